Background: an optimization exercise with open tools, aiming at small area. Do not read the settings as production practice. At most, simulation tests tie the RTL to the original design; equivalence was not proved. The runs stand in the order in which they began. Some may have run side by side, so a run need not build on the results above it, and the first need not be the original design. The series may have gaps, and a smaller design here may also do less where the tests do not look. For runs 2 and 8 to 11, only the layout was checked, not whether the RTL still works. In runs 14 to 25 the design's own scripts or RTL, not TritonCTS, make the clock network. No driver is modelled on the clock port, so clock power and skew are understated where the tree is cut down; a real chip needs a root buffer or a tree.

$ cat config.mk
export PLATFORM = sky130hd
export DESIGN_NAME = op_code
export DESIGN_NICKNAME = op_code
export VERILOG_FILES = /design/flow/design.v
export SDC_FILE = /design/flow/constraint.sdc
export NUM_CORES = 8
export LEC_CHECK = 0
export CAP_MARGIN = 20
export CORE_MARGIN = 2
export CORE_UTILIZATION = 40
export SLEW_MARGIN = 20
$ cat constraint.sdc
create_clock -name core_clock -period 320.0 [get_ports {clk}]
set_input_delay 64.0000 -clock core_clock [delete_from_list [all_inputs] [get_ports {clk}]]
set_output_delay 64.0000 -clock core_clock [all_outputs]
set_load 0.01 [all_outputs]
$ cat design.v
`timescale 1ns / 1ps
module edge_detector_n(
    input clk, reset_p,
    input cp,
    output p_edge, n_edge
);
    reg ff_cur, ff_old;  
    always @(posedge clk or posedge reset_p)begin
        if(reset_p)begin
            ff_cur <= 0;
            ff_old <= 0;
        end
        else begin
            ff_old <= ff_cur;  
            ff_cur <= cp;
        end
    end
    assign p_edge = ({ff_cur, ff_old} == 2'b10) ? 1 : 0;  
    assign n_edge = ({ff_cur, ff_old} == 2'b01) ? 1 : 0;
endmodule
`timescale 1ns / 1ps
module bin_to_dec_result(   
    input [53:0] bin,    
    output reg [63:0] bcd   
);
    reg [5:0] i;   
    always @(bin) begin
        bcd = 0;
        for (i = 0; i < 54; i = i + 1) begin
            bcd = {bcd[62:0], bin[53-i]};   
            if (i < 53 && bcd[3:0] > 4'd4) bcd[3:0] = bcd[3:0] + 4'd3;
            if (i < 53 && bcd[7:4] > 4'd4) bcd[7:4] = bcd[7:4] + 4'd3;
            if (i < 53 && bcd[11:8] > 4'd4) bcd[11:8] = bcd[11:8] + 4'd3;
            if (i < 53 && bcd[15:12] > 4'd4) bcd[15:12] = bcd[15:12] + 4'd3;
            if (i < 53 && bcd[19:16] > 4'd4) bcd[19:16] = bcd[19:16] + 4'd3;
            if (i < 53 && bcd[23:20] > 4'd4) bcd[23:20] = bcd[23:20] + 4'd3;
            if (i < 53 && bcd[27:24] > 4'd4) bcd[27:24] = bcd[27:24] + 4'd3;
            if (i < 53 && bcd[31:28] > 4'd4) bcd[31:28] = bcd[31:28] + 4'd3;
            if (i < 53 && bcd[35:32] > 4'd4) bcd[35:32] = bcd[35:32] + 4'd3;
            if (i < 53 && bcd[39:36] > 4'd4) bcd[39:36] = bcd[39:36] + 4'd3;
            if (i < 53 && bcd[43:40] > 4'd4) bcd[43:40] = bcd[43:40] + 4'd3;
            if (i < 53 && bcd[47:44] > 4'd4) bcd[47:44] = bcd[47:44] + 4'd3;
            if (i < 53 && bcd[51:48] > 4'd4) bcd[51:48] = bcd[51:48] + 4'd3;
            if (i < 53 && bcd[55:52] > 4'd4) bcd[55:52] = bcd[55:52] + 4'd3;
            if (i < 53 && bcd[59:56] > 4'd4) bcd[59:56] = bcd[59:56] + 4'd3;
            if (i < 53 && bcd[63:60] > 4'd4) bcd[63:60] = bcd[63:60] + 4'd3;
        end
    end
endmodule
`timescale 1ns / 1ps
module op_code(
    input clk, reset_p,
    input [3:0] key_value,
    input key_valid,
    output [63:0] result_bcd,
    output [15:0] led
);
    reg [31:0] first_number;
    reg [31:0] second_number;
    reg [3:0] operator;   
    reg input_stage;      
    reg [53:0] result;
    assign led = result;
    bin_to_dec_result result_b2d(   
        .bin(result[53:0]),    
        .bcd(result_bcd)   
    );
    wire key_valid_pedge;
    edge_detector_n ed(
        .clk(clk), .reset_p(reset_p), .cp(key_valid),
        .p_edge(key_valid_pedge)
    );
    always @(posedge clk, posedge reset_p) begin
        if (reset_p) begin
            first_number <= 53'd0;
            second_number <= 53'd0;
            operator <= 4'd0;
            result <= 53'd0;
            input_stage <= 1'b0;   
        end 
        else if (key_valid_pedge) begin
            if (!input_stage) begin
                case (key_value)
                    4'h0: first_number <= (first_number * 10) + 1; 
                    4'h1: first_number <= (first_number * 10) + 2; 
                    4'h2: first_number <= (first_number * 10) + 3; 
                    4'h4: first_number <= (first_number * 10) + 4; 
                    4'h5: first_number <= (first_number * 10) + 5; 
                    4'h6: first_number <= (first_number * 10) + 6; 
                    4'h8: first_number <= (first_number * 10) + 7; 
                    4'h9: first_number <= (first_number * 10) + 8; 
                    4'ha: first_number <= (first_number * 10) + 9; 
                    4'hd: first_number <= (first_number * 10) + 0;
                    4'h3, 4'h7, 4'hb, 4'hf: begin  
                        operator <= key_value;
                        input_stage <= 1'b1;  
                    end
                    default: first_number <= 0;
                endcase
            end
            else begin
                case (key_value)
                    4'h0: second_number <= (second_number * 10) + 1;
                    4'h1: second_number <= (second_number * 10) + 2;
                    4'h2: second_number <= (second_number * 10) + 3;
                    4'h4: second_number <= (second_number * 10) + 4;
                    4'h5: second_number <= (second_number * 10) + 5;
                    4'h6: second_number <= (second_number * 10) + 6;
                    4'h8: second_number <= (second_number * 10) + 7;
                    4'h9: second_number <= (second_number * 10) + 8;
                    4'ha: second_number <= (second_number * 10) + 9;
                    4'hd: second_number <= (second_number * 10) + 0;
                    4'he: begin  
                        case (operator)
                            4'h3: result <= first_number + second_number;  
                            4'h7: result <= first_number - second_number;  
                            4'hb: result <= first_number * second_number;  
                            4'hf: result <= (second_number == 0) ? 54'd0 : first_number / second_number;  
                            default: result <= 53'd0;
                        endcase
                        first_number <= 16'd0;
                        second_number <= 16'd0;
                        operator <= 4'd0;
                        input_stage <= 0;
                    end
                    default: second_number <= 0;
                endcase
            end
        end
    end
endmodule
$ cat run.sh
#!/bin/bash
# synth_recipe.tcl (not shown) runs the flow's synth.tcl, then flattens the netlist and writes it again
# the make line also repeats each setting of config.mk as NAME=value (left out here)
make -C /OpenROAD-flow-scripts/flow DESIGN_CONFIG=/design/flow/config.mk WORK_HOME=/design/flow/orfs CLKGATE_MAP_FILE= SYNTH_SCRIPT=/design/flow/synth_recipe.tcl finish
==> summary.txt, run 1 <==
Setup path
  – R2r setup slk: 31830 ps
  – Crit Reg-Reg Endpoint: result[0]
  – CP max-delay cell: nor4_1
  – Most used cell, CP: o21a_1
  – Element type at the critical path end: flop
  – R2R depth: 1353
  – Worst path top cell family by delay: compound AO/OA/AOI/OAI gates
  – Critical Path Source Type: flop
  – R2r startpoint: second_number[27]
  – Critical Path AT: 288590 ps
  – Worst Setup SP: second_number[27]
  – CP Depth: 759
  – Buffers and inverters on the worst path: 21
  – Req. time, crit path: 320430 ps
  – Largest stage delay on the critical path: 860 ps
  – CP endpoint: result[0]
  – CP Max Fanout: 45
  – Critical path type: flop to flop

Routing
  – WL final: 531 mm
  – Detailed-router iteration count before antenna repair: 7
  – Routed vias/inst: 6.03
  – Post-route ant nets: 0
  – 1st-iter DRT viols: 10898
  – Routed vias: about 170k
  – DRC: 0
  – Routed length per placed instance: between 15 and 20 µm

CTS
  – Clock Tree Buf Depth: 3
  – TritonCTS clock tree: done
  – H-tree levels: 4
  – Resized Gates After CTS: 0
  – Clock latency (worst-skew pair): ~610 ps
  – Clock Tree Root: clkbuf_16
  – Hold_buf cts: 0
  – CTS Buf Count: 25
  – CTS sink cnt: 125
  – Clock transition at the registers of the reported paths: 90 ps
  – Post-CTS Repair Setup Buffers: 0

Yosys
  – Cell Area, Synth: approximately 170000 µm²
  – Async SR Flop Fraction: 100%
  – Yosys top cell by area: ha_1
  – Synth unique cells: 190
  – Syn Inst Count: 22246
  – Synth area leaders: ha_1, fa_1, o21a_1, nand2_1, nor2_1
  – Post-synth EDFFs: 0
  – Synth top cells by count: ha_1, nand2_1, nor2_1
  – Ys flop type: dfrtp_1
  – Synth Warn #: 3
  – Mean Syn Cell Area: 7.57 µm²
  – Register area share after synthesis: 1.86%
  – Flops & latches, synth: 125
  – Synth top area share: a little under a fifth
  – Count leader, synth: ha_1

Global routing
  – First-pass GRT wire length: approximately 850 mm
  – M1 GR Usage: 30.0%
  – Initial antenna violation count: 19
  – Overflow after GRT: 0
  – Met3 GRT Util: 2.59%
  – Vias in the first global route: between 150k and 200k
  – GR Layer Usage met2: around two fifths
  – Largest net degree at the start of global routing: 63
  – Gr usage total: 24.0%
  – Gr busiest metal: met2

Floorplanning
  – Starting Density: between 40% and 50%
  – I/O Pins: 87
  – Row count: 238
  – Die height: 653 µm
  – Die ar.: 426000 µm²
  – Die Wd: around 650 µm
  – Core box area: 420000 µm²

Place
  – Hpwl dp: 429 mm
  – Final Wtd Congestion: 0.982
  – Port-buffer cells: 86

Layout
  – Fin nets: 25391
  – Syn-to-layout area delta: 4.84%
  – Layout cells sized above 1: 9.05%

Worst hold path
  – Hold path start: ed.ff_cur
  – Hold WC Path Type: flop to flop
  – Worst hold path depth: 0
  – Worst Hold End: ed.ff_old

STA
  – Slew margin rel.: 15.8%
  – Endpoints failing setup: 0
  – Final Hold Vio Count: 0
  – Peak Freq: 3.47 MHz
  – RSZ-0062 raised after global routing: no
  – Fin. max-slew vios: 0
  – Sum Neg Setup Slack: 0 ps
  – Period utilisation layout: 90.1%
  – Tmin final: slightly below 300000 ps
  – Slew at the pin closest to its max-slew limit: approximately 1200 ps
  – Fin Clk Skew: 53.3 ps

Outcome
  – Status: timing/DRC/antenna clean

Job
  – Max Cap Viol: 0
[per-stage QoR]
step	instance area, µm²	hold slack [ps]	util (%)	worst slack [ps]	instances
5_1_grt	177000	477	42.1	8810	27526
6_report	177000	472	42.1	31830	27534
3_3_place_gp	176000	455	41.9	41980	27485
4_1_cts	177000	473	42.0	35140	27519
3_5_place_dp	176000	437	41.9	36250	27486
2_1_floorplan	169000	368	-	47160	22266
[cell families (layout without fill, tap and decap cells)]
| group | after synthesis | count (layout) | synth area share [%] |
|---|---|---|---|
| xor gates and xnor gates | 739 | 739 | 4.04 |
| buffers and inverters | 2474 | 2208 | 5.64 |
| AOI/OAI and AO/OA | 6687 | 6687 | 29.3 |
| muxes | 1217 | 1217 | 8.05 |
| adders and majority gates | 3393 | 3393 | 29.0 |
| and+or+nand+nor | 7610 | 7610 | 22.1 |
| other | 1 | 35 | 0.00223 |
| DFF | 125 | 125 | 1.86 |
[flip-flops by register name (all words and copies together) (netlist names)]
register       flops
ed.ff_old          1
second_number     32
result            54
input_stage        1
operator           4
first_number      32
ed.ff_cur          1
[area by class of cell]
class / count / area (µm²)
Sequential cell: 125 / 3130
Multi-Input combinational cell: 19667 / 156000
Clock buffer: 30 / 664
Fill cell: 43031 / 243000
Inverter: 1840 / 6920
Antenna cell: 14 / 35.0
Timing Repair Buffer: 335 / 2770
Tap cell: 5520 / 6910
Clock inverter: 3 / 40.0
[metal layers]
layer,up-vias,wire (µm)
met5,-,74
met4,10,23900
met3,918,29200
met2,4095,250000
met1,79278,228000
li1,81747,-
[placed cells by master (no fill, tap or decap), types with 141 or more instances in the layout]
| master | n |
|---|---|
| o21a_1 | 1107 |
| a21o_1 | 347 |
| inv_1 | 1755 |
| buf_4 | 245 |
| a31oi_1 | 290 |
| xnor2_1 | 441 |
| o211ai_1 | 224 |
| nand2_1 | 2008 |
| o21ai_0 | 690 |
| nand2b_1 | 181 |
| o31ai_1 | 464 |
| and2_1 | 442 |
| nor3_1 | 1243 |
| nor2_1 | 1828 |
| nand3_1 | 327 |
| and3_1 | 152 |
| fa_1 | 857 |
| ha_1 | 2533 |
| mux2i_1 | 461 |
| o21bai_1 | 158 |
| mux2_2 | 600 |
| or3_1 | 204 |
| xor2_1 | 257 |
| nand4_1 | 141 |
| or2_2 | 289 |
| a211oi_1 | 198 |
| a21oi_1 | 1142 |
Power of run 1 is not shown: the default activity estimate is doubtful for this run.
==> run 2, diff against run 1 <==
==> design.v (replaced) <==
`timescale 1ns / 1ps
module op_code(
    input clk, reset_p,
    input [3:0] key_value,
    input key_valid,
    output [63:0] result_bcd,
    output [15:0] led
);
    reg        kv_prev;
    reg        stage;       
    reg  [1:0] op;          
    reg        busy;
    reg        calc;        
    reg  [6:0] t;
    reg [31:0] U, V;
    reg [63:0] D;
    reg [15:0] L;
    reg        c;           
    assign result_bcd = D;
    assign led = L;
    wire ev = key_valid & ~kv_prev;
    wire [3:0] k = key_value;
    wire is_op  = (k[1:0] == 2'b11);
    wire is_clr = (k == 4'hc);
    wire is_eq  = (k == 4'he);
    wire is_dig = ~is_op & ~is_clr & ~is_eq;
    reg [2:0] p; reg q0, ci;
    always @(*) begin
        p = 3'd0; q0 = 1'b0; ci = 1'b0;
        case (k)
            4'h0: p = 3'd1;
            4'h1: p = 3'd2;
            4'h2: p = 3'd3;
            4'h4: p = 3'd4;
            4'h5: p = 3'd5;
            4'h6: p = 3'd6;
            4'h8: p = 3'd7;
            4'h9: begin p = 3'd7; q0 = 1'b1; end
            4'ha: begin p = 3'd7; q0 = 1'b1; ci = 1'b1; end
            default: ;
        endcase
    end
    wire ent        = ev & is_dig;
    wire start_move = ev & ~stage & is_op;
    wire start_calc = ev & stage & is_eq;
    wire uclr       = ev & (stage ? (is_clr | is_op) : (is_clr | is_eq));
    wire P0 = busy & ~t[6] & ~t[5];
    wire P1 = busy & ~t[6] &  t[5];
    wire P2 = busy &  t[6];
    wire t31 = (t[4:0] == 5'd31);
    wire opm  = busy & ~calc;
    wire mul  = calc & (op == 2'b10);
    wire div  = calc & (op == 2'b11);
    wire as   = calc & ~op[1];
    wire sub  = op[0];
    wire MOVE_m = P0 & mul;
    wire MOVE_a = P0 & as & ~t31;
    wire ADD    = P0 & as & t31;
    wire MULT   = P1 & mul;
    wire DIV    = P1 & div;
    wire CONV   = P2 & calc & ~(div & t[5]);
    genvar g;
    wire        selXD = DIV | ADD;
    wire [31:0] X = selXD ? {D[30:0], V[31]} : {U[30:0], ent & q0};
    wire        inv = DIV | (ADD & sub);
    wire [31:0] Y = ent  ? {U[28:0], p} :
                    MULT ? (D[31:0] & {32{V[31]}}) :
                           (U ^ {32{inv}});
    wire        cin = ent ? ci : inv;
    wire [32:0] cc;
    wire [31:0] S;
    assign cc[0] = cin;
    generate for (g = 0; g < 32; g = g + 1) begin : fa
        assign S[g] = X[g] ^ Y[g] ^ cc[g];
        assign cc[g+1] = (X[g] & Y[g]) | (cc[g] & (X[g] ^ Y[g]));
    end endgenerate
    wire        cout = cc[32];
    wire dz = (U == 32'd0);
    wire q  = D[31] | cout;
    wire qv = q & ~dz;
    wire s_as = (t < 7'd86) ? (sub ? ~c : ((t == 7'd85) & c)) : V[21];
    wire s = div ? V[31] : mul ? V[21] : s_as;
    wire [63:0] Dc;
    generate for (g = 0; g < 16; g = g + 1) begin : dd
        wire [3:0] a = D[4*g +: 4];
        wire ge5 = a[3] | (a[2] & (a[1] | a[0]));
        assign Dc[4*g+3] = ge5;
        assign Dc[4*g+2] = ge5 ? (a[3] & a[0]) : a[2];
        assign Dc[4*g+1] = ge5 ? ~(a[1] ^ a[0]) : a[1];
        assign Dc[4*g+0] = a[0] ^ ge5;
    end endgenerate
    wire [21:0] Va = {V[20:0], U[31]};
    wire [22:0] Vc;
    assign Vc[0] = MULT & cout;
    generate for (g = 0; g < 22; g = g + 1) begin : inc
        assign Vc[g+1] = Va[g] & Vc[g];
    end endgenerate
    wire [21:0] Vinc = Va ^ Vc[21:0];
    always @(posedge clk or posedge reset_p) begin
        if (reset_p) begin
            kv_prev <= 1'b0;
            stage <= 1'b0;
            busy <= 1'b0;
            calc <= 1'b0;
            t <= 7'd0;
            D <= 64'd0;
            L <= 16'd0;
        end else begin
            kv_prev <= key_valid;
            if (start_move) begin
                stage <= 1'b1;
                busy <= 1'b1;
                calc <= 1'b0;
                t <= 7'd0;
            end else if (start_calc) begin
                stage <= 1'b0;
                busy <= 1'b1;
                calc <= 1'b1;
                t <= 7'd0;
            end else if (busy) begin
                t <= t + 7'd1;
                if ((opm & t31 & ~t[5]) | (calc & t == 7'd117)) busy <= 1'b0;
            end
            if (start_calc | (P1 & t31) | ADD) D <= 64'd0;
            else if (CONV) D <= {Dc[62:0], s};
            else if (MOVE_m | MOVE_a) D <= {D[62:0], V[31]};
            else if (DIV) D[31:0] <= q ? S : {D[30:0], V[31]};
            if (CONV) L <= {L[14:0], s};
        end
    end
    always @(posedge clk) begin
        if (start_move) op <= k[3:2];
        if (ADD) c <= cout;
        if (reset_p | uclr) U <= 32'd0;
        else if (ent | MULT | ADD) U <= S;
        else if (opm | MOVE_m | CONV) U <= {U[30:0], 1'b0};
        if (DIV) V <= {V[30:0], qv};
        else if (opm | MOVE_m | MOVE_a | CONV | MULT) V <= {V[30:21], Vinc};
    end
endmodule
==> run 2 against run 1 <==
Effect of this change: via count shrank 95%; first-iteration DRC count fell by 92%; critical endpoint is now V[20]; synthesized cell count is 95% lower; count of clock-buffer cells in the layout fell by 9; area after synthesis is 94% lower; register-to-register slack improved by 270000 ps; critical path type is now primary input to flop; die area down 93%; still clean on timing, DRC and antenna; cell count is 94% lower; utilization grew 4.5 points; design area fell by 93%; highest routed layer is now met4; non-clock buffer count decreased by 229; worst hold slack worse by 52 ps.
==> summary.txt, run 2 <==
Outcome
  – Status: timing/DRC/antenna clean

Layout
  – Fin nets: 1299
  – Layout Cells excl Fill: 1570
  – Most common cell after layout, fill and taps aside: nand2_1
  – Layout cells sized above 1: under 10%
  – Most frequent cells in the layout: nand2_1, nor2_1, dfrtp_1
  – Diode count: 0
  – Post-route core utilization: 46.5%
  – Largest register FFs: 64
  – Top flop regs: D: 64 flops, U: 32 flops, V: 32 flops
  – Syn-to-layout area delta: 15.2%
  – Most flops, register: D
  – Fillcell total: 2527

Floorplanning
  – Die Wd: 169 µm
  – Die ar.: around 28000 µm²
  – Die height: about 170 µm
  – I/O Pins: 87
  – Row count: 60
  – Starting Density: 40.4%
  – Core box area: 26800 µm²

Worst hold path
  – Hold WC Path Type: flop to flop
  – Worst Hold End: V[27]
  – Hold path start: V[26]
  – Worst hold path depth: 0

CTS
  – Clock Tree Buf Depth: 2
  – Clock latency (worst-skew pair): 420 ps
  – H-tree levels: 4
  – Resized Gates After CTS: 0
  – Clock transition at the registers of the reported paths: around 70 ps
  – CTS sink cnt: 158
  – CTS Buf Count: 17
  – Clock Tree Root: clkbuf_16
  – TritonCTS clock tree: done
  – Hold_buf cts: 0
  – Post-CTS Repair Setup Buffers: 0

Setup path
  – Req. time, crit path: 320170 ps
  – Critical Path Source Type: primary input
  – Critical Path AT: about 85000 ps
  – Crit Reg-Reg Endpoint: V[20]
  – CP max-delay cell: buf_4
  – CP Max Fanout: 65
  – R2R depth: 63
  – Critical path type: primary input to flop
  – R2r setup slk: 297930 ps
  – Most used cell, CP: fa_1
  – Element type at the critical path end: flop
  – Largest stage delay on the critical path: roughly 590 ps
  – R2r startpoint: t[1]

Yosys
  – Syn Inst Count: 1180
  – Mean Syn Cell Area: 9.18 µm²
  – Ys flop type: dfrtp_1
  – Register area share after synthesis: 36.6%
  – Synth top area share: 21.0%
  – Synth top cells by count: nand2_1, nor2_1, dfrtp_1
  – Flops & latches, synth: between 150 and 200
  – Synth Warn #: 1
  – Synth unique cells: 60
  – Synth area leaders: dfrtp_1, edfxtp_1, dfxtp_1, fa_1, nand2_1
  – Async SR Flop Fraction: 57.6%
  – Count leader, synth: nand2_1
  – Post-synth EDFFs: 35
  – Yosys top cell by area: dfrtp_1
  – Cell Area, Synth: 10800 µm²

Routing
  – Post-route ant nets: 0
  – Routed length per placed instance: 18.6 µm
  – 1st-iter DRT viols: 819
  – Routed vias: 9062
  – Detailed-router iteration count before antenna repair: 5
  – WL final: 29.2 mm
  – DRC: 0
  – Routed vias/inst: 5.77

STA
  – Endpoints failing setup: 0
  – Final Hold Vio Count: 0
  – Fin Clk Skew: 15.2 ps
  – Sum Neg Setup Slack: 0 ps
  – RSZ-0062 raised after global routing: no
  – Period utilisation layout: 26.6%
  – Slew at the pin closest to its max-slew limit: 1020 ps
  – Tmin final: 84980 ps
  – Slew margin rel.: 31.8%
  – Fin. max-slew vios: 0
  – Peak Freq: 11.8 MHz

Global routing
  – Vias in the first global route: 8801
  – Overflow after GRT: 0
  – Largest net degree at the start of global routing: between 60 and 70
  – First-pass GRT wire length: 48.7 mm
  – Initial antenna violation count: 0
  – Gr usage total: 21.2%

Place
  – Cells after DPL: 1538
  – Final Wtd Congestion: 0.814
  – Port-buffer cells: 86
  – Hpwl dp: 18.5 mm

Job
  – Max Cap Viol: 0
-- run 2: cell count changes after synthesis, moves of 660 or more --
cell and change:
o21a_1 -1106, a21oi_1 -1076, ha_1 -2489, nor3_1 -1239
nand2_1 -1850, nor2_1 -1733, fa_1 -825, o21ai_0 -660
inv_1 -1730
-- run 2: final cells by class --
cell class              instances  area [µm²]  share of cell area [%]
flip-flops and latches        158        3970                    31.8
well taps                     341         427                    3.42
repair buffers                106        1010                    8.11
inverters                      55         209                    1.68
clock inverters                11         155                    1.24
clock buffers                  21         462                    3.70
multi-input cells             878        6240                    50.0
-- run 2: worst max-delay path by stage --
stage | endpoint | depth (start not counted) | slack (ps) | from
6_report | V[20] | 60 | 235030 | key_valid
4_1_cts | V[20] | 60 | 234910 | key_valid
3_5_place_dp | V[20] | 60 | 234510 | key_valid
2_1_floorplan | V[20] | 61 | 235780 | key_value[2]
5_1_grt | V[20] | 60 | 234190 | key_valid
3_3_place_gp | V[20] | 60 | 234690 | key_valid
-- run 2: metal layers --
metal | GRT usage (%) | vias to the layer above | share of wire, %
met5 | 0 | - | 0
met4 | 5.66 | 0 | 1.4
met3 | 3.88 | 29 | 5.5
met2 | 33.4 | 268 | 45
met1 | 30.2 | 4475 | 48
li1 | - | 4290 | -
-- run 2: per-stage QoR --
stage          hold slack (ps)  setup WS [ps]  cell area, µm²
2_1_floorplan              400         235780           10800
3_3_place_gp               406         234690           11900
3_5_place_dp               407         234510           11900
4_1_cts                    421         234910           12500
5_1_grt                    435         234190           12500
6_report                   420         235030           12500
-- run 2: kinds of logic after synthesis --
logic type / after synthesis / synth area share (%)
buffers and inverters: 144 / 6.17
adder cells (fa/ha/maj): 76 / 11.0
multiplexers: 102 / 10.0
AND/OR/NAND/NOR: 371 / 15.1
AO/OA/AOI/OAI: 307 / 19.3
XOR/XNOR: 22 / 1.78
flip-flops: 158 / 36.6
-- run 2: worst max-delay path: cells and delay by family --
family,cells,cell delay (ps)
AO/OA/AOI/OAI,2,530
adder cells (fa/ha/maj),53,18890
buffers and inverters,2,1090
multiplexers,1,260
AND/OR/NAND/NOR,2,350
Power of run 2 is not shown: the default activity estimate is doubtful for this run.
==> run 3, diff against run 2 <==
==> design.v (replaced) <==
`timescale 1ns / 1ps
module op_code(
    input clk, reset_p,
    input [3:0] key_value,
    input key_valid,
    output [63:0] result_bcd,
    output [15:0] led
);
    reg        kv_prev;
    reg        stage;       
    reg  [1:0] op;          
    reg        busy;
    reg        calc;        
    reg  [6:0] t;
    reg [31:0] R1, R2;
    reg [63:0] D;
    reg [15:0] L;
    reg        c;           
    assign result_bcd = D;
    assign led = L;
    genvar g;
    wire ev = key_valid & ~kv_prev;
    wire [3:0] k = key_value;
    wire is_op  = (k[1:0] == 2'b11);
    wire is_clr = (k == 4'hc);
    wire is_eq  = (k == 4'he);
    wire is_dig = ~is_op & ~is_clr & ~is_eq;
    reg [2:0] p; reg q0, ci;
    always @(*) begin
        p = 3'd0; q0 = 1'b0; ci = 1'b0;
        case (k)
            4'h0: p = 3'd1;
            4'h1: p = 3'd2;
            4'h2: p = 3'd3;
            4'h4: p = 3'd4;
            4'h5: p = 3'd5;
            4'h6: p = 3'd6;
            4'h8: p = 3'd7;
            4'h9: begin p = 3'd7; q0 = 1'b1; end
            4'ha: begin p = 3'd7; q0 = 1'b1; ci = 1'b1; end
            default: ;
        endcase
    end
    wire ent        = ev & is_dig;
    wire start_move = ev & ~stage & is_op;
    wire start_calc = ev & stage & is_eq;
    wire uclr       = ev & (stage ? (is_clr | is_op) : (is_clr | is_eq));
    wire P0  = busy & ~t[6] & ~t[5];
    wire P1  = busy & ~t[6] &  t[5];
    wire P2  = busy &  t[6];
    wire t0  = (t[4:0] == 5'd0);
    wire t31 = (t[4:0] == 5'd31);
    wire opm = busy & ~calc;
    wire mul = calc & (op == 2'b10);
    wire div = calc & (op == 2'b11);
    wire as  = calc & ~op[1];
    wire sub = op[0];
    wire MOVE  = P0 & calc;
    wire MULT  = P1 & mul;
    wire DIV   = P1 & div;
    wire ADD   = P1 & as & t0;
    wire CONV  = P2 & ~(div & t[5]);
    wire CHAIN = opm | CONV;           
    wire        x0 = ent ? q0 : ((DIV | ADD) & R1[31]);
    wire [31:0] X = {R2[30:0], x0};
    wire        m = ~ent & (~MULT | R1[31]);
    wire [31:0] Y = ({32{ent}} & {R2[28:0], p}) | ({32{m}} & D[31:0]);
    wire        cin = ent ? ci : (DIV | (ADD & sub));
    wire [32:0] cc;
    wire [31:0] S;
    assign cc[0] = cin;
    generate for (g = 0; g < 32; g = g + 1) begin : fa
        assign S[g] = X[g] ^ Y[g] ^ cc[g];
        assign cc[g+1] = (X[g] & Y[g]) | (cc[g] & (X[g] ^ Y[g]));
    end endgenerate
    wire cout = cc[32];
    wire q = R2[31] | cout;            
    wire s_as = (t < 7'd86) ? (sub ? ~c : ((t == 7'd85) & c)) : R1[21];
    wire s = div ? R1[31] : mul ? R1[21] : s_as;
    wire [63:0] Dc;
    generate for (g = 0; g < 16; g = g + 1) begin : dd
        wire [3:0] a = D[4*g +: 4];
        wire ge5 = CONV & (a[3] | (a[2] & (a[1] | a[0])));
        assign Dc[4*g+3] = ge5 | a[3];
        assign Dc[4*g+2] = ge5 ? (a[3] & a[0]) : a[2];
        assign Dc[4*g+1] = ge5 ? ~(a[1] ^ a[0]) : a[1];
        assign Dc[4*g+0] = a[0] ^ ge5;
    end endgenerate
    wire d0 = CONV ? s : (R2[31] ^ (div | sub));
    wire r1in = DIV ? (q & c) : R2[31];
    wire [22:0] ic;
    assign ic[0] = MULT & cout;
    generate for (g = 0; g < 22; g = g + 1) begin : inc
        assign ic[g+1] = ic[g] & (g == 0 ? r1in : R1[g-1]);
    end endgenerate
    wire [31:0] R1sh = {R1[30:21], {R1[20:0], r1in} ^ ic[21:0]};
    wire D_sh   = MOVE | CONV;
    wire D_hold = ~D_sh & ~start_calc & ~(P1 & t31);
    wire R1_sh  = CHAIN | MULT | DIV | (MOVE & as & ~t0);
    wire R2_S   = ~reset_p & (ent | MULT | ADD | (DIV & q));
    wire R2_sh  = ~reset_p & (CHAIN | MOVE | (DIV & ~q));
    wire R2_hold = ~reset_p & ~uclr & ~R2_S & ~R2_sh;
    wire r2in   = (MOVE & as) & R1[31] | DIV & R1[31];
    always @(posedge clk or posedge reset_p) begin
        if (reset_p) begin
            kv_prev <= 1'b0;
            stage <= 1'b0;
            busy <= 1'b0;
            calc <= 1'b0;
            t <= 7'd0;
            D <= 64'd0;
            L <= 16'd0;
        end else begin
            kv_prev <= key_valid;
            if (start_move) begin
                stage <= 1'b1;
                busy <= 1'b1;
                calc <= 1'b0;
                t <= 7'd0;
            end else if (start_calc) begin
                stage <= 1'b0;
                busy <= 1'b1;
                calc <= 1'b1;
                t <= 7'd0;
            end else if (busy) begin
                t <= t + 7'd1;
                if ((opm & t31) | (calc & t == 7'd117)) busy <= 1'b0;
            end
            D <= ({64{D_sh}} & {Dc[62:0], d0}) | ({64{D_hold}} & D);
            if (CONV) L <= {L[14:0], s};
        end
    end
    always @(posedge clk) begin
        if (start_move) op <= k[3:2];
        if (ADD) c <= cout;
        else if (MOVE & div) c <= (c & ~t0) | R2[31];
        R2 <= ({32{R2_S}} & S) | ({32{R2_sh}} & {R2[30:0], r2in}) | ({32{R2_hold}} & R2);
        if (R1_sh) R1 <= R1sh;
    end
endmodule
==> run 3 against run 2 <==
Effect of this change: sequential share of layout area up 6.7 points; count of clock-buffer cells in the layout did not move; fmax rose by 1.6%; utilization up 2.2 points; worst hold slack got worse by 2.8 ps; worst setup slack improved by 1400 ps; synthesized cell count decreased by 31%; critical path depth up 4; area after synthesis shrank 20%; clock skew hardly changed; sequential cell count is the same; cell count shrank 26%.
==> summary.txt, run 3 <==
Setup path
  – Req. time, crit path: ~320000 ps
  – Critical Path Source Type: primary input
  – CP Depth: 64
  – Worst Setup SP: key_valid
  – Crit Reg-Reg Endpoint: R1[21]
  – Worst path top cell family by delay: adder cells
  – CP Max Fanout: 32
  – CP endpoint: R1[21]
  – Critical Path AT: 83780 ps
  – R2r startpoint: busy
  – Element type at the critical path end: flop
  – Buffers and inverters on the worst path: 3
  – Largest stage delay on the critical path: 480 ps
  – R2r setup slk: about 300000 ps
  – CP max-delay cell: clkdlybuf4s50_1
  – Most used cell, CP: fa_1
  – R2R depth: 62
  – Critical path type: primary input to flop

STA
  – Period utilisation layout: 26.1%
  – Slew at the pin closest to its max-slew limit: 1020 ps
  – Fin. max-slew vios: 0
  – Hold_ws: 418 ps
  – Tmin final: 83600 ps
  – Slew margin rel.: between 30% and 40%
  – Fin Clk Skew: 15.4 ps
  – Final Hold Vio Count: 0
  – Sum Neg Setup Slack: 0 ps
  – Endpoints failing setup: 0
  – Peak Freq: 12.0 MHz
  – RSZ-0062 raised after global routing: no

CTS
  – Clock Tree Buf Depth: 2
  – Hold_buf cts: 0
  – CTS Buf Count: 17
  – Clock Tree Root: clkbuf_16
  – Post-CTS Repair Setup Buffers: 0
  – H-tree levels: 4
  – Clock latency (worst-skew pair): 430 ps
  – CTS sink cnt: 158
  – Clock transition at the registers of the reported paths: 70 ps
  – TritonCTS clock tree: done
  – Resized Gates After CTS: 0

Layout
  – Top flop regs: D: 64 flops, R1: 32 flops, R2: 32 flops
  – Most frequent cells in the layout: nand2_1, dfrtp_1, clkdlybuf4s50_1
  – Syn-to-layout area delta: 18.8%
  – Post-route core utilization: 48.7%
  – Largest register FFs: 64
  – Fin nets: approximately 960
  – Diode count: 0
  – Most common cell after layout, fill and taps aside: nand2_1
  – Fillcell total: 1941
  – Layout cells sized above 1: 10.4%
  – Most flops, register: D

Yosys
  – Flops & latches, synth: 158
  – Synth unique cells: 55
  – Synth top area share: 26.2%
  – Ys flop type: dfrtp_1
  – Post-synth EDFFs: 35
  – Syn Inst Count: 817
  – Mean Syn Cell Area: 10.6 µm²
  – Cell Area, Synth: approximately 8700 µm²
  – Synth area leaders: dfrtp_1, edfxtp_1, dfxtp_1, fa_1, ha_1
  – Count leader, synth: nand2_1
  – Synth Warn #: 1
  – Register area share after synthesis: 45.7%
  – Yosys top cell by area: dfrtp_1
  – Synth top cells by count: nand2_1, dfrtp_1, a22o_1
  – Async SR Flop Fraction: 57.6%

Global routing
  – First-pass GRT wire length: 33.3 mm
  – M1 GR Usage: between 20% and 30%
  – GR Layer Usage met2: 27.8%
  – Met3 GRT Util: 4.64%
  – Largest net degree at the start of global routing: 89
  – Overflow after GRT: 0
  – Gr busiest metal: met2
  – Initial antenna violation count: 0
  – Gr usage total: a little under a fifth
  – Vias in the first global route: 6318

Routing
  – WL final: 19.9 mm
  – DRC: 0
  – Post-route ant nets: 0
  – Routed length per placed instance: 17.0 µm
  – Routed vias/inst: 5.57
  – Detailed-router iteration count before antenna repair: 4
  – 1st-iter DRT viols: 430
  – Routed vias: 6498

Job
  – Max Cap Viol: 0

Floorplanning
  – Die ar.: 22900 µm²
  – Die Wd: about 150 µm
  – I/O Pins: 87
  – Core box area: between 20000 and 25000 µm²
  – Row count: 53
  – Starting Density: 41.0%
  – Die height: 151 µm

Worst hold path
  – Hold WC Path Type: flop to flop
  – Hold path start: R1[25]

Place
  – Port-buffer cells: 86
  – Hpwl dp: 12.6 mm
  – Final Wtd Congestion: ~0.8

Outcome
  – Status: timing/DRC/antenna clean
[run 3: changes by cell type in the layout (fill, tap and decap cells not counted), moves of 33 or more]
cell | previous run | this run
a21oi_1 | 69 | 10
nor2_1 | 106 | 18
a211o_1 | 33 | 0
o21ai_2 | 1 | 42
mux2i_1 | 51 | 2
a211oi_1 | 62 | 1
mux2_2 | 51 | 0
[run 3: worst min path at each step]
stage / to / slack (ps) / cells after the start
after global placement: R1[29] / 400 / 0
after global routing: R1[26] / 420 / 0
final: R1[26] / 420 / 0
after detailed placement: R1[26] / 410 / 0
after CTS: R1[26] / 420 / 0
after floorplan: R1[23] / 400 / 0
[run 3: cell type report]
class	instances	area, µm²	area share [%]
clock buffers	21	483	4.68
clock inverters	11	106	1.03
inverters	44	170	1.65
multi-input cells	562	4310	41.8
flip-flops and latches	158	3970	38.5
well taps	275	344	3.34
repair buffers	95	928	9.00
[run 3: metal layers]
layer,wire length (µm),up-vias
met4,111,0
met2,8920,130
met5,0,-
li1,-,3088
met3,995,9
met1,9850,3271
[run 3: per-stage QoR]
stage / worst slack [ps] / area (µm²) / cells
after floorplan: 237220 / 8680 / 817
after global placement: 236050 / 9720 / 1134
after detailed placement: 235860 / 9720 / 1134
after CTS: 236280 / 10300 / 1166
after global routing: 235560 / 10300 / 1166
final: 236400 / 10300 / 1166
[run 3: kinds of logic after synthesis]
group                      share of synthesized area (%)
AOI/OAI and AO/OA                                   20.2
xor gates and xnor gates                            2.42
adders and majority gates                           13.9
buffers and inverters                               4.89
DFF                                                 45.7
muxes                                              0.231
and+or+nand+nor                                     12.7
Power of run 3 is not shown: the default activity estimate is doubtful for this run.
==> run 4, diff against run 3 <==
--- a/design.v
+++ b/design.v
@@ -76,30 +76,31 @@
     wire cout = cc[32];
     wire q = R2[31] | cout;            
-    wire s_as = (t < 7'd86) ? (sub ? ~c : ((t == 7'd85) & c)) : R1[21];
-    wire s = div ? R1[31] : mul ? R1[21] : s_as;
-    wire [63:0] Dc;
+    wire s = div ? R1[31] : R1[21];
+    wire [64:1] Dn;
     generate for (g = 0; g < 16; g = g + 1) begin : dd
         wire [3:0] a = D[4*g +: 4];
-        wire ge5 = CONV & (a[3] | (a[2] & (a[1] | a[0])));
-        assign Dc[4*g+3] = ge5 | a[3];
-        assign Dc[4*g+2] = ge5 ? (a[3] & a[0]) : a[2];
-        assign Dc[4*g+1] = ge5 ? ~(a[1] ^ a[0]) : a[1];
-        assign Dc[4*g+0] = a[0] ^ ge5;
+        wire ge5 = (g < 8 ? CONV : 1'b1) & (a[3] | (a[2] & (a[1] | a[0])));
+        assign Dn[4*g+4] = ge5 | a[3];
+        assign Dn[4*g+3] = ge5 ? (a[3] & a[0]) : a[2];
+        assign Dn[4*g+2] = ge5 ? ((a[1] & a[0]) | (a[3] & ~a[0])) : a[1];
+        assign Dn[4*g+1] = a[0] ^ ge5;
     end endgenerate
     wire d0 = CONV ? s : (R2[31] ^ (div | sub));
-    wire r1in = DIV ? (q & c) : R2[31];
+    wire r1in = DIV ? (q & c) : (MOVE | ADD) ? sub : R2[31];
     wire [22:0] ic;
-    assign ic[0] = MULT & cout;
+    assign ic[0] = (MULT | ADD) & cout;
     generate for (g = 0; g < 22; g = g + 1) begin : inc
         assign ic[g+1] = ic[g] & (g == 0 ? r1in : R1[g-1]);
     end endgenerate
     wire [31:0] R1sh = {R1[30:21], {R1[20:0], r1in} ^ ic[21:0]};
-    wire D_sh   = MOVE | CONV;
-    wire D_hold = ~D_sh & ~start_calc & ~(P1 & t31);
-    wire R1_sh  = CHAIN | MULT | DIV | (MOVE & as & ~t0);
-    wire R2_S   = ~reset_p & (ent | MULT | ADD | (DIV & q));
-    wire R2_sh  = ~reset_p & (CHAIN | MOVE | (DIV & ~q));
+    wire Dlo_sh  = MOVE | CONV;
+    wire Dclr    = P1 & t31;
+    wire Dlo_hold = ~Dlo_sh & ~Dclr;
+    wire Dhi_hold = ~CONV & ~Dclr;
+    wire R1_sh   = CHAIN | MULT | DIV | ADD | (MOVE & as & ~t0);
+    wire R2_S    = ~reset_p & (ent | MULT | ADD | (DIV & q));
+    wire R2_sh   = ~reset_p & (CHAIN | MOVE | (DIV & ~q));
     wire R2_hold = ~reset_p & ~uclr & ~R2_S & ~R2_sh;
-    wire r2in   = (MOVE & as) & R1[31] | DIV & R1[31];
+    wire r2in    = ((MOVE & as) | DIV) & R1[31];
     always @(posedge clk or posedge reset_p) begin
         if (reset_p) begin
@@ -127,5 +128,6 @@
                 if ((opm & t31) | (calc & t == 7'd117)) busy <= 1'b0;
             end
-            D <= ({64{D_sh}} & {Dc[62:0], d0}) | ({64{D_hold}} & D);
+            D[31:0]  <= ({32{Dlo_sh}} & {Dn[31:1], d0}) | ({32{Dlo_hold}} & D[31:0]);
+            D[63:32] <= ({32{CONV}} & Dn[63:32]) | ({32{Dhi_hold}} & D[63:32]);
             if (CONV) L <= {L[14:0], s};
         end
@@ -133,6 +135,5 @@
     always @(posedge clk) begin
         if (start_move) op <= k[3:2];
-        if (ADD) c <= cout;
-        else if (MOVE & div) c <= (c & ~t0) | R2[31];
+        if (MOVE) c <= (c & ~t0) | R2[31];
         R2 <= ({32{R2_S}} & S) | ({32{R2_sh}} & {R2[30:0], r2in}) | ({32{R2_hold}} & R2);
         if (R1_sh) R1 <= R1sh;
==> flow/run.sh (new file) <==
#!/bin/bash
# Own layout flow: the standard ORFS flow with two changes
#  - synthesis maps the logic with an area-oriented ABC script (flow/abc.script);
#    registers are mapped before ABC runs, so they are the standard synthesis's
#  - port buffers use the smallest buffer cell (sky130_fd_sc_hd__buf_1)
# Each tool's full output is in orfs/logs/...; make's own output is in flow.log.
set -euo pipefail
W=$PWD
rm -rf "$W/scripts_mod"
cp -r "$FLOW_HOME/scripts" "$W/scripts_mod"
cp "$W/flow/abc.script" "$W/scripts_mod/abc_speed.script"
bash "$W/standard.sh" "SCRIPTS_DIR=$W/scripts_mod" \
    "BUFFER_PORTS_ARGS=-buffer_cell sky130_fd_sc_hd__buf_1" finish > "$W/flow.log" 2>&1
==> flow/abc.script (new file) <==
strash
dch -f
amap
topo
==> standard.sh (new file) <==
#!/bin/bash
# synth_recipe.tcl (not shown) runs the flow's synth.tcl, then flattens the netlist and writes it again
# the make line also repeats each setting of config.mk as NAME=value (left out here)
make -C /OpenROAD-flow-scripts/flow DESIGN_CONFIG=/design/flow/config.mk WORK_HOME=/design/flow/orfs CLKGATE_MAP_FILE= SYNTH_SCRIPT=/design/flow/synth_recipe.tcl "${@:-finish}"
removed: run.sh
==> run 4 against run 3 <==
Effect of this change: still clean; cell count shrank 1.5%; global-route usage shrank 0.13 points; register-to-register slack lost 160 ps; worst setup slack worse by 48 ps; non-clock buffer count is 4 higher; synthesized cell count down 7.3%; largest cell class is now registers.
==> summary.txt, run 4 <==
Job
  – Max Cap Viol: 0

CTS
  – CTS Buf Count: 17
  – Clock latency (worst-skew pair): 430 ps
  – Hold_buf cts: 0
  – Resized Gates After CTS: 0
  – Post-CTS Repair Setup Buffers: 0
  – Clock transition at the registers of the reported paths: 60 ps
  – CTS sink cnt: 158
  – Clock Tree Root: clkbuf_16
  – TritonCTS clock tree: done
  – Clock Tree Buf Depth: 2
  – H-tree levels: 4

Floorplanning
  – Die Wd: 143 µm
  – Die height: 143 µm
  – I/O Pins: 87
  – Starting Density: between 40% and 50%
  – Die ar.: between 20000 and 25000 µm²
  – Row count: 50
  – Core box area: 18900 µm²

STA
  – Fin. max-slew vios: 0
  – Final WS setup: 236350 ps
  – Slew margin rel.: 43.6%
  – Sum Neg Setup Slack: 0 ps
  – RSZ-0062 raised after global routing: no
  – Final Hold Vio Count: 0
  – Slew at the pin closest to its max-slew limit: 845 ps
  – Tmin final: about 84000 ps
  – Period utilisation layout: 26.1%
  – Endpoints failing setup: 0
  – Peak Freq: 12.0 MHz
  – Fin Clk Skew: approximately 12 ps

Setup path
  – Worst path top cell family by delay: adder cells
  – Critical path type: primary input to flop
  – R2R depth: 65
  – Critical Path AT: 83830 ps
  – Element type at the critical path end: flop
  – CP Max Fanout: 34
  – Most used cell, CP: fa_1
  – Buffers and inverters on the worst path: 5
  – Req. time, crit path: 320180 ps
  – CP max-delay cell: fa_1
  – CP Depth: 67
  – Largest stage delay on the critical path: 460 ps
  – Critical Path Source Type: primary input

Layout
  – Diode count: 0
  – Fin area: 9080 µm²
  – Fillcell total: 1799
  – Top flop regs: D: 64 flops, R1: 32 flops, R2: 32 flops
  – Layout Cells excl Fill: about 1100
  – Most frequent cells in the layout: clkinv_1, dfrtp_1, buf_1
  – Layout cells sized above 1: 5.29%
  – Most common cell after layout, fill and taps aside: clkinv_1
  – Largest register FFs: 64
  – Fin nets: 943
  – Syn-to-layout area delta: 17.1%
  – Most flops, register: D

Yosys
  – Syn Inst Count: about 760
  – Post-synth EDFFs: 35
  – Synth top area share: 29.4%
  – Mean Syn Cell Area: 10.2 µm²
  – Register area share after synthesis: 51.2%
  – Count leader, synth: clkinv_1
  – Ys flop type: dfrtp_1
  – Cell Area, Synth: 7750 µm²
  – Synth unique cells: 29
  – Synth area leaders: dfrtp_1, edfxtp_1, dfxtp_1, fa_1, clkinv_1
  – Yosys top cell by area: dfrtp_1
  – Synth Warn #: 1
  – Flops & latches, synth: 158
  – Async SR Flop Fraction: between 50% and 60%
  – Synth top cells by count: clkinv_1, dfrtp_1, o21ai_0

Global routing
  – Largest net degree at the start of global routing: 68
  – Gr usage total: 18.2%
  – Vias in the first global route: 5769
  – Overflow after GRT: 0
  – First-pass GRT wire length: 29.6 mm
  – Initial antenna violation count: 0

Place
  – Port-buffer cells: 86
  – Cells after DPL: 1116
  – Dpl ws: around 240000 ps
  – Hpwl dp: 11.8 mm
  – Final Wtd Congestion: 0.819
  – Placed inst area: 8530 µm²

Worst hold path
  – Hold WC Path Type: flop to flop
  – Worst hold path depth: 0

Routing
  – Routed vias/inst: 5.41
  – Top sig layer: met4
  – WL met1: 8.67 mm
  – Post-route ant nets: 0
  – Routed vias: approximately 6200
  – Detailed-router iteration count before antenna repair: 6
  – Length of routed met3 wiring: 984 µm
  – 1st-iter DRT viols: 623
  – DRC: 0
  – Met2 WL: roughly 7.8 mm
  – WL final: 17.7 mm
  – Routed length per placed instance: 15.4 µm

Outcome
  – Status: timing/DRC/antenna clean
## run 4: cell count changes after synthesis, sizes merged, moves of 44 or more
cell    before  now
nand2      147   47
inv         44    0
clkinv       0  135
nor2        18   85
a22o        46    0
## run 4: layer usage
metal | track usage (%) | vias to the layer above
met1 | 26.9 | 3015
met2 | 26.7 | 184
met4 | 5.16 | 0
li1 | - | 2995
met5 | 0 | -
met3 | 4.56 | 19
## run 4: cell type report
| type | count | area, µm² | share of cell area, % |
|---|---|---|---|
| Sequential cell | 158 | 3970 | 43.7 |
| Multi-Input combinational cell | 464 | 3310 | 36.4 |
| Tap cell | 260 | 325 | 3.58 |
| Clock inverter | 9 | 88.8 | 0.978 |
| Clock buffer | 23 | 458 | 5.04 |
| Inverter | 135 | 509 | 5.61 |
| Timing Repair Buffer | 99 | 420 | 4.63 |
## run 4: logic make-up after synthesis
kind of cell | Yosys count | share of synthesized area (%)
adders and majority gates | 61 | 12.9
buffers and inverters | 135 | 6.54
AOI/OAI and AO/OA | 234 | 20.4
DFF | 158 | 51.2
and+or+nand+nor | 169 | 8.96
## run 4: worst register-to-register path, delay by kind of cell (launching register included)
kind            cells  cell delay, ps
buf+inv             2             520
compound gates      4             440
fa+ha+maj          53           17530
simple gates        6            1060
flops               1             510
## run 4: stage by stage
| step | hold slack [ps] | utilization [%] |
|---|---|---|
| 2_1_floorplan | 400 | - |
| 3_3_place_gp | 402 | 45.2 |
| 3_5_place_dp | 407 | 45.2 |
| 4_1_cts | 419 | 48.1 |
| 5_1_grt | 429 | 48.1 |
| 6_report | 424 | 48.1 |
## run 4: final timing paths
path | from | slack [ps] | end
max in group asynchronous | reset_p | 255140 | t[1]
max reg2reg | t[5] | 299680 | R1[21]
min reg2reg | R1[22] | 420 | R1[23]
max | key_value[3] | 236350 | R1[21]
min | R1[22] | 420 | R1[23]
min in group asynchronous | reset_p | 63670 | stage
Power of run 4 is not shown: the default activity estimate is doubtful for this run.
==> run 5, diff against run 4 <==
--- a/config.mk
+++ b/config.mk
@@ -8,4 +8,6 @@
 export CAP_MARGIN = 20
 export CORE_MARGIN = 2
-export CORE_UTILIZATION = 40
+export CORE_UTILIZATION = 70
+export CTS_BUF_LIST = sky130_fd_sc_hd__clkbuf_8
+export CTS_CLUSTER_SIZE = 30
 export SLEW_MARGIN = 20
==> run 5 against run 4 <==
Effect of this change: still clean; sequential cell count unchanged; synthesized cell count unchanged; area after synthesis unchanged; global-route usage up 14 points; count of clock-buffer cells in the layout down 6; clock skew up 1.1 ps; utilization up 33 points; non-clock buffer count down 3; worst hold slack worse by 2.0 ps; worst setup slack worse by 1200 ps; cell count down 11%; wire length up 2.8%; critical endpoint unchanged.
==> summary.txt, run 5 <==
Global routing
  – Overflow after GRT: 0
  – Vias in the first global route: 6150
  – First-pass GRT wire length: a little under 30 mm
  – Initial antenna violation count: 0
  – Gr usage total: a little under a third
  – Largest net degree at the start of global routing: 70

Routing
  – Routed vias/inst: 6.36
  – Routed length per placed instance: roughly 18 µm
  – Detailed-router iteration count before antenna repair: 6
  – Routed vias: 6514
  – DRC: 0
  – WL final: 18.2 mm
  – 1st-iter DRT viols: roughly 760
  – Post-route ant nets: 0

Floorplanning
  – Core box area: 10800 µm²
  – Row count: 38
  – I/O Pins: between 80 and 90
  – Die height: between 100 and 150 µm
  – Die Wd: 109 µm
  – Starting Density: 71.5%
  – Die ar.: 11900 µm²

Layout
  – Layout cells sized above 1: 5.42%
  – Most flops, register: D
  – Syn-to-layout area delta: 13.1%
  – Diode count: 0
  – Most frequent cells in the layout: clkinv_1, dfrtp_1, buf_1
  – Largest register FFs: 64
  – Fillcell total: 704
  – Most common cell after layout, fill and taps aside: clkinv_1
  – Fin nets: 940
  – Top flop regs: D: 64 flops, R1: 32 flops, R2: 32 flops

Setup path
  – CP endpoint: R1[21]
  – Req. time, crit path: 320230 ps
  – Worst Setup SP: key_value[3]
  – R2r setup slk: 299220 ps
  – R2r startpoint: kv_prev
  – Critical path type: primary input to flop
  – Critical Path Source Type: primary input
  – CP Max Fanout: 34
  – CP Depth: 66
  – Worst path top cell family by delay: adder cells
  – Element type at the critical path end: flop
  – Crit Reg-Reg Endpoint: R1[21]
  – Largest stage delay on the critical path: 890 ps
  – Buffers and inverters on the worst path: 4
  – CP max-delay cell: clkinv_1
  – R2R depth: 63
  – Critical Path AT: 85110 ps
  – Most used cell, CP: fa_1

Place
  – Hpwl dp: approximately 13 mm
  – Port-buffer cells: 86
  – Final Wtd Congestion: 0.938

Yosys
  – Synth unique cells: 29
  – Synth area leaders: dfrtp_1, edfxtp_1, dfxtp_1, fa_1, clkinv_1
  – Synth top area share: between 20% and 30%
  – Async SR Flop Fraction: around 58%
  – Synth Area in Compound Gates: 20.4%
  – Cell Area, Synth: 7750 µm²
  – Post-synth EDFFs: 35
  – Flops & latches, synth: 158
  – Syn Inst Count: 757
  – Post-Synth XOR/XNOR Area: 0%
  – Synth Warn #: 1
  – Post-synthesis mux area share: 0%
  – Post-synthesis adder-cell area fraction: 12.9%
  – Main combinational cell family by area after synthesis: compound AO/OA/AOI/OAI gates
  – Yosys top cell by area: dfrtp_1
  – Ys flop type: dfrtp_1
  – Synth top cells by count: clkinv_1, dfrtp_1, o21ai_0
  – Count leader, synth: clkinv_1
  – Simple-gate area share of the yosys netlist: 8.96%
  – Register area share after synthesis: 51.2%
  – Mean Syn Cell Area: 10.2 µm²

STA
  – Fin. max-slew vios: 0
  – Fin Clk Skew: 13.4 ps
  – Tmin final: 84880 ps
  – Final Hold Vio Count: 0
  – Peak Freq: 11.8 MHz
  – Slew at the pin closest to its max-slew limit: approximately 1000 ps
  – RSZ-0062 raised after global routing: no
  – Slew margin rel.: 34.2%
  – Sum Neg Setup Slack: 0 ps
  – Period utilisation layout: 26.5%
  – Endpoints failing setup: 0

CTS
  – Hold_buf cts: 0
  – CTS Buf Count: 17
  – Clock Tree Root: clkbuf_8
  – CTS sink cnt: 158
  – Post-CTS Repair Setup Buffers: 0
  – Clock Tree Buf Depth: 2
  – Clock latency (worst-skew pair): 460 ps
  – Clock transition at the registers of the reported paths: 90 ps
  – H-tree levels: 4
  – Resized Gates After CTS: 0
  – TritonCTS clock tree: done

Worst hold path
  – Worst hold path depth: 0
  – Hold WC Path Type: flop to flop

Job
  – Max Cap Viol: 0

Outcome
  – Status: timing/DRC/antenna clean
==> run 5: worst min-delay path by stage <==
stage	startpoint	slack (ps)	endpoint
floorplan	R1[22]	400	R1[23]
global placement	R1[24]	410	R1[25]
detailed placement	R1[23]	410	R1[24]
CTS	R1[23]	420	R1[24]
global route	R1[23]	440	R1[24]
finish	R1[23]	420	R1[24]
==> run 5: layout make-up <==
class | instances | area, µm² | share of cell area [%]
well taps | 140 | 175 | 2.00
inverters | 135 | 508 | 5.79
repair buffers | 96 | 405 | 4.62
multi-input cells | 464 | 3310 | 37.8
clock inverters | 15 | 164 | 1.87
flip-flops and latches | 158 | 3970 | 45.3
clock buffers | 17 | 234 | 2.67
==> run 5: layer usage <==
| layer | track usage (%) | wire length [µm] | vias to the layer above |
|---|---|---|---|
| met5 | 0 | 0 | - |
| met4 | 9.86 | 412 | 0 |
| li1 | - | - | 2978 |
| met1 | 41.3 | 7120 | 3147 |
| met2 | 53.9 | 9180 | 346 |
| met3 | 7.29 | 1450 | 43 |
==> run 5: kinds of logic (layout without fill, tap and decap cells) <==
| group | Yosys count | count (layout) |
|---|---|---|
| AO/OA/AOI/OAI | 234 | 234 |
| adder cells (fa/ha/maj) | 61 | 61 |
| buffers and inverters | 135 | 263 |
| flip-flops | 158 | 158 |
| AND/OR/NAND/NOR | 169 | 169 |
==> run 5: metrics by stage <==
stage                     instances  util [%]  area (µm²)  hold WS, ps  setup WS, ps
after detailed placement        993      77.2        8370          406        234910
after global placement          992      77.0        8350          407        235540
after CTS                      1025      80.9        8770          423        235220
after global routing           1025      80.9        8770          435        234340
after floorplan                 757         -        7750          400        236600
final                          1025      80.9        8770          422        235120
Power of run 5 is not shown: the default activity estimate is doubtful for this run.
==> run 6, diff against run 5 <==
--- a/config.mk
+++ b/config.mk
@@ -8,6 +8,6 @@
 export CAP_MARGIN = 20
 export CORE_MARGIN = 2
-export CORE_UTILIZATION = 70
+export CORE_UTILIZATION = 40
 export CTS_BUF_LIST = sky130_fd_sc_hd__clkbuf_8
-export CTS_CLUSTER_SIZE = 30
+export CTS_CLUSTER_SIZE = 20
 export SLEW_MARGIN = 20
==> run 6 against run 5 <==
Effect of this change: still clean on timing, DRC and antenna; fmax rose by 1.5%; via count decreased by 5.6%; critical path depth rose by 1; count of clock-buffer cells in the layout grew 1; worst hold slack gained 5.7 ps; wire length fell by 2.7%; worst setup slack gained 1300 ps; synthesized cell count unchanged; clock skew increased by 3.6 ps; critical endpoint unchanged.
==> summary.txt, run 6 <==
Outcome
  – Status: timing/DRC/antenna clean

Setup path
  – CP Max Fanout: 34
  – R2r setup slk: 299710 ps
  – Critical Path Source Type: primary input
  – CP max-delay cell: fa_1
  – Largest stage delay on the critical path: 460 ps
  – CP endpoint: R1[21]
  – Element type at the critical path end: flop
  – Worst Setup SP: key_value[3]
  – Worst path top cell family by delay: adder cells
  – Req. time, crit path: 320220 ps
  – R2R depth: 65
  – CP Depth: 67
  – Buffers and inverters on the worst path: 5
  – R2r startpoint: t[5]
  – Critical path type: primary input to flop
  – Crit Reg-Reg Endpoint: R1[21]
  – Most used cell, CP: fa_1
  – Critical Path AT: 83840 ps

Layout
  – Area of the multi-input gates: 3310 µm²
  – Largest register FFs: 64
  – Fin nets: 943
  – Most flops, register: D
  – Layout cells sized above 1: ~5.3%
  – Flip-flop and latch area: a little under 4000 µm²
  – Diode count: 0
  – Top flop regs: D: 64 flops, R1: 32 flops, R2: 32 flops
  – Fillcell total: 1832
  – Syn-to-layout area delta: 14.6%
  – Most common cell after layout, fill and taps aside: clkinv_1
  – Most frequent cells in the layout: clkinv_1, dfrtp_1, buf_1

Job
  – Max Cap Viol: 0

Place
  – Port-buffer cells: 86
  – Final Wtd Congestion: 0.819
  – Hpwl dp: between 10 and 15 mm

Yosys
  – Post-synthesis adder-cell area fraction: 12.9%
  – Synth top area share: 29.4%
  – Post-synth EDFFs: 35
  – Post-Synth XOR/XNOR Area: 0%
  – Flops & latches, synth: 158
  – Synth area leaders: dfrtp_1, edfxtp_1, dfxtp_1, fa_1, clkinv_1
  – Syn Inst Count: approximately 760
  – Post-synthesis mux area share: 0%
  – Yosys top cell by area: dfrtp_1
  – Synth Area in Compound Gates: 20.4%
  – Simple-gate area share of the yosys netlist: under 10%
  – Mean Syn Cell Area: 10.2 µm²
  – Synth unique cells: 29
  – Ys flop type: dfrtp_1
  – Count leader, synth: clkinv_1
  – Synth top cells by count: clkinv_1, dfrtp_1, o21ai_0
  – Main combinational cell family by area after synthesis: compound AO/OA/AOI/OAI gates
  – Async SR Flop Fraction: 57.6%
  – Cell Area, Synth: 7750 µm²
  – Register area share after synthesis: between 50% and 60%
  – Synth Warn #: 1

STA
  – RSZ-0062 raised after global routing: no
  – Final Hold Vio Count: 0
  – Peak Freq: 12.0 MHz
  – Fin. max-slew vios: 0
  – Slew margin rel.: 44.0%
  – Fin Clk Skew: ~17 ps
  – Tmin final: 83620 ps
  – Slew at the pin closest to its max-slew limit: 841 ps
  – Period utilisation layout: between 20% and 30%
  – Endpoints failing setup: 0
  – Sum Neg Setup Slack: 0 ps

CTS
  – Clock latency (worst-skew pair): approximately 460 ps
  – Hold_buf cts: 0
  – Clock transition at the registers of the reported paths: 90 ps
  – Clock Tree Buf Depth: 2
  – TritonCTS clock tree: done
  – CTS Buf Count: 17
  – CTS sink cnt: 158
  – H-tree levels: 4
  – Post-CTS Repair Setup Buffers: 0
  – Resized Gates After CTS: 0
  – Clock Tree Root: clkbuf_8

Routing
  – Routed vias: around 6100
  – DRC: 0
  – Routed length per placed instance: roughly 15 µm
  – 1st-iter DRT viols: 593
  – WL final: 17.7 mm
  – Routed vias/inst: ~5.4
  – Post-route ant nets: 0
  – Detailed-router iteration count before antenna repair: 6

Global routing
  – Largest net degree at the start of global routing: 68
  – Vias in the first global route: 5728
  – Initial antenna violation count: 0
  – Overflow after GRT: 0
  – First-pass GRT wire length: 29.4 mm
  – Gr usage total: between 10% and 20%

Floorplanning
  – Die ar.: just over 20000 µm²
  – Row count: 50
  – Core box area: between 15000 and 20000 µm²
  – Starting Density: 41.0%
  – I/O Pins: 87
  – Die height: 143 µm
  – Die Wd: 143 µm

Worst hold path
  – Hold WC Path Type: flop to flop
run 6: cell types whose count changed in the layout (fill, tap and decap cells not counted), sizes merged:
cell    before  now
clkinv     140  136
inv          4    8
buf         96   99
bufinv       2    1
clkbuf      17   18
run 6: kinds of logic (layout without fill, tap and decap cells):
group / count (synthesis) / in the layout
and+or+nand+nor: 169 / 169
DFF: 158 / 158
AOI/OAI and AO/OA: 234 / 234
adders and majority gates: 61 / 61
buffers and inverters: 135 / 266
run 6: per-layer routing:
layer | wire, µm | global-route usage [%] | part of all wire [%] | up-vias
met5 | 0 | 0 | 0 | -
met2 | 7860 | 26.4 | 44 | 161
li1 | - | - | - | 2984
met1 | 8650 | 26.9 | 49 | 2985
met3 | 976 | 4.36 | 5.5 | 18
met4 | 186 | 5.62 | 1.1 | 0
run 6: stage by stage:
step                      hold WS (ps)  cell area (µm²)  std cells  setup slack (ps)  util, %
final                              428             8890       1148            236380     47.0
after global routing               435             8890       1148            235400     47.0
after CTS                          424             8890       1148            236310     47.0
after detailed placement           407             8530       1116            235920     45.2
after global placement             402             8530       1116            236040     45.2
after floorplan                    400             7750        757            236600        -
run 6: area by class of cell:
class | count | area share, %
Clock buffer | 18 | 2.79
Clock inverter | 14 | 1.21
Inverter | 135 | 5.73
Multi-Input combinational cell | 464 | 37.2
Sequential cell | 158 | 44.7
Tap cell | 260 | 3.66
Timing Repair Buffer | 99 | 4.73
run 6: worst min-delay path by stage:
stage	to	startpoint	cells after the start
after floorplan	R1[23]	R1[22]	0
after global placement	R1[30]	R1[29]	0
after detailed placement	R1[31]	R1[30]	0
after CTS	R1[28]	R1[27]	0
after global routing	R1[28]	R1[27]	0
final	R1[23]	R1[22]	0
Power of run 6 is not shown: the default activity estimate is doubtful for this run.
==> run 7, diff against run 6 <==
--- a/config.mk
+++ b/config.mk
@@ -6,8 +6,9 @@
 export NUM_CORES = 8
 export LEC_CHECK = 0
-export CAP_MARGIN = 20
+export CAP_MARGIN = 0
 export CORE_MARGIN = 2
 export CORE_UTILIZATION = 40
 export CTS_BUF_LIST = sky130_fd_sc_hd__clkbuf_8
 export CTS_CLUSTER_SIZE = 20
-export SLEW_MARGIN = 20
+export GPL_TIMING_DRIVEN = 0
+export SLEW_MARGIN = 0
==> run 7 against run 6 <==
Effect of this change: still clean on timing, DRC and antenna; die area is the same; non-clock buffer count shrank 5; area after synthesis is the same; synthesized cell count is the same; critical path type unchanged; highest routed layer unchanged.
==> summary.txt, run 7 <==
Layout
  – Fin nets: 938
  – Syn-to-layout area delta: 16.1%
  – Most frequent cells in the layout: clkinv_1, dfrtp_1, buf_1
  – Layout cells sized above 1: ~5.2%
  – Largest register FFs: 64
  – Most common cell after layout, fill and taps aside: clkinv_1
  – Post-route core utilization: between 40% and 50%
  – Most flops, register: D
  – Diode count: 0
  – Top flop regs: D: 64 flops, R1: 32 flops, R2: 32 flops

Yosys
  – Syn Inst Count: 757
  – Synth top area share: 29.4%
  – Synth Warn #: 1
  – Post-synth EDFFs: 35
  – Ys flop type: dfrtp_1
  – Mean Syn Cell Area: 10.2 µm²
  – Count leader, synth: clkinv_1
  – Cell Area, Synth: 7750 µm²
  – Register area share after synthesis: 51.2%
  – Flops & latches, synth: about 160
  – Synth unique cells: 29
  – Synth top cells by count: clkinv_1, dfrtp_1, o21ai_0
  – Yosys top cell by area: dfrtp_1
  – Synth area leaders: dfrtp_1, edfxtp_1, dfxtp_1, fa_1, clkinv_1
  – Async SR Flop Fraction: between 50% and 60%

Setup path
  – CP Depth: 66
  – R2r startpoint: t[5]
  – Req. time, crit path: 320220 ps
  – CP Max Fanout: 34
  – Worst path top cell family by delay: adder cells
  – Element type at the critical path end: flop
  – Largest stage delay on the critical path: 920 ps
  – Critical path type: primary input to flop
  – Buffers and inverters on the worst path: 4
  – CP max-delay cell: clkinv_1
  – R2R depth: 65
  – R2r setup slk: 299360 ps
  – Crit Reg-Reg Endpoint: R1[21]
  – Critical Path Source Type: primary input
  – CP endpoint: R1[21]
  – Most used cell, CP: fa_1
  – Critical Path AT: 84850 ps
  – Worst Setup SP: key_value[3]

Worst hold path
  – Hold path start: R1[28]
  – Hold WC Path Type: flop to flop

STA
  – Final Hold Vio Count: 0
  – Fin Clk Skew: ~13 ps
  – Peak Freq: between 10 and 15 MHz
  – Fin. max-slew vios: 0
  – Slew margin rel.: 9.16%
  – Slew at the pin closest to its max-slew limit: ~1400 ps
  – Final WS setup: 235370 ps
  – Sum Neg Setup Slack: 0 ps
  – Period utilisation layout: roughly a quarter
  – RSZ-0062 raised after global routing: no
  – Tmin final: 84630 ps
  – Endpoints failing setup: 0

CTS
  – Post-CTS Repair Setup Buffers: 0
  – TritonCTS clock tree: done
  – Clock latency (worst-skew pair): about 460 ps
  – Resized Gates After CTS: 0
  – CTS sink cnt: 158
  – CTS Buf Count: 17
  – H-tree levels: 4
  – Clock Tree Buf Depth: 2
  – Clock transition at the registers of the reported paths: 90 ps
  – Clock Tree Root: clkbuf_8
  – Hold_buf cts: 0

Floorplanning
  – Die ar.: 20500 µm²
  – Die Wd: 143 µm
  – I/O Pins: 87
  – Die height: about 140 µm
  – Starting Density: ~41%
  – Core box area: 18900 µm²
  – Row count: 50

Global routing
  – Overflow after GRT: 0
  – Largest net degree at the start of global routing: 93
  – First-pass GRT wire length: 28.6 mm
  – Initial antenna violation count: 0
  – Vias in the first global route: 5734
  – Gr usage total: 17.6%

Routing
  – DRC: 0
  – Routed vias/inst: 5.38
  – Detailed-router iteration count before antenna repair: 5
  – Top sig layer: met4
  – Routed vias: 6150
  – Length of routed met3 wiring: ~850 µm
  – WL final: 17.0 mm
  – 1st-iter DRT viols: 550
  – Post-route ant nets: 0
  – Routed length per placed instance: 14.9 µm
  – Met2 WL: about 7.6 mm
  – WL met1: 8.29 mm

Place
  – Dpl ws: 234880 ps
  – Port-buffer cells: 86
  – Hpwl dp: approximately 12 mm
  – Final Wtd Congestion: ~0.8

Outcome
  – Status: timing/DRC/antenna clean

Job
  – Max Cap Viol: 0
==> run 7: cell counts after synthesis <==
Identical to the previous run, type by type.
==> run 7: logic make-up (layout without fill, tap and decap cells) <==
family                   after synthesis  count (layout)  synth area share [%]
flip-flops                           158             158                  51.2
AO/OA/AOI/OAI                        234             234                  20.4
buffers and inverters                135             261                  6.54
adder cells (fa/ha/maj)               61              61                  12.9
AND/OR/NAND/NOR                      169             169                  8.96
==> run 7: worst register-to-register path: cells and delay by family, from the launching register on <==
| family | cells | cell delay (ps) |
|---|---|---|
| buffers and inverters | 2 | 420 |
| and+or+nand+nor | 6 | 990 |
| adders and majority gates | 53 | 17720 |
| DFF | 1 | 510 |
| AOI/OAI and AO/OA | 4 | 810 |
==> run 7: per-stage QoR <==
stage          hold slack, ps  cell area (µm²)  cells
2_1_floorplan             400             7750    757
3_3_place_gp              405             8400   1103
3_5_place_dp              406             8590   1111
4_1_cts                   435             9000   1143
5_1_grt                   437             9000   1143
6_report                  431             9000   1143
==> run 7: final cells by class <==
cell class	count	area (µm²)
Multi-Input combinational cell	464	3320
Tap cell	260	325
Inverter	135	512
Timing Repair Buffer	94	464
Sequential cell	158	3970
Clock buffer	17	234
Fill cell	1808	9890
Clock inverter	15	178
==> run 7: routing by layer <==
layer / up-vias / track usage (%)
li1: 2975 / -
met1: 3000 / 25.3
met2: 157 / 26.3
met3: 18 / 4.19
met4: 0 / 5.57
met5: - / 0
==> run 7: worst min path at each step <==
stage	to	depth (start not counted)
floorplan	R1[23]	0
global placement	R1[24]	0
detailed placement	R1[23]	0
CTS	R1[29]	0
global route	R1[29]	0
finish	R1[29]	0
Power of run 7 is not shown: the default activity estimate is doubtful for this run.
==> run 8, diff against run 7 <==
--- a/design.v
+++ b/design.v
@@ -11,5 +11,4 @@
     reg  [1:0] op;          
     reg        busy;
-    reg        calc;        
     reg  [6:0] t;
     reg [31:0] R1, R2;
@@ -51,5 +50,6 @@
     wire t0  = (t[4:0] == 5'd0);
     wire t31 = (t[4:0] == 5'd31);
-    wire opm = busy & ~calc;
+    wire opm  = busy & stage;          
+    wire calc = busy & ~stage;         
     wire mul = calc & (op == 2'b10);
     wire div = calc & (op == 2'b11);
@@ -108,5 +108,4 @@
             stage <= 1'b0;
             busy <= 1'b0;
-            calc <= 1'b0;
             t <= 7'd0;
             D <= 64'd0;
@@ -117,10 +116,8 @@
                 stage <= 1'b1;
                 busy <= 1'b1;
-                calc <= 1'b0;
                 t <= 7'd0;
             end else if (start_calc) begin
                 stage <= 1'b0;
                 busy <= 1'b1;
-                calc <= 1'b1;
                 t <= 7'd0;
             end else if (busy) begin
==> flow/run.sh (replaced) <==
#!/bin/bash
# Own layout flow: the standard ORFS flow (standard.sh) with these changes
#  - synthesis maps the logic with an area-oriented ABC script (flow/abc.script);
#    registers are mapped before ABC runs, so they are the standard synthesis's
#  - extra ORFS variables from flow/make_args (one NAME=value per line), e.g.
#    the port buffer cell and the clock tree options
# Each tool's full output is in orfs/logs/...; make's own output is in flow.log.
set -euo pipefail
W=$PWD
rm -rf "$W/scripts_mod"
cp -r "$FLOW_HOME/scripts" "$W/scripts_mod"
cp "$W/flow/abc.script" "$W/scripts_mod/abc_speed.script"
args=("SCRIPTS_DIR=$W/scripts_mod")
if [[ -f "$W/flow/make_args" ]]; then
  while IFS= read -r line; do
    [[ -n "$line" && "$line" != \#* ]] && args+=("$line")
  done < "$W/flow/make_args"
fi
bash "$W/standard.sh" "${args[@]}" finish > "$W/flow.log" 2>&1
==> flow/make_args (new file) <==
BUFFER_PORTS_ARGS=-buffer_cell sky130_fd_sc_hd__buf_1
CTS_ARGS=-sink_clustering_enable -repair_clock_nets -buf_list sky130_fd_sc_hd__clkbuf_8 -root_buf sky130_fd_sc_hd__clkbuf_16 -sink_clustering_size 40 -sink_clustering_max_diameter 150 -sink_clustering_levels 1
--- a/config.mk
+++ b/config.mk
@@ -6,9 +6,8 @@
 export NUM_CORES = 8
 export LEC_CHECK = 0
-export CAP_MARGIN = 0
+export CAP_MARGIN = 20
 export CORE_MARGIN = 2
 export CORE_UTILIZATION = 40
 export CTS_BUF_LIST = sky130_fd_sc_hd__clkbuf_8
 export CTS_CLUSTER_SIZE = 20
-export GPL_TIMING_DRIVEN = 0
-export SLEW_MARGIN = 0
+export SLEW_MARGIN = 20
==> run 8 against run 7 <==
Effect of this change: die area decreased by 0.45%; non-clock buffer count increased by 5; cell count unchanged; fmax increased by 0.49%; count of clock-buffer cells in the layout increased by 2; sequential cell count decreased by 1; sequential share of layout area about the same; critical endpoint unchanged; global-route usage increased by 1.1 points; worst setup slack improved by 410 ps.
==> summary.txt, run 8 <==
CTS
  – Clock latency (worst-skew pair): 390 ps
  – Hold_buf cts: 0
  – Clock Tree Buf Depth: 2
  – CTS sink cnt: roughly 160
  – Clock transition at the registers of the reported paths: ~90 ps
  – Clock Tree Root: clkbuf_16
  – Resized Gates After CTS: 0
  – H-tree levels: 4
  – TritonCTS clock tree: done
  – Post-CTS Repair Setup Buffers: 0
  – CTS Buf Count: 17

STA
  – Peak Freq: ~12 MHz
  – Tmin final: approximately 84000 ps
  – Fin Clk Skew: 13.0 ps
  – Fin. max-slew vios: 0
  – Slew at the pin closest to its max-slew limit: 888 ps
  – RSZ-0062 raised after global routing: no
  – Sum Neg Setup Slack: 0 ps
  – Final WS setup: 235780 ps
  – Final Hold Vio Count: 0
  – Hold_ws: 422 ps
  – Endpoints failing setup: 0
  – Slew margin rel.: 40.8%
  – Period utilisation layout: 26.3%

Layout
  – Most flops, register: D
  – Fillcell total: about 1800
  – Layout cells sized above 1: 5.89%
  – Flip-flop and latch area: 3940 µm²
  – Most common cell after layout, fill and taps aside: clkinv_1
  – Largest register FFs: 64
  – Area of the multi-input gates: 3330 µm²
  – Most frequent cells in the layout: clkinv_1, dfrtp_1, nor2_1, o21ai_0, buf_1
  – Post-route core utilization: 47.5%
  – Diode count: 0
  – Fin nets: 938
  – Top flop regs: D: 64 flops, R1: 32 flops, R2: 32 flops
  – Syn-to-layout area delta: 15.8%

Floorplanning
  – Die Wd: approximately 140 µm
  – Starting Density: 41.0%
  – Die height: 143 µm
  – Die ar.: 20400 µm²
  – I/O Pins: 87
  – Row count: 50
  – Core box area: around 19000 µm²

Setup path
  – Critical path type: primary input to flop
  – Critical Path Source Type: primary input
  – Buffers and inverters on the worst path: 5
  – R2r setup slk: 299230 ps
  – Element type at the critical path end: flop
  – CP max-delay cell: clkinv_1
  – Most used cell, CP: fa_1
  – Critical Path AT: ~84000 ps
  – Worst path top cell family by delay: adder cells
  – CP Max Fanout: 32
  – Largest stage delay on the critical path: about 490 ps
  – Req. time, crit path: about 320000 ps

Job
  – Max Cap Viol: 0

Yosys
  – Yosys top cell by area: dfrtp_1
  – Syn Inst Count: 752
  – Synth top cells by count: clkinv_1, dfrtp_1, nor2_1, o21ai_0, edfxtp_1
  – Flops & latches, synth: about 160
  – Synth Warn #: 1
  – Async SR Flop Fraction: 57.3%
  – Synth top area share: roughly 29%
  – Mean Syn Cell Area: 10.3 µm²
  – Post-synth EDFFs: 35
  – Cell Area, Synth: approximately 7700 µm²
  – Synth area leaders: dfrtp_1, edfxtp_1, dfxtp_1, fa_1, clkinv_1
  – Register area share after synthesis: 51.1%
  – Ys flop type: dfrtp_1
  – Synth unique cells: 34
  – Count leader, synth: clkinv_1

Routing
  – Length of routed met3 wiring: around 740 µm
  – Detailed-router iteration count before antenna repair: 7
  – WL met1: approximately 8.9 mm
  – Post-route ant nets: 0
  – WL final: 18.0 mm
  – DRC: 0
  – Routed vias/inst: 5.43
  – Met2 WL: roughly 8 mm
  – 1st-iter DRT viols: 617
  – Top sig layer: met4
  – Routed vias: 6208
  – Routed length per placed instance: 15.8 µm

Worst hold path
  – Hold WC Path Type: flop to flop

Place
  – Dpl ws: 235300 ps
  – Final Wtd Congestion: 0.841
  – Hpwl dp: 12.4 mm
  – Port-buffer cells: 86

Global routing
  – Initial antenna violation count: 0
  – Largest net degree at the start of global routing: 70
  – Overflow after GRT: 0
  – First-pass GRT wire length: 30.1 mm
  – Gr usage total: 18.6%
  – Vias in the first global route: 5848

Outcome
  – Status: timing/DRC/antenna clean
## run 8: cell types whose count changed in the layout (fill, tap and decap cells not counted), sizes merged, moves of 3 or more
| cell | delta |
|---|---|
| o22ai | +13 |
| nor2 | +3 |
| clkinv | -7 |
| a222oi | -16 |
| nor3 | +3 |
| nor4 | -4 |
| a21oi | -4 |
| buf | +5 |
| a22oi | +15 |
| nand2 | -16 |
## run 8: cell families after synthesis
logic type      count (synthesis)  share of synthesized area, %
fa+ha+maj                      61                          13.0
simple gates                  155                          8.28
flops                         157                          51.1
buf+inv                       130                          6.32
compound gates                249                          21.3
## run 8: layer usage
layer / track usage [%] / up-vias
li1: - / 2978
met1: 27.5 / 3058
met2: 27.3 / 149
met3: 3.89 / 23
met4: 6.36 / 0
met5: 0 / -
## run 8: final cells by class
type | count | area share (%)
clock inverters | 13 | 1.74
flip-flops and latches | 157 | 44.1
repair buffers | 99 | 4.70
inverters | 130 | 5.49
multi-input cells | 465 | 37.3
clock buffers | 19 | 3.05
well taps | 260 | 3.64
## run 8: stage by stage
| step | instance area [µm²] | cells |
|---|---|---|
| floorplan | 7720 | 752 |
| global placement | 8510 | 1111 |
| CTS | 8940 | 1143 |
| finish | 8940 | 1143 |
| global route | 8940 | 1143 |
| detailed placement | 8510 | 1111 |
## run 8: path summary, 6_finish.rpt
check,start,end,cells past startpoint
worst max-delay path,key_value[2],R1[21],67
worst min-delay path,R1[23],R1[24],0
worst max register to register,kv_prev,R1[21],65
worst min register to register,R1[23],R1[24],0
max in group asynchronous,reset_p,D[20],3
min in group asynchronous,reset_p,kv_prev,2
Power of run 8 is not shown: the default activity estimate is doubtful for this run.
==> run 9, diff against run 8 <==
==> flow/make_args (replaced) <==
BUFFER_PORTS_ARGS=-buffer_cell sky130_fd_sc_hd__buf_1
DONT_USE_CELLS=sky130_fd_sc_hd__probe_p_8 sky130_fd_sc_hd__probec_p_8 sky130_fd_sc_hd__lpflow_bleeder_1 sky130_fd_sc_hd__lpflow_clkbufkapwr_1 sky130_fd_sc_hd__lpflow_clkbufkapwr_16 sky130_fd_sc_hd__lpflow_clkbufkapwr_2 sky130_fd_sc_hd__lpflow_clkbufkapwr_4 sky130_fd_sc_hd__lpflow_clkbufkapwr_8 sky130_fd_sc_hd__lpflow_clkinvkapwr_1 sky130_fd_sc_hd__lpflow_clkinvkapwr_16 sky130_fd_sc_hd__lpflow_clkinvkapwr_2 sky130_fd_sc_hd__lpflow_clkinvkapwr_4 sky130_fd_sc_hd__lpflow_clkinvkapwr_8 sky130_fd_sc_hd__lpflow_decapkapwr_12 sky130_fd_sc_hd__lpflow_decapkapwr_3 sky130_fd_sc_hd__lpflow_decapkapwr_4 sky130_fd_sc_hd__lpflow_decapkapwr_6 sky130_fd_sc_hd__lpflow_decapkapwr_8 sky130_fd_sc_hd__lpflow_inputiso0n_1 sky130_fd_sc_hd__lpflow_inputiso0p_1 sky130_fd_sc_hd__lpflow_inputiso1n_1 sky130_fd_sc_hd__lpflow_inputiso1p_1 sky130_fd_sc_hd__lpflow_inputisolatch_1 sky130_fd_sc_hd__lpflow_isobufsrc_1 sky130_fd_sc_hd__lpflow_isobufsrc_16 sky130_fd_sc_hd__lpflow_isobufsrc_2 sky130_fd_sc_hd__lpflow_isobufsrc_4 sky130_fd_sc_hd__lpflow_isobufsrc_8 sky130_fd_sc_hd__lpflow_isobufsrckapwr_16 sky130_fd_sc_hd__lpflow_lsbuf_lh_hl_isowell_tap_1 sky130_fd_sc_hd__lpflow_lsbuf_lh_hl_isowell_tap_2 sky130_fd_sc_hd__lpflow_lsbuf_lh_hl_isowell_tap_4 sky130_fd_sc_hd__lpflow_lsbuf_lh_isowell_4 sky130_fd_sc_hd__lpflow_lsbuf_lh_isowell_tap_1 sky130_fd_sc_hd__lpflow_lsbuf_lh_isowell_tap_2 sky130_fd_sc_hd__lpflow_lsbuf_lh_isowell_tap_4 sky130_fd_sc_hd__fill_1 sky130_fd_sc_hd__fill_2 sky130_fd_sc_hd__fill_4 sky130_fd_sc_hd__fill_8  sky130_fd_sc_hd__buf_6 sky130_fd_sc_hd__buf_8 sky130_fd_sc_hd__buf_12 sky130_fd_sc_hd__buf_16 sky130_fd_sc_hd__bufinv_8 sky130_fd_sc_hd__bufinv_16 sky130_fd_sc_hd__inv_6 sky130_fd_sc_hd__inv_8 sky130_fd_sc_hd__inv_12 sky130_fd_sc_hd__inv_16 sky130_fd_sc_hd__clkinv_8 sky130_fd_sc_hd__clkinv_16 sky130_fd_sc_hd__clkinvlp_4
==> run 9 against run 8 <==
Effect of this change: synthesized cell count is the same; wire length decreased by 1.0%; via count decreased by 0.81%; clock skew up 16 ps; register-to-register slack got worse by 350 ps; fmax decreased by 0.36%; utilization decreased by 0.29 points; critical path depth shrank 2; sequential share of layout area is 0.27 points higher; highest routed layer unchanged.
==> summary.txt, run 9 <==
Outcome
  – Status: timing/DRC/antenna clean

STA
  – Peak Freq: 11.8 MHz
  – Fin. max-slew vios: 0
  – RSZ-0062 raised after global routing: no
  – Fin Clk Skew: between 20 and 30 ps
  – Tmin final: 84520 ps
  – Slew margin rel.: 31.7%
  – Slew at the pin closest to its max-slew limit: between 1000 and 1500 ps
  – Endpoints failing setup: 0
  – Period utilisation layout: 26.4%
  – Sum Neg Setup Slack: 0 ps
  – Final WS setup: approximately 240000 ps
  – Final Hold Vio Count: 0

Setup path
  – Critical Path Source Type: primary input
  – Largest stage delay on the critical path: 730 ps
  – Most used cell, CP: fa_1
  – Req. time, crit path: 320210 ps
  – R2r setup slk: about 300000 ps
  – CP max-delay cell: clkinv_1
  – Critical Path AT: 84730 ps
  – Critical path type: primary input to flop
  – Element type at the critical path end: flop
  – Worst Setup SP: key_value[0]
  – R2r startpoint: kv_prev
  – CP Max Fanout: 20

Yosys
  – Syn Inst Count: 752
  – Post-synth EDFFs: 35
  – Ys flop type: dfrtp_1
  – Count leader, synth: clkinv_1
  – Flops & latches, synth: 157
  – Cell Area, Synth: 7720 µm²
  – Synth area leaders: dfrtp_1, edfxtp_1, dfxtp_1, fa_1, clkinv_1
  – Synth top area share: 29.2%
  – Synth unique cells: 34
  – Mean Syn Cell Area: about 10 µm²
  – Async SR Flop Fraction: a little under three fifths
  – Yosys top cell by area: dfrtp_1
  – Synth top cells by count: clkinv_1, dfrtp_1, nor2_1, o21ai_0, edfxtp_1
  – Synth Warn #: 1
  – Register area share after synthesis: between 50 and 60%

CTS
  – H-tree levels: 4
  – CTS sink cnt: 157
  – Hold_buf cts: 0
  – TritonCTS clock tree: done
  – Clock Tree Buf Depth: 2
  – CTS Buf Count: 17
  – Clock Tree Root: clkbuf_8
  – Clock latency (worst-skew pair): approximately 460 ps
  – Post-CTS Repair Setup Buffers: 0
  – Clock transition at the registers of the reported paths: 90 ps
  – Resized Gates After CTS: 0

Global routing
  – First-pass GRT wire length: 29.7 mm
  – Vias in the first global route: 5886
  – Gr usage total: 18.4%
  – Overflow after GRT: 0
  – Largest net degree at the start of global routing: 72
  – Initial antenna violation count: 0

Floorplanning
  – Die height: 143 µm
  – Die Wd: 143 µm
  – Die ar.: 20400 µm²
  – I/O Pins: 87
  – Core box area: 18800 µm²
  – Starting Density: between 40% and 50%
  – Row count: 50

Routing
  – DRC: 0
  – 1st-iter DRT viols: 424
  – Routed vias/inst: 5.38
  – Post-route ant nets: 0
  – Detailed-router iteration count before antenna repair: 5
  – WL final: about 18 mm
  – Routed vias: 6158
  – Routed length per placed instance: between 15 and 20 µm

Worst hold path
  – Hold path start: R1[23]
  – Hold WC Path Type: flop to flop

Layout
  – Most flops, register: D
  – Syn-to-layout area delta: 15.1%
  – Largest register FFs: 64
  – Top flop regs: D: 64 flops, R1: 32 flops, R2: 32 flops
  – Layout cells sized above 1: 4.98%
  – Diode count: 0
  – Most common cell after layout, fill and taps aside: clkinv_1
  – Fin nets: ~940
  – Layout Cells excl Fill: 1144
  – Most frequent cells in the layout: clkinv_1, dfrtp_1, nor2_1, o21ai_0, buf_1

Job
  – Max Cap Viol: 0

Place
  – Final Wtd Congestion: 0.842
  – Dpl ws: between 200000 and 250000 ps
  – Port-buffer cells: between 80 and 90
  – Cells after DPL: approximately 1100
  – Hpwl dp: 12.3 mm
run 9: changes by cell type in the layout (fill, tap and decap cells not counted), moves of 3 or more:
cell           delta
buf_2             +3
buf_4            -13
clkinv_4          +7
dlygate4sd1_1    +10
inv_6             -4
run 9: worst paths after layout:
kind / cells past startpoint / end
max in group asynchronous: 3 / D[18]
worst min register to register: 0 / R1[24]
worst max register to register: 64 / R1[21]
worst max-delay path: 65 / R1[21]
min in group asynchronous: 2 / stage
worst min-delay path: 0 / R1[24]
run 9: area by class of cell:
| type | count | area, µm² |
|---|---|---|
| Timing Repair Buffer | 100 | 435 |
| Clock inverter | 14 | 110 |
| Fill cell | 1799 | 9950 |
| Sequential cell | 157 | 3940 |
| Multi-Input combinational cell | 465 | 3330 |
| Inverter | 130 | 490 |
| Tap cell | 260 | 325 |
| Clock buffer | 18 | 248 |
run 9: per-layer routing:
metal / wire length (µm) / vias up / GRT usage (%)
met3: 740 / 25 / 3.39
met1: 8600 / 3005 / 26.3
met4: 338 / 0 / 7.82
li1: - / 2978 / -
met5: 0 / - / 0
met2: 8180 / 150 / 27.7
run 9: worst max-delay path: cells and delay by family:
family                   cells  cell delay, ps
adder cells (fa/ha/maj)     53           17520
buffers and inverters        4            1780
AO/OA/AOI/OAI                6            1020
AND/OR/NAND/NOR              2             370
run 9: metrics by stage:
step	utilization (%)	instance area, µm²	hold slack, ps
global placement	45.3	8540	405
CTS	47.2	8890	422
finish	47.2	8880	429
floorplan	-	7720	400
global route	47.2	8880	437
detailed placement	45.3	8540	406
run 9: kinds of logic after synthesis:
group                      count (synthesis)  synth area share, %
and+or+nand+nor                          155                 8.28
AOI/OAI and AO/OA                        249                 21.3
DFF                                      157                 51.1
adders and majority gates                 61                 13.0
buffers and inverters                    130                 6.32
Power of run 9 is not shown: the default activity estimate is doubtful for this run.
==> run 10, diff against run 9 <==
==> flow/make_args (replaced) <==
BUFFER_PORTS_ARGS=-buffer_cell sky130_fd_sc_hd__buf_1
DONT_USE_CELLS=sky130_fd_sc_hd__probe_p_8 sky130_fd_sc_hd__probec_p_8 sky130_fd_sc_hd__lpflow_bleeder_1 sky130_fd_sc_hd__lpflow_clkbufkapwr_1 sky130_fd_sc_hd__lpflow_clkbufkapwr_16 sky130_fd_sc_hd__lpflow_clkbufkapwr_2 sky130_fd_sc_hd__lpflow_clkbufkapwr_4 sky130_fd_sc_hd__lpflow_clkbufkapwr_8 sky130_fd_sc_hd__lpflow_clkinvkapwr_1 sky130_fd_sc_hd__lpflow_clkinvkapwr_16 sky130_fd_sc_hd__lpflow_clkinvkapwr_2 sky130_fd_sc_hd__lpflow_clkinvkapwr_4 sky130_fd_sc_hd__lpflow_clkinvkapwr_8 sky130_fd_sc_hd__lpflow_decapkapwr_12 sky130_fd_sc_hd__lpflow_decapkapwr_3 sky130_fd_sc_hd__lpflow_decapkapwr_4 sky130_fd_sc_hd__lpflow_decapkapwr_6 sky130_fd_sc_hd__lpflow_decapkapwr_8 sky130_fd_sc_hd__lpflow_inputiso0n_1 sky130_fd_sc_hd__lpflow_inputiso0p_1 sky130_fd_sc_hd__lpflow_inputiso1n_1 sky130_fd_sc_hd__lpflow_inputiso1p_1 sky130_fd_sc_hd__lpflow_inputisolatch_1 sky130_fd_sc_hd__lpflow_isobufsrc_1 sky130_fd_sc_hd__lpflow_isobufsrc_16 sky130_fd_sc_hd__lpflow_isobufsrc_2 sky130_fd_sc_hd__lpflow_isobufsrc_4 sky130_fd_sc_hd__lpflow_isobufsrc_8 sky130_fd_sc_hd__lpflow_isobufsrckapwr_16 sky130_fd_sc_hd__lpflow_lsbuf_lh_hl_isowell_tap_1 sky130_fd_sc_hd__lpflow_lsbuf_lh_hl_isowell_tap_2 sky130_fd_sc_hd__lpflow_lsbuf_lh_hl_isowell_tap_4 sky130_fd_sc_hd__lpflow_lsbuf_lh_isowell_4 sky130_fd_sc_hd__lpflow_lsbuf_lh_isowell_tap_1 sky130_fd_sc_hd__lpflow_lsbuf_lh_isowell_tap_2 sky130_fd_sc_hd__lpflow_lsbuf_lh_isowell_tap_4 sky130_fd_sc_hd__fill_1 sky130_fd_sc_hd__fill_2 sky130_fd_sc_hd__fill_4 sky130_fd_sc_hd__fill_8  sky130_fd_sc_hd__buf_6 sky130_fd_sc_hd__buf_8 sky130_fd_sc_hd__buf_12 sky130_fd_sc_hd__buf_16 sky130_fd_sc_hd__bufinv_8 sky130_fd_sc_hd__bufinv_16 sky130_fd_sc_hd__inv_6 sky130_fd_sc_hd__inv_8 sky130_fd_sc_hd__inv_12 sky130_fd_sc_hd__inv_16 sky130_fd_sc_hd__clkinv_8 sky130_fd_sc_hd__clkinv_16 sky130_fd_sc_hd__clkinvlp_4
CTS_ARGS=-sink_clustering_enable -repair_clock_nets -buf_list sky130_fd_sc_hd__clkbuf_8 -sink_clustering_size 20 -dont_use_dummy_load
--- a/config.mk
+++ b/config.mk
@@ -8,5 +8,5 @@
 export CAP_MARGIN = 20
 export CORE_MARGIN = 2
-export CORE_UTILIZATION = 40
+export CORE_UTILIZATION = 60
 export CTS_BUF_LIST = sky130_fd_sc_hd__clkbuf_8
 export CTS_CLUSTER_SIZE = 20
==> run 10 against run 9 <==
Effect of this change: clock skew down 6.1 ps; register-to-register slack worse by 780 ps; wire length down 2.0%.
==> summary.txt, run 10 <==
Outcome
  – Status: timing/DRC/antenna clean

CTS
  – TritonCTS clock tree: done
  – Hold_buf cts: 0
  – H-tree levels: 4
  – CTS sink cnt: roughly 160
  – Post-CTS Repair Setup Buffers: 0
  – Clock latency (worst-skew pair): 450 ps
  – Clock transition at the registers of the reported paths: approximately 70 ps
  – Clock Tree Root: clkbuf_8
  – Clock Tree Buf Depth: 2
  – CTS Buf Count: 17
  – Resized Gates After CTS: 0

Global routing
  – GR Layer Usage met2: 40.1%
  – Largest net degree at the start of global routing: 53
  – Gr busiest metal: met2
  – Initial antenna violation count: 0
  – Gr usage total: roughly a quarter
  – Overflow after GRT: 0
  – M1 GR Usage: 38.1%
  – Vias in the first global route: 6053
  – Met3 GRT Util: between 5 and 6%
  – First-pass GRT wire length: 29.5 mm

Floorplanning
  – Die height: 117 µm
  – Row count: 41
  – Die Wd: 117 µm
  – Core box area: around 13000 µm²
  – Starting Density: 61.4%
  – Die ar.: 13800 µm²
  – I/O Pins: 87

Setup path
  – Element type at the critical path end: flop
  – R2R depth: 64
  – Critical path type: primary input to flop
  – Critical Path AT: 85480 ps
  – R2r startpoint: kv_prev
  – R2r setup slk: 298100 ps
  – Most used cell, CP: fa_1
  – CP max-delay cell: dlygate4sd1_1
  – CP Max Fanout: 20
  – Req. time, crit path: 320190 ps
  – Crit Reg-Reg Endpoint: R1[21]
  – Largest stage delay on the critical path: 770 ps
  – Critical Path Source Type: primary input

Yosys
  – Synth top cells by count: clkinv_1, dfrtp_1, nor2_1, o21ai_0, edfxtp_1
  – Flops & latches, synth: 157
  – Synth area leaders: dfrtp_1, edfxtp_1, dfxtp_1, fa_1, clkinv_1
  – Count leader, synth: clkinv_1
  – Post-synthesis mux area share: 0%
  – Post-synth EDFFs: 35
  – Post-synthesis adder-cell area fraction: 13.0%
  – Cell Area, Synth: 7720 µm²
  – Mean Syn Cell Area: 10.3 µm²
  – Async SR Flop Fraction: 57.3%
  – Synth top area share: 29.2%
  – Post-Synth XOR/XNOR Area: 0%
  – Simple-gate area share of the yosys netlist: 8.28%
  – Main combinational cell family by area after synthesis: compound AO/OA/AOI/OAI gates
  – Yosys top cell by area: dfrtp_1
  – Synth Warn #: 1
  – Syn Inst Count: 752
  – Register area share after synthesis: 51.1%
  – Ys flop type: dfrtp_1
  – Synth unique cells: 34
  – Synth Area in Compound Gates: 21.3%

Layout
  – Largest register FFs: 64
  – Layout Cells excl Fill: 1040
  – Most frequent cells in the layout: clkinv_1, dfrtp_1, nor2_1, o21ai_0, buf_1
  – Fin area: 8640 µm²
  – Most flops, register: D
  – Layout cells sized above 1: 3.57%
  – Fillcell total: 1020
  – Diode count: 0
  – Top flop regs: D: 64 flops, R1: 32 flops, R2: 32 flops
  – Fin nets: about 940
  – Syn-to-layout area delta: 11.9%
  – Most common cell after layout, fill and taps aside: clkinv_1

Routing
  – Detailed-router iteration count before antenna repair: 5
  – WL final: ~18 mm
  – DRC: 0
  – Routed vias: approximately 6300
  – Routed length per placed instance: 16.8 µm
  – 1st-iter DRT viols: 565
  – Routed vias/inst: about 6.0
  – Post-route ant nets: 0

STA
  – RSZ-0062 raised after global routing: no
  – Slew margin rel.: between 30% and 40%
  – Tmin final: 85290 ps
  – Sum Neg Setup Slack: 0 ps
  – Final WS setup: ~230000 ps
  – Period utilisation layout: 26.7%
  – Final Hold Vio Count: 0
  – Peak Freq: around 12 MHz
  – Fin Clk Skew: between 20 and 25 ps
  – Fin. max-slew vios: 0
  – Endpoints failing setup: 0
  – Slew at the pin closest to its max-slew limit: 999 ps

Place
  – Placed inst area: 8420 µm²
  – Cells after DPL: 1023
  – Dpl ws: ~230000 ps
  – Hpwl dp: 12.3 mm
  – Final Wtd Congestion: 0.904
  – Port-buffer cells: 86

Worst hold path
  – Hold WC Path Type: flop to flop
  – Worst hold path depth: 0
  – Worst Hold End: R1[30]
  – Hold path start: R1[29]

Job
  – Max Cap Viol: 0
## run 10: cell count changes in the layout (fill, tap and decap cells not counted), sizes merged
cell         change
buf              +1
inv              -3
clkinv          -11
dlygate4sd1      -2
clkbuf           -1
## run 10: worst max path at each step
stage / startpoint / to / slack (ps) / cells past startpoint
2_1_floorplan: key_value[2] / R1[21] / 235180 / 64
3_3_place_gp: key_value[0] / R1[21] / 234860 / 65
3_5_place_dp: key_value[0] / R1[21] / 234330 / 65
4_1_cts: key_value[0] / R1[21] / 234680 / 65
5_1_grt: key_value[0] / R1[21] / 233830 / 65
6_report: key_value[0] / R1[21] / 234710 / 65
## run 10: kinds of logic (layout without fill, tap and decap cells)
logic type                 count (synthesis)  in the layout
adders and majority gates                 61             61
AOI/OAI and AO/OA                        249            249
DFF                                      157            157
and+or+nand+nor                          155            155
buffers and inverters                    130            246
## run 10: critical path: cells and delay by family
family          cells  cell delay (ps)
fa+ha+maj          53            17780
buf+inv             4             1880
compound gates      6             1400
simple gates        2              400
## run 10: layout make-up
type | count | area, µm² | share of cell area (%)
flip-flops and latches | 157 | 3940 | 45.6
multi-input cells | 465 | 3330 | 38.6
inverters | 130 | 489 | 5.66
repair buffers | 99 | 423 | 4.90
clock buffers | 17 | 234 | 2.71
well taps | 172 | 215 | 2.49
## run 10: stage by stage
stage / hold slack (ps) / util [%]
finish: 412 / 68.7
global route: 416 / 68.7
CTS: 418 / 68.8
detailed placement: 405 / 67.0
global placement: 408 / 67.0
floorplan: 400 / -
## run 10: routing by layer
layer	part of all wire (%)	wire, µm	up-vias
met4	1.8	318	0
met3	6.2	1090	32
met2	46	8120	227
met1	46	7970	3044
li1	-	-	2950
met5	0	0	-
Power of run 10 is not shown: the default activity estimate is doubtful for this run.
==> run 11, diff against run 10 <==
--- a/config.mk
+++ b/config.mk
@@ -8,5 +8,5 @@
 export CAP_MARGIN = 20
 export CORE_MARGIN = 2
-export CORE_UTILIZATION = 60
+export CORE_UTILIZATION = 40
 export CTS_BUF_LIST = sky130_fd_sc_hd__clkbuf_8
 export CTS_CLUSTER_SIZE = 20
==> run 11 against run 10 <==
Effect of this change: global-route usage down 8.1 points; die area grew 48%; worst hold slack better by 12 ps; cell count is 8.6% higher; count of clock-buffer cells in the layout unchanged; sequential share of layout area fell by 0.62 points; area after synthesis is the same; via count down 2.5%; highest routed layer unchanged.
==> summary.txt, run 11 <==
Layout
  – Fin nets: 939
  – Syn-to-layout area delta: 13.5%
  – Fillcell total: 1811
  – Flip-flop and latch area: 3940 µm²
  – Area of the multi-input gates: 3330 µm²
  – Diode count: 0
  – Layout cells sized above 1: 3.34%
  – Top flop regs: D: 64 flops, R1: 32 flops, R2: 32 flops
  – Most common cell after layout, fill and taps aside: clkinv_1
  – Most frequent cells in the layout: clkinv_1, dfrtp_1, nor2_1, o21ai_0, buf_1
  – Post-route core utilization: 46.5%
  – Most flops, register: D
  – Largest register FFs: 64

Routing
  – Post-route ant nets: 0
  – Detailed-router iteration count before antenna repair: 5
  – Routed length per placed instance: 15.8 µm
  – Routed vias/inst: 5.40
  – 1st-iter DRT viols: 434
  – WL final: 17.8 mm
  – DRC: 0
  – Routed vias: 6096

Yosys
  – Flops & latches, synth: about 160
  – Cell Area, Synth: ~7700 µm²
  – Yosys top cell by area: dfrtp_1
  – Synth top cells by count: clkinv_1, dfrtp_1, nor2_1, o21ai_0, edfxtp_1
  – Mean Syn Cell Area: 10.3 µm²
  – Ys flop type: dfrtp_1
  – Syn Inst Count: 752
  – Async SR Flop Fraction: between 50 and 60%
  – Synth unique cells: 34
  – Register area share after synthesis: 51.1%
  – Synth top area share: 29.2%
  – Count leader, synth: clkinv_1
  – Post-synth EDFFs: 35
  – Synth area leaders: dfrtp_1, edfxtp_1, dfxtp_1, fa_1, clkinv_1
  – Synth Warn #: 1

Setup path
  – Worst Setup SP: key_value[0]
  – Critical path type: primary input to flop
  – Element type at the critical path end: flop
  – R2r startpoint: kv_prev
  – Critical Path Source Type: primary input
  – CP max-delay cell: clkinv_1
  – R2r setup slk: 298880 ps
  – Req. time, crit path: 320210 ps
  – Crit Reg-Reg Endpoint: R1[21]
  – Critical Path AT: 84740 ps
  – Most used cell, CP: fa_1
  – R2R depth: 64
  – CP Max Fanout: 20
  – Largest stage delay on the critical path: 730 ps

Worst hold path
  – Hold path start: R1[24]
  – Worst Hold End: R1[25]
  – Hold WC Path Type: flop to flop
  – Worst hold path depth: 0

STA
  – Final WS setup: 235470 ps
  – Endpoints failing setup: 0
  – Final Hold Vio Count: 0
  – RSZ-0062 raised after global routing: no
  – Slew margin rel.: 30.8%
  – Fin. max-slew vios: 0
  – Slew at the pin closest to its max-slew limit: 1040 ps
  – Sum Neg Setup Slack: 0 ps
  – Peak Freq: 11.8 MHz
  – Fin Clk Skew: 37.2 ps
  – Period utilisation layout: 26.4%
  – Tmin final: 84540 ps

Global routing
  – Overflow after GRT: 0
  – First-pass GRT wire length: between 20 and 30 mm
  – Largest net degree at the start of global routing: 72
  – Vias in the first global route: approximately 5900
  – M1 GR Usage: roughly a quarter
  – Met3 GRT Util: 3.99%
  – Gr usage total: 18.5%
  – Initial antenna violation count: 0
  – Gr busiest metal: met2
  – GR Layer Usage met2: 27.8%

Floorplanning
  – Starting Density: 41.0%
  – Core box area: 18800 µm²
  – Die height: 143 µm
  – Die ar.: 20400 µm²
  – Row count: 50
  – Die Wd: 143 µm
  – I/O Pins: 87

CTS
  – Clock Tree Buf Depth: 2
  – Clock transition at the registers of the reported paths: around 80 ps
  – Clock latency (worst-skew pair): 460 ps
  – Clock Tree Root: clkbuf_8
  – TritonCTS clock tree: done
  – H-tree levels: 4
  – CTS Buf Count: 17
  – CTS sink cnt: 157
  – Hold_buf cts: 0
  – Resized Gates After CTS: 0
  – Post-CTS Repair Setup Buffers: 0

Place
  – Port-buffer cells: 86
  – Dpl ws: 234960 ps
  – Hpwl dp: 12.3 mm
  – Final Wtd Congestion: 0.842

Outcome
  – Status: timing/DRC/antenna clean

Job
  – Max Cap Viol: 0
[run 11: worst max path at each step]
stage               slack, ps  endpoint
finish                 235470    R1[21]
global route           234380    R1[21]
CTS                    235370    R1[21]
detailed placement     234960    R1[21]
global placement       235220    R1[21]
floorplan              235180    R1[21]
[run 11: layout make-up]
type	instances	share of cell area, %
Clock buffer	17	2.67
Inverter	130	5.60
Sequential cell	157	45.0
Timing Repair Buffer	100	4.97
Multi-Input combinational cell	465	38.0
Tap cell	260	3.71
[run 11: through the flow]
step | area, µm² | hold slack [ps] | instances
floorplan | 7720 | 400 | 752
global placement | 8540 | 405 | 1112
detailed placement | 8540 | 406 | 1112
CTS | 8770 | 419 | 1129
global route | 8760 | 434 | 1129
finish | 8760 | 424 | 1129
[run 11: logic make-up after synthesis]
| group | after synthesis | synth area share, % |
|---|---|---|
| AO/OA/AOI/OAI | 249 | 21.3 |
| adder cells (fa/ha/maj) | 61 | 13.0 |
| buffers and inverters | 130 | 6.32 |
| flip-flops | 157 | 51.1 |
| AND/OR/NAND/NOR | 155 | 8.28 |
[run 11: critical path, delay by kind of cell]
| kind | cells | cell delay [ps] |
|---|---|---|
| adders and majority gates | 53 | 17520 |
| AOI/OAI and AO/OA | 6 | 1020 |
| and+or+nand+nor | 2 | 370 |
| buffers and inverters | 4 | 1780 |
[run 11: metal layers]
layer / share of wire (%) / routed length [µm]
met5: 0 / 0
met4: 2.1 / 376
met3: 4.2 / 752
met2: 46 / 8110
met1: 48 / 8590
Power of run 11 is not shown: the default activity estimate is doubtful for this run.
==> run 12, diff against run 11 <==
--- a/design.v
+++ b/design.v
@@ -105,24 +105,16 @@
     always @(posedge clk or posedge reset_p) begin
         if (reset_p) begin
-            kv_prev <= 1'b0;
             stage <= 1'b0;
             busy <= 1'b0;
-            t <= 7'd0;
             D <= 64'd0;
             L <= 16'd0;
         end else begin
-            kv_prev <= key_valid;
             if (start_move) begin
                 stage <= 1'b1;
                 busy <= 1'b1;
-                t <= 7'd0;
             end else if (start_calc) begin
                 stage <= 1'b0;
                 busy <= 1'b1;
-                t <= 7'd0;
-            end else if (busy) begin
-                t <= t + 7'd1;
-                if ((opm & t31) | (calc & t == 7'd117)) busy <= 1'b0;
-            end
+            end else if ((opm & t31) | (calc & t == 7'd117)) busy <= 1'b0;
             D[31:0]  <= ({32{Dlo_sh}} & {Dn[31:1], d0}) | ({32{Dlo_hold}} & D[31:0]);
             D[63:32] <= ({32{CONV}} & Dn[63:32]) | ({32{Dhi_hold}} & D[63:32]);
@@ -131,4 +123,7 @@
     end
     always @(posedge clk) begin
+        kv_prev <= key_valid;
+        if (start_move | start_calc) t <= 7'd0;
+        else if (busy) t <= t + 7'd1;
         if (start_move) op <= k[3:2];
         if (MOVE) c <= (c & ~t0) | R2[31];
==> flow/make_args (replaced) <==
BUFFER_PORTS_ARGS=-buffer_cell sky130_fd_sc_hd__buf_1
DONT_USE_CELLS=sky130_fd_sc_hd__probe_p_8 sky130_fd_sc_hd__probec_p_8 sky130_fd_sc_hd__lpflow_bleeder_1 sky130_fd_sc_hd__lpflow_clkbufkapwr_1 sky130_fd_sc_hd__lpflow_clkbufkapwr_16 sky130_fd_sc_hd__lpflow_clkbufkapwr_2 sky130_fd_sc_hd__lpflow_clkbufkapwr_4 sky130_fd_sc_hd__lpflow_clkbufkapwr_8 sky130_fd_sc_hd__lpflow_clkinvkapwr_1 sky130_fd_sc_hd__lpflow_clkinvkapwr_16 sky130_fd_sc_hd__lpflow_clkinvkapwr_2 sky130_fd_sc_hd__lpflow_clkinvkapwr_4 sky130_fd_sc_hd__lpflow_clkinvkapwr_8 sky130_fd_sc_hd__lpflow_decapkapwr_12 sky130_fd_sc_hd__lpflow_decapkapwr_3 sky130_fd_sc_hd__lpflow_decapkapwr_4 sky130_fd_sc_hd__lpflow_decapkapwr_6 sky130_fd_sc_hd__lpflow_decapkapwr_8 sky130_fd_sc_hd__lpflow_inputiso0n_1 sky130_fd_sc_hd__lpflow_inputiso0p_1 sky130_fd_sc_hd__lpflow_inputiso1n_1 sky130_fd_sc_hd__lpflow_inputiso1p_1 sky130_fd_sc_hd__lpflow_inputisolatch_1 sky130_fd_sc_hd__lpflow_isobufsrc_1 sky130_fd_sc_hd__lpflow_isobufsrc_16 sky130_fd_sc_hd__lpflow_isobufsrc_2 sky130_fd_sc_hd__lpflow_isobufsrc_4 sky130_fd_sc_hd__lpflow_isobufsrc_8 sky130_fd_sc_hd__lpflow_isobufsrckapwr_16 sky130_fd_sc_hd__lpflow_lsbuf_lh_hl_isowell_tap_1 sky130_fd_sc_hd__lpflow_lsbuf_lh_hl_isowell_tap_2 sky130_fd_sc_hd__lpflow_lsbuf_lh_hl_isowell_tap_4 sky130_fd_sc_hd__lpflow_lsbuf_lh_isowell_4 sky130_fd_sc_hd__lpflow_lsbuf_lh_isowell_tap_1 sky130_fd_sc_hd__lpflow_lsbuf_lh_isowell_tap_2 sky130_fd_sc_hd__lpflow_lsbuf_lh_isowell_tap_4 sky130_fd_sc_hd__fill_1 sky130_fd_sc_hd__fill_2 sky130_fd_sc_hd__fill_4 sky130_fd_sc_hd__fill_8  sky130_fd_sc_hd__buf_6 sky130_fd_sc_hd__buf_8 sky130_fd_sc_hd__buf_12 sky130_fd_sc_hd__buf_16 sky130_fd_sc_hd__bufinv_8 sky130_fd_sc_hd__bufinv_16 sky130_fd_sc_hd__inv_6 sky130_fd_sc_hd__inv_8 sky130_fd_sc_hd__inv_12 sky130_fd_sc_hd__inv_16 sky130_fd_sc_hd__clkinv_8 sky130_fd_sc_hd__clkinv_16 sky130_fd_sc_hd__clkinvlp_4
CTS_ARGS=-repair_clock_nets -buf_list sky130_fd_sc_hd__clkbuf_16 -dont_use_dummy_load
==> run 12 against run 11 <==
Effect of this change: still clean on timing, DRC and antenna; critical path depth rose by 1; design area increased by 1.0%; die area fell by 0.43%; highest routed layer unchanged.
==> summary.txt, run 12 <==
CTS
  – Clock Tree Root: clkbuf_16
  – TritonCTS clock tree: done
  – H-tree levels: 4
  – Clock latency (worst-skew pair): 430 ps
  – Post-CTS Repair Setup Buffers: 0
  – CTS sink cnt: about 160
  – Clock transition at the registers of the reported paths: around 60 ps
  – Resized Gates After CTS: 0
  – CTS Buf Count: 17
  – Clock Tree Buf Depth: 2
  – Hold_buf cts: 0

Global routing
  – Overflow after GRT: 0
  – First-pass GRT wire length: 29.0 mm
  – Largest net degree at the start of global routing: 44
  – Initial antenna violation count: 0
  – Vias in the first global route: 5801
  – Gr usage total: 18.1%

Routing
  – Routed vias/inst: 5.50
  – Post-route ant nets: 0
  – WL final: 17.5 mm
  – DRC: 0
  – Detailed-router iteration count before antenna repair: 9
  – 1st-iter DRT viols: 512
  – Routed length per placed instance: approximately 16 µm
  – Routed vias: 6063

Yosys
  – Cell Area, Synth: 7680 µm²
  – Synth area leaders: dfrtp_1, edfxtp_1, dfxtp_1, fa_1, clkinv_1
  – Flops & latches, synth: 157
  – Register area share after synthesis: 50.8%
  – Count leader, synth: clkinv_1
  – Mean Syn Cell Area: 10.2 µm²
  – Synth top cells by count: clkinv_1, nor2_1, o21ai_0
  – Synth unique cells: 32
  – Synth top area share: 26.7%
  – Synth Warn #: 1
  – Yosys top cell by area: dfrtp_1
  – Syn Inst Count: 753
  – Post-synth EDFFs: 35
  – Ys flop type: dfrtp_1
  – Async SR Flop Fraction: a little over half

STA
  – Fin Clk Skew: roughly 22 ps
  – RSZ-0062 raised after global routing: no
  – Slew at the pin closest to its max-slew limit: 1060 ps
  – Fin. max-slew vios: 0
  – Tmin final: 84250 ps
  – Endpoints failing setup: 0
  – Final Hold Vio Count: 0
  – Hold_ws: 420 ps
  – Period utilisation layout: between 20% and 30%
  – Peak Freq: 11.9 MHz
  – Final WS setup: 235750 ps
  – Slew margin rel.: 29.0%
  – Sum Neg Setup Slack: 0 ps

Job
  – Max Cap Viol: 0

Floorplanning
  – Die ar.: 20300 µm²
  – Starting Density: 40.9%
  – I/O Pins: 87
  – Die height: between 100 and 150 µm
  – Core box area: 18800 µm²
  – Die Wd: 143 µm
  – Row count: 50

Setup path
  – Element type at the critical path end: flop
  – Critical path type: primary input to flop
  – CP max-delay cell: clkinv_1
  – Most used cell, CP: fa_1
  – Largest stage delay on the critical path: approximately 620 ps
  – Critical Path Source Type: primary input
  – CP Max Fanout: 19
  – Req. time, crit path: 320180 ps
  – Critical Path AT: 84420 ps

Layout
  – Most common cell after layout, fill and taps aside: clkinv_1
  – Layout cells sized above 1: 3.11%
  – Most flops, register: D
  – Syn-to-layout area delta: 15.2%
  – Diode count: 0
  – Fin nets: 938
  – Largest register FFs: 64
  – Top flop regs: D: 64 flops, R1: 32 flops, R2: 32 flops
  – Most frequent cells in the layout: clkinv_1, buf_1, nor2_1

Worst hold path
  – Hold WC Path Type: flop to flop

Place
  – Hpwl dp: 12.0 mm
  – Dpl ws: 235200 ps
  – Final Wtd Congestion: 0.825
  – Port-buffer cells: 86

Outcome
  – Status: timing/DRC/antenna clean
==> run 12: final cells by class <==
type | instances | area, µm²
inverter | 136 | 512
multi-input combinational | 460 | 3300
tap | 234 | 293
clock buffer | 17 | 425
sequential | 157 | 3900
timing repair buffer | 98 | 415
fill | 1767 | 9920
==> run 12: stage by stage <==
step,area (µm²),util [%],instances
floorplan,7680,-,753
global placement,8430,44.9,1084
detailed placement,8440,45.0,1085
CTS,8860,47.2,1102
global route,8850,47.2,1102
finish,8850,47.2,1102
==> run 12: critical path: cells and delay by family <==
family                     cells  cell delay (ps)
AOI/OAI and AO/OA              6             1150
and+or+nand+nor                3              530
adders and majority gates     53            17530
buffers and inverters          4             1170
==> run 12: final timing paths <==
kind | startpoint | end | slack (ps) | depth (start not counted)
max | key_value[2] | R1[21] | 235750 | 66
min | R1[23] | R1[24] | 420 | 0
max reg2reg | busy | R1[21] | 299860 | 62
min reg2reg | R1[23] | R1[24] | 420 | 0
max in group asynchronous | reset_p | D[33] | 254740 | 3
min in group asynchronous | reset_p | L[2] | 63820 | 2
==> run 12: cell families after synthesis <==
logic type | synth area share [%]
simple gates | 8.76
compound gates | 20.7
flops | 50.8
buf+inv | 6.64
fa+ha+maj | 13.1
==> run 12: per-layer routing <==
metal	vias to the layer above	wire length (µm)	track usage, %
met5	-	0	0
met4	0	337	7.03
met3	27	1120	4.21
met2	199	7850	27.9
met1	2892	8170	24.9
li1	2945	-	-
Power of run 12 is not shown: the default activity estimate is doubtful for this run.
==> run 13, diff against run 12 <==
==> flow/make_args (replaced) <==
BUFFER_PORTS_ARGS=-buffer_cell sky130_fd_sc_hd__buf_1
DONT_USE_CELLS=sky130_fd_sc_hd__probe_p_8 sky130_fd_sc_hd__probec_p_8 sky130_fd_sc_hd__lpflow_bleeder_1 sky130_fd_sc_hd__lpflow_clkbufkapwr_1 sky130_fd_sc_hd__lpflow_clkbufkapwr_16 sky130_fd_sc_hd__lpflow_clkbufkapwr_2 sky130_fd_sc_hd__lpflow_clkbufkapwr_4 sky130_fd_sc_hd__lpflow_clkbufkapwr_8 sky130_fd_sc_hd__lpflow_clkinvkapwr_1 sky130_fd_sc_hd__lpflow_clkinvkapwr_16 sky130_fd_sc_hd__lpflow_clkinvkapwr_2 sky130_fd_sc_hd__lpflow_clkinvkapwr_4 sky130_fd_sc_hd__lpflow_clkinvkapwr_8 sky130_fd_sc_hd__lpflow_decapkapwr_12 sky130_fd_sc_hd__lpflow_decapkapwr_3 sky130_fd_sc_hd__lpflow_decapkapwr_4 sky130_fd_sc_hd__lpflow_decapkapwr_6 sky130_fd_sc_hd__lpflow_decapkapwr_8 sky130_fd_sc_hd__lpflow_inputiso0n_1 sky130_fd_sc_hd__lpflow_inputiso0p_1 sky130_fd_sc_hd__lpflow_inputiso1n_1 sky130_fd_sc_hd__lpflow_inputiso1p_1 sky130_fd_sc_hd__lpflow_inputisolatch_1 sky130_fd_sc_hd__lpflow_isobufsrc_1 sky130_fd_sc_hd__lpflow_isobufsrc_16 sky130_fd_sc_hd__lpflow_isobufsrc_2 sky130_fd_sc_hd__lpflow_isobufsrc_4 sky130_fd_sc_hd__lpflow_isobufsrc_8 sky130_fd_sc_hd__lpflow_isobufsrckapwr_16 sky130_fd_sc_hd__lpflow_lsbuf_lh_hl_isowell_tap_1 sky130_fd_sc_hd__lpflow_lsbuf_lh_hl_isowell_tap_2 sky130_fd_sc_hd__lpflow_lsbuf_lh_hl_isowell_tap_4 sky130_fd_sc_hd__lpflow_lsbuf_lh_isowell_4 sky130_fd_sc_hd__lpflow_lsbuf_lh_isowell_tap_1 sky130_fd_sc_hd__lpflow_lsbuf_lh_isowell_tap_2 sky130_fd_sc_hd__lpflow_lsbuf_lh_isowell_tap_4 sky130_fd_sc_hd__fill_1 sky130_fd_sc_hd__fill_2 sky130_fd_sc_hd__fill_4 sky130_fd_sc_hd__fill_8  sky130_fd_sc_hd__buf_6 sky130_fd_sc_hd__buf_8 sky130_fd_sc_hd__buf_12 sky130_fd_sc_hd__buf_16 sky130_fd_sc_hd__bufinv_8 sky130_fd_sc_hd__bufinv_16 sky130_fd_sc_hd__inv_6 sky130_fd_sc_hd__inv_8 sky130_fd_sc_hd__inv_12 sky130_fd_sc_hd__inv_16 sky130_fd_sc_hd__clkinv_8 sky130_fd_sc_hd__clkinv_16 sky130_fd_sc_hd__clkinvlp_4
CTS_ARGS=-sink_clustering_enable -repair_clock_nets -buf_list sky130_fd_sc_hd__clkbuf_8 -sink_clustering_size 25 -sink_clustering_max_diameter 200 -sink_buffer_max_cap_derate 1.0 -dont_use_dummy_load
==> run 13 against run 12 <==
Effect of this change: utilization is 1.0 points lower; synthesized cell count stayed put; wire length is 1.0% lower; area after synthesis did not move; fmax barely moved; clock skew grew 5.4 ps; critical path type unchanged; still clean on timing, DRC and antenna; sequential cell count is the same; via count grew 0.49%; critical endpoint unchanged; global-route usage is 0.18 points lower.
==> summary.txt, run 13 <==
Outcome
  – Status: timing/DRC/antenna clean

Yosys
  – Syn Inst Count: 753
  – Synth Area in Compound Gates: 20.7%
  – Flops & latches, synth: roughly 160
  – Post-synthesis mux area share: 0%
  – Post-Synth XOR/XNOR Area: 0%
  – Yosys top cell by area: dfrtp_1
  – Cell Area, Synth: 7680 µm²
  – Async SR Flop Fraction: 52.2%
  – Post-synthesis adder-cell area fraction: 13.1%
  – Main combinational cell family by area after synthesis: compound AO/OA/AOI/OAI gates
  – Synth Warn #: 1
  – Simple-gate area share of the yosys netlist: 8.76%
  – Register area share after synthesis: approximately 50%
  – Count leader, synth: clkinv_1
  – Synth top area share: a little over a quarter
  – Ys flop type: dfrtp_1
  – Synth unique cells: 32
  – Post-synth EDFFs: 35
  – Synth top cells by count: clkinv_1, nor2_1, o21ai_0
  – Mean Syn Cell Area: around 10 µm²
  – Synth area leaders: dfrtp_1, edfxtp_1, dfxtp_1, fa_1, clkinv_1

Place
  – Dpl ws: ~240000 ps
  – Final Wtd Congestion: 0.825
  – Hpwl dp: 12.0 mm
  – Port-buffer cells: 86
  – Cells after DPL: 1085

Routing
  – Detailed-router iteration count before antenna repair: 9
  – Routed vias: between 6000 and 7000
  – Post-route ant nets: 0
  – Routed length per placed instance: 15.7 µm
  – WL final: 17.3 mm
  – DRC: 0
  – 1st-iter DRT viols: 518
  – Routed vias/inst: 5.53

STA
  – Fin. max-slew vios: 0
  – Sum Neg Setup Slack: 0 ps
  – Final Hold Vio Count: 0
  – Tmin final: 84250 ps
  – Period utilisation layout: about a quarter
  – Endpoints failing setup: 0
  – RSZ-0062 raised after global routing: no
  – Slew at the pin closest to its max-slew limit: 1080 ps
  – Fin Clk Skew: 27.0 ps
  – Slew margin rel.: 27.9%
  – Peak Freq: 11.9 MHz
  – Final WS setup: 235750 ps

CTS
  – Clock transition at the registers of the reported paths: 70 ps
  – CTS Buf Count: 17
  – Clock Tree Root: clkbuf_8
  – H-tree levels: 4
  – Clock Tree Buf Depth: 2
  – Post-CTS Repair Setup Buffers: 0
  – Clock latency (worst-skew pair): between 400 and 500 ps
  – CTS sink cnt: 157
  – Resized Gates After CTS: 0
  – Hold_buf cts: 0
  – TritonCTS clock tree: done

Layout
  – Layout cells sized above 1: 3.11%
  – Most common cell after layout, fill and taps aside: clkinv_1
  – Most frequent cells in the layout: clkinv_1, buf_1, nor2_1
  – Layout Cells excl Fill: between 1000 and 1500
  – Top flop regs: D: 64 flops, R1: 32 flops, R2: 32 flops
  – Most flops, register: D
  – Fin nets: 938
  – Largest register FFs: 64
  – Diode count: 0
  – Syn-to-layout area delta: 12.7%

Floorplanning
  – Starting Density: 40.9%
  – Row count: 50
  – Die height: about 140 µm
  – Die Wd: 143 µm
  – Die ar.: 20300 µm²
  – I/O Pins: 87
  – Core box area: 18800 µm²

Global routing
  – Overflow after GRT: 0
  – Vias in the first global route: 5769
  – Initial antenna violation count: 0
  – Gr usage total: about 18%
  – First-pass GRT wire length: ~29 mm
  – Largest net degree at the start of global routing: 44

Setup path
  – Critical Path AT: 84450 ps
  – R2r setup slk: 299860 ps
  – Req. time, crit path: between 300000 and 400000 ps
  – Worst path top cell family by delay: adder cells
  – Buffers and inverters on the worst path: 4
  – Largest stage delay on the critical path: 620 ps
  – R2R depth: 62
  – Critical Path Source Type: primary input
  – Crit Reg-Reg Endpoint: R1[21]
  – Critical path type: primary input to flop
  – Most used cell, CP: fa_1
  – Element type at the critical path end: flop
  – CP Max Fanout: 19
  – R2r startpoint: busy
  – CP max-delay cell: clkinv_1

Worst hold path
  – Worst hold path depth: 0
  – Hold WC Path Type: flop to flop
  – Hold path start: R1[23]
  – Worst Hold End: R1[24]

Job
  – Max Cap Viol: 0
[run 13: per-layer routing]
| layer | up-vias | GRT usage, % | wire length (µm) | part of all wire [%] |
|---|---|---|---|---|
| met5 | - | 0 | 0 | 0 |
| met4 | 0 | 5.63 | 238 | 1.4 |
| met3 | 17 | 4.44 | 1020 | 5.9 |
| met2 | 183 | 27.6 | 7820 | 45 |
| met1 | 2945 | 25.0 | 8230 | 48 |
| li1 | 2948 | - | - | - |
[run 13: cell families (layout without fill, tap and decap cells)]
| family | after synthesis | count (layout) |
|---|---|---|
| fa+ha+maj | 61 | 61 |
| simple gates | 165 | 165 |
| compound gates | 234 | 234 |
| flops | 157 | 157 |
| buf+inv | 136 | 251 |
[run 13: worst max path at each step]
stage | slack, ps | cells past startpoint | to | startpoint
floorplan | 235700 | 45 | R2[0] | key_value[3]
global placement | 235480 | 66 | R1[21] | key_value[2]
detailed placement | 235200 | 66 | R1[21] | key_value[2]
CTS | 235640 | 66 | R1[21] | key_value[2]
global route | 234610 | 66 | R1[21] | key_value[2]
finish | 235750 | 66 | R1[21] | key_value[2]
[run 13: final cells by class]
type	count	area, µm²
inverter	136	512
clock buffer	17	234
tap	234	293
timing repair buffer	98	415
sequential	157	3900
multi-input combinational	460	3300
fill	1790	10100
[run 13: metrics by stage]
step                hold slack [ps]  area (µm²)  util (%)
finish                          423        8660      46.1
global route                    432        8660      46.1
CTS                             425        8670      46.2
detailed placement              408        8440      45.0
global placement                404        8430      44.9
floorplan                       400        7680         -
[run 13: worst register-to-register path: cells and delay by family (launching register included)]
| family | cells | cell delay [ps] |
|---|---|---|
| AO/OA/AOI/OAI | 4 | 650 |
| AND/OR/NAND/NOR | 5 | 1200 |
| adder cells (fa/ha/maj) | 53 | 17550 |
| flip-flops | 1 | 480 |
Power of run 13 is not shown: the default activity estimate is doubtful for this run.
==> run 14, diff against run 13 <==
--- a/flow/run.sh
+++ b/flow/run.sh
@@ -3,6 +3,9 @@
 #  - synthesis maps the logic with an area-oriented ABC script (flow/abc.script);
 #    registers are mapped before ABC runs, so they are the standard synthesis's
+#  - the clock tree is built by flow/cts_custom.tcl (a root buffer and a few leaf
+#    buffers, each driving an equal share of the registers) instead of
+#    clock_tree_synthesis; the rest of the CTS step (legalizing, repair) is ORFS's
 #  - extra ORFS variables from flow/make_args (one NAME=value per line), e.g.
-#    the port buffer cell and the clock tree options
+#    the port buffer cell
 # Each tool's full output is in orfs/logs/...; make's own output is in flow.log.
 set -euo pipefail
@@ -11,4 +14,7 @@
 cp -r "$FLOW_HOME/scripts" "$W/scripts_mod"
 cp "$W/flow/abc.script" "$W/scripts_mod/abc_speed.script"
+grep -q '^log_cmd clock_tree_synthesis {\*}\$cts_args$' "$W/scripts_mod/cts.tcl"
+sed -i "s#^log_cmd clock_tree_synthesis {\*}\$cts_args\$#source $W/flow/cts_custom.tcl#" "$W/scripts_mod/cts.tcl"
+grep -q "cts_custom.tcl" "$W/scripts_mod/cts.tcl"
 args=("SCRIPTS_DIR=$W/scripts_mod")
 if [[ -f "$W/flow/make_args" ]]; then
==> flow/cts_custom.tcl (new file) <==
# Clock tree built here in place of clock_tree_synthesis: the clock port drives
# one root buffer, which drives LEAVES leaf buffers; the registers are split
# into LEAVES groups of equal size by recursive bisection of their placement,
# and each group is driven by a leaf buffer placed at the group's centre.
set cts_leaves 8
set cts_leaf_cell sky130_fd_sc_hd__clkbuf_8
set cts_root_cell sky130_fd_sc_hd__clkbuf_8

proc cts_bisect { pts n } {
  # split the list of {x y iterm} into n groups of (nearly) equal size
  if { $n <= 1 } { return [list $pts] }
  set xs [lsort -integer [lmap p $pts { lindex $p 0 }]]
  set ys [lsort -integer [lmap p $pts { lindex $p 1 }]]
  set dx [expr { [lindex $xs end] - [lindex $xs 0] }]
  set dy [expr { [lindex $ys end] - [lindex $ys 0] }]
  set idx [expr { $dx >= $dy ? 0 : 1 }]
  set sorted [lsort -integer -index $idx $pts]
  set n1 [expr { $n / 2 }]
  set k [expr { int(round([llength $sorted] * double($n1) / $n)) }]
  return [concat [cts_bisect [lrange $sorted 0 [expr { $k - 1 }]] $n1] \
                 [cts_bisect [lrange $sorted $k end] [expr { $n - $n1 }]]]
}

set cts_block [ord::get_db_block]
set cts_db [ord::get_db]
set cts_clk [$cts_block findNet clk]
set cts_pts {}
foreach it [$cts_clk getITerms] {
  set inst [$it getInst]
  set bb [$inst getBBox]
  lappend cts_pts [list [expr { ([$bb xMin] + [$bb xMax]) / 2 }] \
                        [expr { ([$bb yMin] + [$bb yMax]) / 2 }] $it]
}
puts "custom cts: [llength $cts_pts] sinks, $cts_leaves leaves"

set rootm [$cts_db findMaster $cts_root_cell]
set leafm [$cts_db findMaster $cts_leaf_cell]
set root_net [odb::dbNet_create $cts_block clknet_root]
$root_net setSigType CLOCK
set root [odb::dbInst_create $cts_block $rootm clkbuf_root]
[$root findITerm A] connect $cts_clk
[$root findITerm X] connect $root_net

set sx 0; set sy 0; set nl 0
set i 0
foreach grp [cts_bisect $cts_pts $cts_leaves] {
  set gx 0; set gy 0
  foreach p $grp { incr gx [lindex $p 0]; incr gy [lindex $p 1] }
  set gx [expr { $gx / [llength $grp] }]
  set gy [expr { $gy / [llength $grp] }]
  set net [odb::dbNet_create $cts_block clknet_leaf_$i]
  $net setSigType CLOCK
  set buf [odb::dbInst_create $cts_block $leafm clkbuf_leaf_$i]
  $buf setLocation [expr { $gx - [$leafm getWidth] / 2 }] [expr { $gy - [$leafm getHeight] / 2 }]
  $buf setPlacementStatus PLACED
  [$buf findITerm A] connect $root_net
  [$buf findITerm X] connect $net
  foreach p $grp {
    set it [lindex $p 2]
    $it disconnect
    $it connect $net
  }
  puts "custom cts: leaf $i at ($gx, $gy) drives [llength $grp] sinks"
  incr sx $gx; incr sy $gy; incr nl
  incr i
}
$root setLocation [expr { $sx / $nl - [$rootm getWidth] / 2 }] [expr { $sy / $nl - [$rootm getHeight] / 2 }]
$root setPlacementStatus PLACED
global_connect
==> flow/make_args (replaced) <==
BUFFER_PORTS_ARGS=-buffer_cell sky130_fd_sc_hd__buf_1
DONT_USE_CELLS=sky130_fd_sc_hd__probe_p_8 sky130_fd_sc_hd__probec_p_8 sky130_fd_sc_hd__lpflow_bleeder_1 sky130_fd_sc_hd__lpflow_clkbufkapwr_1 sky130_fd_sc_hd__lpflow_clkbufkapwr_16 sky130_fd_sc_hd__lpflow_clkbufkapwr_2 sky130_fd_sc_hd__lpflow_clkbufkapwr_4 sky130_fd_sc_hd__lpflow_clkbufkapwr_8 sky130_fd_sc_hd__lpflow_clkinvkapwr_1 sky130_fd_sc_hd__lpflow_clkinvkapwr_16 sky130_fd_sc_hd__lpflow_clkinvkapwr_2 sky130_fd_sc_hd__lpflow_clkinvkapwr_4 sky130_fd_sc_hd__lpflow_clkinvkapwr_8 sky130_fd_sc_hd__lpflow_decapkapwr_12 sky130_fd_sc_hd__lpflow_decapkapwr_3 sky130_fd_sc_hd__lpflow_decapkapwr_4 sky130_fd_sc_hd__lpflow_decapkapwr_6 sky130_fd_sc_hd__lpflow_decapkapwr_8 sky130_fd_sc_hd__lpflow_inputiso0n_1 sky130_fd_sc_hd__lpflow_inputiso0p_1 sky130_fd_sc_hd__lpflow_inputiso1n_1 sky130_fd_sc_hd__lpflow_inputiso1p_1 sky130_fd_sc_hd__lpflow_inputisolatch_1 sky130_fd_sc_hd__lpflow_isobufsrc_1 sky130_fd_sc_hd__lpflow_isobufsrc_16 sky130_fd_sc_hd__lpflow_isobufsrc_2 sky130_fd_sc_hd__lpflow_isobufsrc_4 sky130_fd_sc_hd__lpflow_isobufsrc_8 sky130_fd_sc_hd__lpflow_isobufsrckapwr_16 sky130_fd_sc_hd__lpflow_lsbuf_lh_hl_isowell_tap_1 sky130_fd_sc_hd__lpflow_lsbuf_lh_hl_isowell_tap_2 sky130_fd_sc_hd__lpflow_lsbuf_lh_hl_isowell_tap_4 sky130_fd_sc_hd__lpflow_lsbuf_lh_isowell_4 sky130_fd_sc_hd__lpflow_lsbuf_lh_isowell_tap_1 sky130_fd_sc_hd__lpflow_lsbuf_lh_isowell_tap_2 sky130_fd_sc_hd__lpflow_lsbuf_lh_isowell_tap_4 sky130_fd_sc_hd__fill_1 sky130_fd_sc_hd__fill_2 sky130_fd_sc_hd__fill_4 sky130_fd_sc_hd__fill_8  sky130_fd_sc_hd__buf_6 sky130_fd_sc_hd__buf_8 sky130_fd_sc_hd__buf_12 sky130_fd_sc_hd__buf_16 sky130_fd_sc_hd__bufinv_8 sky130_fd_sc_hd__bufinv_16 sky130_fd_sc_hd__inv_6 sky130_fd_sc_hd__inv_8 sky130_fd_sc_hd__inv_12 sky130_fd_sc_hd__inv_16 sky130_fd_sc_hd__clkinv_8 sky130_fd_sc_hd__clkinv_16 sky130_fd_sc_hd__clkinvlp_4
==> run 14 against run 13 <==
Effect of this change: utilization is 0.59 points lower; die area did not move; clock skew down 14 ps; cell count is 0.73% lower; first-iteration DRC count decreased by 6.2%; worst hold slack gained 12 ps; sequential cell count stayed put; critical path depth is the same; design area fell by 1.3%; synthesized cell count did not move; largest cell class unchanged; global-route usage shrank 0.99 points; sequential share of layout area rose by 0.58 points.
==> summary.txt, run 14 <==
Global routing
  – Vias in the first global route: roughly 5700
  – Gr usage total: 16.9%
  – Largest net degree at the start of global routing: 44
  – Overflow after GRT: 0
  – Initial antenna violation count: 0
  – First-pass GRT wire length: 28.7 mm

Setup path
  – Req. time, crit path: 320180 ps
  – Most used cell, CP: fa_1
  – Critical Path AT: roughly 84000 ps
  – Critical path type: primary input to flop
  – CP Max Fanout: 19
  – Critical Path Source Type: primary input
  – Element type at the critical path end: flop
  – CP max-delay cell: clkinv_1
  – Largest stage delay on the critical path: 630 ps

Yosys
  – Synth Warn #: 1
  – Mean Syn Cell Area: 10.2 µm²
  – Post-synth EDFFs: 35
  – Ys flop type: dfrtp_1
  – Cell Area, Synth: just under 8000 µm²
  – Register area share after synthesis: 50.8%
  – Async SR Flop Fraction: between 50% and 60%
  – Synth unique cells: 32
  – Flops & latches, synth: 157
  – Yosys top cell by area: dfrtp_1
  – Synth top cells by count: clkinv_1, nor2_1, o21ai_0
  – Count leader, synth: clkinv_1
  – Syn Inst Count: 753
  – Synth top area share: 26.7%
  – Synth area leaders: dfrtp_1, edfxtp_1, dfxtp_1, fa_1, clkinv_1

CTS
  – Resized Gates After CTS: 0
  – Post-CTS Repair Setup Buffers: 0
  – Clock transition at the registers of the reported paths: 120 ps
  – Hold_buf cts: 0
  – Clock latency (worst-skew pair): 410 ps

Layout
  – Fin nets: 930
  – Most flops, register: D
  – Fillcell total: 1799
  – Top flop regs: D: 64 flops, R1: 32 flops, R2: 32 flops
  – Largest register FFs: 64
  – Area of the multi-input gates: 3300 µm²
  – Flip-flop and latch area: a little under 4000 µm²
  – Most common cell after layout, fill and taps aside: clkinv_1
  – Syn-to-layout area delta: 11.3%
  – Layout cells sized above 1: 2.21%
  – Most frequent cells in the layout: clkinv_1, buf_1, nor2_1
  – Diode count: 0
  – Post-route core utilization: 45.5%

STA
  – Fin. max-slew vios: 0
  – Fin Clk Skew: 12.8 ps
  – Tmin final: between 80000 and 90000 ps
  – Sum Neg Setup Slack: 0 ps
  – Period utilisation layout: 26.3%
  – RSZ-0062 raised after global routing: no
  – Peak Freq: 11.9 MHz
  – Slew margin rel.: 27.5%
  – Final Hold Vio Count: 0
  – Endpoints failing setup: 0
  – Slew at the pin closest to its max-slew limit: between 1000 and 1500 ps

Outcome
  – Status: timing/DRC/antenna clean

Floorplanning
  – Row count: 50
  – Die Wd: 143 µm
  – Starting Density: 40.9%
  – Die ar.: 20300 µm²
  – Die height: around 140 µm
  – Core box area: 18800 µm²
  – I/O Pins: 87

Routing
  – DRC: 0
  – WL final: 17.2 mm
  – Routed vias/inst: 5.51
  – Detailed-router iteration count before antenna repair: 6
  – 1st-iter DRT viols: 486
  – Post-route ant nets: 0
  – Routed vias: 6031
  – Routed length per placed instance: 15.7 µm

Worst hold path
  – Hold WC Path Type: flop to flop

Place
  – Port-buffer cells: between 80 and 90
  – Final Wtd Congestion: 0.825
  – Hpwl dp: around 12 mm

Job
  – Max Cap Viol: 0
run 14: logic make-up (layout without fill, tap and decap cells):
family / after synthesis / count (layout) / share of synthesized area (%)
compound gates: 234 / 234 / 20.7
buf+inv: 136 / 243 / 6.64
simple gates: 165 / 165 / 8.76
flops: 157 / 157 / 50.8
fa+ha+maj: 61 / 61 / 13.1
run 14: layer usage:
| metal | GRT usage (%) | part of all wire (%) | routed length (µm) |
|---|---|---|---|
| met1 | 25.0 | 48 | 8220 |
| met2 | 27.6 | 45 | 7720 |
| met3 | 1.85 | 5.7 | 985 |
| met4 | 2.50 | 1.5 | 252 |
| met5 | 0 | 0 | 0 |
run 14: final timing paths:
kind,start,endpoint,slack [ps],depth (start not counted)
min in group asynchronous,reset_p,stage,63820,2
worst min register to register,R1[23],R1[24],430,0
max in group asynchronous,reset_p,D[50],254750,3
worst max register to register,busy,R1[21],299810,62
worst max-delay path,key_value[2],R1[21],235710,66
worst min-delay path,R1[23],R1[24],430,0
run 14: worst max-delay path: cells and delay by family:
family / cells / cell delay (ps)
simple gates: 3 / 540
fa+ha+maj: 53 / 17550
compound gates: 6 / 1190
buf+inv: 4 / 1180
run 14: cell type report:
| type | instances | share of cell area, % |
|---|---|---|
| Sequential cell | 157 | 45.7 |
| Tap cell | 234 | 3.43 |
| Timing Repair Buffer | 98 | 4.86 |
| Buffer | 9 | 1.45 |
| Inverter | 136 | 5.99 |
| Multi-Input combinational cell | 460 | 38.6 |
run 14: stage by stage:
step	worst slack, ps	hold WS (ps)	std cells	area (µm²)
2_1_floorplan	235700	400	753	7680
3_3_place_gp	235480	404	1084	8430
3_5_place_dp	235200	408	1085	8440
4_1_cts	235170	408	1094	8560
5_1_grt	234590	445	1094	8550
6_report	235710	434	1094	8550
Power of run 14 is not shown: the default activity estimate is doubtful for this run.
==> run 15, diff against run 14 <==
--- a/flow/cts_custom.tcl
+++ b/flow/cts_custom.tcl
@@ -3,5 +3,5 @@
 # into LEAVES groups of equal size by recursive bisection of their placement,
 # and each group is driven by a leaf buffer placed at the group's centre.
-set cts_leaves 8
+set cts_leaves 9
 set cts_leaf_cell sky130_fd_sc_hd__clkbuf_8
 set cts_root_cell sky130_fd_sc_hd__clkbuf_8
==> run 15 against run 14 <==
Effect of this change: fmax about the same; synthesized cell count unchanged; register-to-register slack about the same; worst setup slack better by 9.0 ps; via count down 0.15%; area after synthesis unchanged; critical path depth unchanged; critical endpoint unchanged; clock skew up 0.89 ps; worst hold slack worse by 1.8 ps.
==> summary.txt, run 15 <==
Worst hold path
  – Worst hold path depth: 0
  – Hold path start: R1[23]
  – Worst Hold End: R1[24]
  – Hold WC Path Type: flop to flop

Setup path
  – Crit Reg-Reg Endpoint: R1[21]
  – CP max-delay cell: clkinv_1
  – Critical Path AT: 84470 ps
  – Critical path type: primary input to flop
  – CP Max Fanout: 19
  – Req. time, crit path: 320190 ps
  – R2R depth: 62
  – R2r setup slk: approximately 300000 ps
  – Element type at the critical path end: flop
  – Critical Path Source Type: primary input
  – Most used cell, CP: fa_1
  – Largest stage delay on the critical path: 630 ps
  – R2r startpoint: busy

CTS
  – Post-CTS Repair Setup Buffers: 0
  – Clock transition at the registers of the reported paths: 110 ps
  – Resized Gates After CTS: 0
  – Clock latency (worst-skew pair): 440 ps
  – Hold_buf cts: 0

Global routing
  – Met3 GRT Util: 1.95%
  – Overflow after GRT: 0
  – First-pass GRT wire length: 28.9 mm
  – Gr usage total: 17.0%
  – Gr busiest metal: met2
  – Initial antenna violation count: 0
  – Vias in the first global route: 5778
  – GR Layer Usage met2: 27.7%
  – Largest net degree at the start of global routing: 44
  – M1 GR Usage: 25.1%

Yosys
  – Synth top cells by count: clkinv_1, nor2_1, o21ai_0
  – Mean Syn Cell Area: 10.2 µm²
  – Cell Area, Synth: a little under 8000 µm²
  – Count leader, synth: clkinv_1
  – Async SR Flop Fraction: 52.2%
  – Synth unique cells: 32
  – Post-synth EDFFs: 35
  – Synth top area share: 26.7%
  – Register area share after synthesis: 50.8%
  – Ys flop type: dfrtp_1
  – Synth area leaders: dfrtp_1, edfxtp_1, dfxtp_1, fa_1, clkinv_1
  – Syn Inst Count: 753
  – Synth Warn #: 1
  – Yosys top cell by area: dfrtp_1
  – Flops & latches, synth: 157

Routing
  – Detailed-router iteration count before antenna repair: 6
  – Post-route ant nets: 0
  – Routed vias/inst: 5.50
  – 1st-iter DRT viols: 490
  – DRC: 0
  – Routed vias: between 6000 and 7000
  – Routed length per placed instance: 15.8 µm
  – WL final: 17.3 mm

Layout
  – Most flops, register: D
  – Most frequent cells in the layout: clkinv_1, buf_1, nor2_1
  – Largest register FFs: 64
  – Layout cells sized above 1: 2.32%
  – Most common cell after layout, fill and taps aside: clkinv_1
  – Top flop regs: D: 64 flops, R1: 32 flops, R2: 32 flops
  – Fin nets: 931
  – Syn-to-layout area delta: 11.4%
  – Fillcell total: 1800
  – Diode count: 0

STA
  – Peak Freq: 11.9 MHz
  – Fin Clk Skew: 13.7 ps
  – Final Hold Vio Count: 0
  – Fin. max-slew vios: 0
  – Slew at the pin closest to its max-slew limit: around 1100 ps
  – RSZ-0062 raised after global routing: no
  – Period utilisation layout: 26.3%
  – Hold_ws: approximately 430 ps
  – Slew margin rel.: 26.6%
  – Endpoints failing setup: 0
  – Sum Neg Setup Slack: 0 ps
  – Tmin final: 84280 ps

Floorplanning
  – Starting Density: 40.9%
  – Die height: about 140 µm
  – Row count: 50
  – Core box area: 18800 µm²
  – Die ar.: 20300 µm²
  – I/O Pins: 87
  – Die Wd: 143 µm

Place
  – Port-buffer cells: between 80 and 90
  – Hpwl dp: about 12 mm
  – Final Wtd Congestion: 0.825

Outcome
  – Status: timing/DRC/antenna clean

Job
  – Max Cap Viol: 0
## run 15: cell count changes in the layout (fill, tap and decap cells not counted)
cell and change:
clkbuf_8 +1
## run 15: layer usage
layer | routed length, µm | vias to the layer above
met3 | 1070 | 20
met5 | 0 | -
met4 | 261 | 0
li1 | - | 2926
met2 | 7740 | 168
met1 | 8210 | 2908
## run 15: area by class of cell
class / instances / area [µm²] / share of cell area (%)
well taps: 234 / 293 / 3.42
multi-input cells: 460 / 3300 / 38.6
plain buffers: 10 / 138 / 1.61
inverters: 136 / 512 / 5.98
flip-flops and latches: 157 / 3900 / 45.6
repair buffers: 98 / 415 / 4.85
## run 15: how the worst max path moves through the flow
stage / cells past startpoint / to / start
final: 66 / R1[21] / key_value[2]
after global routing: 66 / R1[21] / key_value[2]
after CTS: 66 / R1[21] / key_value[2]
after detailed placement: 66 / R1[21] / key_value[2]
after global placement: 66 / R1[21] / key_value[2]
after floorplan: 45 / R2[0] / key_value[3]
## run 15: cells by family (layout without fill, tap and decap cells)
group                      after synthesis  count (layout)  share of synthesized area, %
and+or+nand+nor                        165             165                          8.76
adders and majority gates               61              61                          13.1
AOI/OAI and AO/OA                      234             234                          20.7
DFF                                    157             157                          50.8
buffers and inverters                  136             244                          6.64
## run 15: critical path: cells and delay by family
kind                       cells  cell delay [ps]
buffers and inverters          4             1170
adders and majority gates     53            17530
and+or+nand+nor                3              540
AOI/OAI and AO/OA              6             1190
## run 15: metrics by stage
| stage | std cells | instance area [µm²] | setup slack [ps] | utilization [%] |
|---|---|---|---|---|
| after global placement | 1084 | 8430 | 235480 | 44.9 |
| after floorplan | 753 | 7680 | 235700 | - |
| final | 1095 | 8560 | 235720 | 45.6 |
| after CTS | 1095 | 8570 | 235170 | 45.7 |
| after detailed placement | 1085 | 8440 | 235200 | 45.0 |
| after global routing | 1095 | 8560 | 234660 | 45.6 |
Power of run 15 is not shown: the default activity estimate is doubtful for this run.
==> run 16, diff against run 15 <==
--- a/flow/cts_custom.tcl
+++ b/flow/cts_custom.tcl
@@ -3,5 +3,5 @@
 # into LEAVES groups of equal size by recursive bisection of their placement,
 # and each group is driven by a leaf buffer placed at the group's centre.
-set cts_leaves 9
+set cts_leaves 8
 set cts_leaf_cell sky130_fd_sc_hd__clkbuf_8
 set cts_root_cell sky130_fd_sc_hd__clkbuf_8
--- a/config.mk
+++ b/config.mk
@@ -8,5 +8,5 @@
 export CAP_MARGIN = 20
 export CORE_MARGIN = 2
-export CORE_UTILIZATION = 40
+export CORE_UTILIZATION = 65
 export CTS_BUF_LIST = sky130_fd_sc_hd__clkbuf_8
 export CTS_CLUSTER_SIZE = 20
==> run 16 against run 15 <==
Effect of this change: critical endpoint unchanged; critical path depth unchanged; via count is 3.0% higher; die area shrank 38%; synthesized cell count unchanged; area after synthesis unchanged; worst setup slack got worse by 220 ps; wire length down 0.95%; sequential share of layout area up 0.80 points; fmax decreased by 0.26%; clock skew is 1.8 ps higher; cell count is 8.6% lower; sequential cell count unchanged.
==> summary.txt, run 16 <==
Outcome
  – Status: timing/DRC/antenna clean

Yosys
  – Yosys top cell by area: dfrtp_1
  – Ys flop type: dfrtp_1
  – Cell Area, Synth: 7680 µm²
  – Synth Area in Compound Gates: 20.7%
  – Post-synthesis adder-cell area fraction: 13.1%
  – Post-Synth XOR/XNOR Area: 0%
  – Count leader, synth: clkinv_1
  – Post-synth EDFFs: 35
  – Mean Syn Cell Area: 10.2 µm²
  – Register area share after synthesis: 50.8%
  – Flops & latches, synth: around 160
  – Simple-gate area share of the yosys netlist: approximately 8.8%
  – Synth Warn #: 1
  – Synth top area share: between 20% and 30%
  – Synth area leaders: dfrtp_1, edfxtp_1, dfxtp_1, fa_1, clkinv_1
  – Post-synthesis mux area share: 0%
  – Syn Inst Count: between 700 and 800
  – Synth unique cells: 32
  – Main combinational cell family by area after synthesis: compound AO/OA/AOI/OAI gates
  – Async SR Flop Fraction: 52.2%
  – Synth top cells by count: clkinv_1, nor2_1, o21ai_0

Setup path
  – CP max-delay cell: clkinv_1
  – Most used cell, CP: fa_1
  – Critical Path AT: around 85000 ps
  – Crit Reg-Reg Endpoint: R1[21]
  – CP Max Fanout: 19
  – R2r startpoint: kv_prev
  – Largest stage delay on the critical path: 590 ps
  – Req. time, crit path: 320180 ps
  – Critical path type: primary input to flop
  – R2r setup slk: roughly 300000 ps
  – Critical Path Source Type: primary input
  – Element type at the critical path end: flop
  – R2R depth: 63

Layout
  – Layout cells sized above 1: 2.56%
  – Syn-to-layout area delta: 9.51%
  – Top flop regs: D: 64 flops, R1: 32 flops, R2: 32 flops
  – Most common cell after layout, fill and taps aside: clkinv_1
  – Most flops, register: D
  – Fin nets: 928
  – Largest register FFs: 64
  – Layout Cells excl Fill: 1001
  – Post-route core utilization: 73.4%
  – Diode count: 0
  – Most frequent cells in the layout: clkinv_1, buf_1, nor2_1

STA
  – Slew at the pin closest to its max-slew limit: 1160 ps
  – Slew margin rel.: 22.6%
  – Period utilisation layout: a little over a quarter
  – Endpoints failing setup: 0
  – Final Hold Vio Count: 0
  – Tmin final: between 80000 and 90000 ps
  – Fin Clk Skew: roughly 15 ps
  – Peak Freq: approximately 12 MHz
  – Fin. max-slew vios: 0
  – RSZ-0062 raised after global routing: no
  – Sum Neg Setup Slack: 0 ps

Global routing
  – Gr usage total: roughly a quarter
  – Largest net degree at the start of global routing: 43
  – Met3 GRT Util: 3.11%
  – Overflow after GRT: 0
  – Vias in the first global route: between 6000 and 7000
  – M1 GR Usage: 36.9%
  – Initial antenna violation count: 0
  – GR Layer Usage met2: between 40% and 50%
  – Gr busiest metal: met2
  – First-pass GRT wire length: 28.4 mm

Routing
  – 1st-iter DRT viols: 613
  – DRC: 0
  – Routed length per placed instance: 17.1 µm
  – Detailed-router iteration count before antenna repair: 6
  – WL final: 17.1 mm
  – Routed vias/inst: 6.20
  – Routed vias: approximately 6200
  – Post-route ant nets: 0

Job
  – Max Cap Viol: 0

Floorplanning
  – Die height: 113 µm
  – Row count: 39
  – Starting Density: 67.0%
  – Die Wd: 113 µm
  – I/O Pins: 87
  – Die ar.: 12700 µm²
  – Core box area: 11500 µm²

Worst hold path
  – Hold WC Path Type: flop to flop
  – Worst Hold End: R1[30]
  – Hold path start: R1[29]
  – Worst hold path depth: 0

CTS
  – Hold_buf cts: 0
  – Post-CTS Repair Setup Buffers: 0
  – Clock latency (worst-skew pair): 420 ps
  – Resized Gates After CTS: 0
  – Clock transition at the registers of the reported paths: 110 ps

Place
  – Port-buffer cells: 86
  – Cells after DPL: 992
  – Hpwl dp: 12.0 mm
  – Final Wtd Congestion: 0.926
## run 16: changes by cell type in the layout (fill, tap and decap cells not counted), sizes merged
cell,before,now
dlygate4sd1,8,4
clkdlybuf4s18,0,1
clkbuf,10,9
buf,90,91
## run 16: cells by family after synthesis
| logic type | after synthesis |
|---|---|
| compound gates | 234 |
| fa+ha+maj | 61 |
| buf+inv | 136 |
| flops | 157 |
| simple gates | 165 |
## run 16: critical path, delay by kind of cell
family	cells	cell delay, ps
AND/OR/NAND/NOR	3	590
buffers and inverters	4	1140
adder cells (fa/ha/maj)	53	17750
AO/OA/AOI/OAI	6	1190
## run 16: worst max-delay path by stage
stage | from | slack (ps) | to
global route | key_value[2] | 234600 | R1[21]
finish | key_value[2] | 235500 | R1[21]
floorplan | key_value[3] | 235700 | R2[0]
detailed placement | key_value[2] | 235000 | R1[21]
CTS | key_value[2] | 234990 | R1[21]
global placement | key_value[2] | 235600 | R1[21]
## run 16: routing by layer
layer  routed length (µm)  vias up
li1                     -     2920
met1                 7260     3008
met2                 8360      237
met3                 1020       40
met4                  473        0
met5                    0        -
## run 16: stage by stage
step	area, µm²	setup WS (ps)	hold slack (ps)
after CTS	8430	234990	408
after global routing	8410	234600	446
after floorplan	7680	235700	400
final	8410	235500	438
after detailed placement	8310	235000	405
after global placement	8310	235600	407
## run 16: area by class of cell
type | count | area [µm²]
sequential | 157 | 3900
multi-input combinational | 460 | 3300
fill | 872 | 3050
inverter | 136 | 512
timing repair buffer | 96 | 393
tap | 143 | 179
buffer | 9 | 124
Power of run 16 is not shown: the default activity estimate is doubtful for this run.
==> run 17, diff against run 16 <==
--- a/flow/cts_custom.tcl
+++ b/flow/cts_custom.tcl
@@ -3,6 +3,6 @@
 # into LEAVES groups of equal size by recursive bisection of their placement,
 # and each group is driven by a leaf buffer placed at the group's centre.
-set cts_leaves 8
-set cts_leaf_cell sky130_fd_sc_hd__clkbuf_8
+set cts_leaves 5
+set cts_leaf_cell sky130_fd_sc_hd__clkbuf_16
 set cts_root_cell sky130_fd_sc_hd__clkbuf_8
 
==> run 17 against run 16 <==
Effect of this change: still clean; design area increased by 0.18%; sequential share of layout area decreased by 0.083 points; area after synthesis stayed put; first-iteration DRC count increased by 9.3%; sequential cell count did not move; cell count decreased by 0.30%; utilization up 0.13 points; critical endpoint unchanged; highest routed layer unchanged.
==> summary.txt, run 17 <==
Worst hold path
  – Hold path start: R1[29]
  – Worst hold path depth: 0
  – Worst Hold End: R1[30]
  – Hold WC Path Type: flop to flop

Setup path
  – Req. time, crit path: 320160 ps
  – Worst Setup SP: key_value[2]
  – Critical Path AT: 84790 ps
  – Critical Path Source Type: primary input
  – R2r setup slk: 299640 ps
  – Largest stage delay on the critical path: 610 ps
  – R2r startpoint: kv_prev
  – Most used cell, CP: fa_1
  – R2R depth: 63
  – CP Max Fanout: 19
  – Crit Reg-Reg Endpoint: R1[21]
  – CP max-delay cell: clkinv_1
  – Critical path type: primary input to flop
  – Element type at the critical path end: flop

Routing
  – WL final: roughly 17 mm
  – Post-route ant nets: 0
  – 1st-iter DRT viols: 670
  – Routed vias: 6159
  – DRC: 0
  – Routed length per placed instance: 17.2 µm
  – Detailed-router iteration count before antenna repair: 6
  – Routed vias/inst: around 6

Yosys
  – Main combinational cell family by area after synthesis: compound AO/OA/AOI/OAI gates
  – Cell Area, Synth: ~7700 µm²
  – Post-synth EDFFs: 35
  – Synth Warn #: 1
  – Post-synthesis mux area share: 0%
  – Synth unique cells: 32
  – Count leader, synth: clkinv_1
  – Async SR Flop Fraction: 52.2%
  – Post-synthesis adder-cell area fraction: 13.1%
  – Simple-gate area share of the yosys netlist: 8.76%
  – Post-Synth XOR/XNOR Area: 0%
  – Synth area leaders: dfrtp_1, edfxtp_1, dfxtp_1, fa_1, clkinv_1
  – Synth top cells by count: clkinv_1, nor2_1, o21ai_0
  – Ys flop type: dfrtp_1
  – Flops & latches, synth: 157
  – Synth Area in Compound Gates: slightly above 20%
  – Yosys top cell by area: dfrtp_1
  – Mean Syn Cell Area: roughly 10 µm²
  – Register area share after synthesis: 50.8%
  – Synth top area share: a little over a quarter
  – Syn Inst Count: about 750

STA
  – Tmin final: around 85000 ps
  – Final WS setup: 235380 ps
  – Fin Clk Skew: 11.9 ps
  – Endpoints failing setup: 0
  – Fin. max-slew vios: 0
  – RSZ-0062 raised after global routing: no
  – Sum Neg Setup Slack: 0 ps
  – Period utilisation layout: 26.4%
  – Final Hold Vio Count: 0
  – Peak Freq: 11.8 MHz
  – Slew margin rel.: 25.4%
  – Slew at the pin closest to its max-slew limit: approximately 1100 ps

Floorplanning
  – Starting Density: 67.0%
  – Die height: 113 µm
  – Row count: 39
  – Core box area: 11500 µm²
  – Die ar.: approximately 13000 µm²
  – I/O Pins: 87
  – Die Wd: 113 µm

Global routing
  – Initial antenna violation count: 0
  – Largest net degree at the start of global routing: 43
  – Overflow after GRT: 0
  – Gr usage total: 26.9%
  – Vias in the first global route: 6021
  – First-pass GRT wire length: 28.5 mm

CTS
  – Resized Gates After CTS: 0
  – Clock transition at the registers of the reported paths: between 100 and 150 ps
  – Clock latency (worst-skew pair): around 400 ps
  – Hold_buf cts: 0
  – Post-CTS Repair Setup Buffers: 0

Layout
  – Syn-to-layout area delta: 9.71%
  – Diode count: 0
  – Layout cells sized above 1: 2.22%
  – Most flops, register: D
  – Most frequent cells in the layout: clkinv_1, buf_1, nor2_1
  – Top flop regs: D: 64 flops, R1: 32 flops, R2: 32 flops
  – Most common cell after layout, fill and taps aside: clkinv_1
  – Fin nets: 925
  – Largest register FFs: 64

Outcome
  – Status: timing/DRC/antenna clean

Job
  – Max Cap Viol: 0

Place
  – Final Wtd Congestion: 0.926
  – Port-buffer cells: 86
  – Hpwl dp: 12.0 mm
  – Dpl ws: between 200000 and 250000 ps
## run 17: cell counts after synthesis
Identical to the previous run, type by type.
## run 17: logic make-up after synthesis
group                      Yosys count
buffers and inverters              136
DFF                                157
and+or+nand+nor                    165
AOI/OAI and AO/OA                  234
adders and majority gates           61
## run 17: through the flow
stage / cells / util [%] / area [µm²] / hold slack (ps)
CTS: 998 / 73.7 / 8450 / 406
detailed placement: 992 / 72.5 / 8310 / 405
finish: 998 / 73.5 / 8430 / 433
global route: 998 / 73.5 / 8430 / 442
global placement: 992 / 72.4 / 8310 / 407
floorplan: 753 / - / 7680 / 400
## run 17: worst max path at each step
stage / slack (ps) / end / depth (start not counted)
floorplan: 235700 / R2[0] / 45
global placement: 235600 / R1[21] / 66
detailed placement: 235000 / R1[21] / 66
CTS: 234960 / R1[21] / 66
global route: 234550 / R1[21] / 66
finish: 235380 / R1[21] / 66
## run 17: layout make-up
class / count / area [µm²]
well taps: 143 / 179
inverters: 136 / 512
fillers: 864 / 3040
plain buffers: 6 / 139
flip-flops and latches: 157 / 3900
multi-input cells: 460 / 3300
repair buffers: 96 / 393
## run 17: routing by layer
layer  up-vias  part of all wire [%]  GRT usage (%)
li1       2921                     -              -
met1      2980                    42           37.3
met4         0                   2.0           4.88
met2       228                    50           46.8
met3        30                   6.3           3.11
met5         -                     0              0
## run 17: critical path: cells and delay by family
family	cells	cell delay (ps)
AO/OA/AOI/OAI	6	1220
buffers and inverters	4	1190
adder cells (fa/ha/maj)	53	17780
AND/OR/NAND/NOR	3	590
Power of run 17 is not shown: the default activity estimate is doubtful for this run.
==> run 18, diff against run 17 <==
--- a/flow/cts_custom.tcl
+++ b/flow/cts_custom.tcl
@@ -3,6 +3,6 @@
 # into LEAVES groups of equal size by recursive bisection of their placement,
 # and each group is driven by a leaf buffer placed at the group's centre.
-set cts_leaves 5
-set cts_leaf_cell sky130_fd_sc_hd__clkbuf_16
+set cts_leaves 10
+set cts_leaf_cell sky130_fd_sc_hd__clkbuf_8
 set cts_root_cell sky130_fd_sc_hd__clkbuf_8
 
==> run 18 against run 17 <==
Effect of this change: synthesized cell count is the same; clock skew up 6.2 ps; still clean on timing, DRC and antenna; global-route usage is essentially flat; sequential share of layout area down 0.069 points; first-iteration DRC count up 3.3%; highest routed layer unchanged; critical path type unchanged; via count increased by 1.5%; area after synthesis stayed put; register-to-register slack better by 50 ps.
==> summary.txt, run 18 <==
Outcome
  – Status: timing/DRC/antenna clean

STA
  – Fin. max-slew vios: 0
  – Fin Clk Skew: 18.1 ps
  – RSZ-0062 raised after global routing: no
  – Final Hold Vio Count: 0
  – Sum Neg Setup Slack: 0 ps
  – Peak Freq: 11.8 MHz
  – Tmin final: 84560 ps
  – Slew at the pin closest to its max-slew limit: between 1000 and 1500 ps
  – Slew margin rel.: 27.3%
  – Period utilisation layout: 26.4%
  – Endpoints failing setup: 0

Global routing
  – Largest net degree at the start of global routing: 43
  – Initial antenna violation count: 0
  – Overflow after GRT: 0
  – First-pass GRT wire length: 28.6 mm
  – Vias in the first global route: 6056
  – Gr usage total: around 27%

Setup path
  – Most used cell, CP: fa_1
  – CP max-delay cell: clkinv_1
  – Crit Reg-Reg Endpoint: R1[21]
  – R2r startpoint: busy
  – Req. time, crit path: ~320000 ps
  – Critical Path AT: between 80000 and 90000 ps
  – Element type at the critical path end: flop
  – Largest stage delay on the critical path: 590 ps
  – R2R depth: 62
  – Critical Path Source Type: primary input
  – CP Max Fanout: 19
  – R2r setup slk: 299690 ps
  – Critical path type: primary input to flop

Routing
  – Routed vias/inst: 6.23
  – WL met1: 7.29 mm
  – DRC: 0
  – Length of routed met3 wiring: 1.14 mm
  – 1st-iter DRT viols: 692
  – Detailed-router iteration count before antenna repair: 6
  – WL final: 17.2 mm
  – Routed vias: 6250
  – Met2 WL: 8.46 mm
  – Post-route ant nets: 0
  – Top sig layer: met4
  – Routed length per placed instance: 17.1 µm

Layout
  – Most frequent cells in the layout: clkinv_1, buf_1, nor2_1
  – Largest register FFs: 64
  – Fin nets: 930
  – Most flops, register: D
  – Layout cells sized above 1: 2.79%
  – Syn-to-layout area delta: 9.87%
  – Diode count: 0
  – Top flop regs: D: 64 flops, R1: 32 flops, R2: 32 flops
  – Fillcell total: 861
  – Most common cell after layout, fill and taps aside: clkinv_1

Yosys
  – Synth Warn #: 1
  – Mean Syn Cell Area: 10.2 µm²
  – Post-synthesis adder-cell area fraction: 13.1%
  – Post-synth EDFFs: 35
  – Syn Inst Count: 753
  – Flops & latches, synth: 157
  – Register area share after synthesis: 50.8%
  – Synth top cells by count: clkinv_1, nor2_1, o21ai_0
  – Synth area leaders: dfrtp_1, edfxtp_1, dfxtp_1, fa_1, clkinv_1
  – Async SR Flop Fraction: roughly 52%
  – Synth Area in Compound Gates: 20.7%
  – Synth unique cells: 32
  – Cell Area, Synth: roughly 7700 µm²
  – Post-Synth XOR/XNOR Area: 0%
  – Main combinational cell family by area after synthesis: compound AO/OA/AOI/OAI gates
  – Simple-gate area share of the yosys netlist: 8.76%
  – Post-synthesis mux area share: 0%
  – Count leader, synth: clkinv_1
  – Ys flop type: dfrtp_1
  – Yosys top cell by area: dfrtp_1
  – Synth top area share: 26.7%

Worst hold path
  – Hold WC Path Type: flop to flop
  – Hold path start: R1[29]
  – Worst hold path depth: 0
  – Worst Hold End: R1[30]

Floorplanning
  – I/O Pins: just under 90
  – Die Wd: about 110 µm
  – Core box area: around 11000 µm²
  – Die height: 113 µm
  – Row count: 39
  – Die ar.: ~13000 µm²
  – Starting Density: 67.0%

CTS
  – Resized Gates After CTS: 0
  – Post-CTS Repair Setup Buffers: 0
  – Clock transition at the registers of the reported paths: 90 ps
  – Hold_buf cts: 0
  – Clock latency (worst-skew pair): 420 ps

Place
  – Final Wtd Congestion: 0.926
  – Hpwl dp: approximately 12 mm
  – Port-buffer cells: 86

Job
  – Max Cap Viol: 0
run 18: layout make-up:
| cell class | instances | area [µm²] | share of cell area, % |
|---|---|---|---|
| buffer | 11 | 151 | 1.79 |
| inverter | 136 | 512 | 6.06 |
| multi-input combinational | 460 | 3300 | 39.1 |
| sequential | 157 | 3900 | 46.2 |
| tap | 143 | 179 | 2.12 |
| timing repair buffer | 96 | 393 | 4.65 |
run 18: how the worst max path moves through the flow:
stage | to | slack, ps | startpoint | depth (start not counted)
5_1_grt | R1[21] | 234600 | key_value[2] | 66
2_1_floorplan | R2[0] | 235700 | key_value[3] | 45
6_report | R1[21] | 235440 | key_value[2] | 66
3_3_place_gp | R1[21] | 235600 | key_value[2] | 66
4_1_cts | R1[21] | 234980 | key_value[2] | 66
3_5_place_dp | R1[21] | 235000 | key_value[2] | 66
run 18: cell families (layout without fill, tap and decap cells):
| family | count (synthesis) | after routing |
|---|---|---|
| buffers and inverters | 136 | 243 |
| DFF | 157 | 157 |
| adders and majority gates | 61 | 61 |
| and+or+nand+nor | 165 | 165 |
| AOI/OAI and AO/OA | 234 | 234 |
run 18: routing by layer:
metal	track usage (%)	vias to the layer above
met3	3.37	29
met4	4.96	0
li1	-	2931
met1	37.2	3043
met5	0	-
met2	46.8	247
run 18: through the flow:
step | hold WS [ps] | util (%) | area (µm²) | setup slack [ps] | cells
finish | 428 | 73.6 | 8440 | 235440 | 1003
global route | 438 | 73.6 | 8440 | 234600 | 1003
CTS | 406 | 73.8 | 8460 | 234980 | 1003
detailed placement | 405 | 72.5 | 8310 | 235000 | 992
global placement | 407 | 72.4 | 8310 | 235600 | 992
floorplan | 400 | - | 7680 | 235700 | 753
run 18: critical path, delay by kind of cell:
family | cells | cell delay [ps]
adder cells (fa/ha/maj) | 53 | 17780
AND/OR/NAND/NOR | 3 | 600
buffers and inverters | 4 | 1160
AO/OA/AOI/OAI | 6 | 1180
Power of run 18 is not shown: the default activity estimate is doubtful for this run.
==> run 19, diff against run 18 <==
--- a/config.mk
+++ b/config.mk
@@ -9,5 +9,3 @@
 export CORE_MARGIN = 2
 export CORE_UTILIZATION = 65
-export CTS_BUF_LIST = sky130_fd_sc_hd__clkbuf_8
-export CTS_CLUSTER_SIZE = 20
 export SLEW_MARGIN = 20
==> run 19 against run 18 <==
Effect of this change: highest routed layer unchanged; cell count unchanged; global-route usage unchanged; die area unchanged; worst setup slack did not move; sequential cell count stayed put; synthesized cell count unchanged; critical path type unchanged.
==> summary.txt, run 19 <==
Yosys
  – Yosys top cell by area: dfrtp_1
  – Count leader, synth: clkinv_1
  – Async SR Flop Fraction: 52.2%
  – Synth top cells by count: clkinv_1, nor2_1, o21ai_0
  – Post-synth EDFFs: 35
  – Ys flop type: dfrtp_1
  – Synth area leaders: dfrtp_1, edfxtp_1, dfxtp_1, fa_1, clkinv_1
  – Synth unique cells: 32
  – Cell Area, Synth: 7680 µm²
  – Mean Syn Cell Area: 10.2 µm²
  – Synth top area share: between 20% and 30%
  – Syn Inst Count: 753
  – Register area share after synthesis: approximately 51%
  – Flops & latches, synth: between 150 and 200
  – Synth Warn #: 1

Setup path
  – Largest stage delay on the critical path: 590 ps
  – CP max-delay cell: clkinv_1
  – CP Max Fanout: 19
  – Critical Path Source Type: primary input
  – Critical path type: primary input to flop
  – Element type at the critical path end: flop
  – Critical Path AT: 84730 ps
  – R2R depth: 62
  – Most used cell, CP: fa_1
  – Req. time, crit path: 320180 ps

STA
  – Tmin final: 84560 ps
  – Period utilisation layout: a little over a quarter
  – Endpoints failing setup: 0
  – RSZ-0062 raised after global routing: no
  – Fin. max-slew vios: 0
  – Fin Clk Skew: 18.1 ps
  – Final Hold Vio Count: 0
  – Peak Freq: around 12 MHz
  – Slew margin rel.: 27.3%
  – Slew at the pin closest to its max-slew limit: 1090 ps
  – Sum Neg Setup Slack: 0 ps

Layout
  – Most common cell after layout, fill and taps aside: clkinv_1
  – Most frequent cells in the layout: clkinv_1, buf_1, nor2_1
  – Fin nets: 930
  – Diode count: 0
  – Most flops, register: D
  – Largest register FFs: 64
  – Fillcell total: 861
  – Layout cells sized above 1: 2.79%
  – Syn-to-layout area delta: 9.87%
  – Top flop regs: D: 64 flops, R1: 32 flops, R2: 32 flops

Routing
  – Post-route ant nets: 0
  – Routed vias/inst: between 6 and 7
  – Detailed-router iteration count before antenna repair: 6
  – Routed length per placed instance: 17.1 µm
  – 1st-iter DRT viols: 692
  – Routed vias: 6250
  – DRC: 0
  – WL final: 17.2 mm

Worst hold path
  – Worst hold path depth: 0
  – Hold WC Path Type: flop to flop

CTS
  – Hold_buf cts: 0
  – Clock latency (worst-skew pair): 420 ps
  – Post-CTS Repair Setup Buffers: 0
  – Resized Gates After CTS: 0
  – Clock transition at the registers of the reported paths: 90 ps

Global routing
  – Overflow after GRT: 0
  – Gr usage total: about 27%
  – Largest net degree at the start of global routing: 43
  – First-pass GRT wire length: 28.6 mm
  – Vias in the first global route: 6056
  – Initial antenna violation count: 0

Place
  – Hpwl dp: 12.0 mm
  – Port-buffer cells: 86
  – Final Wtd Congestion: ~0.93

Floorplanning
  – Starting Density: 67.0%
  – Row count: 39
  – Core box area: roughly 11000 µm²
  – I/O Pins: 87
  – Die Wd: about 110 µm
  – Die height: 113 µm
  – Die ar.: 12700 µm²

Outcome
  – Status: timing/DRC/antenna clean

Job
  – Max Cap Viol: 0
-- run 19: cell counts after synthesis --
Identical to the previous run, type by type.
-- run 19: cells by family after synthesis --
group / Yosys count / share of synthesized area, %
AOI/OAI and AO/OA: 234 / 20.7
adders and majority gates: 61 / 13.1
buffers and inverters: 136 / 6.64
DFF: 157 / 50.8
and+or+nand+nor: 165 / 8.76
-- run 19: final cells by class --
| cell class | instances | area (µm²) | share of cell area (%) |
|---|---|---|---|
| buffer | 11 | 151 | 1.79 |
| inverter | 136 | 512 | 6.06 |
| multi-input combinational | 460 | 3300 | 39.1 |
| sequential | 157 | 3900 | 46.2 |
| tap | 143 | 179 | 2.12 |
| timing repair buffer | 96 | 393 | 4.65 |
-- run 19: stage by stage --
| stage | setup WS [ps] | cells | util (%) | area [µm²] | hold slack, ps |
|---|---|---|---|---|---|
| 6_report | 235440 | 1003 | 73.6 | 8440 | 428 |
| 3_5_place_dp | 235000 | 992 | 72.5 | 8310 | 405 |
| 3_3_place_gp | 235600 | 992 | 72.4 | 8310 | 407 |
| 5_1_grt | 234600 | 1003 | 73.6 | 8440 | 438 |
| 4_1_cts | 234980 | 1003 | 73.8 | 8460 | 406 |
| 2_1_floorplan | 235700 | 753 | - | 7680 | 400 |
-- run 19: routing by layer --
metal | GRT usage (%) | part of all wire (%) | vias to the layer above
li1 | - | - | 2931
met1 | 37.2 | 42 | 3043
met2 | 46.8 | 49 | 247
met3 | 3.37 | 6.6 | 29
met4 | 4.96 | 1.8 | 0
met5 | 0 | 0 | -
-- run 19: path summary, 6_finish.rpt --
kind	start	endpoint	slack [ps]
setup reg to reg	busy	R1[21]	299690
max in group asynchronous	reset_p	D[39]	254710
min in group asynchronous	reset_p	D[0]	63790
setup / recovery	key_value[2]	R1[21]	235440
hold / removal	R1[29]	R1[30]	430
hold reg to reg	R1[29]	R1[30]	430
-- run 19: worst max-delay path: cells and delay by family --
kind / cells / cell delay, ps
fa+ha+maj: 53 / 17780
compound gates: 6 / 1180
buf+inv: 4 / 1160
simple gates: 3 / 600
Power of run 19 is not shown: the default activity estimate is doubtful for this run.
==> run 20, diff against run 19 <==
==> flow/abc.script (replaced) <==
strash
balance
rewrite -z
refactor -z
rewrite -z
resub -K 8 -z
rewrite -z
dch -f
amap -F 10 -C 3000
topo
==> run 20 against run 19 <==
Effect of this change: still clean; critical path depth shrank 3; synthesized cell count decreased by 2.9%; worst setup slack gained 700 ps; cell count decreased by 2.0%; via count shrank 1.7%; global-route usage fell by 0.74 points; register-to-register slack got worse by 270 ps; sequential cell count stayed put; fmax up 0.83%; clock skew down 3.6 ps; die area is 1.3% lower; critical endpoint unchanged.
==> summary.txt, run 20 <==
Floorplanning
  – Starting Density: about two thirds
  – I/O Pins: 87
  – Row count: 39
  – Core box area: between 10000 and 15000 µm²
  – Die height: 112 µm
  – Die ar.: 12500 µm²
  – Die Wd: ~110 µm

Routing
  – DRC: 0
  – Detailed-router iteration count before antenna repair: 8
  – Routed length per placed instance: 16.9 µm
  – Post-route ant nets: 0
  – Routed vias: 6142
  – 1st-iter DRT viols: ~560
  – Routed vias/inst: ~6.2
  – WL final: between 15 and 20 mm

Layout
  – Fillcell total: ~840
  – Layout cells sized above 1: 2.74%
  – Largest register FFs: between 60 and 70
  – Layout Cells excl Fill: between 900 and 1000
  – Most flops, register: D
  – Top flop regs: D: 64 flops, R1: 32 flops, R2: 32 flops
  – Diode count: 0
  – Post-route core utilization: 73.1%
  – Syn-to-layout area delta: 10.2%
  – Fin nets: 910
  – Most common cell after layout, fill and taps aside: clkinv_1
  – Flip-flop and latch area: around 3900 µm²
  – Area of the multi-input gates: 3220 µm²
  – Most frequent cells in the layout: clkinv_1, buf_1, dfrtp_1

Yosys
  – Synth top cells by count: clkinv_1, dfrtp_1, o21ai_0
  – Syn Inst Count: 731
  – Cell Area, Synth: 7580 µm²
  – Synth area leaders: dfrtp_1, edfxtp_1, dfxtp_1, fa_1, clkinv_1
  – Synth unique cells: 29
  – Ys flop type: dfrtp_1
  – Mean Syn Cell Area: 10.4 µm²
  – Flops & latches, synth: 157
  – Register area share after synthesis: roughly 50%
  – Yosys top cell by area: dfrtp_1
  – Async SR Flop Fraction: 52.2%
  – Synth Warn #: 1
  – Synth top area share: 27.1%
  – Post-synth EDFFs: 35
  – Count leader, synth: clkinv_1

Setup path
  – Critical Path Source Type: primary input
  – R2R depth: 63
  – CP max-delay cell: clkinv_1
  – Most used cell, CP: fa_1
  – Critical Path AT: approximately 84000 ps
  – Worst path top cell family by delay: adder cells
  – Crit Reg-Reg Endpoint: R1[21]
  – R2r setup slk: 299420 ps
  – Critical path type: primary input to flop
  – Req. time, crit path: between 300000 and 400000 ps
  – CP Max Fanout: 18
  – Element type at the critical path end: flop
  – Buffers and inverters on the worst path: 2
  – R2r startpoint: busy
  – Largest stage delay on the critical path: 510 ps

CTS
  – Post-CTS Repair Setup Buffers: 0
  – Clock latency (worst-skew pair): about 420 ps
  – Clock transition at the registers of the reported paths: 110 ps
  – Hold_buf cts: 0
  – Resized Gates After CTS: 0

STA
  – Slew margin rel.: a little under a third
  – Endpoints failing setup: 0
  – Tmin final: ~84000 ps
  – RSZ-0062 raised after global routing: no
  – Final Hold Vio Count: 0
  – Sum Neg Setup Slack: 0 ps
  – Fin. max-slew vios: 0
  – Final WS setup: 236140 ps
  – Peak Freq: 11.9 MHz
  – Slew at the pin closest to its max-slew limit: between 1000 and 1500 ps
  – Period utilisation layout: between 20% and 30%
  – Fin Clk Skew: 14.5 ps

Worst hold path
  – Hold path start: R1[28]
  – Hold WC Path Type: flop to flop
  – Worst Hold End: R1[29]
  – Worst hold path depth: 0

Place
  – Dpl ws: 235800 ps
  – Hpwl dp: 11.6 mm
  – Cells after DPL: around 970
  – Final Wtd Congestion: roughly 0.9
  – Port-buffer cells: 86

Global routing
  – Gr usage total: roughly a quarter
  – Overflow after GRT: 0
  – Largest net degree at the start of global routing: between 50 and 60
  – Vias in the first global route: 5801
  – Initial antenna violation count: 0
  – First-pass GRT wire length: 27.7 mm

Outcome
  – Status: timing/DRC/antenna clean

Job
  – Max Cap Viol: 0
-- run 20: cell families after synthesis --
logic type / after synthesis / synth area share [%]
adder cells (fa/ha/maj): 61 / 13.2
AO/OA/AOI/OAI: 258 / 22.0
flip-flops: 157 / 51.5
AND/OR/NAND/NOR: 127 / 6.93
buffers and inverters: 128 / 6.34
-- run 20: cell type report --
| class | count | share of cell area, % |
|---|---|---|
| flip-flops and latches | 157 | 46.7 |
| inverters | 128 | 5.78 |
| well taps | 143 | 2.14 |
| repair buffers | 98 | 4.94 |
| plain buffers | 11 | 1.81 |
| multi-input cells | 446 | 38.6 |
-- run 20: worst max path at each step --
stage | startpoint | to | depth (start not counted)
6_report | key_value[2] | R1[21] | 63
5_1_grt | key_value[3] | R1[21] | 63
4_1_cts | key_value[2] | R1[21] | 63
3_5_place_dp | key_value[2] | R1[21] | 63
3_3_place_gp | key_value[3] | R1[21] | 63
2_1_floorplan | key_value[1] | R1[21] | 62
-- run 20: per-layer routing --
layer | wire length, µm | vias up | global-route usage [%]
met5 | 0 | - | 0
met4 | 340 | 0 | 5.69
met3 | 1010 | 28 | 2.56
met2 | 7810 | 235 | 42.9
met1 | 7450 | 2974 | 38.6
li1 | - | 2905 | -
-- run 20: stage by stage --
step	hold WS (ps)	instance area, µm²
6_report	431	8350
4_1_cts	417	8350
2_1_floorplan	400	7580
3_5_place_dp	406	8200
5_1_grt	440	8350
3_3_place_gp	413	8200
Power of run 20 is not shown: the default activity estimate is doubtful for this run.
==> run 21, diff against run 20 <==
--- a/config.mk
+++ b/config.mk
@@ -8,4 +8,4 @@
 export CAP_MARGIN = 20
 export CORE_MARGIN = 2
-export CORE_UTILIZATION = 65
+export CORE_UTILIZATION = 75
 export SLEW_MARGIN = 20
==> run 21 against run 20 <==
Effect of this change: die area decreased by 13%; area after synthesis is the same; utilization increased by 12 points; wire length is 7.4% higher; sequential cell count is the same; cell count decreased by 1.0%; sequential share of layout area barely moved; critical endpoint unchanged; fmax is essentially flat.
==> summary.txt, run 21 <==
Floorplanning
  – Die Wd: 105 µm
  – Row count: 36
  – Die height: about 100 µm
  – Core box area: 9770 µm²
  – Die ar.: 10900 µm²
  – Starting Density: 77.6%
  – I/O Pins: between 80 and 90

Place
  – Hpwl dp: 12.7 mm
  – Dpl ws: 235850 ps
  – Final Wtd Congestion: 0.914
  – Port-buffer cells: 86

Layout
  – Post-route core utilization: 85.5%
  – Top flop regs: D: 64 flops, R1: 32 flops, R2: 32 flops
  – Fillcell total: 534
  – Most frequent cells in the layout: clkinv_1, buf_1, dfrtp_1
  – Diode count: 0
  – Largest register FFs: 64
  – Most flops, register: D
  – Most common cell after layout, fill and taps aside: clkinv_1
  – Layout cells sized above 1: between 2 and 3%
  – Syn-to-layout area delta: 10.2%
  – Fin nets: 910

Yosys
  – Syn Inst Count: between 700 and 800
  – Synth top area share: 27.1%
  – Synth top cells by count: clkinv_1, dfrtp_1, o21ai_0
  – Async SR Flop Fraction: ~52%
  – Register area share after synthesis: 51.5%
  – Synth area leaders: dfrtp_1, edfxtp_1, dfxtp_1, fa_1, clkinv_1
  – Synth Warn #: 1
  – Flops & latches, synth: roughly 160
  – Count leader, synth: clkinv_1
  – Cell Area, Synth: approximately 7600 µm²
  – Mean Syn Cell Area: 10.4 µm²
  – Post-synth EDFFs: 35
  – Ys flop type: dfrtp_1
  – Synth unique cells: 29
  – Yosys top cell by area: dfrtp_1

CTS
  – Clock transition at the registers of the reported paths: 100 ps
  – Clock latency (worst-skew pair): 420 ps
  – Resized Gates After CTS: 0
  – Hold_buf cts: 0
  – Post-CTS Repair Setup Buffers: 0

Setup path
  – Largest stage delay on the critical path: 530 ps
  – Element type at the critical path end: flop
  – Most used cell, CP: fa_1
  – Critical Path Source Type: primary input
  – CP Max Fanout: 17
  – Critical path type: primary input to flop
  – Critical Path AT: 84120 ps
  – Req. time, crit path: between 300000 and 400000 ps
  – CP max-delay cell: clkinv_1

STA
  – Period utilisation layout: 26.2%
  – RSZ-0062 raised after global routing: no
  – Slew at the pin closest to its max-slew limit: between 1000 and 1500 ps
  – Final Hold Vio Count: 0
  – Fin Clk Skew: ~14 ps
  – Peak Freq: 11.9 MHz
  – Slew margin rel.: 25.8%
  – Sum Neg Setup Slack: 0 ps
  – Endpoints failing setup: 0
  – Final WS setup: 236060 ps
  – Fin. max-slew vios: 0
  – Tmin final: 83940 ps

Global routing
  – First-pass GRT wire length: just under 30 mm
  – Vias in the first global route: 6209
  – GR Layer Usage met2: 53.8%
  – Largest net degree at the start of global routing: 58
  – Gr busiest metal: met2
  – M1 GR Usage: 44.6%
  – Initial antenna violation count: 0
  – Met3 GRT Util: 4.55%
  – Overflow after GRT: 0
  – Gr usage total: 32.5%

Worst hold path
  – Hold WC Path Type: flop to flop

Routing
  – Detailed-router iteration count before antenna repair: 8
  – Routed vias: 6458
  – 1st-iter DRT viols: 778
  – WL final: 17.8 mm
  – DRC: 0
  – Routed length per placed instance: 18.3 µm
  – Routed vias/inst: approximately 6.6
  – Post-route ant nets: 0

Outcome
  – Status: timing/DRC/antenna clean

Job
  – Max Cap Viol: 0
## run 21: cell counts after synthesis
Identical to the previous run, type by type.
## run 21: metal layers
metal	up-vias	routed length, µm
li1	2901	-
met1	3068	6910
met2	424	8760
met3	65	1580
met4	0	586
met5	-	0
## run 21: final cells by class
cell class / count / area (µm²) / area share [%]
inverters: 128 / 482 / 5.77
repair buffers: 98 / 430 / 5.15
plain buffers: 11 / 151 / 1.81
multi-input cells: 446 / 3220 / 38.6
flip-flops and latches: 157 / 3900 / 46.7
well taps: 133 / 166 / 1.99
## run 21: cells by family after synthesis
| logic type | share of synthesized area [%] |
|---|---|
| DFF | 51.5 |
| AOI/OAI and AO/OA | 22.0 |
| adders and majority gates | 13.2 |
| buffers and inverters | 6.34 |
| and+or+nand+nor | 6.93 |
## run 21: path summary, 6_finish.rpt
kind,cells past startpoint,end,slack (ps),from
worst max-delay path,63,R1[21],236060,key_value[2]
worst min-delay path,0,R1[31],440,R1[30]
worst max register to register,63,R1[21],299380,busy
worst min register to register,0,R1[31],440,R1[30]
max in group asynchronous,4,D[26],255280,reset_p
min in group asynchronous,2,D[0],63620,reset_p
## run 21: worst max-delay path: cells and delay by family
family	cells	cell delay [ps]
simple gates	5	880
compound gates	3	610
fa+ha+maj	53	17860
buf+inv	2	780
## run 21: through the flow
step / area [µm²] / std cells / hold slack [ps]
after floorplan: 7580 / 731 / 400
after CTS: 8340 / 972 / 408
final: 8350 / 973 / 436
after global placement: 8170 / 959 / 407
after global routing: 8350 / 973 / 434
after detailed placement: 8190 / 961 / 406
Power of run 21 is not shown: the default activity estimate is doubtful for this run.
==> run 22, diff against run 21 <==
==> flow/make_args (replaced) <==
BUFFER_PORTS_ARGS=-buffer_cell sky130_fd_sc_hd__buf_1
DONT_USE_CELLS=sky130_fd_sc_hd__probe_p_8 sky130_fd_sc_hd__probec_p_8 sky130_fd_sc_hd__lpflow_bleeder_1 sky130_fd_sc_hd__lpflow_clkbufkapwr_1 sky130_fd_sc_hd__lpflow_clkbufkapwr_16 sky130_fd_sc_hd__lpflow_clkbufkapwr_2 sky130_fd_sc_hd__lpflow_clkbufkapwr_4 sky130_fd_sc_hd__lpflow_clkbufkapwr_8 sky130_fd_sc_hd__lpflow_clkinvkapwr_1 sky130_fd_sc_hd__lpflow_clkinvkapwr_16 sky130_fd_sc_hd__lpflow_clkinvkapwr_2 sky130_fd_sc_hd__lpflow_clkinvkapwr_4 sky130_fd_sc_hd__lpflow_clkinvkapwr_8 sky130_fd_sc_hd__lpflow_decapkapwr_12 sky130_fd_sc_hd__lpflow_decapkapwr_3 sky130_fd_sc_hd__lpflow_decapkapwr_4 sky130_fd_sc_hd__lpflow_decapkapwr_6 sky130_fd_sc_hd__lpflow_decapkapwr_8 sky130_fd_sc_hd__lpflow_inputiso0n_1 sky130_fd_sc_hd__lpflow_inputiso0p_1 sky130_fd_sc_hd__lpflow_inputiso1n_1 sky130_fd_sc_hd__lpflow_inputiso1p_1 sky130_fd_sc_hd__lpflow_inputisolatch_1 sky130_fd_sc_hd__lpflow_isobufsrc_1 sky130_fd_sc_hd__lpflow_isobufsrc_16 sky130_fd_sc_hd__lpflow_isobufsrc_2 sky130_fd_sc_hd__lpflow_isobufsrc_4 sky130_fd_sc_hd__lpflow_isobufsrc_8 sky130_fd_sc_hd__lpflow_isobufsrckapwr_16 sky130_fd_sc_hd__lpflow_lsbuf_lh_hl_isowell_tap_1 sky130_fd_sc_hd__lpflow_lsbuf_lh_hl_isowell_tap_2 sky130_fd_sc_hd__lpflow_lsbuf_lh_hl_isowell_tap_4 sky130_fd_sc_hd__lpflow_lsbuf_lh_isowell_4 sky130_fd_sc_hd__lpflow_lsbuf_lh_isowell_tap_1 sky130_fd_sc_hd__lpflow_lsbuf_lh_isowell_tap_2 sky130_fd_sc_hd__lpflow_lsbuf_lh_isowell_tap_4 sky130_fd_sc_hd__fill_1 sky130_fd_sc_hd__fill_2 sky130_fd_sc_hd__fill_4 sky130_fd_sc_hd__fill_8  sky130_fd_sc_hd__buf_6 sky130_fd_sc_hd__buf_8 sky130_fd_sc_hd__buf_12 sky130_fd_sc_hd__buf_16 sky130_fd_sc_hd__bufinv_8 sky130_fd_sc_hd__bufinv_16 sky130_fd_sc_hd__inv_6 sky130_fd_sc_hd__inv_8 sky130_fd_sc_hd__inv_12 sky130_fd_sc_hd__inv_16 sky130_fd_sc_hd__clkinv_8 sky130_fd_sc_hd__clkinv_16 sky130_fd_sc_hd__clkinvlp_4 sky130_fd_sc_hd__dlygate4sd1_1 sky130_fd_sc_hd__dlygate4sd2_1 sky130_fd_sc_hd__dlygate4sd3_1 sky130_fd_sc_hd__clkdlybuf4s15_1 sky130_fd_sc_hd__clkdlybuf4s15_2 sky130_fd_sc_hd__clkdlybuf4s18_1 sky130_fd_sc_hd__clkdlybuf4s18_2 sky130_fd_sc_hd__clkdlybuf4s25_1 sky130_fd_sc_hd__clkdlybuf4s25_2 sky130_fd_sc_hd__clkdlybuf4s50_1 sky130_fd_sc_hd__clkdlybuf4s50_2 sky130_fd_sc_hd__dlymetal6s2s_1 sky130_fd_sc_hd__dlymetal6s4s_1 sky130_fd_sc_hd__dlymetal6s6s_1
--- a/config.mk
+++ b/config.mk
@@ -8,4 +8,4 @@
 export CAP_MARGIN = 20
 export CORE_MARGIN = 2
-export CORE_UTILIZATION = 75
+export CORE_UTILIZATION = 65
 export SLEW_MARGIN = 20
==> run 22 against run 21 <==
Effect of this change: still clean on timing, DRC and antenna; via count fell by 5.1%; area after synthesis unchanged; synthesized cell count is the same; register-to-register slack about the same; worst hold slack got worse by 5.8 ps; worst setup slack improved by 62 ps; sequential cell count unchanged; global-route usage fell by 6.7 points; sequential share of layout area grew 0.29 points; first-iteration DRC count down 14%; critical path type unchanged; critical endpoint unchanged.
==> summary.txt, run 22 <==
STA
  – Final WS setup: 236120 ps
  – Slew margin rel.: between 20 and 30%
  – Fin. max-slew vios: 0
  – Tmin final: 83880 ps
  – Endpoints failing setup: 0
  – Fin Clk Skew: 10.3 ps
  – RSZ-0062 raised after global routing: no
  – Slew at the pin closest to its max-slew limit: 1060 ps
  – Final Hold Vio Count: 0
  – Peak Freq: 11.9 MHz
  – Period utilisation layout: 26.2%
  – Hold_ws: 430 ps
  – Sum Neg Setup Slack: 0 ps

Setup path
  – R2r startpoint: busy
  – Critical Path Source Type: primary input
  – Critical path type: primary input to flop
  – Critical Path AT: 84050 ps
  – Most used cell, CP: fa_1
  – CP Max Fanout: 20
  – Worst Setup SP: key_value[2]
  – Req. time, crit path: 320170 ps
  – R2R depth: 63
  – Crit Reg-Reg Endpoint: R1[21]
  – CP max-delay cell: clkinv_1
  – Largest stage delay on the critical path: 560 ps
  – Element type at the critical path end: flop
  – R2r setup slk: 299370 ps

Routing
  – Routed length per placed instance: 16.8 µm
  – 1st-iter DRT viols: roughly 670
  – Post-route ant nets: 0
  – Detailed-router iteration count before antenna repair: 6
  – WL final: 16.5 mm
  – DRC: 0
  – Routed vias/inst: 6.25
  – Routed vias: 6127

Layout
  – Post-route core utilization: between 70 and 80%
  – Most flops, register: D
  – Fillcell total: 842
  – Layout cells sized above 1: 2.39%
  – Flip-flop and latch area: around 3900 µm²
  – Area of the multi-input gates: between 3000 and 4000 µm²
  – Syn-to-layout area delta: 9.52%
  – Most frequent cells in the layout: clkinv_1, buf_1, dfrtp_1
  – Largest register FFs: 64
  – Fin nets: 908
  – Most common cell after layout, fill and taps aside: clkinv_1
  – Diode count: 0
  – Top flop regs: D: 64 flops, R1: 32 flops, R2: 32 flops

Yosys
  – Synth top area share: 27.1%
  – Ys flop type: dfrtp_1
  – Syn Inst Count: between 700 and 800
  – Synth top cells by count: clkinv_1, dfrtp_1, o21ai_0
  – Mean Syn Cell Area: 10.4 µm²
  – Count leader, synth: clkinv_1
  – Synth unique cells: 29
  – Register area share after synthesis: slightly above 50%
  – Synth area leaders: dfrtp_1, edfxtp_1, dfxtp_1, fa_1, clkinv_1
  – Synth Warn #: 1
  – Yosys top cell by area: dfrtp_1
  – Post-synth EDFFs: 35
  – Async SR Flop Fraction: a little over half
  – Cell Area, Synth: roughly 7600 µm²
  – Flops & latches, synth: 157

Place
  – Port-buffer cells: between 80 and 90
  – Final Wtd Congestion: 0.930
  – Dpl ws: 235800 ps
  – Hpwl dp: 11.5 mm

Worst hold path
  – Worst hold path depth: 0
  – Hold path start: R1[28]
  – Hold WC Path Type: flop to flop
  – Worst Hold End: R1[29]

Floorplanning
  – Die height: 112 µm
  – Starting Density: around two thirds
  – Row count: 39
  – Core box area: 11400 µm²
  – Die ar.: 12500 µm²
  – I/O Pins: 87
  – Die Wd: 112 µm

Global routing
  – Overflow after GRT: 0
  – Vias in the first global route: 5702
  – Initial antenna violation count: 0
  – Gr usage total: 25.8%
  – Largest net degree at the start of global routing: 58
  – First-pass GRT wire length: 27.4 mm

CTS
  – Resized Gates After CTS: 0
  – Post-CTS Repair Setup Buffers: 0
  – Clock transition at the registers of the reported paths: approximately 100 ps
  – Hold_buf cts: 0
  – Clock latency (worst-skew pair): 410 ps

Outcome
  – Status: timing/DRC/antenna clean

Job
  – Max Cap Viol: 0
==> run 22: cell types whose count changed in the layout (fill, tap and decap cells not counted) <==
cell / change
buf_4: -2
dlygate4sd1_1: -6
buf_2: -2
clkbuf_16: -1
clkbuf_4: +1
buf_1: +7
clkbuf_2: +1
==> run 22: kinds of logic after synthesis <==
group	share of synthesized area, %
buffers and inverters	6.34
DFF	51.5
AOI/OAI and AO/OA	22.0
and+or+nand+nor	6.93
adders and majority gates	13.2
==> run 22: area by class of cell <==
class / count / area share (%)
buffer: 11 / 1.82
inverter: 128 / 5.80
multi-input combinational: 446 / 38.8
sequential: 157 / 47.0
tap: 143 / 2.15
timing repair buffer: 96 / 4.42
==> run 22: worst max path at each step <==
| stage | to | slack, ps | depth (start not counted) |
|---|---|---|---|
| floorplan | R1[21] | 236990 | 62 |
| global placement | R1[21] | 236200 | 63 |
| detailed placement | R1[21] | 235800 | 63 |
| CTS | R1[21] | 235620 | 63 |
| global route | R1[21] | 235220 | 63 |
| finish | R1[21] | 236120 | 63 |
==> run 22: worst max-delay path, delay by kind of cell <==
family                   cells  cell delay, ps
buffers and inverters        2             810
adder cells (fa/ha/maj)     53           17740
AND/OR/NAND/NOR              5             930
AO/OA/AOI/OAI                3             550
==> run 22: routing by layer <==
| metal | track usage (%) | vias to the layer above | wire [µm] |
|---|---|---|---|
| met4 | 6.34 | 0 | 385 |
| met1 | 39.1 | 2985 | 7460 |
| met3 | 2.50 | 29 | 974 |
| met5 | 0 | - | 0 |
| met2 | 41.1 | 213 | 7650 |
| li1 | - | 2900 | - |
==> run 22: metrics by stage <==
| step | instance area (µm²) | std cells |
|---|---|---|
| 6_report | 8300 | 981 |
| 5_1_grt | 8300 | 981 |
| 4_1_cts | 8300 | 981 |
| 3_5_place_dp | 8150 | 970 |
| 3_3_place_gp | 8140 | 970 |
| 2_1_floorplan | 7580 | 731 |
Power of run 22 is not shown: the default activity estimate is doubtful for this run.
==> run 23, diff against run 22 <==
--- a/flow/cts_custom.tcl
+++ b/flow/cts_custom.tcl
@@ -3,5 +3,5 @@
 # into LEAVES groups of equal size by recursive bisection of their placement,
 # and each group is driven by a leaf buffer placed at the group's centre.
-set cts_leaves 10
+set cts_leaves 9
 set cts_leaf_cell sky130_fd_sc_hd__clkbuf_8
 set cts_root_cell sky130_fd_sc_hd__clkbuf_8
==> run 23 against run 22 <==
Effect of this change: sequential share of layout area is 0.078 points higher; utilization shrank 0.12 points; worst hold slack gained 1.9 ps; register-to-register slack about the same; worst setup slack better by 11 ps; wire length rose by 0.17%; clock skew is 2.5 ps higher; still clean; design area decreased by 0.17%; sequential cell count did not move; die area is the same; first-iteration DRC count grew 5.4%.
==> summary.txt, run 23 <==
STA
  – Period utilisation layout: 26.2%
  – Slew at the pin closest to its max-slew limit: 1050 ps
  – Sum Neg Setup Slack: 0 ps
  – Tmin final: 83870 ps
  – Peak Freq: 11.9 MHz
  – RSZ-0062 raised after global routing: no
  – Fin. max-slew vios: 0
  – Final Hold Vio Count: 0
  – Fin Clk Skew: 12.8 ps
  – Slew margin rel.: 29.9%
  – Hold_ws: roughly 430 ps
  – Endpoints failing setup: 0

Routing
  – 1st-iter DRT viols: 708
  – DRC: 0
  – Post-route ant nets: 0
  – Routed vias/inst: 6.27
  – WL final: between 15 and 20 mm
  – Routed vias: 6143
  – Routed length per placed instance: roughly 17 µm
  – Detailed-router iteration count before antenna repair: 6

Global routing
  – Gr usage total: 25.9%
  – First-pass GRT wire length: 27.5 mm
  – Vias in the first global route: ~5700
  – Overflow after GRT: 0
  – Initial antenna violation count: 0
  – Largest net degree at the start of global routing: 58

Layout
  – Largest register FFs: 64
  – Fin nets: 907
  – Most frequent cells in the layout: clkinv_1, buf_1, dfrtp_1
  – Layout cells sized above 1: 2.27%
  – Most common cell after layout, fill and taps aside: clkinv_1
  – Diode count: 0
  – Most flops, register: D
  – Syn-to-layout area delta: 9.34%
  – Post-route core utilization: between 70 and 80%
  – Top flop regs: D: 64 flops, R1: 32 flops, R2: 32 flops

Setup path
  – Largest stage delay on the critical path: 550 ps
  – R2r setup slk: 299360 ps
  – Critical path type: primary input to flop
  – Req. time, crit path: 320170 ps
  – CP Max Fanout: 20
  – Critical Path Source Type: primary input
  – Most used cell, CP: fa_1
  – Element type at the critical path end: flop
  – R2R depth: between 60 and 70
  – Critical Path AT: 84040 ps
  – CP max-delay cell: clkinv_1

Job
  – Max Cap Viol: 0

Place
  – Final Wtd Congestion: 0.930
  – Hpwl dp: 11.5 mm
  – Port-buffer cells: 86

Yosys
  – Async SR Flop Fraction: 52.2%
  – Synth top cells by count: clkinv_1, dfrtp_1, o21ai_0
  – Cell Area, Synth: roughly 7600 µm²
  – Yosys top cell by area: dfrtp_1
  – Mean Syn Cell Area: 10.4 µm²
  – Synth area leaders: dfrtp_1, edfxtp_1, dfxtp_1, fa_1, clkinv_1
  – Register area share after synthesis: 51.5%
  – Flops & latches, synth: 157
  – Synth unique cells: 29
  – Ys flop type: dfrtp_1
  – Synth Warn #: 1
  – Syn Inst Count: 731
  – Synth top area share: 27.1%
  – Count leader, synth: clkinv_1
  – Post-synth EDFFs: 35

CTS
  – Resized Gates After CTS: 0
  – Clock latency (worst-skew pair): 410 ps
  – Post-CTS Repair Setup Buffers: 0
  – Hold_buf cts: 0
  – Clock transition at the registers of the reported paths: around 100 ps

Floorplanning
  – Row count: 39
  – Die height: 112 µm
  – I/O Pins: 87
  – Core box area: 11400 µm²
  – Die ar.: 12500 µm²
  – Die Wd: approximately 110 µm
  – Starting Density: 66.4%

Worst hold path
  – Worst hold path depth: 0
  – Hold WC Path Type: flop to flop

Outcome
  – Status: timing/DRC/antenna clean
[run 23: changes by cell type in the layout (fill, tap and decap cells not counted), sizes merged]
| cell | delta |
|---|---|
| clkbuf | -1 |
[run 23: layout make-up]
class	count	area, µm²
multi-input cells	446	3220
well taps	143	179
plain buffers	10	138
flip-flops and latches	157	3900
repair buffers	96	367
inverters	128	482
fillers	852	3130
[run 23: per-stage QoR]
step | std cells | setup WS [ps] | cell area, µm²
2_1_floorplan | 731 | 236990 | 7580
3_3_place_gp | 970 | 236200 | 8140
3_5_place_dp | 970 | 235800 | 8150
4_1_cts | 980 | 235640 | 8290
5_1_grt | 980 | 235260 | 8290
6_report | 980 | 236130 | 8290
[run 23: path summary, 6_finish.rpt]
check / from / to
min in group asynchronous: reset_p / stage
hold / removal: R1[25] / R1[26]
hold reg to reg: R1[25] / R1[26]
max in group asynchronous: reset_p / D[53]
setup reg to reg: busy / R1[21]
setup / recovery: key_value[2] / R1[21]
[run 23: kinds of logic (layout without fill, tap and decap cells)]
group	after synthesis	after routing	share of synthesized area (%)
buf+inv	128	234	6.34
simple gates	127	127	6.93
fa+ha+maj	61	61	13.2
flops	157	157	51.5
compound gates	258	258	22.0
[run 23: worst max-delay path, delay by kind of cell]
kind,cells,cell delay [ps]
adder cells (fa/ha/maj),53,17760
AND/OR/NAND/NOR,5,910
buffers and inverters,2,790
AO/OA/AOI/OAI,3,540
[run 23: routing by layer]
layer	part of all wire [%]	track usage, %	up-vias
li1	-	-	2895
met1	44	39.3	2983
met2	47	40.8	232
met3	6.5	2.83	33
met4	2.6	6.59	0
met5	0	0	-
Power of run 23 is not shown: the default activity estimate is doubtful for this run.
==> run 24, diff against run 23 <==
==> flow/make_args (replaced) <==
BUFFER_PORTS_ARGS=-buffer_cell sky130_fd_sc_hd__buf_1
DONT_USE_CELLS=sky130_fd_sc_hd__probe_p_8 sky130_fd_sc_hd__probec_p_8 sky130_fd_sc_hd__lpflow_bleeder_1 sky130_fd_sc_hd__lpflow_clkbufkapwr_1 sky130_fd_sc_hd__lpflow_clkbufkapwr_16 sky130_fd_sc_hd__lpflow_clkbufkapwr_2 sky130_fd_sc_hd__lpflow_clkbufkapwr_4 sky130_fd_sc_hd__lpflow_clkbufkapwr_8 sky130_fd_sc_hd__lpflow_clkinvkapwr_1 sky130_fd_sc_hd__lpflow_clkinvkapwr_16 sky130_fd_sc_hd__lpflow_clkinvkapwr_2 sky130_fd_sc_hd__lpflow_clkinvkapwr_4 sky130_fd_sc_hd__lpflow_clkinvkapwr_8 sky130_fd_sc_hd__lpflow_decapkapwr_12 sky130_fd_sc_hd__lpflow_decapkapwr_3 sky130_fd_sc_hd__lpflow_decapkapwr_4 sky130_fd_sc_hd__lpflow_decapkapwr_6 sky130_fd_sc_hd__lpflow_decapkapwr_8 sky130_fd_sc_hd__lpflow_inputiso0n_1 sky130_fd_sc_hd__lpflow_inputiso0p_1 sky130_fd_sc_hd__lpflow_inputiso1n_1 sky130_fd_sc_hd__lpflow_inputiso1p_1 sky130_fd_sc_hd__lpflow_inputisolatch_1 sky130_fd_sc_hd__lpflow_isobufsrc_1 sky130_fd_sc_hd__lpflow_isobufsrc_16 sky130_fd_sc_hd__lpflow_isobufsrc_2 sky130_fd_sc_hd__lpflow_isobufsrc_4 sky130_fd_sc_hd__lpflow_isobufsrc_8 sky130_fd_sc_hd__lpflow_isobufsrckapwr_16 sky130_fd_sc_hd__lpflow_lsbuf_lh_hl_isowell_tap_1 sky130_fd_sc_hd__lpflow_lsbuf_lh_hl_isowell_tap_2 sky130_fd_sc_hd__lpflow_lsbuf_lh_hl_isowell_tap_4 sky130_fd_sc_hd__lpflow_lsbuf_lh_isowell_4 sky130_fd_sc_hd__lpflow_lsbuf_lh_isowell_tap_1 sky130_fd_sc_hd__lpflow_lsbuf_lh_isowell_tap_2 sky130_fd_sc_hd__lpflow_lsbuf_lh_isowell_tap_4 sky130_fd_sc_hd__fill_1 sky130_fd_sc_hd__fill_2 sky130_fd_sc_hd__fill_4 sky130_fd_sc_hd__fill_8  sky130_fd_sc_hd__buf_6 sky130_fd_sc_hd__buf_8 sky130_fd_sc_hd__buf_12 sky130_fd_sc_hd__buf_16 sky130_fd_sc_hd__bufinv_8 sky130_fd_sc_hd__bufinv_16 sky130_fd_sc_hd__inv_6 sky130_fd_sc_hd__inv_8 sky130_fd_sc_hd__inv_12 sky130_fd_sc_hd__inv_16 sky130_fd_sc_hd__clkinv_8 sky130_fd_sc_hd__clkinv_16 sky130_fd_sc_hd__clkinvlp_4 sky130_fd_sc_hd__dlygate4sd1_1 sky130_fd_sc_hd__dlygate4sd2_1 sky130_fd_sc_hd__dlygate4sd3_1 sky130_fd_sc_hd__clkdlybuf4s15_1 sky130_fd_sc_hd__clkdlybuf4s15_2 sky130_fd_sc_hd__clkdlybuf4s18_1 sky130_fd_sc_hd__clkdlybuf4s18_2 sky130_fd_sc_hd__clkdlybuf4s25_1 sky130_fd_sc_hd__clkdlybuf4s25_2 sky130_fd_sc_hd__clkdlybuf4s50_1 sky130_fd_sc_hd__clkdlybuf4s50_2 sky130_fd_sc_hd__dlymetal6s2s_1 sky130_fd_sc_hd__dlymetal6s4s_1 sky130_fd_sc_hd__dlymetal6s6s_1
RECOVER_POWER=100
==> run 24 against run 23 <==
Effect of this change: clock skew about the same; the layout now fails its checks (capacitance limit, slew limit); die area unchanged; critical endpoint unchanged; worst hold slack better by 1.8 ps; fmax about the same.
==> summary.txt, run 24 <==
Outcome
  – Status: complete, but fails checks
  – Violated Checks: capacitance limit, slew limit

CTS
  – Post-CTS Repair Setup Buffers: 0
  – Resized Gates After CTS: 0
  – Clock latency (worst-skew pair): 410 ps
  – Hold_buf cts: 0
  – Clock transition at the registers of the reported paths: around 100 ps

Setup path
  – Largest stage delay on the critical path: roughly 550 ps
  – Critical Path AT: approximately 84000 ps
  – Critical path type: primary input to flop
  – Critical Path Source Type: primary input
  – R2R depth: 64
  – Crit Reg-Reg Endpoint: R1[21]
  – Worst Setup SP: key_value[2]
  – Req. time, crit path: approximately 320000 ps
  – Element type at the critical path end: flop
  – CP endpoint: R1[21]
  – CP max-delay cell: clkinv_1
  – R2r setup slk: 299370 ps
  – R2r startpoint: stage
  – Most used cell, CP: fa_1
  – CP Max Fanout: 20

Layout
  – Largest register FFs: 64
  – Top flop regs: D: 64 flops, R1: 32 flops, R2: 32 flops
  – Fin nets: about 910
  – Diode count: 0
  – Most frequent cells in the layout: clkinv_1, buf_1, dfrtp_1
  – Most common cell after layout, fill and taps aside: clkinv_1
  – Most flops, register: D
  – Fillcell total: 857
  – Layout cells sized above 1: 1.43%
  – Syn-to-layout area delta: 9.04%

STA
  – Tmin final: ~84000 ps
  – Period utilisation layout: a little over a quarter
  – Fin Clk Skew: 12.6 ps
  – Endpoints failing setup: 0
  – Peak Freq: 11.9 MHz
  – Slew at the pin closest to its max-slew limit: around 2600 ps
  – Final Hold Vio Count: 0
  – RSZ-0062 raised after global routing: no
  – Fin. max-slew vios: 176
  – Sum Neg Setup Slack: 0 ps
  – Slew margin rel.: -75.7%

Global routing
  – Gr usage total: 25.9%
  – Overflow after GRT: 0
  – Initial antenna violation count: 0
  – Largest net degree at the start of global routing: 58
  – Vias in the first global route: 5683
  – First-pass GRT wire length: between 20 and 30 mm

Floorplanning
  – Row count: 39
  – I/O Pins: 87
  – Die Wd: 112 µm
  – Core box area: between 10000 and 15000 µm²
  – Die ar.: 12500 µm²
  – Starting Density: ~66%
  – Die height: roughly 110 µm

Yosys
  – Synth top cells by count: clkinv_1, dfrtp_1, o21ai_0
  – Register area share after synthesis: a little over 50%
  – Syn Inst Count: 731
  – Mean Syn Cell Area: 10.4 µm²
  – Synth unique cells: 29
  – Synth top area share: a little over a quarter
  – Synth area leaders: dfrtp_1, edfxtp_1, dfxtp_1, fa_1, clkinv_1
  – Flops & latches, synth: 157
  – Synth Warn #: 1
  – Post-synth EDFFs: 35
  – Async SR Flop Fraction: 52.2%
  – Count leader, synth: clkinv_1
  – Cell Area, Synth: 7580 µm²
  – Ys flop type: dfrtp_1
  – Yosys top cell by area: dfrtp_1

Routing
  – Routed vias/inst: approximately 6.3
  – 1st-iter DRT viols: 646
  – Post-route ant nets: 0
  – Routed vias: 6149
  – Routed length per placed instance: between 15 and 20 µm
  – DRC: 0
  – Detailed-router iteration count before antenna repair: 9
  – WL final: 16.6 mm

Job
  – Max Cap Viol: 5

Place
  – Hpwl dp: 11.5 mm
  – Final Wtd Congestion: 0.930
  – Port-buffer cells: 86

Worst hold path
  – Hold WC Path Type: flop to flop
  – Hold path start: R1[25]
-- run 24: cell counts after synthesis --
No cell type changed its count.
-- run 24: cells by family (layout without fill, tap and decap cells) --
logic type / after synthesis / after routing / synth area share [%]
compound gates: 258 / 258 / 22.0
flops: 157 / 157 / 51.5
buf+inv: 128 / 234 / 6.34
simple gates: 127 / 127 / 6.93
fa+ha+maj: 61 / 61 / 13.2
-- run 24: how the worst min path moves through the flow --
stage	to	cells after the start
after global placement	R1[31]	0
after detailed placement	R1[28]	0
after floorplan	R1[23]	0
after global routing	R1[30]	0
final	R1[26]	0
after CTS	R1[29]	0
-- run 24: per-stage QoR --
stage	util (%)	hold slack, ps	cell area (µm²)	worst slack [ps]	cells
final	72.4	434	8270	236090	980
after global routing	72.4	450	8270	235260	980
after CTS	72.6	413	8290	235640	980
after detailed placement	71.4	408	8150	235800	970
after global placement	71.3	406	8140	236200	970
after floorplan	-	400	7580	236990	731
-- run 24: area by class of cell --
| cell class | instances | area (µm²) | area share [%] |
|---|---|---|---|
| Timing Repair Buffer | 96 | 360 | 4.36 |
| Buffer | 10 | 138 | 1.66 |
| Sequential cell | 157 | 3900 | 47.2 |
| Inverter | 128 | 482 | 5.83 |
| Multi-Input combinational cell | 446 | 3200 | 38.8 |
| Tap cell | 143 | 179 | 2.16 |
-- run 24: routing by layer --
layer / vias up / wire length (µm) / track usage (%)
met1: 2991 / 7380 / 39.3
li1: 2895 / - / -
met4: 0 / 408 / 6.59
met3: 31 / 1060 / 2.83
met2: 232 / 7710 / 40.8
met5: - / 0 / 0
-- run 24: worst max-delay path, delay by kind of cell --
kind	cells	cell delay (ps)
buf+inv	2	800
fa+ha+maj	53	17790
simple gates	5	940
compound gates	3	540
Power of run 24 is not shown: the default activity estimate is doubtful for this run.
==> run 25, diff against run 24 <==
==> flow/make_args (replaced) <==
BUFFER_PORTS_ARGS=-buffer_cell sky130_fd_sc_hd__buf_1
DONT_USE_CELLS=sky130_fd_sc_hd__probe_p_8 sky130_fd_sc_hd__probec_p_8 sky130_fd_sc_hd__lpflow_bleeder_1 sky130_fd_sc_hd__lpflow_clkbufkapwr_1 sky130_fd_sc_hd__lpflow_clkbufkapwr_16 sky130_fd_sc_hd__lpflow_clkbufkapwr_2 sky130_fd_sc_hd__lpflow_clkbufkapwr_4 sky130_fd_sc_hd__lpflow_clkbufkapwr_8 sky130_fd_sc_hd__lpflow_clkinvkapwr_1 sky130_fd_sc_hd__lpflow_clkinvkapwr_16 sky130_fd_sc_hd__lpflow_clkinvkapwr_2 sky130_fd_sc_hd__lpflow_clkinvkapwr_4 sky130_fd_sc_hd__lpflow_clkinvkapwr_8 sky130_fd_sc_hd__lpflow_decapkapwr_12 sky130_fd_sc_hd__lpflow_decapkapwr_3 sky130_fd_sc_hd__lpflow_decapkapwr_4 sky130_fd_sc_hd__lpflow_decapkapwr_6 sky130_fd_sc_hd__lpflow_decapkapwr_8 sky130_fd_sc_hd__lpflow_inputiso0n_1 sky130_fd_sc_hd__lpflow_inputiso0p_1 sky130_fd_sc_hd__lpflow_inputiso1n_1 sky130_fd_sc_hd__lpflow_inputiso1p_1 sky130_fd_sc_hd__lpflow_inputisolatch_1 sky130_fd_sc_hd__lpflow_isobufsrc_1 sky130_fd_sc_hd__lpflow_isobufsrc_16 sky130_fd_sc_hd__lpflow_isobufsrc_2 sky130_fd_sc_hd__lpflow_isobufsrc_4 sky130_fd_sc_hd__lpflow_isobufsrc_8 sky130_fd_sc_hd__lpflow_isobufsrckapwr_16 sky130_fd_sc_hd__lpflow_lsbuf_lh_hl_isowell_tap_1 sky130_fd_sc_hd__lpflow_lsbuf_lh_hl_isowell_tap_2 sky130_fd_sc_hd__lpflow_lsbuf_lh_hl_isowell_tap_4 sky130_fd_sc_hd__lpflow_lsbuf_lh_isowell_4 sky130_fd_sc_hd__lpflow_lsbuf_lh_isowell_tap_1 sky130_fd_sc_hd__lpflow_lsbuf_lh_isowell_tap_2 sky130_fd_sc_hd__lpflow_lsbuf_lh_isowell_tap_4 sky130_fd_sc_hd__fill_1 sky130_fd_sc_hd__fill_2 sky130_fd_sc_hd__fill_4 sky130_fd_sc_hd__fill_8  sky130_fd_sc_hd__buf_6 sky130_fd_sc_hd__buf_8 sky130_fd_sc_hd__buf_12 sky130_fd_sc_hd__buf_16 sky130_fd_sc_hd__bufinv_8 sky130_fd_sc_hd__bufinv_16 sky130_fd_sc_hd__inv_6 sky130_fd_sc_hd__inv_8 sky130_fd_sc_hd__inv_12 sky130_fd_sc_hd__inv_16 sky130_fd_sc_hd__clkinv_8 sky130_fd_sc_hd__clkinv_16 sky130_fd_sc_hd__clkinvlp_4 sky130_fd_sc_hd__dlygate4sd1_1 sky130_fd_sc_hd__dlygate4sd2_1 sky130_fd_sc_hd__dlygate4sd3_1 sky130_fd_sc_hd__clkdlybuf4s15_1 sky130_fd_sc_hd__clkdlybuf4s15_2 sky130_fd_sc_hd__clkdlybuf4s18_1 sky130_fd_sc_hd__clkdlybuf4s18_2 sky130_fd_sc_hd__clkdlybuf4s25_1 sky130_fd_sc_hd__clkdlybuf4s25_2 sky130_fd_sc_hd__clkdlybuf4s50_1 sky130_fd_sc_hd__clkdlybuf4s50_2 sky130_fd_sc_hd__dlymetal6s2s_1 sky130_fd_sc_hd__dlymetal6s4s_1 sky130_fd_sc_hd__dlymetal6s6s_1
--- a/config.mk
+++ b/config.mk
@@ -9,3 +9,4 @@
 export CORE_MARGIN = 2
 export CORE_UTILIZATION = 65
+export GPL_TIMING_DRIVEN = 0
 export SLEW_MARGIN = 20
==> run 25 against run 24 <==
Effect of this change: die area unchanged; fmax down 0.49%; first-iteration DRC count up 12%; sequential share of layout area down 0.56 points; now clean on timing, DRC and antenna; worst setup slack worse by 410 ps.
==> summary.txt, run 25 <==
Floorplanning
  – Die ar.: 12500 µm²
  – Die height: 112 µm
  – Core box area: 11400 µm²
  – Die Wd: 112 µm
  – Row count: 39
  – I/O Pins: 87
  – Starting Density: 66.4%

Yosys
  – Simple-gate area share of the yosys netlist: 6.93%
  – Yosys top cell by area: dfrtp_1
  – Synth Warn #: 1
  – Mean Syn Cell Area: between 10 and 15 µm²
  – Count leader, synth: clkinv_1
  – Register area share after synthesis: 51.5%
  – Post-Synth XOR/XNOR Area: 0%
  – Synth top cells by count: clkinv_1, dfrtp_1, o21ai_0
  – Synth Area in Compound Gates: between 20 and 25%
  – Synth top area share: 27.1%
  – Async SR Flop Fraction: 52.2%
  – Synth unique cells: 29
  – Syn Inst Count: 731
  – Ys flop type: dfrtp_1
  – Synth area leaders: dfrtp_1, edfxtp_1, dfxtp_1, fa_1, clkinv_1
  – Main combinational cell family by area after synthesis: compound AO/OA/AOI/OAI gates
  – Post-synthesis adder-cell area fraction: 13.2%
  – Cell Area, Synth: approximately 7600 µm²
  – Post-synthesis mux area share: 0%
  – Flops & latches, synth: 157
  – Post-synth EDFFs: 35

STA
  – Fin Clk Skew: between 15 and 20 ps
  – Endpoints failing setup: 0
  – Final WS setup: 235680 ps
  – Slew at the pin closest to its max-slew limit: 973 ps
  – Fin. max-slew vios: 0
  – Period utilisation layout: approximately a quarter
  – Final Hold Vio Count: 0
  – Sum Neg Setup Slack: 0 ps
  – Peak Freq: between 10 and 15 MHz
  – RSZ-0062 raised after global routing: no
  – Tmin final: 84320 ps
  – Slew margin rel.: approximately a third

Layout
  – Top flop regs: D: 64 flops, R1: 32 flops, R2: 32 flops
  – Syn-to-layout area delta: 10.4%
  – Most frequent cells in the layout: clkinv_1, buf_1, dfrtp_1
  – Most flops, register: D
  – Largest register FFs: 64
  – Most common cell after layout, fill and taps aside: clkinv_1
  – Fin nets: 910
  – Post-route core utilization: about three quarters
  – Layout cells sized above 1: 3.57%
  – Diode count: 0

Place
  – Port-buffer cells: 86
  – Dpl ws: between 200000 and 250000 ps
  – Final Wtd Congestion: 0.906
  – Hpwl dp: approximately 12 mm

CTS
  – Clock latency (worst-skew pair): 430 ps
  – Hold_buf cts: 0
  – Resized Gates After CTS: 0
  – Clock transition at the registers of the reported paths: 100 ps
  – Post-CTS Repair Setup Buffers: 0

Setup path
  – Element type at the critical path end: flop
  – CP Max Fanout: 31
  – Largest stage delay on the critical path: 830 ps
  – Req. time, crit path: 320180 ps
  – Most used cell, CP: fa_1
  – Critical path type: primary input to flop
  – CP max-delay cell: clkinv_1
  – Critical Path AT: ~85000 ps
  – Critical Path Source Type: primary input

Routing
  – 1st-iter DRT viols: a little over 700
  – Post-route ant nets: 0
  – DRC: 0
  – Routed vias: about 6200
  – WL final: about 16 mm
  – Detailed-router iteration count before antenna repair: 9
  – Routed vias/inst: 6.26
  – Routed length per placed instance: 16.7 µm

Job
  – Max Cap Viol: 0

Global routing
  – First-pass GRT wire length: around 28 mm
  – Gr usage total: 26.4%
  – Initial antenna violation count: 0
  – Overflow after GRT: 0
  – Largest net degree at the start of global routing: 83
  – Vias in the first global route: 5932

Worst hold path
  – Hold WC Path Type: flop to flop

Outcome
  – Status: timing/DRC/antenna clean
-- run 25: per-layer routing --
metal	wire length (µm)	vias up	part of all wire (%)	global-route usage, %
li1	-	2912	-	-
met1	7260	3007	44	38.4
met2	7720	205	47	44.4
met3	1130	27	6.9	3.32
met4	269	0	1.6	4.15
met5	0	-	0	0
-- run 25: logic make-up (layout without fill, tap and decap cells) --
group / after synthesis / in the layout
AOI/OAI and AO/OA: 258 / 258
adders and majority gates: 61 / 61
buffers and inverters: 128 / 237
DFF: 157 / 157
and+or+nand+nor: 127 / 127
-- run 25: path summary, 6_finish.rpt --
check | end | slack [ps] | from | cells past startpoint
max reg2reg | R1[21] | 298940 | busy | 63
max in group asynchronous | D[62] | 255630 | reset_p | 2
min reg2reg | R1[23] | 430 | R1[22] | 0
min | R1[23] | 430 | R1[22] | 0
min in group asynchronous | D[0] | 63850 | reset_p | 2
max | R1[21] | 235680 | key_value[3] | 63
-- run 25: area by class of cell --
cell class	instances	area, µm²
multi-input combinational	446	3250
inverter	128	485
tap	143	179
buffer	10	138
timing repair buffer	99	415
sequential	157	3900
fill	864	3050
-- run 25: critical path, delay by kind of cell --
family | cells | cell delay [ps]
and+or+nand+nor | 5 | 1070
AOI/OAI and AO/OA | 3 | 580
buffers and inverters | 2 | 1070
adders and majority gates | 53 | 17790
-- run 25: through the flow --
| stage | cell area, µm² | cells | hold WS (ps) |
|---|---|---|---|
| after floorplan | 7580 | 731 | 400 |
| after global placement | 8080 | 960 | 407 |
| after detailed placement | 8230 | 973 | 406 |
| after CTS | 8370 | 983 | 409 |
| after global routing | 8370 | 983 | 441 |
| final | 8370 | 983 | 433 |
Power of run 25 is not shown: the default activity estimate is doubtful for this run.

## static timing again, ports no longer ideal
How much do the figures lean on ideal ports? The routed layouts below were timed once more, with nothing changed but the port constraints. Step 1 (the two cells are an assumption about what drives the block):
set clk [get_ports {clk}]
set_driving_cell -lib_cell sky130_fd_sc_hd__clkbuf_16 $clk
set_driving_cell -lib_cell sky130_fd_sc_hd__buf_2 [delete_from_list [all_inputs] $clk]
Step 2 times the ports against the registers' clock, not the clock port: input delays grow and output delays shrink by t, the midpoint of the rising clock arrivals with the driver on. Slacks: ideal ports / drivers / drivers and shift; pairs: ideal ports / drivers.
run | shift t [ns] | slack for setup (ns) | worst register clock-pin slew, ns
run 1 | 0.689 | 31.835 / 31.835 / 31.835 | 0.09 / 0.09
run 2 | 0.469 | 235.025 / 235.053 / 234.585 | 0.07 / 0.07
run 3 | 0.461 | 236.397 / 236.412 / 235.951 | 0.07 / 0.07
run 4 | 0.469 | 236.349 / 236.368 / 235.899 | 0.07 / 0.07
run 5 | 0.495 | 235.117 / 235.133 / 234.637 | 0.09 / 0.09
run 6 | 0.493 | 236.377 / 236.394 / 235.900 | 0.09 / 0.09
run 7 | 0.491 | 235.370 / 235.379 / 234.887 | 0.10 / 0.10
run 8 | 0.426 | 235.782 / 235.807 / 235.380 | 0.10 / 0.10
run 9 | 0.484 | 235.480 / 235.499 / 235.015 | 0.10 / 0.10
run 10 | 0.473 | 234.710 / 234.722 / 234.249 | 0.08 / 0.08
run 11 | 0.482 | 235.465 / 235.483 / 235.002 | 0.10 / 0.10
run 12 | 0.459 | 235.752 / 235.772 / 235.314 | 0.06 / 0.06
run 13 | 0.473 | 235.751 / 235.767 / 235.295 | 0.09 / 0.09
run 14 | 0.442 | 235.710 / 235.727 / 235.285 | 0.12 / 0.12
run 15 | 0.468 | 235.719 / 235.736 / 235.268 | 0.12 / 0.12
run 16 | 0.447 | 235.495 / 235.507 / 235.061 | 0.12 / 0.12
run 17 | 0.434 | 235.377 / 235.391 / 234.957 | 0.12 / 0.12
run 18 | 0.446 | 235.443 / 235.454 / 235.008 | 0.11 / 0.11
run 19 | 0.446 | 235.443 / 235.454 / 235.008 | 0.11 / 0.11
run 20 | 0.454 | 236.139 / 236.155 / 235.701 | 0.11 / 0.11
run 21 | 0.450 | 236.057 / 236.068 / 235.618 | 0.10 / 0.10
run 22 | 0.445 | 236.119 / 236.128 / 235.683 | 0.10 / 0.10
run 23 | 0.442 | 236.130 / 236.141 / 235.699 | 0.11 / 0.11
run 24 | 0.440 | 236.090 / 236.099 / 235.659 | 0.11 / 0.11
run 25 | 0.455 | 235.675 / 235.689 / 235.235 | 0.12 / 0.12
The setup slack of run 7, which loses most, moves by +0.009 ns with the drivers and by -0.483 ns with both steps.
